This is an optimization exercise on Yosys and OpenROAD, whose aim is small area, not a production implementation. Where RTL was checked, it was by simulation tests only, not by an equivalence proof against the original. Runs are listed by start time; runs that overlapped did not see each other's results, and the first one shown may already differ from the original design. Not every run is shown, and edits may drop behaviour that the tests do not exercise. Only the layout flow was run in run 1; the RTL was not checked for function there. Power and IR drop assume default switching activity.

File: run.sh
#!/bin/bash
# synth_recipe.tcl (not shown) runs the flow's synth.tcl, then flattens the netlist and writes it again
# the make line also repeats each setting of config.mk as NAME=value (left out here)
make -C /OpenROAD-flow-scripts/flow DESIGN_CONFIG=/design/flow/config.mk WORK_HOME=/design/flow/orfs CLKGATE_MAP_FILE= SYNTH_SCRIPT=/design/flow/synth_recipe.tcl finish
File: config.mk
export PLATFORM = sky130hd
export DESIGN_NAME = uart_alu_top
export DESIGN_NICKNAME = uart_alu_top
export VERILOG_FILES = /design/flow/design.v
export SDC_FILE = /design/flow/constraint.sdc
export NUM_CORES = 4
export LEC_CHECK = 0
export CAP_MARGIN = 20
export CORE_MARGIN = 2
export CORE_UTILIZATION = 40
export SLEW_MARGIN = 20
File: constraint.sdc
create_clock -name core_clock -period 10.0 [get_ports {clk}]
set_input_delay 2.0000 -clock core_clock [delete_from_list [all_inputs] [get_ports {clk}]]
set_output_delay 2.0000 -clock core_clock [all_outputs]
set_load 0.01 [all_outputs]
File: design.v
`timescale 1ns / 1ps
module alu #(parameter N = 8)(    
    input  [N-1:0] i_datoA,
    input  [N-1:0] i_datoB,
    input  [5:0]   i_operacion,
    output reg [N-1:0] o_resultado,
    output o_zero,       
    output o_overflow,   
    output o_carry      
    );
    wire signo_A, signo_B, signo_resultado;
    wire overflow_add, overflow_sub;
    wire [N:0] suma_extendida;
    wire carry_add;
    localparam OP_ADD = 6'b100000;
    localparam OP_SUB = 6'b100010;
    localparam OP_AND = 6'b100100;
    localparam OP_OR  = 6'b100101;
    localparam OP_XOR = 6'b100110;
    localparam OP_NOR = 6'b100111;
    localparam OP_SRL = 6'b000010;
    localparam OP_SRA = 6'b000011;
    always @(*) begin
       case(i_operacion)
           OP_ADD: o_resultado = i_datoA + i_datoB;    
           OP_SUB: o_resultado = i_datoA - i_datoB;    
           OP_AND: o_resultado = i_datoA & i_datoB;    
           OP_OR: o_resultado = i_datoA | i_datoB;     
           OP_XOR: o_resultado = i_datoA ^ i_datoB;    
           OP_NOR: o_resultado = ~(i_datoA | i_datoB); 
           OP_SRL: o_resultado = i_datoA >> i_datoB[$clog2(N)-1:0];              
           OP_SRA: o_resultado = $signed(i_datoA) >>> i_datoB[$clog2(N)-1:0];    
               default: o_resultado = {N{1'b0}};           
       endcase
    end
    assign signo_A = i_datoA[N-1];
    assign signo_B = i_datoB[N-1];
    assign signo_resultado = o_resultado[N-1];
    assign o_zero = (o_resultado == {N{1'b0}});
    assign overflow_add = (signo_A == signo_B) && (signo_A != signo_resultado);
    assign overflow_sub = (signo_A != signo_B) && (signo_A != signo_resultado);
    assign o_overflow = ((i_operacion == OP_ADD) && overflow_add) ||
                    ((i_operacion == OP_SUB) && overflow_sub);
    assign suma_extendida = {1'b0, i_datoA} + {1'b0, i_datoB}; 
    assign carry_add = suma_extendida[N];
    assign o_carry = (i_operacion == OP_ADD ) ? carry_add : 1'b0;
endmodule
`timescale 1ns / 1ps
module baud_rate_generator #(
    parameter DIVISOR = 651  
)(
    input  wire clk,
    input  wire reset,
    output wire tick
);
    localparam COUNTER_WIDTH = $clog2(DIVISOR);
    reg [COUNTER_WIDTH-1:0] counter;
    always @(posedge clk) begin
        if (reset) begin
            counter <= 0;
        end else begin
            if (counter == DIVISOR - 1) begin
                counter <= 0;
            end else begin
                counter <= counter + 1;
            end
        end
    end
    assign tick = (counter == DIVISOR - 1);
endmodule
`timescale 1ns / 1ps
module uart_rx #(
    parameter DBIT = 8,
    parameter SB_TICK = 16
)(
    input  wire clk,
    input  wire reset,
    input  wire rx,
    input  wire s_tick,
    output reg  rx_done_tick,
    output reg  [DBIT-1:0] dout
);
    localparam [1:0] IDLE  = 2'b00;
    localparam [1:0] START = 2'b01;
    localparam [1:0] DATA  = 2'b10;
    localparam [1:0] STOP  = 2'b11;
    reg [1:0] state_reg, state_next;
    reg [3:0] s_reg, s_next;
    reg [2:0] n_reg, n_next;
    reg [DBIT-1:0] b_reg, b_next;
    always @(posedge clk) begin
        if (reset) begin
            state_reg <= IDLE;
            s_reg <= 4'd0;
            n_reg <= 3'd0;
            b_reg <= {DBIT{1'b0}};
            dout <= {DBIT{1'b0}};
            rx_done_tick <= 1'b0;
        end else begin
            state_reg <= state_next;
            s_reg <= s_next;
            n_reg <= n_next;
            b_reg <= b_next;
            rx_done_tick <= (state_reg == STOP && s_reg == 4'd15 && s_tick);
            if (state_reg == STOP && s_reg == 4'd15 && s_tick) begin
                dout <= b_reg;
            end
        end
    end
    always @(*) begin
        state_next = state_reg;
        s_next = s_reg;
        n_next = n_reg;
        b_next = b_reg;
        case (state_reg)
            IDLE: begin
                if (~rx) begin
                    state_next = START;
                    s_next = 4'd0;
                end
            end
            START: begin
                if (s_tick) begin
                    if (s_reg == 4'd7) begin
                        if (~rx) begin
                            s_next = s_reg + 4'd1;
                        end else begin
                            state_next = IDLE;
                        end
                    end else if (s_reg == 4'd15) begin
                        state_next = DATA;
                        s_next = 4'd0;
                        n_next = 3'd0;
                    end else begin
                        s_next = s_reg + 4'd1;
                    end
                end
            end
            DATA: begin
                if (s_tick) begin
                    if (s_reg == 4'd7) begin
                        b_next = {rx, b_reg[DBIT-1:1]};
                    end
                    if (s_reg == 4'd15) begin
                        s_next = 4'd0;
                        if (n_reg == (DBIT - 1)) begin
                            state_next = STOP;
                        end else begin
                            n_next = n_reg + 3'd1;
                        end
                    end else begin
                        s_next = s_reg + 4'd1;
                    end
                end
            end
            STOP: begin
                if (s_tick) begin
                    if (s_reg == 4'd15) begin
                        state_next = IDLE;
                        s_next = 4'd0;
                    end else begin
                        s_next = s_reg + 4'd1;
                    end
                end
            end
            default: state_next = IDLE;
        endcase
    end
endmodule
`timescale 1ns / 1ps
module uart_tx #(
    parameter DBIT = 8,       
    parameter SB_TICK = 16    
)(
    input  wire clk,
    input  wire reset,
    input  wire tx_start,          
    input  wire s_tick,            
    input  wire [DBIT-1:0] din,    
    output wire  tx,                
    output wire tx_done_tick       
);
    localparam IDLE  = 2'b00;
    localparam START = 2'b01;
    localparam DATA  = 2'b10;
    localparam STOP  = 2'b11;
    reg [1:0] state_reg, state_next;   
    reg [3:0] s_reg, s_next;           
    reg [2:0] n_reg, n_next;           
    reg [DBIT-1:0] b_reg, b_next;      
    reg tx_reg, tx_next;               
    always @(posedge clk) begin
        if (reset) begin
            state_reg <= IDLE;
            s_reg <= 0;
            n_reg <= 0;
            b_reg <= 0;
            tx_reg <= 1'b1;   
        end else begin
            state_reg <= state_next;
            s_reg <= s_next;
            n_reg <= n_next;
            b_reg <= b_next;
            tx_reg <= tx_next;
        end
    end
    always @(*) begin
        state_next = state_reg;
        s_next = s_reg;
        n_next = n_reg;
        b_next = b_reg;
        tx_next = tx_reg;
        case (state_reg)
            IDLE: begin
                tx_next = 1'b1;   
                if (tx_start) begin
                    state_next = START;
                    s_next = 0;
                    b_next = din;   
                end
            end
            START: begin
                tx_next = 1'b0;   
                if (s_tick) begin
                    if (s_reg == SB_TICK - 1) begin   
                        state_next = DATA;
                        s_next = 0;
                        n_next = 0;
                    end else begin
                        s_next = s_reg + 1;
                    end
                end
            end
            DATA: begin
                tx_next = b_reg[0];   
                if (s_tick) begin
                    if (s_reg == SB_TICK - 1) begin  
                        s_next = 0;
                        b_next = {1'b0, b_reg[DBIT-1:1]};   
                        if (n_reg == DBIT - 1) begin
                            state_next = STOP;
                        end else begin
                            n_next = n_reg + 1;
                        end
                    end else begin
                        s_next = s_reg + 1;
                    end
                end
            end
            STOP: begin
                tx_next = 1'b1;   
                if (s_tick) begin
                    if (s_reg == SB_TICK - 1) begin
                        state_next = IDLE;
                    end else begin
                        s_next = s_reg + 1;
                    end
                end
            end
        endcase
    end
    assign tx = tx_reg;
    assign tx_done_tick = (state_reg == STOP) && (s_reg == SB_TICK - 1) && s_tick;
endmodule
`timescale 1ns / 1ps
module uart_alu_top #(
    parameter CLK_FREQ = 100_000_000,
    parameter BAUD_RATE = 9600,
    parameter DATA_BITS = 8
)(
    input  wire clk,
    input  wire reset,
    input  wire rx,
    output wire tx,
    output wire [15:0] led
);
    localparam DIVISOR = CLK_FREQ / (BAUD_RATE * 16);
    wire tick;
    baud_rate_generator #(
        .DIVISOR(DIVISOR)
    ) baud_gen (
        .clk(clk),
        .reset(reset),
        .tick(tick)
    );
    wire rx_done;
    wire [7:0] rx_data;
    uart_rx #(
        .DBIT(8),
        .SB_TICK(16)
    ) uart_rx_inst (
        .clk(clk),
        .reset(reset),
        .rx(rx),
        .s_tick(tick),
        .rx_done_tick(rx_done),
        .dout(rx_data)
    );
    reg tx_start_reg;
    reg [7:0] tx_data_reg;
    wire tx_done;
    wire tx_internal;
    uart_tx #(
        .DBIT(8),
        .SB_TICK(16)
    ) uart_tx_inst (
        .clk(clk),
        .reset(reset),
        .tx_start(tx_start_reg),
        .s_tick(tick),
        .din(tx_data_reg),
        .tx(tx_internal),
        .tx_done_tick(tx_done)
    );
    assign tx = tx_internal;
    reg [DATA_BITS-1:0] reg_A;
    reg [DATA_BITS-1:0] reg_B;
    reg [5:0] reg_op;
    wire [DATA_BITS-1:0] alu_result;
    wire alu_zero, alu_overflow, alu_carry;
    alu #(
        .N(DATA_BITS)
    ) alu_inst (
        .i_datoA(reg_A),
        .i_datoB(reg_B),
        .i_operacion(reg_op),
        .o_resultado(alu_result),
        .o_zero(alu_zero),
        .o_overflow(alu_overflow),
        .o_carry(alu_carry)
    );
    localparam S_IDLE         = 4'd0;    
    localparam S_RECV_A       = 4'd1;    
    localparam S_WAIT_B       = 4'd2;    
    localparam S_RECV_B       = 4'd3;    
    localparam S_WAIT_OP      = 4'd4;    
    localparam S_RECV_OP      = 4'd5;    
    localparam S_EXECUTE      = 4'd6;    
    localparam S_SEND_RES_ST  = 4'd7;    
    localparam S_SEND_RES_WT  = 4'd8;    
    localparam S_SEND_FLG_ST  = 4'd9;    
    localparam S_SEND_FLG_WT  = 4'd10;   
    localparam S_SEND_STA_ST  = 4'd11;   
    localparam S_SEND_STA_WT  = 4'd12;   
    reg [3:0] state_reg, state_next;
    always @(posedge clk) begin
        if (reset) begin
            state_reg <= S_IDLE;
        end else begin
            state_reg <= state_next;
        end
    end
    always @(posedge clk) begin
        if (reset) begin
            reg_A <= 0;
            reg_B <= 0;
            reg_op <= 0;
        end else begin
            case (state_reg)
                S_RECV_A:  reg_A <= rx_data;
                S_RECV_B:  reg_B <= rx_data;
                S_RECV_OP: reg_op <= rx_data[5:0];
            endcase
        end
    end
    always @(*) begin
        state_next = state_reg;
        case (state_reg)
            S_IDLE: begin
                if (rx_done) state_next = S_RECV_A;
            end
            S_RECV_A: begin
                state_next = S_WAIT_B;
            end
            S_WAIT_B: begin
                if (rx_done) state_next = S_RECV_B;
            end
            S_RECV_B: begin
                state_next = S_WAIT_OP;
            end
            S_WAIT_OP: begin
                if (rx_done) state_next = S_RECV_OP;
            end
            S_RECV_OP: begin
                state_next = S_EXECUTE;
            end
            S_EXECUTE: begin
                state_next = S_SEND_RES_ST;
            end
            S_SEND_RES_ST: begin
                state_next = S_SEND_RES_WT;
            end
            S_SEND_RES_WT: begin
                if (tx_done) state_next = S_SEND_FLG_ST;
            end
            S_SEND_FLG_ST: begin
                state_next = S_SEND_FLG_WT;
            end
            S_SEND_FLG_WT: begin
                if (tx_done) state_next = S_SEND_STA_ST;
            end
            S_SEND_STA_ST: begin
                state_next = S_SEND_STA_WT;
            end
            S_SEND_STA_WT: begin
                if (tx_done) state_next = S_IDLE;
            end
            default: state_next = S_IDLE;
        endcase
    end
    reg [3:0] state_prev;
    always @(posedge clk) begin
        if (reset) begin
            tx_start_reg <= 1'b0;
            tx_data_reg <= 8'h00;
            state_prev <= S_IDLE;
        end else begin
            state_prev <= state_reg;
            tx_start_reg <= 1'b0;   
            if ((state_prev != S_SEND_RES_ST) && (state_reg == S_SEND_RES_ST)) begin
                tx_start_reg <= 1'b1;
                tx_data_reg <= alu_result;
            end
            else if ((state_prev != S_SEND_FLG_ST) && (state_reg == S_SEND_FLG_ST)) begin
                tx_start_reg <= 1'b1;
                tx_data_reg <= {alu_zero, alu_overflow, alu_carry, 5'b00000};
            end
            else if ((state_prev != S_SEND_STA_ST) && (state_reg == S_SEND_STA_ST)) begin
                tx_start_reg <= 1'b1;
                tx_data_reg <= 8'h55;
            end
            else if (state_reg == S_SEND_RES_WT) begin
                tx_data_reg <= alu_result;
            end
            else if (state_reg == S_SEND_FLG_WT) begin
                tx_data_reg <= {alu_zero, alu_overflow, alu_carry, 5'b00000};
            end
            else if (state_reg == S_SEND_STA_WT) begin
                tx_data_reg <= 8'h55;
            end
        end
    end
    assign led[7:0] = alu_result;
    assign led[8] = alu_zero;
    assign led[9] = alu_overflow;
    assign led[10] = alu_carry;
    assign led[11] = (state_reg == S_RECV_A);
    assign led[12] = (state_reg == S_RECV_B);
    assign led[13] = (state_reg == S_RECV_OP);
    assign led[14] = rx_done;
    assign led[15] = tx_done;   
endmodule
==> results of run 1 <==
-- routing by layer --
layer  share of wire (%)  track usage [%]  up-vias  wire length (um)
li1                    -                -     2411                 -
met1                  49             24.9     2212              6350
met2                  45             27.6       89              5870
met3                 3.7             3.55       11               480
met4                 1.6             5.82        0               202
met5                   0                0        -                 0
-- Yosys cell counts, types with 4 or more instances --
cell and count:
a211oi_1 10, nor2b_1 12, a41oi_1 4, or3_1 6, nand2b_1 10, a21o_1 4, and3_1 7, buf_2 5
clkbuf_1 22, xor2_1 12, nand2_1 83, buf_4 8, inv_1 32, dfxtp_1 93, xnor2_1 19, ha_1 43
o211ai_1 4, o21ai_0 26, a21oi_1 56, nor2_1 66, nand3_1 24, nand4_1 6, nor3_1 11, mux2i_1 30
o21ai_1 4
-- report_power, final --
part	leakage (nW)	internal, mW	switching [mW]
sequential	0.750	0.393	0.0131
clock	0.152	0.226	0.140
combinational	1.44	0.0544	0.0842
-- cells by family (layout without fill, tap and decap cells) --
| kind of cell | after synthesis | count (layout) |
|---|---|---|
| buffers and inverters | 73 | 73 |
| xor gates and xnor gates | 31 | 31 |
| AOI/OAI and AO/OA | 157 | 157 |
| adders and majority gates | 44 | 44 |
| muxes | 40 | 40 |
| and+or+nand+nor | 250 | 250 |
| DFF | 93 | 93 |
-- cell type report --
cell class / instances / area, um2 / share of cell area, %
inverters: 35 / 131 / 2.09
repair buffers: 22 / 208 / 3.31
multi-input cells: 522 / 3530 / 56.2
clock buffers: 11 / 243 / 3.86
flip-flops and latches: 93 / 1860 / 29.6
well taps: 180 / 225 / 3.59
clock inverters: 5 / 83.8 / 1.33
-- path summary, 6_finish.rpt --
kind	from	end	cells past startpoint
worst max-delay path	reg_op[1]	led[8]	12
worst max register to register	reg_op[1]	tx_data_reg[7]	11
worst min register to register	tx_data_reg[2]	tx_data_reg[2]	2
worst min-delay path	tx_data_reg[2]	tx_data_reg[2]	2
-- worst reg2reg max path, stage by stage, from the launching register on --
cell and delay (ns):
dfxtp_1 1.00, nor2b_1 0.44, and2_1 0.32, mux2_2 0.39, fa_1 0.46, nand2b_1 0.18, a21oi_1 0.17, xor2_1 0.08
a211o_1 0.35, nor4_2 0.28, nand3_1 0.14, o31ai_2 0.30
-- per-stage QoR --
| stage | hold WS, ns | setup slack (ns) | area, um2 | std cells | total power, mW |
|---|---|---|---|---|---|
| final | 0.457 | 3.16 | 6280 | 868 | 0.910 |
| after CTS | 0.460 | 3.17 | 6280 | 868 | 0.922 |
| after global placement | 0.446 | 3.68 | 5950 | 852 | 0.546 |
| after detailed placement | 0.453 | 3.57 | 5950 | 852 | 0.552 |
| after global routing | 0.487 | 2.87 | 6280 | 868 | 0.959 |
| after floorplan | 0.431 | 4.71 | 5710 | 688 | 0.521 |
-- placed cells by master (no fill, tap or decap), drive strengths merged, types with 6 or more instances in the layout --
cell,synthesis,routed
dfxtp,93,93
nand2,83,83
nor2,67,67
a21oi,57,57
ha,43,43
inv,32,32
mux2i,30,30
o21ai,30,30
nand3,24,24
xnor2,19,19
clkdlybuf4s50,0,18
nor2b,12,12
xor2,12,12
nor3,11,11
a211oi,11,11
clkbuf,22,11
nand2b,10,10
and3,7,7
mux2,7,7
or3,6,6
nand4,6,6
==> qor.csv, run 1 <==
metric,value,unit
status,timing/DRC/antenna clean,
synth.area.top_cells,"dfxtp_1 33%, ha_1 9.4%, nand2_1 5.5%, mux2i_1 5.3%, a21oi_1 4.9%",
grt_pass1_wl,21.6,mm
cp.arrival,4.84,ns
synth_xor_area_share,4.76,%
die_x,123,um
vias,4723,
finalSetupTns,0,ns
start_util,41.0,%
clkSlewWorstSetupHoldPaths,0.06,ns
critPathRequiredTime,8.00,ns
die_h,123,um
hold_violations,0,
core,13900,um2
relSlewSlack,31.3,%
synth-compound-area-share,18.2,%
start_kind,flop,
ys_warn_count,5,
synth_area,5710,um2
crit_path_top_delay_cell,dfxtp_1,
crit_family,simple AND/OR/NAND/NOR gates,
post_cts_resized,0,
dr.pass1.iters,7,
synthSimpleGateAreaFrac,21.0,%
first_global_vias,4374,
critPathMaxStageDelay,1.00,ns
fmax,0.146,GHz
htree_num_levels,3,
hold_class,flop to flop,
overflow,0,
cts_setup_buffers,0,
maxCapViolCount,0,
cts_hold_buffers,0,
rsz0062_at_grt,no,
ir_drop,0.0925,mV
power_density,145,nW/um2
ys_ff_latch,93,
crit_type,flop to output port,
leakage,2.34,nW
crit_buf_inv,1,
cts.sinks,93,
tightestPinTransition,1.03,ns
grt_max_degree,76,
clock_latency,0.35,ns
die-area,15200,um2
syn_area_per_cell,8.30,um2
cts_tree,yes,
ys.flop_type,dfxtp_1,
path_cells,nor2b_1 > and2_1 > mux2_2 > fa_1 > nand2b_1 > a21oi_1 > xor2_1 > a211o_1 > nor4_2 > nand3_1 > nor2_1 > clkdlybuf4s50_1,
synth_nets,735,
async_flop_share,0,%
yosysTopAreaCell,dfxtp_1,
postRouteAntennaNets,0,
syn2layout_area_growth,10.0,%
maxSlewViolCount,0,
cts_buffers,9,
io_pins,20,
dp_hpwl,9.44,mm
synth_top_area_share,32.6,%
clk_root_buffer_cell,clkbuf_16,
yosysUniqueCellTypes,74,
r2r_slack,5.79,ns
critPathMaxFanout,20,
io_buffers,19,
routedWlPerCell,14.9,um
drc,0,
drtIter0Drc,339,
synth_edf_count,0,
yosys-mux-area-fraction,7.96,%
regMostFlops,baud_gen.counter,
nFillCells,1354,
setup_viol,0,
synth_fa_ha_area_share,9.77,%
gp_congestion,0.950,
groute.usage.overall,17.9,%
finalNetCount,730,
diodes,0,
fin_crit_sh,68.4,%
worst_setup_path_end_kind,output port,
skew,0.00819,ns
drive_gt1_share,5.96,%
syn_inst,688,
fin_util,45.1,%
synth_top_family_by_area,simple AND/OR/NAND/NOR gates,
largest_reg_flops,10,
clockBufferDepth,2,
min_period,6.84,ns
antenna_found_initial,0,
fp-row-count,43,
wl,12.9,mm
vias_per_cell,5.44,
yosysSeqAreaShare,32.6,%
==> inputs of run 2 (changes only) <==
==> design.v (replaced) <==
`timescale 1ns / 1ps
module alu (
    input  wire [7:0] a,
    input  wire [7:0] b,
    input  wire [3:0] e,
    output reg  [7:0] result,
    output wire       zero,
    output wire       overflow,
    output wire       carry
);
    wire arith = e[3] & ~e[2];
    wire sub   = ~e[2] & e[1];
    wire [7:0] bx = b ^ {8{sub}};
    wire [9:0] sum = {1'b0, a, sub} + {1'b0, bx, sub};
    wire [7:0] sh = $signed({e[0] & a[7], a}) >>> b[2:0];
    always @(*) begin
        if (e[3]) begin
            if (!e[2])
                result = sum[8:1];
            else case (e[1:0])
                2'b00: result = a & b;
                2'b01: result = a | b;
                2'b10: result = a ^ b;
                default: result = ~(a | b);
            endcase
        end else if (e[1])
            result = sh;
        else
            result = 8'd0;
    end
    assign zero     = (result == 8'd0);
    assign overflow = arith & (a[7] == bx[7]) & (a[7] != sum[8]);
    assign carry    = arith & ~e[1] & sum[9];
endmodule
`timescale 1ns / 1ps
module baud_rate_generator #(
    parameter DIVISOR = 651
)(
    input  wire clk,
    input  wire reset,
    output wire tick
);
    localparam COUNTER_WIDTH = $clog2(DIVISOR);
    reg [COUNTER_WIDTH-1:0] counter;
    assign tick = (counter == DIVISOR - 1);
    always @(posedge clk) begin
        if (reset || tick)
            counter <= 0;
        else
            counter <= counter + 1'b1;
    end
endmodule
`timescale 1ns / 1ps
module uart_rx (
    input  wire       clk,
    input  wire       reset,
    input  wire       rx,
    input  wire       s_tick,
    output wire       rx_done_tick,
    output reg  [7:0] dout
);
    localparam [3:0] Q_START = 4'd7;
    localparam [3:0] Q_STOP  = 4'd0;
    localparam [3:0] Q_IDLE  = 4'd1;
    reg [3:0] q;
    reg [3:0] s;
    wire idle  = (q == Q_IDLE);
    wire data  = q[3];
    wire s15   = (s == 4'd15);
    wire s7    = (s == 4'd7);
    assign rx_done_tick = idle && (s == 4'd0);
    always @(posedge clk) begin
        if (reset) begin
            q    <= Q_IDLE;
            s[0] <= 1'b1;
        end else if (idle) begin
            if (!rx) q <= Q_START;
            s <= {3'b000, rx};
        end else if (s_tick) begin
            s <= s + 1'b1;
            if (q == Q_START && s7 && rx)
                q <= Q_IDLE;
            else if (s15)
                q <= q + 1'b1;
        end
    end
    always @(posedge clk) begin
        if (data && s_tick && s7)
            dout <= {rx, dout[7:1]};
    end
endmodule
`timescale 1ns / 1ps
module uart_tx (
    input  wire [1:0] f,
    input  wire [2:0] k,
    input  wire [7:0] result,
    input  wire [2:0] flags,
    output wire       bit_out
);
    wire [7:0] flag_byte = {flags, 5'b00000};
    assign bit_out = (f == 2'd1) ? result[k] :
                     (f == 2'd2) ? flag_byte[k] : ~k[0];
endmodule
`timescale 1ns / 1ps
module uart_alu_top #(
    parameter CLK_FREQ = 100_000_000,
    parameter BAUD_RATE = 9600,
    parameter DATA_BITS = 8
)(
    input  wire clk,
    input  wire reset,
    input  wire rx,
    output wire tx,
    output wire [15:0] led
);
    localparam DIVISOR = CLK_FREQ / (BAUD_RATE * 16);
    wire tick;
    baud_rate_generator #(.DIVISOR(DIVISOR)) baud_gen (
        .clk(clk), .reset(reset), .tick(tick)
    );
    wire rx_done;
    wire [7:0] rx_data;
    uart_rx uart_rx_inst (
        .clk(clk), .reset(reset), .rx(rx), .s_tick(tick),
        .rx_done_tick(rx_done), .dout(rx_data)
    );
    reg [7:0] reg_A, reg_B;
    reg [3:0] reg_op;
    wire [7:0] alu_result;
    wire alu_zero, alu_overflow, alu_carry;
    alu alu_inst (
        .a(reg_A), .b(reg_B), .e(reg_op),
        .result(alu_result), .zero(alu_zero),
        .overflow(alu_overflow), .carry(alu_carry)
    );
    reg [1:0] f;
    reg [3:0] p;
    reg [3:0] ts;
    reg tx_reg;
    wire recv    = (f == 2'd0);
    wire sending = !recv && (p[3] || p == 4'd7 || p == 4'd0);
    wire ts15    = (ts == 4'd15);
    wire tx_done = !recv && (p == 4'd0) && ts15 && tick;
    wire op_valid = ~rx_data[4] & ~rx_data[3] &
                    (rx_data[5] ? ~(rx_data[0] & ~rx_data[2]) : (~rx_data[2] & rx_data[1]));
    always @(posedge clk) begin
        if (recv && p == 4'd1) reg_A <= rx_data;
        if (recv && p == 4'd3) reg_B <= rx_data;
    end
    always @(posedge clk) begin
        if (reset)
            reg_op <= 4'd0;
        else if (recv && p == 4'd5)
            reg_op <= {rx_data[5], rx_data[2:0]} & {4{op_valid}};
    end
    always @(posedge clk) begin
        if (reset) begin
            f <= 2'd0;
            p <= 4'd0;
        end else if (recv) begin
            if (p == 4'd5) begin
                f <= 2'd1;
                p <= 4'd4;
            end else if (p[0] || rx_done)
                p <= p + 1'b1;
        end else if (sending) begin
            if (tick && ts15) begin
                if (p == 4'd0) begin
                    f <= f + 1'b1;
                    p <= (f == 2'd3) ? 4'd0 : 4'd5;
                end else
                    p <= p + 1'b1;
            end
        end else
            p <= p + 1'b1;
    end
    always @(posedge clk) begin
        if (!sending)
            ts <= 4'd0;
        else if (tick)
            ts <= ts + 1'b1;
    end
    wire data_bit;
    uart_tx uart_tx_inst (
        .f(f), .k(p[2:0]), .result(alu_result),
        .flags({alu_zero, alu_overflow, alu_carry}), .bit_out(data_bit)
    );
    always @(posedge clk) begin
        if (reset)
            tx_reg <= 1'b1;
        else
            tx_reg <= !(sending && p == 4'd7) && !(sending && p[3] && !data_bit);
    end
    assign tx = tx_reg;
    assign led[7:0] = alu_result;
    assign led[8]   = alu_zero;
    assign led[9]   = alu_overflow;
    assign led[10]  = alu_carry;
    assign led[11]  = recv && (p == 4'd1);
    assign led[12]  = recv && (p == 4'd3);
    assign led[13]  = recv && (p == 4'd5);
    assign led[14]  = rx_done;
    assign led[15]  = tx_done;
endmodule
==> run 2 against run 1 <==
  * Combinational power about the same
  * Die area down 26%
  * Highest routed layer unchanged
  * Non-clock buffer count unchanged
  * Register-to-register slack better by 0.57 ns
  * Total power down 33%
  * Critical path depth down 1
  * Sequential power down 27%
  * Final cell count down 31%
  * Sequential share of layout area up 1.3 points
  * Critical endpoint unchanged
  * Routed wire length down 30%
  * Flip-flop and latch count down 36
  * Largest cell class unchanged
  * Still clean on timing, DRC and antenna
==> qor.csv, run 2 <==
metric,value,unit,change
pwr-share-comb,22.9,%,was 15.2%
nFillCells,983,,was 1354
min_period,6.27,ns,was 6.84 ns
maxSlewViolCount,0,,unchanged
power.share.clock,28.8,%,was 40.2%
ys_ff_latch,57,,was 93
die-area,11300,um2,was 15200 um2
cts_buffers,9,,unchanged
p_seq_share,48.3,%,was 44.6%
ys_top_cells_by_count,"47 x nor2_1, 40 x ha_1, 32 x inv_1",,"was 93 x dfxtp_1, 83 x nand2_1, 66 x nor2_1"
clk_root_buffer_cell,clkbuf_8,,was clkbuf_16
crit_type,flop to output port,,unchanged
crit_path_top_delay_cell,dfxtp_1,,unchanged
p_sw,195,uW,was 237 uW
overflow,0,,unchanged
fin_ws,3.73,ns,was 3.16 ns
first_global_vias,3184,,was 4374
yosysSeqAreaShare,33.7,%,was 32.6%
vias_per_cell,5.38,,was 5.44
final_common_cell,nor2_1,,was dfxtp_1
power_density,134,nW/um2,was 145 nW/um2
internal-power,415,uW,was 673 uW
synth_top_area_share,19.4,%,was 32.6%
leakage,1.73,nW,was 2.34 nW
htree_num_levels,3,,unchanged
die_h,106,um,was 123 um
drive_gt1_share,7.11,%,was 5.96%
cts_tree,yes,,unchanged
power.share.switching,31.9,%,was 26.0%
largest_reg_flops,10,,unchanged
layout_common_cells,"47 x nor2_1, 40 x ha_1, 32 x inv_1",,"was 93 x dfxtp_1, 83 x nand2_1, 66 x nor2_1"
clockBufferDepth,2,,unchanged
syn_area_per_cell,9.14,um2,was 8.30 um2
timing.hold.ws,0.472,ns,was 0.457 ns
critPathMaxFanout,15,,was 20
finalNetCount,502,,was 730
dr.pass1.iters,5,,was 7
die_x,106,um,was 123 um
drtIter0Drc,144,,was 339
gp_congestion,0.875,,was 0.950
hold_class,flop to flop,,unchanged
diodes,0,,unchanged
dp_cells,584,,was 852
io_buffers,19,,unchanged
regMostFlops,baud_gen.counter,,unchanged
finalSetupTns,0,ns,unchanged
fp-row-count,37,,was 43
cts.sinks,57,,was 93
synth_most_common_cell,nor2_1,,was dfxtp_1
path_cells,nand2b_1 > xnor2_1 > ha_1 > a21oi_1 > nand2_1 > xnor2_1 > o211ai_1 > or4_1 > or4_1 > nor2_2 > clkdlybuf4s50_1,,was nor2b_1 > and2_1 > mux2_2 > fa_1 > nand2b_1 > a21oi_1 > xor2_1 > a211o_1 > nor4_2 > nand3_1 > nor2_1 > clkdlybuf4s50_1
crit_family,simple AND/OR/NAND/NOR gates,,unchanged
setup_viol,0,,unchanged
cts_hold_buffers,0,,unchanged
tightestPinTransition,0.787,ns,was 1.03 ns
start_kind,flop,,unchanged
yosysUniqueCellTypes,64,,was 74
post_cts_resized,0,,unchanged
yosysTopAreaCell,edfxtp_1,,was dfxtp_1
postRouteAntennaNets,0,,unchanged
antenna_found_initial,0,,unchanged
critPathMaxStageDelay,0.65,ns,was 1.00 ns
routedWlPerCell,15.0,um,was 14.9 um
syn_inst,458,,was 688
critPathRequiredTime,8.00,ns,about the same
start_util,40.9,%,was 41.0%
relSlewSlack,47.5,%,was 31.3%
synth_edf_count,27,,was 0
crit_buf_inv,1,,unchanged
ir_drop,0.148,mV,was 0.0925 mV
groute.usage.overall,17.0,%,was 17.9%
clock_latency,0.33,ns,was 0.35 ns
synth.area.top_cells,"edfxtp_1 19%, dfxtp_1 14%, ha_1 12%, xnor2_1 4.6%, nor2_1 4.2%",,"was dfxtp_1 33%, ha_1 9.4%, nand2_1 5.5%, mux2i_1 5.3%, a21oi_1 4.9%"
grt_max_degree,26,,was 76
cp.arrival,4.27,ns,was 4.84 ns
io_pins,20,,unchanged
synth_nets,501,,was 735
ys_warn_count,4,,was 5
drc,0,,unchanged
core,10200,um2,was 13900 um2
syn2layout_area_growth,9.09,%,was 10.0%
worst_setup_path_end_kind,output port,,unchanged
fmax,0.159,GHz,was 0.146 GHz
layout.cells.non_filler,600,,was 868
grt_pass1_wl,15.5,mm,was 21.6 mm
rsz0062_at_grt,no,,unchanged
hold_violations,0,,unchanged
fin_crit_sh,62.7,%,was 68.4%
clkSlewWorstSetupHoldPaths,0.07,ns,was 0.06 ns
cts_setup_buffers,0,,unchanged
status,timing/DRC/antenna clean,,unchanged
wl,9.00,mm,was 12.9 mm
maxCapViolCount,0,,unchanged
vias,3225,,was 4723
async_flop_share,0,%,unchanged
ys.flop_type,dfxtp_1,,unchanged
dp_hpwl,6.68,mm,was 9.44 mm
synth_area,4190,um2,was 5710 um2
pre_cts_ws,4.10,ns,was 3.57 ns
skew,0.00928,ns,was 0.00819 ns
-- run 2: cell types whose count changed after synthesis, moves of 10 or more --
cell / previous run / this run
mux2i_1: 30 / 14
o21ai_0: 26 / 13
nand2_1: 83 / 31
dfxtp_1: 93 / 30
edfxtp_1: 0 / 27
a21oi_1: 56 / 19
nor2_1: 66 / 47
nand3_1: 24 / 14
-- run 2: final cells by class --
type | count | area (um2) | share of cell area, %
clock buffers | 11 | 131 | 2.88
inverters | 32 | 120 | 2.63
multi-input cells | 337 | 2500 | 54.7
flip-flops and latches | 57 | 1410 | 30.9
repair buffers | 22 | 213 | 4.66
well taps | 136 | 170 | 3.73
clock inverters | 5 | 22.5 | 0.493
-- run 2: kinds of logic (layout without fill, tap and decap cells) --
family                     count (synthesis)  in the layout  synth area share [%]
muxes                                     26             26                  8.10
DFF                                       57             57                  33.7
adders and majority gates                 40             40                  12.0
and+or+nand+nor                          152            152                  18.5
xor gates and xnor gates                  34             34                  7.11
buffers and inverters                     64             70                  6.60
AOI/OAI and AO/OA                         85             85                  14.0
-- run 2: layer usage --
metal | routed length [um] | part of all wire [%] | track usage (%)
met4 | 186 | 2.1 | 5.73
met3 | 439 | 4.9 | 3.49
met5 | 0 | 0 | 0
met1 | 4220 | 47 | 22.7
met2 | 4150 | 46 | 27.6
-- run 2: worst paths after layout --
kind              depth (start not counted)                 from             endpoint  slack [ns]
hold / removal                            1  baud_gen.counter[0]  baud_gen.counter[0]        0.47
setup / recovery                         11            reg_op[2]               led[8]        3.73
setup reg to reg                         11            reg_op[2]               tx_reg        6.36
hold reg to reg                           1  baud_gen.counter[0]  baud_gen.counter[0]        0.47
-- run 2: stage by stage --
step	power (mW)	util (%)	area (um2)
floorplan	0.406	-	4190
global placement	0.435	43.1	4410
detailed placement	0.439	43.1	4410
CTS	0.618	44.6	4570
global route	0.652	44.6	4570
finish	0.610	44.6	4570
-- run 2: power by group through the flow --
stage	Sequential, mW	Combinational (mW)	Clock, mW
final	0.295	0.140	0.176
after global routing	0.298	0.162	0.191
after CTS	0.295	0.141	0.182
after detailed placement	0.299	0.139	0
after global placement	0.299	0.136	0
after floorplan	0.289	0.117	0
==> inputs of run 3 (changes only) <==
--- a/design.v
+++ b/design.v
@@ -1,36 +1,39 @@
-`timescale 1ns / 1ps
 module alu (
     input  wire [7:0] a,
     input  wire [7:0] b,
     input  wire [3:0] e,
-    output reg  [7:0] result,
+    output wire [7:0] result,
     output wire       zero,
     output wire       overflow,
     output wire       carry
 );
     wire arith = e[3] & ~e[2];
-    wire sub   = ~e[2] & e[1];
+    wire logic_ = e[3] & e[2];
+    wire sub   = arith & e[1];
+    wire L     = logic_ & e[0];           
+    wire useS  = arith | (logic_ & e[1] & ~e[0]);    
+    wire inv   = logic_ & e[1] & e[0];    
+    wire shift = ~e[3] & e[1];
+    wire la_en = e[3];
     wire [7:0] bx = b ^ {8{sub}};
-    wire [9:0] sum = {1'b0, a, sub} + {1'b0, bx, sub};
+    wire [8:0] c;
+    wire [7:0] cin;
+    wire [7:0] s;
+    genvar i;
+    generate
+        for (i = 0; i < 8; i = i + 1) begin : rc
+            if (i == 0) assign cin[i] = sub | L;
+            else        assign cin[i] = (arith & c[i]) | L;
+            assign s[i]     = a[i] ^ bx[i] ^ cin[i];
+            assign c[i + 1] = (a[i] & bx[i]) | (cin[i] & (a[i] ^ bx[i]));
+        end
+    endgenerate
+    wire [7:0] la = useS ? s : (c[8:1] ^ {8{inv}});
     wire [7:0] sh = $signed({e[0] & a[7], a}) >>> b[2:0];
-    always @(*) begin
-        if (e[3]) begin
-            if (!e[2])
-                result = sum[8:1];
-            else case (e[1:0])
-                2'b00: result = a & b;
-                2'b01: result = a | b;
-                2'b10: result = a ^ b;
-                default: result = ~(a | b);
-            endcase
-        end else if (e[1])
-            result = sh;
-        else
-            result = 8'd0;
-    end
-    assign zero     = (result == 8'd0);
-    assign overflow = arith & (a[7] == bx[7]) & (a[7] != sum[8]);
-    assign carry    = arith & ~e[1] & sum[9];
+    assign result = ({8{shift}} & sh) | ({8{la_en}} & la);
+    assign zero     = ~|result;
+    assign overflow = arith & (c[8] ^ c[7]);
+    assign carry    = arith & ~e[1] & c[8];
 endmodule
 `timescale 1ns / 1ps
 module baud_rate_generator #(
@@ -40,14 +43,25 @@
     input  wire reset,
     output wire tick
 );
-    localparam COUNTER_WIDTH = $clog2(DIVISOR);
-    reg [COUNTER_WIDTH-1:0] counter;
-    assign tick = (counter == DIVISOR - 1);
+    function [9:0] lfsr_after;
+        input integer n;
+        integer i;
+        reg [9:0] x;
+        begin
+            x = 10'd0;
+            for (i = 0; i < n; i = i + 1)
+                x = {x[8:0], ~(x[9] ^ x[6])};
+            lfsr_after = x;
+        end
+    endfunction
+    localparam [9:0] LAST = lfsr_after(DIVISOR - 1);
+    reg [9:0] counter;
+    assign tick = (counter == LAST);
     always @(posedge clk) begin
         if (reset || tick)
-            counter <= 0;
+            counter <= 10'd0;
         else
-            counter <= counter + 1'b1;
+            counter <= {counter[8:0], ~(counter[9] ^ counter[6])};
     end
 endmodule
 `timescale 1ns / 1ps
==> run 3 against run 2 <==
  * Still clean
  * Die area down 15%
  * Design area down 13%
  * Worst setup slack worse by 3.2 ns
  * Area after synthesis down 16%
  * Non-clock buffer count up 5
  * Hold slack worse by 0.0081 ns
  * Clock power about the same
  * Global-route usage down 0.059 points
  * Final cell count down 16%
  * Critical path type unchanged
  * Highest routed layer unchanged
==> qor.csv, run 3 <==
metric,value,unit,change
status,timing/DRC/antenna clean,,unchanged
start_kind,flop,,unchanged
die_x,98.0,um,was 106 um
die-area,9600,um2,was 11300 um2
timing.hold.ws,0.464,ns,was 0.472 ns
post-route-cell-area,3950,um2,was 4570 um2
critPathRequiredTime,8.00,ns,about the same
dr.pass1.iters,5,,unchanged
drc,0,,unchanged
synth.area.top_cells,"edfxtp_1 23%, dfxtp_1 17%, ha_1 4.6%, fa_1 4.5%, a21oi_1 4.4%",,"was edfxtp_1 19%, dfxtp_1 14%, ha_1 12%, xnor2_1 4.6%, nor2_1 4.2%"
fin_ws,0.500,ns,was 3.73 ns
htree_num_levels,3,,unchanged
crit_path_top_delay_cell,fa_2,,was dfxtp_1
antenna_found_initial,0,,unchanged
min_period,9.50,ns,was 6.27 ns
seqCellArea,1420,um2,was 1410 um2
largest_reg_flops,10,,unchanged
power_density,144,nW/um2,was 134 nW/um2
synth_most_common_cell,nand2_1,,was nor2_1
synth_area,3530,um2,was 4190 um2
fp-row-count,34,,was 37
routedWlPerCell,15.2,um,was 15.0 um
clk_root_buffer_cell,clkbuf_8,,unchanged
setup_viol,0,,unchanged
vias,2749,,was 3225
maxSlewViolCount,0,,unchanged
synth_edf_count,27,,unchanged
ys_top_cells_by_count,"36 x nand2_1, 31 x a21oi_1, 30 x dfxtp_1",,"was 47 x nor2_1, 40 x ha_1, 32 x inv_1"
cts_hold_buffers,0,,unchanged
cts_buffers,9,,unchanged
regMostFlops,baud_gen.counter,,unchanged
hold_violations,0,,unchanged
overflow,0,,unchanged
fin_crit_sh,95.0,%,was 62.7%
grt_max_degree,27,,was 26
dpl-instance-area,3760,um2,was 4410 um2
power.total,570,uW,was 610 uW
finalNetCount,418,,was 502
cp.arrival,7.50,ns,was 4.27 ns
hold_class,flop to flop,,unchanged
leakage,1.44,nW,was 1.73 nW
ys_ff_latch,57,,unchanged
final_common_cell,nand2_1,,was nor2_1
grt_pass1_wl,13.1,mm,was 15.5 mm
crit_type,flop to output port,,unchanged
syn_area_per_cell,9.32,um2,was 9.14 um2
core,8640,um2,was 10200 um2
synth_top_area_share,23.0,%,was 19.4%
dp_cells,488,,was 584
drtIter0Drc,174,,was 144
drive_gt1_share,11.8,%,was 7.11%
pre_cts_ws,0.563,ns,was 4.10 ns
async_flop_share,0,%,unchanged
first_global_vias,2617,,was 3184
io_pins,20,,unchanged
yosysUniqueCellTypes,64,,unchanged
clockBufferDepth,2,,unchanged
relSlewSlack,36.3,%,was 47.5%
yosysTopAreaCell,edfxtp_1,,unchanged
multi_input_area,1870,um2,was 2500 um2
ir_drop,0.134,mV,was 0.148 mV
worst_setup_path_end_kind,output port,,unchanged
groute.usage.overall,17.0,%,about the same
critPathMaxFanout,4,,was 15
layout_common_cells,"36 x nand2_1, 31 x a21oi_1, 29 x inv_1",,"was 47 x nor2_1, 40 x ha_1, 32 x inv_1"
ys_warn_count,3,,was 4
diodes,0,,unchanged
crit_top_cell,o21ai_0,,
rsz0062_at_grt,no,,unchanged
nFillCells,823,,was 983
skew,0.00763,ns,was 0.00928 ns
clock_latency,0.33,ns,about the same
r2r_slack,3.07,ns,was 6.36 ns
synth_nets,403,,was 501
yosysSeqAreaShare,40.0,%,was 33.7%
maxCapViolCount,0,,unchanged
fmax,0.105,GHz,was 0.159 GHz
wl,7.71,mm,was 9.00 mm
gp_congestion,0.936,,was 0.875
syn_inst,379,,was 458
layout.cells.non_filler,507,,was 600
vias_per_cell,5.42,,was 5.38
clkSlewWorstSetupHoldPaths,0.07,ns,about the same
postRouteAntennaNets,0,,unchanged
io_buffers,19,,unchanged
ys.flop_type,dfxtp_1,,unchanged
cts.sinks,57,,unchanged
dp_hpwl,5.67,mm,was 6.68 mm
start_util,40.9,%,about the same
tightestPinTransition,0.952,ns,was 0.787 ns
fin_util,45.8,%,was 44.6%
die_h,98.0,um,was 106 um
finalSetupTns,0,ns,unchanged
syn2layout_area_growth,11.9,%,was 9.09%
critPathMaxStageDelay,0.56,ns,was 0.65 ns
cts_tree,yes,,unchanged
## run 3: worst paths after layout
check | start | endpoint | depth (start not counted)
max | reg_op[2] | led[8] | 30
min | baud_gen.counter[0] | baud_gen.counter[1] | 1
min reg2reg | baud_gen.counter[0] | baud_gen.counter[1] | 1
max reg2reg | reg_op[2] | tx_reg | 31
## run 3: repair_timing
item                                    in CTS  in global routing
gates resized for setup                      0                  4
hold endpoints to repair                     0                  0
setup buffers                                0                  3
endpoints found under the setup margin       0                  1
## run 3: layout make-up
cell class / instances / share of cell area [%]
tap: 108 / 3.42
multi-input combinational: 268 / 47.3
inverter: 31 / 2.94
clock buffer: 10 / 3.23
sequential: 57 / 35.8
clock inverter: 6 / 0.887
timing repair buffer: 27 / 6.33
## run 3: cell families after synthesis
family	count (synthesis)	synth area share, %
and+or+nand+nor	128	18.9
AOI/OAI and AO/OA	95	18.2
DFF	57	40.0
buffers and inverters	54	7.16
adders and majority gates	21	9.14
xor gates and xnor gates	16	3.97
muxes	8	2.73
## run 3: report_power, final
part | leakage (nW) | total (mW) | internal (mW) | switching, mW
logic | 0.871 | 0.104 | 0.0451 | 0.0593
clock network | 0.0835 | 0.178 | 0.0879 | 0.0906
registers | 0.490 | 0.287 | 0.265 | 0.0215
total | 1.44 | 0.570 | 0.398 | 0.171
## run 3: per-layer routing
| layer | routed length [um] | up-vias | global-route usage [%] |
|---|---|---|---|
| li1 | - | 1379 | - |
| met3 | 371 | 17 | 3.65 |
| met4 | 228 | 0 | 8.23 |
| met1 | 3620 | 1291 | 22.9 |
| met5 | 0 | - | 0 |
| met2 | 3490 | 62 | 25.9 |
## run 3: critical path: cells and delay by family, from the launching register on
family,cells,cell delay [ns]
buffers and inverters,8,1.04
AOI/OAI and AO/OA,9,0.87
xor gates and xnor gates,1,0.17
and+or+nand+nor,4,0.86
DFF,1,0.36
adders and majority gates,8,3.89
==> inputs of run 4 (changes only) <==
==> flow/run.sh (new file) <==
#!/bin/bash
set -euo pipefail
W=$(pwd)
FLOWDIR=$W/flow
# synthesis script: ORFS's synth.tcl with an ABC script override
sed 's|^  log_cmd abc {\*}\$abc_args|  if { [env_var_exists_and_non_empty MY_ABC_SCRIPT] } { set abc_args [lreplace $abc_args 1 1 $::env(MY_ABC_SCRIPT)] }\n  log_cmd abc {*}$abc_args|' \
  "$FLOW_HOME/scripts/synth.tcl" > "$W/synth_mod.tcl"
grep -q MY_ABC_SCRIPT "$W/synth_mod.tcl"
sed "s|\$::env(SCRIPTS_DIR)/synth.tcl|$W/synth_mod.tcl|" "$W/synth_recipe.tcl" > "$W/synth_recipe_mod.tcl"
grep -q synth_mod.tcl "$W/synth_recipe_mod.tcl"

bash "$W/standard.sh" \
  SYNTH_SCRIPT="$W/synth_recipe_mod.tcl" \
  ADDER_MAP_FILE= \
  MY_ABC_SCRIPT="$FLOWDIR/abc_area.script" \
  BUFFER_PORTS_ARGS="-buffer_cell sky130_fd_sc_hd__buf_1" \
  CTS_ARGS="-sink_clustering_enable -repair_clock_nets -dont_use_dummy_load" \
  finish > "$W/run_make.log" 2>&1
==> flow/abc_area.script (new file) <==
strash
&get -n
&fraig -x
&put
dc2
strash
&get -n
&dch -f
&nf -a
&put
==> standard.sh (new file) <==
#!/bin/bash
# synth_recipe.tcl (not shown) runs the flow's synth.tcl, then flattens the netlist and writes it again
# the make line also repeats each setting of config.mk as NAME=value (left out here)
make -C /OpenROAD-flow-scripts/flow DESIGN_CONFIG=/design/flow/config.mk WORK_HOME=/design/flow/orfs CLKGATE_MAP_FILE= SYNTH_SCRIPT=/design/flow/synth_recipe.tcl "${@:-finish}"
removed: run.sh
==> run 4 against run 3 <==
  * Routed wire length down 16%
  * Global-route usage down 1.0 points
  * Maximum frequency is 14% higher
  * Area after synthesis fell by 12%
  * Synthesized cell count shrank 8.2%
  * Non-clock buffer count decreased by 5
  * Final cell count shrank 6.1%
  * Via count shrank 9.7%
  * Design area fell by 13%
  * Highest routed layer unchanged
==> qor.csv, run 4 <==
metric,value,unit,change
start_util,40.8,%,was 40.9%
drtIter0Drc,145,,was 174
groute.usage.overall,15.9,%,was 17.0%
critPathMaxFanout,17,,was 4
critPathRequiredTime,8.00,ns,about the same
clock_latency,0.34,ns,was 0.33 ns
drive_gt1_share,3.74,%,was 11.8%
syn_inst,348,,was 379
cts.sinks,57,,unchanged
synth_most_common_cell,nor2_1,,was nand2_1
crit_type,flop to output port,,unchanged
worst_setup_path_end_kind,output port,,unchanged
route.met2.wl,2.91,mm,was 3.49 mm
vias_per_cell,5.21,,was 5.42
timing.hold.ws,0.443,ns,was 0.464 ns
syn2layout_area_growth,10.3,%,was 11.9%
first_global_vias,2222,,was 2617
leakage,1.13,nW,was 1.44 nW
yosysUniqueCellTypes,40,,was 64
largest_reg_flops,10,,unchanged
drc,0,,unchanged
syn_area_per_cell,8.96,um2,was 9.32 um2
wl_met1,3.22,mm,was 3.62 mm
start_kind,flop,,unchanged
fin_crit_sh,83.4,%,was 95.0%
die_h,92.3,um,was 98.0 um
diodes,0,,unchanged
synth_nets,351,,was 403
r2r_start,reg_op[3],,was reg_op[2]
cts_setup_buffers,0,,unchanged
regMostFlops,baud_gen.counter,,unchanged
die_x,92.3,um,was 98.0 um
synth-compound-area-share,16.2,%,was 18.2%
setup_viol,0,,unchanged
clockBufferDepth,2,,unchanged
cts_hold_buffers,0,,unchanged
dpl-instance-area,3310,um2,was 3760 um2
rsz0062_at_grt,no,,unchanged
antenna_found_initial,0,,unchanged
synth_top_family_by_area,simple AND/OR/NAND/NOR gates,,unchanged
postRouteAntennaNets,0,,unchanged
clk_root_buffer_cell,clkbuf_8,,unchanged
tightestPinTransition,0.986,ns,was 0.952 ns
hold_start,baud_gen.counter[4],,was baud_gen.counter[0]
finalNetCount,379,,was 418
layout_common_cells,"51 x nor2_1, 30 x dfxtp_1, 29 x a21oi_1",,"was 36 x nand2_1, 31 x a21oi_1, 29 x inv_1"
htree_num_levels,3,,unchanged
ir_drop,0.128,mV,was 0.134 mV
yosysTopAreaCell,edfxtp_1,,unchanged
wl,6.46,mm,was 7.71 mm
dr.pass1.iters,4,,was 5
async_flop_share,0,%,unchanged
synth_fa_ha_area_share,1.93,%,was 9.14%
min_period,8.34,ns,was 9.50 ns
cp.arrival,6.34,ns,was 7.50 ns
core,7650,um2,was 8640 um2
maxSlewViolCount,0,,unchanged
synth.area.top_cells,"edfxtp_1 26%, dfxtp_1 19%, nor2_1 6.1%, xnor2_1 5.9%, a21oi_1 4.7%",,"was edfxtp_1 23%, dfxtp_1 17%, ha_1 4.6%, fa_1 4.5%, a21oi_1 4.4%"
pre_cts_ws,2.05,ns,was 0.563 ns
cts_buffers,9,,unchanged
routedWlPerCell,13.6,um,was 15.2 um
synth_area,3120,um2,was 3530 um2
io_pins,20,,unchanged
ys_top_cells_by_count,"51 x nor2_1, 30 x dfxtp_1, 29 x a21oi_1",,"was 36 x nand2_1, 31 x a21oi_1, 30 x dfxtp_1"
skew,0.0303,ns,was 0.00763 ns
io_buffers,19,,unchanged
vias,2482,,was 2749
ys_warn_count,3,,unchanged
hold_violations,0,,unchanged
synth_top_area_share,26.0,%,was 23.0%
synth_xor_area_share,10.4,%,was 3.97%
status,timing/DRC/antenna clean,,unchanged
fmax,0.120,GHz,was 0.105 GHz
grt_pass1_wl,10.6,mm,was 13.1 mm
top_layer_used,met4,,unchanged
fin_ws,1.66,ns,was 0.500 ns
power_density,172,nW/um2,was 144 nW/um2
post-route-cell-area,3440,um2,was 3950 um2
maxCapViolCount,0,,unchanged
crit_start,reg_op[3],,was reg_op[2]
cts_tree,yes,,unchanged
finalSetupTns,0,ns,unchanged
yosysSeqAreaShare,45.3,%,was 40.0%
met3WireLength,230,um,was 371 um
post_cts_resized,0,,unchanged
synth_edf_count,27,,unchanged
grt_max_degree,23,,was 27
dp_hpwl,4.82,mm,was 5.67 mm
fp-row-count,32,,was 34
hold_class,flop to flop,,unchanged
gp_congestion,0.873,,was 0.936
yosys-mux-area-fraction,1.93,%,was 2.73%
synthSimpleGateAreaFrac,21.1,%,was 18.9%
clkSlewWorstSetupHoldPaths,0.08,ns,was 0.07 ns
overflow,0,,unchanged
die-area,8520,um2,was 9600 um2
relSlewSlack,34.3,%,was 36.3%
ys.flop_type,dfxtp_1,,unchanged
ys_ff_latch,57,,unchanged
final_common_cell,nor2_1,,was nand2_1
## run 4: cell count changes after synthesis, moves of 7 or more
cell      before  now
clkinv_1       0   16
nor2_1        25   51
o21ai_1        7    0
clkbuf_1       9    0
o21ai_0       15   23
fa_1           8    0
and2_1         7    0
xnor2_1        6   21
nand2_1       36   18
inv_1         29    0
and2_0         0    9
ha_1          13    0
## run 4: through the flow
step | cells | total power, mW | utilization (%)
finish | 476 | 0.592 | 45.0
global route | 476 | 0.631 | 45.0
CTS | 476 | 0.599 | 45.0
detailed placement | 467 | 0.442 | 43.3
global placement | 467 | 0.440 | 43.3
floorplan | 348 | 0.408 | -
## run 4: cells by family (layout without fill, tap and decap cells)
logic type / Yosys count / in the layout
compound gates: 86 / 86
xor+xnor: 37 / 37
fa+ha+maj: 6 / 6
buf+inv: 21 / 47
flops: 57 / 57
mux: 6 / 6
simple gates: 135 / 135
## run 4: critical path: stages (launching register included)
cell and delay, ns:
dfxtp_1 0.60, nand3b_1 0.42, xnor2_1 0.27, maj3_1 0.38, o21ai_0 0.30, maj3_1 0.28
a21oi_1 0.11, maj3_1 0.40, o21ai_0 0.29, a21oi_1 0.15, o21ai_0 0.30, maj3_1 0.28
a21oi_1 0.11, maj3_1 0.40, o21ai_0 0.29, maj3_1 0.31, a21oi_1 0.13, xor2_1 0.17
o21ai_0 0.15, o22ai_1 0.13, nor4b_1 0.35, buf_1 0.20
## run 4: where the power goes
group	total [mW]	internal (mW)	switching, mW
logic	0.137	0.0557	0.0810
registers	0.301	0.274	0.0278
clock network	0.154	0.0795	0.0747
## run 4: layer usage
metal	GRT usage, %	vias to the layer above
met5	0	-
met3	3.99	8
met1	21.9	1133
met2	24.1	54
li1	-	1287
met4	6.47	0
## run 4: area by class of cell
cell class                 count  area (um2)
clock buffer                   9         124
sequential                    57        1410
multi-input combinational    270        1620
tap                          102         128
fill                         762        4210
inverter                      16        60.1
timing repair buffer          22        93.8
## run 4: worst paths after layout
kind                         endpoint  slack, ns  cells past startpoint
setup / recovery               led[8]       1.66                     21
hold / removal    baud_gen.counter[5]       0.44                      1
hold reg to reg   baud_gen.counter[5]       0.44                      1
setup reg to reg               tx_reg       3.72                     23
==> inputs of run 5 (changes only) <==
--- a/flow/run.sh
+++ b/flow/run.sh
@@ -14,5 +14,5 @@
   ADDER_MAP_FILE= \
   MY_ABC_SCRIPT="$FLOWDIR/abc_area.script" \
   BUFFER_PORTS_ARGS="-buffer_cell sky130_fd_sc_hd__buf_1" \
-  CTS_ARGS="-sink_clustering_enable -repair_clock_nets -dont_use_dummy_load" \
+  CTS_ARGS="-sink_clustering_enable -repair_clock_nets -dont_use_dummy_load -buf_list sky130_fd_sc_hd__clkbuf_4 -root_buf sky130_fd_sc_hd__clkbuf_4 -sink_clustering_size 30 -sink_clustering_max_diameter 100" \
   finish > "$W/run_make.log" 2>&1
==> run 5 against run 4 <==
  * Sequential share of layout area increased by 0.68 points
  * Via count about the same
  * Highest routed layer unchanged
  * Critical endpoint unchanged
  * First-iteration DRC count decreased by 16%
  * Non-clock buffer count unchanged
  * Largest cell class unchanged
==> qor.csv, run 5 <==
metric,value,unit,change
cp.arrival,6.44,ns,was 6.34 ns
synth_fa_ha_area_share,1.93,%,unchanged
dp_hpwl,4.82,mm,unchanged
drc,0,,unchanged
ys_ff_latch,57,,unchanged
first_global_vias,2235,,was 2222
dpl-instance-area,3310,um2,unchanged
yosysUniqueCellTypes,40,,unchanged
ys_top_cells_by_count,"51 x nor2_1, 30 x dfxtp_1, 29 x a21oi_1",,unchanged
start_kind,flop,,unchanged
route.met2.wl,2.83,mm,was 2.91 mm
grt_max_degree,23,,unchanged
worst_setup_path_end_kind,output port,,unchanged
min_period,8.44,ns,was 8.34 ns
drive_gt1_share,3.74,%,unchanged
critPathRequiredTime,8.00,ns,about the same
synth_area,3120,um2,unchanged
synth_top_family_by_area,simple AND/OR/NAND/NOR gates,,unchanged
maxCapViolCount,0,,unchanged
synth-compound-area-share,16.2,%,unchanged
synthSimpleGateAreaFrac,21.1,%,unchanged
cts_hold_buffers,0,,unchanged
fmax,0.119,GHz,was 0.120 GHz
cts_setup_buffers,0,,unchanged
ys_warn_count,3,,unchanged
power_density,163,nW/um2,was 172 nW/um2
die-area,8520,um2,unchanged
relSlewSlack,34.7,%,was 34.3%
ir_drop,0.150,mV,was 0.128 mV
vias,2480,,was 2482
syn2layout_area_growth,8.47,%,was 10.3%
hold_violations,0,,unchanged
syn_area_per_cell,8.96,um2,unchanged
io_pins,20,,unchanged
syn_inst,348,,unchanged
largest_reg_flops,10,,unchanged
critPathMaxFanout,17,,unchanged
yosysSeqAreaShare,45.3,%,unchanged
cts_tree,yes,,unchanged
layout.cells.non_filler,476,,unchanged
gp_congestion,0.873,,unchanged
drtIter0Drc,122,,was 145
grt_pass1_wl,10.6,mm,about the same
cts_buffers,9,,unchanged
die_x,92.3,um,unchanged
pre_cts_ws,2.05,ns,unchanged
yosys-mux-area-fraction,1.93,%,unchanged
ys.flop_type,dfxtp_1,,unchanged
wl_met1,3.28,mm,was 3.22 mm
rsz0062_at_grt,no,,unchanged
r2r_start,reg_op[3],,unchanged
clk_root_buffer_cell,clkbuf_4,,was clkbuf_8
synth.area.top_cells,"edfxtp_1 26%, dfxtp_1 19%, nor2_1 6.1%, xnor2_1 5.9%, a21oi_1 4.7%",,unchanged
overflow,0,,unchanged
clkSlewWorstSetupHoldPaths,0.12,ns,was 0.08 ns
io_buffers,19,,unchanged
regMostFlops,baud_gen.counter,,unchanged
wl,6.45,mm,was 6.46 mm
power.total,550,uW,was 592 uW
leakage,1.10,nW,was 1.13 nW
async_flop_share,0,%,unchanged
fp-row-count,32,,unchanged
vias_per_cell,5.21,,about the same
postRouteAntennaNets,0,,unchanged
dr.pass1.iters,4,,unchanged
post_cts_resized,0,,unchanged
crit_type,flop to output port,,unchanged
hold_start,baud_gen.counter[4],,unchanged
die_h,92.3,um,unchanged
final_common_cell,nor2_1,,unchanged
hold_class,flop to flop,,unchanged
finalNetCount,379,,unchanged
fin_ws,1.56,ns,was 1.66 ns
yosysTopAreaCell,edfxtp_1,,unchanged
timing.hold.ws,0.428,ns,was 0.443 ns
setup_viol,0,,unchanged
antenna_found_initial,0,,unchanged
synth_edf_count,27,,unchanged
synth_top_area_share,26.0,%,unchanged
core,7650,um2,unchanged
synth_nets,351,,unchanged
clock_latency,0.41,ns,was 0.34 ns
maxSlewViolCount,0,,unchanged
met3WireLength,219,um,was 230 um
fin_util,44.2,%,was 45.0%
layout_common_cells,"51 x nor2_1, 30 x dfxtp_1, 29 x a21oi_1",,unchanged
fin_crit_sh,84.4,%,was 83.4%
clockBufferDepth,2,,unchanged
synth_xor_area_share,10.4,%,unchanged
tightestPinTransition,0.980,ns,was 0.986 ns
diodes,0,,unchanged
routedWlPerCell,13.6,um,about the same
cts.sinks,57,,unchanged
crit_start,reg_op[3],,unchanged
start_util,40.8,%,unchanged
top_layer_used,met4,,unchanged
synth_most_common_cell,nor2_1,,unchanged
groute.usage.overall,15.8,%,was 15.9%
dp_cells,467,,unchanged
finalSetupTns,0,ns,unchanged
htree_num_levels,3,,unchanged
skew,0.0512,ns,was 0.0303 ns
post-route-cell-area,3380,um2,was 3440 um2
status,timing/DRC/antenna clean,,unchanged
[run 5: worst paths after layout]
kind,to,slack (ns),cells past startpoint
worst min register to register,baud_gen.counter[5],0.43,1
worst min-delay path,baud_gen.counter[5],0.43,1
worst max-delay path,led[8],1.56,21
worst max register to register,tx_reg,3.70,23
[run 5: kinds of logic after synthesis]
kind of cell | count (synthesis)
simple gates | 135
compound gates | 86
flops | 57
xor+xnor | 37
buf+inv | 21
mux | 6
fa+ha+maj | 6
[run 5: final cells by class]
| type | instances | area (um2) |
|---|---|---|
| inverters | 16 | 60.1 |
| fillers | 766 | 4270 |
| repair buffers | 22 | 93.8 |
| well taps | 102 | 128 |
| flip-flops and latches | 57 | 1410 |
| multi-input cells | 270 | 1620 |
| clock buffers | 9 | 67.6 |
[run 5: critical path, stage by stage (launching register included)]
cell and delay [ns]:
dfxtp_1 0.61, nand3b_1 0.42, xnor2_1 0.27, maj3_1 0.38, o21ai_0 0.30, maj3_1 0.28, a21oi_1 0.11, maj3_1 0.40
o21ai_0 0.29, a21oi_1 0.15, o21ai_0 0.30, maj3_1 0.28, a21oi_1 0.11, maj3_1 0.40, o21ai_0 0.29, maj3_1 0.31
a21oi_1 0.13, xor2_1 0.17, o21ai_0 0.15, o22ai_1 0.13, nor4b_1 0.37, buf_1 0.20
[run 5: report_power, final]
group	internal (mW)	switching (mW)	leakage, nW	total (mW)
logic	0.0557	0.0813	0.572	0.137
clock network	0.0417	0.0700	0.0414	0.112
registers	0.273	0.0281	0.490	0.301
[run 5: routing by layer]
layer | GRT usage, % | vias to the layer above
li1 | - | 1292
met1 | 21.8 | 1133
met2 | 24.0 | 44
met3 | 3.25 | 11
met4 | 6.84 | 0
met5 | 0 | -
==> inputs of run 6 (changes only) <==
--- a/flow/run.sh
+++ b/flow/run.sh
@@ -14,5 +14,5 @@
   ADDER_MAP_FILE= \
   MY_ABC_SCRIPT="$FLOWDIR/abc_area.script" \
   BUFFER_PORTS_ARGS="-buffer_cell sky130_fd_sc_hd__buf_1" \
-  CTS_ARGS="-sink_clustering_enable -repair_clock_nets -dont_use_dummy_load -buf_list sky130_fd_sc_hd__clkbuf_4 -root_buf sky130_fd_sc_hd__clkbuf_4 -sink_clustering_size 30 -sink_clustering_max_diameter 100" \
+  CTS_ARGS="-sink_clustering_enable -repair_clock_nets -dont_use_dummy_load -buf_list sky130_fd_sc_hd__clkbuf_8 -root_buf sky130_fd_sc_hd__clkbuf_8 -sink_clustering_size 60 -sink_clustering_max_diameter 400" \
   finish > "$W/run_make.log" 2>&1
==> run 6 against run 5 <==
  * Routed wire length is 0.15% higher
  * Design area rose by 1.7%
  * First-iteration DRC count rose by 19%
  * Clock skew fell by 0.021 ns
  * Hold slack gained 0.015 ns
  * Non-clock buffer count did not move
==> qor.csv, run 6 <==
metric,value,unit,change
status,timing/DRC/antenna clean,,unchanged
fp-row-count,32,,unchanged
ys_ff_latch,57,,unchanged
power_density,172,nW/um2,was 163 nW/um2
ys_warn_count,3,,unchanged
pre_cts_ws,2.05,ns,unchanged
power.total,592,uW,was 550 uW
dpl-instance-area,3310,um2,unchanged
power.share.switching,31.0,%,was 32.6%
min_period,8.34,ns,was 8.44 ns
syn_area_per_cell,8.96,um2,unchanged
critPathMaxFanout,17,,unchanged
cts_setup_buffers,0,,unchanged
routedWlPerCell,13.6,um,about the same
cts_tree,yes,,unchanged
yosysUniqueCellTypes,40,,unchanged
die-area,8520,um2,unchanged
finalSetupTns,0,ns,unchanged
die_h,92.3,um,unchanged
ys.flop_type,dfxtp_1,,unchanged
grt_max_degree,23,,unchanged
hold_violations,0,,unchanged
final_common_cell,nor2_1,,unchanged
clk_root_buffer_cell,clkbuf_8,,was clkbuf_4
dp_hpwl,4.82,mm,unchanged
ir_drop,0.128,mV,was 0.150 mV
synth_edf_count,27,,unchanged
p_seq_share,50.9,%,was 54.8%
post-route-cell-area,3440,um2,was 3380 um2
first_global_vias,2222,,was 2235
crit_buf_inv,1,,unchanged
maxCapViolCount,0,,unchanged
grt_pass1_wl,10.6,mm,about the same
antenna_found_initial,0,,unchanged
groute.usage.overall,15.9,%,was 15.8%
reg2reg_depth,23,,unchanged
clkSlewWorstSetupHoldPaths,0.08,ns,was 0.12 ns
fin_ws,1.66,ns,was 1.56 ns
crit_path_top_delay_cell,dfxtp_1,,unchanged
ys_top_cells_by_count,"51 x nor2_1, 30 x dfxtp_1, 29 x a21oi_1",,unchanged
dr.pass1.iters,4,,unchanged
yosysTopAreaCell,edfxtp_1,,unchanged
hold_class,flop to flop,,unchanged
pwr-share-comb,23.1,%,was 24.9%
synth.area.top_cells,"edfxtp_1 26%, dfxtp_1 19%, nor2_1 6.1%, xnor2_1 5.9%, a21oi_1 4.7%",,unchanged
overflow,0,,unchanged
relSlewSlack,34.3,%,was 34.7%
cts.sinks,57,,unchanged
setup_viol,0,,unchanged
critPathMaxStageDelay,0.60,ns,was 0.61 ns
die_x,92.3,um,unchanged
drive_gt1_share,3.74,%,unchanged
layout.cells.non_filler,476,,unchanged
io_buffers,19,,unchanged
start_kind,flop,,unchanged
maxSlewViolCount,0,,unchanged
critPathRequiredTime,8.00,ns,about the same
path_cells,nand3b_1 > xnor2_1 > maj3_1 > o21ai_0 > maj3_1 > a21oi_1 > maj3_1 > o21ai_0 > a21oi_1 > o21ai_0 > maj3_1 > a21oi_1 > maj3_1 > o21ai_0 > maj3_1 > a21oi_1 > xor2_1 > o21ai_0 > o22ai_1 > nor4b_1 > buf_1,,unchanged
leakage,1.13,nW,was 1.10 nW
cts_hold_buffers,0,,unchanged
htree_num_levels,3,,unchanged
nFillCells,762,,was 766
postRouteAntennaNets,0,,unchanged
fin_util,45.0,%,was 44.2%
synth_top_area_share,26.0,%,unchanged
diodes,0,,unchanged
post_cts_resized,0,,unchanged
crit_top_cell,maj3_1,,unchanged
cp.arrival,6.34,ns,was 6.44 ns
vias_per_cell,5.21,,about the same
syn_inst,348,,unchanged
rsz0062_at_grt,no,,unchanged
drc,0,,unchanged
crit_type,flop to output port,,unchanged
dp_cells,467,,unchanged
async_flop_share,0,%,unchanged
skew,0.0303,ns,was 0.0512 ns
synth_area,3120,um2,unchanged
worstHoldPathCells,1,,unchanged
syn2layout_area_growth,10.3,%,was 8.47%
fmax,0.120,GHz,was 0.119 GHz
timing.hold.ws,0.443,ns,was 0.428 ns
gp_congestion,0.873,,unchanged
fin_crit_sh,83.4,%,was 84.4%
crit_family,adder cells,,unchanged
worst_setup_path_end_kind,output port,,unchanged
power.share.clock,26.0,%,was 20.3%
layout_common_cells,"51 x nor2_1, 30 x dfxtp_1, 29 x a21oi_1",,unchanged
tightestPinTransition,0.986,ns,was 0.980 ns
vias,2482,,was 2480
clock_latency,0.34,ns,was 0.41 ns
largest_reg_flops,10,,unchanged
regMostFlops,baud_gen.counter,,unchanged
p_sw,183,uW,was 179 uW
internal-power,409,uW,was 371 uW
core,7650,um2,unchanged
finalNetCount,379,,unchanged
clockBufferDepth,2,,unchanged
synth_most_common_cell,nor2_1,,unchanged
wl,6.46,mm,was 6.45 mm
cts_buffers,9,,unchanged
io_pins,20,,unchanged
start_util,40.8,%,unchanged
synth_nets,351,,unchanged
yosysSeqAreaShare,45.3,%,unchanged
path_depth,21,,unchanged
drtIter0Drc,145,,was 122
-- run 6: routing by layer --
layer  track usage (%)  routed length [um]
met5                 0                   0
met4              6.47                  97
met3              3.99                 230
met2              24.1                2910
met1              21.9                3220
-- run 6: path summary, 6_finish.rpt --
check	startpoint	to	slack (ns)
worst max-delay path	reg_op[3]	led[8]	1.66
worst min-delay path	baud_gen.counter[4]	baud_gen.counter[5]	0.44
worst max register to register	reg_op[3]	tx_reg	3.72
worst min register to register	baud_gen.counter[4]	baud_gen.counter[5]	0.44
-- run 6: power groups by stage --
stage	clock (mW)	sequential (mW)	combinational (mW)
final	0.154	0.301	0.137
after global routing	0.170	0.305	0.155
after global placement	0	0.305	0.135
after CTS	0.160	0.301	0.137
after floorplan	0	0.298	0.109
after detailed placement	0	0.306	0.136
-- run 6: cells by family (layout without fill, tap and decap cells) --
group | count (synthesis) | in the layout | share of synthesized area (%)
compound gates | 86 | 86 | 16.2
simple gates | 135 | 135 | 21.1
buf+inv | 21 | 47 | 3.13
mux | 6 | 6 | 1.93
flops | 57 | 57 | 45.3
fa+ha+maj | 6 | 6 | 1.93
xor+xnor | 37 | 37 | 10.4
-- run 6: final cells by class --
cell class	count	area, um2	area share (%)
inverters	16	60.1	1.75
multi-input cells	270	1620	47.2
repair buffers	22	93.8	2.73
clock buffers	9	124	3.60
flip-flops and latches	57	1410	41.0
well taps	102	128	3.71
==> inputs of run 7 (changes only) <==
--- a/design.v
+++ b/design.v
@@ -160,12 +160,19 @@
     always @(posedge clk) begin
         if (recv && p == 4'd1) reg_A <= rx_data;
         if (recv && p == 4'd3) reg_B <= rx_data;
-    end
-    always @(posedge clk) begin
-        if (reset)
-            reg_op <= 4'd0;
-        else if (recv && p == 4'd5)
-            reg_op <= {rx_data[5], rx_data[2:0]} & {4{op_valid}};
+        if (recv && p == 4'd5) begin
+            reg_op[2] <= rx_data[2];
+            reg_op[0] <= rx_data[0];
+        end
+    end
+    always @(posedge clk) begin
+        if (reset) begin
+            reg_op[3] <= 1'b0;
+            reg_op[1] <= 1'b0;
+        end else if (recv && p == 4'd5) begin
+            reg_op[3] <= rx_data[5] & op_valid;
+            reg_op[1] <= rx_data[1] & op_valid;
+        end
     end
     always @(posedge clk) begin
         if (reset) begin
==> flow/run.sh (replaced) <==
#!/bin/bash
# Layout flow: the standard ORFS flow (standard.sh) with these changes:
#  - synthesis: no full/half-adder extraction (ADDER_MAP_FILE empty), and ABC is run with each
#    area-oriented script flow/abc*.script in turn, keeping the smallest netlist (flow/abc_pick.tcl);
#    everything before ABC, the flip-flop mapping and everything after is ORFS's synth.tcl as is;
#  - ports are buffered with buf_1;
#  - CTS inserts no dummy loads.
# Floorplan, power grid, tap cells, placement, CTS, routing and finishing are the standard flow.
# Each tool's full output is in orfs/logs/ (one log per step); make's output is in run_make.log.
set -euo pipefail
W=$(pwd)
FLOWDIR=$W/flow
sed "s|^  log_cmd abc {\*}\$abc_args|  source $FLOWDIR/abc_pick.tcl|" \
  "$FLOW_HOME/scripts/synth.tcl" > "$W/synth_mod.tcl"
grep -q abc_pick.tcl "$W/synth_mod.tcl"
sed "s|\$::env(SCRIPTS_DIR)/synth.tcl|$W/synth_mod.tcl|" "$W/synth_recipe.tcl" > "$W/synth_recipe_mod.tcl"
grep -q synth_mod.tcl "$W/synth_recipe_mod.tcl"

bash "$W/standard.sh" \
  SYNTH_SCRIPT="$W/synth_recipe_mod.tcl" \
  ADDER_MAP_FILE= \
  MY_ABC_SCRIPTS="$(ls $FLOWDIR/abc*.script | tr '\n' ' ')" \
  BUFFER_PORTS_ARGS="-buffer_cell sky130_fd_sc_hd__buf_1" \
  CTS_ARGS="-sink_clustering_enable -repair_clock_nets -dont_use_dummy_load" \
  finish > "$W/run_make.log" 2>&1
==> flow/abc1.script (new file) <==
strash
&get -n
&fraig -x
&put
dc2
strash
dch -f
amap
==> flow/abc2.script (new file) <==
strash
&get -n
&fraig -x
&put
dc2
strash

dch -f
amap -F 4 -A 50 -C 1000
==> flow/abc3.script (new file) <==
strash
&get -n
&fraig -x
&put
dc2
strash
&get -n
&deepsyn -T 20
&put
dch -f
amap
==> flow/abc4.script (new file) <==
strash
&get -n
&fraig -x
&put
dc2
strash
&get -n
&dch -f
&nf -a
&put
==> flow/abc_pick.tcl (new file) <==
# Run ABC with each script in MY_ABC_SCRIPTS on the same netlist and keep the smallest result.
design -save my_pre_abc
set my_best_area ""
set my_best_script ""
set my_i 0
foreach my_script $::env(MY_ABC_SCRIPTS) {
  incr my_i
  design -load my_pre_abc
  log_cmd abc {*}[lreplace $abc_args 1 1 $my_script]
  opt_clean -purge
  set my_stat [tee -q -s result.string stat {*}$lib_args]
  if { [regexp {Chip area for module[^:]*:\s*([0-9.]+)} $my_stat -> my_area] } {
    puts "ABC script $my_script: area $my_area"
    if { $my_best_area eq "" || $my_area < $my_best_area } {
      set my_best_area $my_area
      set my_best_script $my_script
      design -save my_abc_best
    }
  }
}
puts "ABC script chosen: $my_best_script (area $my_best_area)"
design -load my_abc_best
removed: flow/abc_area.script
==> run 7 against run 6 <==
  * Die area shrank 4.5%
  * Sequential power shrank 6%
  * First-iteration DRC count grew 10%
  * Clock skew shrank 0.0062 ns
  * Area after synthesis shrank 4.7%
  * Combinational power shrank 25%
  * Global-route usage grew 1.8 points
  * Core utilization grew 0.84 points
  * Highest routed layer unchanged
==> qor.csv, run 7 <==
metric,value,unit,change
htree_num_levels,3,,unchanged
layout_common_cells,"59 x nor2_1, 49 x clkinv_1, 35 x o21ai_0",,"was 51 x nor2_1, 30 x dfxtp_1, 29 x a21oi_1"
start_kind,flop,,unchanged
cts_hold_buffers,0,,unchanged
synth_edf_count,29,,was 27
grt_pass1_wl,11.5,mm,was 10.6 mm
rsz0062_at_grt,no,,unchanged
reg2reg_depth,40,,was 23
tightestPinTransition,0.630,ns,was 0.986 ns
drive_gt1_share,4.13,%,was 3.74%
maxCapViolCount,0,,unchanged
worstHoldPathCells,2,,was 1
die-area,8130,um2,was 8520 um2
finalSetupTns,0,ns,unchanged
grt_max_degree,16,,was 23
yosysSeqAreaShare,48.2,%,was 45.3%
syn_area_per_cell,8.30,um2,was 8.96 um2
start_util,41.2,%,was 40.8%
first_global_vias,2415,,was 2222
dpl-instance-area,3170,um2,was 3310 um2
drtIter0Drc,160,,was 145
ir_drop,0.103,mV,was 0.128 mV
critPathMaxFanout,12,,was 17
final_common_cell,nor2_1,,unchanged
finalNetCount,392,,was 379
leakage,1.10,nW,was 1.13 nW
largest_reg_flops,10,,unchanged
vias_per_cell,5.42,,was 5.21
io_pins,20,,unchanged
relSlewSlack,58.0,%,was 34.3%
synth_area,2970,um2,was 3120 um2
r2r-end,tx_reg,,unchanged
syn2layout_area_growth,11.2,%,was 10.3%
crit_path_top_delay_cell,dfxtp_1,,unchanged
worst_setup_path_end_kind,output port,,unchanged
cts_tree,yes,,unchanged
die_x,90.2,um,was 92.3 um
overflow,0,,unchanged
hold_end,baud_gen.counter[9],,was baud_gen.counter[5]
ys_ff_latch,57,,unchanged
drc,0,,unchanged
synth_most_common_cell,nor2_1,,unchanged
ys_warn_count,3,,unchanged
min_period,8.98,ns,was 8.34 ns
clk_root_buffer_cell,clkbuf_8,,unchanged
antenna_found_initial,0,,unchanged
synth.area.top_cells,"edfxtp_1 29%, dfxtp_1 19%, nor2_1 7.6%, clkinv_1 6.2%, o21ai_0 5.9%",,"was edfxtp_1 26%, dfxtp_1 19%, nor2_1 6.1%, xnor2_1 5.9%, a21oi_1 4.7%"
hold_violations,0,,unchanged
async_flop_share,0,%,unchanged
routedWlPerCell,14.2,um,was 13.6 um
clkSlewWorstSetupHoldPaths,0.08,ns,about the same
ys_top_cells_by_count,"60 x nor2_1, 49 x clkinv_1, 35 x o21ai_0",,"was 51 x nor2_1, 30 x dfxtp_1, 29 x a21oi_1"
io_buffers,19,,unchanged
power_density,164,nW/um2,was 172 nW/um2
crit_top_cell,o21ai_0,,was maj3_1
clockBufferDepth,2,,unchanged
vias,2636,,was 2482
diodes,0,,unchanged
syn_inst,358,,was 348
synth_nets,361,,was 351
postRouteAntennaNets,0,,unchanged
die_h,90.2,um,was 92.3 um
wl,6.92,mm,was 6.46 mm
status,timing/DRC/antenna clean,,unchanged
crit_type,flop to output port,,unchanged
gp_congestion,0.943,,was 0.873
fin_crit_sh,89.8,%,was 83.4%
dr.pass1.iters,4,,unchanged
ys.flop_type,edfxtp_1,,was dfxtp_1
cts.sinks,57,,unchanged
synth_top_area_share,29.3,%,was 26.0%
core,7210,um2,was 7650 um2
cts_buffers,9,,unchanged
maxSlewViolCount,0,,unchanged
critPathMaxStageDelay,0.54,ns,was 0.60 ns
r2r_slack,2.61,ns,was 3.72 ns
dp_hpwl,5.17,mm,was 4.82 mm
groute.usage.overall,17.7,%,was 15.9%
r2r_start,reg_op[3],,unchanged
fmax,0.111,GHz,was 0.120 GHz
hold_start,baud_gen.counter[8],,was baud_gen.counter[4]
critPathRequiredTime,8.00,ns,about the same
regMostFlops,baud_gen.counter,,unchanged
setup_viol,0,,unchanged
cp.arrival,6.98,ns,was 6.34 ns
post-route-cell-area,3300,um2,was 3440 um2
clock_latency,0.34,ns,about the same
yosysTopAreaCell,edfxtp_1,,unchanged
fp-row-count,31,,was 32
skew,0.0241,ns,was 0.0303 ns
hold_class,flop to flop,,unchanged
yosysUniqueCellTypes,32,,was 40
run 7: cell count changes in the layout (fill, tap and decap cells not counted), moves of 9 or more:
cell      before  now
o22ai_1        7   22
o21a_1         1   14
xor2_1        16    0
and2_0         9    0
xnor2_1       21    0
o21ai_0       23   35
nand2b_1      10    0
a21oi_1       29   19
clkinv_1      16   49
run 7: area by class of cell:
type | instances | area, um2
inverter | 49 | 184
timing repair buffer | 25 | 116
multi-input combinational | 247 | 1330
tap | 99 | 124
fill | 734 | 3910
clock buffer | 9 | 124
sequential | 57 | 1430
run 7: kinds of logic after synthesis:
logic type	count (synthesis)	synth area share [%]
AND/OR/NAND/NOR	129	19.3
AO/OA/AOI/OAI	118	25.1
flip-flops	57	48.2
buffers and inverters	54	7.46
run 7: metrics by stage:
stage | utilization (%) | total power, mW | setup WS, ns | hold slack, ns | instances
after floorplan | - | 0.361 | 2.12 | 0.403 | 358
after global placement | 43.9 | 0.385 | 1.13 | 0.414 | 476
after detailed placement | 43.9 | 0.389 | 0.845 | 0.414 | 476
after CTS | 45.6 | 0.545 | 0.457 | 0.425 | 485
after global routing | 45.8 | 0.574 | 0.151 | 0.436 | 486
final | 45.8 | 0.541 | 1.02 | 0.421 | 486
run 7: critical path, delay by kind of cell, from the launching register on:
family	cells	cell delay [ns]
flip-flops	1	0.54
AO/OA/AOI/OAI	18	3.24
AND/OR/NAND/NOR	11	1.74
buffers and inverters	8	1.12
run 7: power by group:
| part | internal (mW) | leakage [nW] | switching (mW) |
|---|---|---|---|
| clock | 0.0795 | 0.0647 | 0.0770 |
| combinational | 0.0392 | 0.541 | 0.0633 |
| sequential | 0.267 | 0.490 | 0.0146 |
| total | 0.386 | 1.10 | 0.155 |
run 7: metal layers:
metal | routed length (um) | track usage, % | vias up
li1 | - | - | 1363
met3 | 198 | 3.77 | 7
met5 | 0 | 0 | -
met1 | 3500 | 24.3 | 1229
met2 | 3110 | 27.3 | 37
met4 | 108 | 7.31 | 0
run 7: repair_timing:
action | 4_1_cts | 5_1_grt
endpoints found under the setup margin | 0 | 4
resized for setup | 0 | 2
setup buffers | 0 | 1
run 7: worst max path at each step:
stage,startpoint,end,slack (ns),depth (start not counted)
floorplan,reg_op[3],led[8],2.12,37
global placement,reg_op[3],led[8],1.13,37
global route,reg_op[3],led[8],0.15,37
detailed placement,reg_op[3],led[8],0.85,37
CTS,reg_op[3],led[8],0.46,37
finish,reg_op[3],led[8],1.02,37
==> inputs of run 8 (changes only) <==
--- a/config.mk
+++ b/config.mk
@@ -7,5 +7,6 @@
 export LEC_CHECK = 0
 export CAP_MARGIN = 20
 export CORE_MARGIN = 2
-export CORE_UTILIZATION = 40
+export CORE_UTILIZATION = 70
+export PLACE_DENSITY = 0.85
 export SLEW_MARGIN = 20
==> run 8 against run 7 <==
  * Still clean on timing, DRC and antenna
  * Maximum frequency fell by 0.63%
  * Clock power is essentially flat
  * Critical path depth unchanged
  * Total power about the same
  * Core utilization rose by 34 points
  * Routed wire length up 6.0%
==> qor.csv, run 8 <==
metric,value,unit,change
min_period,9.04,ns,was 8.98 ns
crit_path_top_delay_cell,dfxtp_1,,unchanged
start_util,73.7,%,was 41.2%
synth_most_common_cell,nor2_1,,unchanged
routedWlPerCell,16.9,um,was 14.2 um
worst_setup_path_end_kind,output port,,unchanged
crit_buf_inv,7,,was 8
htree_num_levels,3,,unchanged
ys_top_cells_by_count,"60 x nor2_1, 49 x clkinv_1, 35 x o21ai_0",,unchanged
critPathMaxFanout,12,,unchanged
synth_top_area_share,29.3,%,unchanged
hold_violations,0,,unchanged
ys_warn_count,3,,unchanged
ir_drop,0.173,mV,was 0.103 mV
clockBufferDepth,2,,unchanged
finalSetupTns,0,ns,unchanged
status,timing/DRC/antenna clean,,unchanged
cts.sinks,57,,unchanged
dr.pass1.iters,5,,was 4
finalNetCount,389,,was 392
relSlewSlack,31.9,%,was 58.0%
core,4030,um2,was 7210 um2
leakage,1.08,nW,was 1.10 nW
maxCapViolCount,0,,unchanged
overflow,0,,unchanged
vias,2861,,was 2636
async_flop_share,0,%,unchanged
hold_class,flop to flop,,unchanged
synth_nets,361,,unchanged
crit_family,compound AO/OA/AOI/OAI gates,,unchanged
pre_cts_ws,0.996,ns,was 0.845 ns
critPathMaxStageDelay,0.52,ns,was 0.54 ns
layout_common_cells,"59 x nor2_1, 49 x clkinv_1, 35 x o21ai_0",,unchanged
dp_hpwl,5.16,mm,was 5.17 mm
first_global_vias,2605,,was 2415
vias_per_cell,6.59,,was 5.42
syn2layout_area_growth,8.42,%,was 11.2%
power.share.switching,29.4,%,was 28.6%
synth.area.top_cells,"edfxtp_1 29%, dfxtp_1 19%, nor2_1 7.6%, clkinv_1 6.2%, o21ai_0 5.9%",,unchanged
ys.flop_type,edfxtp_1,,unchanged
cts_buffers,9,,unchanged
synth_edf_count,29,,unchanged
fmax,0.111,GHz,about the same
yosysTopAreaCell,edfxtp_1,,unchanged
die_h,69.1,um,was 90.2 um
crit_type,flop to output port,,unchanged
syn_inst,358,,unchanged
fin_crit_sh,90.4,%,was 89.8%
crit_top_cell,o21ai_0,,unchanged
nFillCells,262,,was 734
cts_hold_buffers,0,,unchanged
synth_area,2970,um2,unchanged
pwr-share-comb,18.7,%,was 19.0%
clk_root_buffer_cell,clkbuf_8,,unchanged
diodes,0,,unchanged
fp-row-count,23,,was 31
power.share.clock,28.9,%,about the same
internal-power,382,uW,was 386 uW
drtIter0Drc,426,,was 160
rsz0062_at_grt,no,,unchanged
grt_pass1_wl,12.2,mm,was 11.5 mm
io_buffers,19,,unchanged
io_pins,20,,unchanged
die_x,69.1,um,was 90.2 um
critPathRequiredTime,8.00,ns,about the same
wl,7.33,mm,was 6.92 mm
ys_ff_latch,57,,unchanged
final_common_cell,nor2_1,,unchanged
timing.hold.ws,0.426,ns,was 0.421 ns
drive_gt1_share,3.39,%,was 4.13%
postRouteAntennaNets,0,,unchanged
cts_tree,yes,,unchanged
start_kind,flop,,unchanged
yosysSeqAreaShare,48.2,%,unchanged
grt_max_degree,16,,unchanged
p_sw,159,uW,was 155 uW
tightestPinTransition,1.02,ns,was 0.630 ns
skew,0.0142,ns,was 0.0241 ns
yosysUniqueCellTypes,32,,unchanged
groute.usage.overall,32.5,%,was 17.7%
largest_reg_flops,10,,unchanged
p_seq_share,52.4,%,was 52.1%
regMostFlops,baud_gen.counter,,unchanged
drc,0,,unchanged
clkSlewWorstSetupHoldPaths,0.06,ns,was 0.08 ns
fin_ws,0.959,ns,was 1.02 ns
clock_latency,0.33,ns,was 0.34 ns
die-area,4780,um2,was 8130 um2
antenna_found_initial,0,,unchanged
setup_viol,0,,unchanged
gp_congestion,1.01,,was 0.943
maxSlewViolCount,0,,unchanged
power_density,168,nW/um2,was 164 nW/um2
cp.arrival,7.04,ns,was 6.98 ns
syn_area_per_cell,8.30,um2,unchanged
-- run 8: kinds of logic (layout without fill, tap and decap cells) --
group | count (synthesis) | in the layout | synth area share (%)
AO/OA/AOI/OAI | 118 | 118 | 25.1
buffers and inverters | 54 | 80 | 7.46
flip-flops | 57 | 57 | 48.2
AND/OR/NAND/NOR | 129 | 129 | 19.3
-- run 8: final cells by class --
cell class | count | area, um2 | area share, %
clock buffer | 9 | 124 | 3.85
inverter | 49 | 184 | 5.71
sequential | 57 | 1430 | 44.4
tap | 50 | 62.6 | 1.94
multi-input combinational | 247 | 1330 | 41.1
timing repair buffer | 22 | 93.8 | 2.91
-- run 8: per-layer routing --
layer  global-route usage (%)  part of all wire (%)  vias up
met5                        0                     0        -
met4                     13.3                   2.9        0
met3                     9.65                    10       30
met2                     50.5                    47      189
met1                     42.7                    40     1279
li1                         -                     -     1363
-- run 8: worst min-delay path: stages (launching register included) --
cell and delay (ns):
dfxtp_1 0.30, clkinv_1 0.05, nor2_1 0.04
-- run 8: power by group through the flow --
stage,combinational (mW),clock (mW),sequential [mW]
6_report,0.101,0.156,0.284
4_1_cts,0.0994,0.157,0.283
2_1_floorplan,0.0778,0,0.283
3_3_place_gp,0.0920,0,0.286
5_1_grt,0.115,0.168,0.286
3_5_place_dp,0.0986,0,0.287
-- run 8: final timing paths --
kind	startpoint	to	slack, ns	cells after the start
max	reg_op[3]	led[8]	0.96	37
min	baud_gen.counter[8]	baud_gen.counter[9]	0.43	2
max reg2reg	reg_op[3]	tx_reg	2.58	40
min reg2reg	baud_gen.counter[8]	baud_gen.counter[9]	0.43	2
-- run 8: per-stage QoR --
| step | total power [mW] | std cells | utilization (%) | instance area (um2) |
|---|---|---|---|---|
| final | 0.541 | 434 | 79.9 | 3220 |
| after global routing | 0.569 | 434 | 79.9 | 3220 |
| after CTS | 0.539 | 433 | 79.6 | 3210 |
| after detailed placement | 0.386 | 424 | 76.5 | 3080 |
| after global placement | 0.378 | 424 | 76.5 | 3080 |
| after floorplan | 0.361 | 358 | - | 2970 |
-- run 8: repair_timing --
action | CTS | global route
resized for setup | 0 | 2
setup buffers | 0 | 1
setup endpoints to repair | 0 | 4
==> inputs of run 9 (changes only) <==
--- a/design.v
+++ b/design.v
@@ -11,8 +11,8 @@
     wire logic_ = e[3] & e[2];
     wire sub   = arith & e[1];
     wire L     = logic_ & e[0];           
-    wire useS  = arith | (logic_ & e[1] & ~e[0]);    
-    wire inv   = logic_ & e[1] & e[0];    
+    wire kx    = logic_ & e[1];           
+    wire useS  = arith | kx;
     wire shift = ~e[3] & e[1];
     wire la_en = e[3];
     wire [7:0] bx = b ^ {8{sub}};
@@ -28,7 +28,7 @@
             assign c[i + 1] = (a[i] & bx[i]) | (cin[i] & (a[i] ^ bx[i]));
         end
     endgenerate
-    wire [7:0] la = useS ? s : (c[8:1] ^ {8{inv}});
+    wire [7:0] la = useS ? (s & ~(c[8:1] & {8{kx}})) : c[8:1];
     wire [7:0] sh = $signed({e[0] & a[7], a}) >>> b[2:0];
     assign result = ({8{shift}} & sh) | ({8{la_en}} & la);
     assign zero     = ~|result;
--- a/flow/run.sh
+++ b/flow/run.sh
@@ -4,7 +4,7 @@
 #    area-oriented script flow/abc*.script in turn, keeping the smallest netlist (flow/abc_pick.tcl);
 #    everything before ABC, the flip-flop mapping and everything after is ORFS's synth.tcl as is;
 #  - ports are buffered with buf_1;
-#  - CTS inserts no dummy loads.
+#  - CTS builds its tree from clkbuf_4 cells and inserts no dummy loads.
 # Floorplan, power grid, tap cells, placement, CTS, routing and finishing are the standard flow.
 # Each tool's full output is in orfs/logs/ (one log per step); make's output is in run_make.log.
 set -euo pipefail
@@ -21,5 +21,5 @@
   ADDER_MAP_FILE= \
   MY_ABC_SCRIPTS="$(ls $FLOWDIR/abc*.script | tr '\n' ' ')" \
   BUFFER_PORTS_ARGS="-buffer_cell sky130_fd_sc_hd__buf_1" \
-  CTS_ARGS="-sink_clustering_enable -repair_clock_nets -dont_use_dummy_load" \
+  CTS_ARGS="-sink_clustering_enable -repair_clock_nets -dont_use_dummy_load -buf_list sky130_fd_sc_hd__clkbuf_4 -root_buf sky130_fd_sc_hd__clkbuf_4" \
   finish > "$W/run_make.log" 2>&1
==> run 9 against run 8 <==
  * First-iteration DRC count decreased by 17%
  * Critical path depth decreased by 6
  * Via count decreased by 2.9%
  * Final cell count decreased by 2.1%
  * Synthesized cell count decreased by 3.1%
  * Clock power decreased by about 30%
  * Total power decreased by 9.4%
  * Worst setup slack got worse by 0.029 ns
  * Sequential share of layout area increased by 1.5 points
  * Sequential power about the same
  * Global-route usage decreased by 1.8 points
==> qor.csv, run 9 <==
metric,value,unit,change
ys_ff_latch,57,,unchanged
ys_top_cells_by_count,"65 x nor2_1, 45 x clkinv_1, 30 x a21oi_1",,"was 60 x nor2_1, 49 x clkinv_1, 35 x o21ai_0"
async_flop_share,0,%,unchanged
gp_congestion,0.951,,was 1.01
crit_type,flop to output port,,unchanged
die_h,68.5,um,was 69.1 um
synth.area.top_cells,"edfxtp_1 30%, dfxtp_1 19%, nor2_1 8.4%, clkinv_1 5.8%, a21oi_1 5.2%",,"was edfxtp_1 29%, dfxtp_1 19%, nor2_1 7.6%, clkinv_1 6.2%, o21ai_0 5.9%"
first_global_vias,2290,,was 2605
cts.sinks,57,,unchanged
crit_top_cell,a21oi_1,,was o21ai_0
cts_buffers,9,,unchanged
drtIter0Drc,354,,was 426
hold_violations,0,,unchanged
ir_drop,0.181,mV,was 0.173 mV
yosysUniqueCellTypes,36,,was 32
worst_setup_path_end_kind,output port,,unchanged
hold_class,flop to flop,,unchanged
rsz0062_at_grt,no,,unchanged
tightestPinTransition,1.04,ns,was 1.02 ns
diodes,0,,unchanged
final_common_cell,nor2_1,,unchanged
leakage,1.03,nW,was 1.08 nW
die_x,68.5,um,was 69.1 um
clk_root_buffer_cell,clkbuf_4,,was clkbuf_8
maxSlewViolCount,0,,unchanged
crit_path_top_delay_cell,nor2_1,,was dfxtp_1
syn_area_per_cell,8.39,um2,was 8.30 um2
grt_pass1_wl,10.2,mm,was 12.2 mm
htree_num_levels,3,,unchanged
synthSimpleGateAreaFrac,18.9,%,was 19.3%
finalNetCount,380,,was 389
synth_most_common_cell,nor2_1,,unchanged
cts_setup_buffers,0,,unchanged
fin_crit_sh,90.7,%,was 90.4%
critPathMaxStageDelay,0.49,ns,was 0.52 ns
finalSetupTns,0,ns,unchanged
synth_fa_ha_area_share,0,%,unchanged
critPathRequiredTime,8.00,ns,about the same
vias_per_cell,6.54,,was 6.59
synth_top_area_share,29.9,%,was 29.3%
clkSlewWorstSetupHoldPaths,0.08,ns,was 0.06 ns
synth_xor_area_share,0,%,unchanged
groute.usage.overall,30.7,%,was 32.5%
status,timing/DRC/antenna clean,,unchanged
regMostFlops,baud_gen.counter,,unchanged
die-area,4690,um2,was 4780 um2
largest_reg_flops,10,,unchanged
relSlewSlack,30.2,%,was 31.9%
yosys-mux-area-fraction,0,%,unchanged
start_kind,flop,,unchanged
maxCapViolCount,0,,unchanged
nFillCells,291,,was 262
dp_hpwl,5.07,mm,was 5.16 mm
power_density,157,nW/um2,was 168 nW/um2
synth_edf_count,29,,unchanged
synth-compound-area-share,24.8,%,was 25.1%
cts_tree,yes,,unchanged
io_pins,20,,unchanged
dpl-instance-area,3050,um2,was 3080 um2
antenna_found_initial,0,,unchanged
fp-row-count,23,,unchanged
critPathMaxFanout,15,,was 12
drc,0,,unchanged
yosysSeqAreaShare,49.1,%,was 48.2%
seqCellArea,1430,um2,unchanged
ys_warn_count,3,,unchanged
skew,0.0345,ns,was 0.0142 ns
synth_nets,350,,was 361
min_period,9.07,ns,was 9.04 ns
cp.arrival,7.07,ns,was 7.04 ns
multi_input_area,1280,um2,was 1330 um2
fmax,0.110,GHz,was 0.111 GHz
post-route-cell-area,3120,um2,was 3220 um2
clockBufferDepth,2,,unchanged
clock_latency,0.39,ns,was 0.33 ns
grt_max_degree,16,,unchanged
synth_top_family_by_area,compound AO/OA/AOI/OAI gates,,unchanged
core,4000,um2,was 4030 um2
routedWlPerCell,16.0,um,was 16.9 um
start_util,72.8,%,was 73.7%
ys.flop_type,edfxtp_1,,unchanged
fin_util,77.9,%,was 79.9%
dr.pass1.iters,6,,was 5
drive_gt1_share,4.00,%,was 3.39%
overflow,0,,unchanged
io_buffers,19,,unchanged
wl,6.79,mm,was 7.33 mm
syn_inst,347,,was 358
synth_area,2910,um2,was 2970 um2
timing.hold.ws,0.425,ns,was 0.426 ns
setup_viol,0,,unchanged
yosysTopAreaCell,edfxtp_1,,unchanged
syn2layout_area_growth,7.00,%,was 8.42%
postRouteAntennaNets,0,,unchanged
layout_common_cells,"64 x nor2_1, 45 x clkinv_1, 30 x a21oi_1",,"was 59 x nor2_1, 49 x clkinv_1, 35 x o21ai_0"
vias,2778,,was 2861
run 9: changes by cell type in the layout (fill, tap and decap cells not counted), moves of 5 or more:
| cell | before | now |
|---|---|---|
| nor4_1 | 4 | 10 |
| a21oi_1 | 19 | 30 |
| clkbuf_4 | 0 | 9 |
| o21a_1 | 14 | 4 |
| clkbuf_8 | 9 | 0 |
| nand2_1 | 25 | 18 |
| o21ai_0 | 35 | 28 |
| nor3_1 | 14 | 9 |
| nor2_1 | 59 | 64 |
run 9: worst max-delay path: cells and delay by family (launching register included):
kind / cells / cell delay [ns]
DFF: 1 / 0.48
buffers and inverters: 6 / 1.14
and+or+nand+nor: 7 / 1.62
AOI/OAI and AO/OA: 18 / 3.48
run 9: final cells by class:
cell class,instances,share of cell area [%]
flip-flops and latches,57,45.9
inverters,45,5.42
repair buffers,24,3.49
multi-input cells,240,41.0
well taps,50,2.01
clock buffers,9,2.17
run 9: worst paths after layout:
check                                         start                   to  cells past startpoint  slack [ns]
worst max-delay path                      reg_op[3]               led[8]                     31        0.93
worst min-delay path            baud_gen.counter[0]  baud_gen.counter[1]                      2        0.43
worst max register to register            reg_op[3]               tx_reg                     34        2.87
worst min register to register  baud_gen.counter[0]  baud_gen.counter[1]                      2        0.43
run 9: power breakdown:
part	switching [mW]	leakage (nW)	total, mW	internal (mW)
logic	0.0661	0.499	0.101	0.0349
clock network	0.0672	0.0414	0.109	0.0416
registers	0.0154	0.491	0.281	0.265
total	0.149	1.03	0.491	0.342
run 9: cell families (layout without fill, tap and decap cells):
| family | after synthesis | in the layout |
|---|---|---|
| flops | 57 | 57 |
| buf+inv | 50 | 78 |
| compound gates | 116 | 116 |
| simple gates | 124 | 124 |
run 9: layer usage:
layer | GRT usage (%) | routed length (um) | part of all wire (%) | vias up
li1 | - | - | - | 1342
met5 | 0 | 0 | 0 | -
met4 | 12.0 | 184 | 2.7 | 0
met2 | 47.6 | 3050 | 45 | 146
met3 | 6.82 | 504 | 7.4 | 29
met1 | 42.2 | 3050 | 45 | 1261
run 9: per-stage QoR:
stage	setup slack, ns	power [mW]	cells
global route	0.175	0.513	425
finish	0.930	0.491	425
detailed placement	1.29	0.383	416
floorplan	2.27	0.352	347
CTS	0.900	0.489	425
global placement	1.72	0.373	416
run 9: timing repair:
item | in CTS | in global routing
resized for setup | 0 | 1
hold endpoints to repair | 0 | 0
hold buffers | 0 | 0
setup endpoints to repair | 0 | 1
==> inputs of run 10 (changes only) <==
==> flow/run.sh (replaced) <==
#!/bin/bash
# Layout flow: the standard ORFS flow (standard.sh) with these changes:
#  - synthesis: no full/half-adder extraction (ADDER_MAP_FILE empty), and ABC is run with each of
#    a set of area-oriented scripts (written below into abc_scripts/) in turn, keeping the
#    smallest netlist (flow/abc_pick.tcl). Everything before ABC, the flip-flop mapping and
#    everything after ABC is ORFS's synth.tcl as is;
#  - ports are buffered with buf_1;
#  - CTS builds its tree from clkbuf_4 cells and inserts no dummy loads.
# Floorplan, power grid, tap cells, placement, CTS, routing and finishing are the standard flow.
# Each tool's full output is in orfs/logs/ (one log per step); make's output is in run_make.log.
set -euo pipefail
W=$(pwd)
FLOWDIR=$W/flow

# ABC scripts: logic optimisation x choice computation x area-recovering standard-cell mapping
mkdir -p "$W/abc_scripts"
PRE_p0="strash"
PRE_p1=$'strash\ndc2'
PRE_p2=$'strash\n&get -n\n&fraig -x\n&put\ndc2\nstrash'
PRE_p3=$'strash\ndc2\ndc2\nstrash'
PRE_p4=$'strash\nrewrite\nrefactor\nbalance\nrewrite -z\nrefactor -z\nrewrite -z\nbalance\nstrash'
CH_c0="dch"
CH_c1="dch -f"
MAP_m1="amap -F 4 -A 50 -C 1000"
MAP_m4="amap -F 8 -A 100 -C 5000"
MAP_m5="amap -F 2 -A 20 -C 500"
MAP_m6="amap -F 4 -A 50 -C 1000 -m"
for p in p0 p1 p2 p3 p4; do
  for c in c0 c1; do
    for m in m1 m4 m5 m6; do
      pv=PRE_$p; cv=CH_$c; mv=MAP_$m
      printf '%s\n%s\n%s\n' "${!pv}" "${!cv}" "${!mv}" > "$W/abc_scripts/$p$c$m.script"
    done
  done
done

sed "s|^  log_cmd abc {\*}\$abc_args|  source $FLOWDIR/abc_pick.tcl|" \
  "$FLOW_HOME/scripts/synth.tcl" > "$W/synth_mod.tcl"
grep -q abc_pick.tcl "$W/synth_mod.tcl"
sed "s|\$::env(SCRIPTS_DIR)/synth.tcl|$W/synth_mod.tcl|" "$W/synth_recipe.tcl" > "$W/synth_recipe_mod.tcl"
grep -q synth_mod.tcl "$W/synth_recipe_mod.tcl"

bash "$W/standard.sh" \
  SYNTH_SCRIPT="$W/synth_recipe_mod.tcl" \
  ADDER_MAP_FILE= \
  MY_ABC_SCRIPTS="$(ls "$W"/abc_scripts/*.script | tr '\n' ' ')" \
  BUFFER_PORTS_ARGS="-buffer_cell sky130_fd_sc_hd__buf_1" \
  CTS_ARGS="-sink_clustering_enable -repair_clock_nets -dont_use_dummy_load -buf_list sky130_fd_sc_hd__clkbuf_4 -root_buf sky130_fd_sc_hd__clkbuf_4" \
  finish > "$W/run_make.log" 2>&1
--- a/flow/abc_pick.tcl
+++ b/flow/abc_pick.tcl
@@ -11,6 +11,9 @@
   set my_stat [tee -q -s result.string stat {*}$lib_args]
   if { [regexp {Chip area for module[^:]*:\s*([0-9.]+)} $my_stat -> my_area] } {
     puts "ABC script $my_script: area $my_area"
+    if { $my_i == 1 } { set my_first_area $my_area }
+    # a result far below the first script's is taken for a failed ABC run and not used
+    if { $my_area < 0.8 * $my_first_area } { continue }
     if { $my_best_area eq "" || $my_area < $my_best_area } {
       set my_best_area $my_area
       set my_best_script $my_script
removed: flow/abc1.script
removed: flow/abc2.script
removed: flow/abc3.script
removed: flow/abc4.script
==> run 10 against run 9 <==
  * Worst setup slack better by 0.13 ns
  * First-iteration DRC count down 12%
  * Maximum frequency up 1.4%
  * Flip-flop and latch count unchanged
  * Highest routed layer unchanged
  * Hold slack better by 0.025 ns
  * Die area down 0.60%
  * Synthesized cell count down 1.7%
  * Largest power group unchanged
  * Critical endpoint unchanged
  * Routed wire length down 2.6%
  * Register-to-register slack better by 0.02 ns
  * Largest cell class unchanged
  * Combinational power up 48%
  * Clock-buffer cell count unchanged
==> qor.csv, run 10 <==
metric,value,unit,change
status,timing/DRC/antenna clean,,unchanged
synth_area,2890,um2,was 2910 um2
crit_top_cell,a21oi_1,,unchanged
synth.area.top_cells,"edfxtp_1 30%, dfxtp_1 19%, nor2_1 7.7%, a21oi_1 6.2%, o21ai_0 5.7%",,"was edfxtp_1 30%, dfxtp_1 19%, nor2_1 8.4%, clkinv_1 5.8%, a21oi_1 5.2%"
worst_setup_path_end_kind,output port,,unchanged
postRouteAntennaNets,0,,unchanged
critPathMaxStageDelay,0.54,ns,was 0.49 ns
vias_per_cell,6.47,,was 6.54
regMostFlops,baud_gen.counter,,unchanged
io_buffers,19,,unchanged
dr.pass1.iters,5,,was 6
layout.cells.non_filler,418,,was 425
yosysUniqueCellTypes,32,,was 36
htree_num_levels,3,,unchanged
vias,2705,,was 2778
core,4000,um2,unchanged
antenna_found_initial,0,,unchanged
async_flop_share,0,%,unchanged
multi_input_area,1290,um2,was 1280 um2
die_h,68.3,um,was 68.5 um
layout_common_cells,"59 x nor2_1, 38 x clkinv_1, 36 x a21oi_1",,"was 64 x nor2_1, 45 x clkinv_1, 30 x a21oi_1"
grt_pass1_wl,10.2,mm,unchanged
die-area,4660,um2,was 4690 um2
grt_max_degree,16,,unchanged
post_cts_resized,0,,unchanged
dp_cells,409,,was 416
hold_class,flop to flop,,unchanged
synth_edf_count,29,,unchanged
r2r_slack,2.89,ns,was 2.87 ns
dp_hpwl,4.76,mm,was 5.07 mm
diodes,0,,unchanged
drc,0,,unchanged
fmax,0.112,GHz,was 0.110 GHz
clk_root_buffer_cell,clkbuf_4,,unchanged
groute.usage.overall,30.6,%,was 30.7%
tightestPinTransition,0.848,ns,was 1.04 ns
clkSlewWorstSetupHoldPaths,0.07,ns,was 0.08 ns
fp-row-count,23,,unchanged
maxCapViolCount,0,,unchanged
min_period,8.94,ns,was 9.07 ns
syn2layout_area_growth,6.87,%,was 7.00%
finalNetCount,373,,was 380
cts_tree,yes,,unchanged
wl,6.61,mm,was 6.79 mm
hold_violations,0,,unchanged
drive_gt1_share,3.80,%,was 4.00%
ys_top_cells_by_count,"59 x nor2_1, 38 x clkinv_1, 36 x a21oi_1",,"was 65 x nor2_1, 45 x clkinv_1, 30 x a21oi_1"
cts_setup_buffers,0,,unchanged
synth_top_area_share,30.1,%,was 29.9%
critPathRequiredTime,8.00,ns,about the same
io_pins,20,,unchanged
routedWlPerCell,15.8,um,was 16.0 um
drtIter0Drc,311,,was 354
maxSlewViolCount,0,,unchanged
yosysTopAreaCell,edfxtp_1,,unchanged
ys.flop_type,edfxtp_1,,unchanged
power_density,182,nW/um2,was 157 nW/um2
yosysSeqAreaShare,49.5,%,was 49.1%
relSlewSlack,43.1,%,was 30.2%
cp.arrival,6.94,ns,was 7.07 ns
cts.sinks,57,,unchanged
nFillCells,287,,was 291
setup_viol,0,,unchanged
leakage,1.01,nW,was 1.03 nW
crit_type,flop to output port,,unchanged
rsz0062_at_grt,no,,unchanged
clockBufferDepth,2,,unchanged
crit_path_top_delay_cell,dfxtp_1,,was nor2_1
critPathMaxFanout,15,,unchanged
ys_warn_count,3,,unchanged
first_global_vias,2252,,was 2290
syn_area_per_cell,8.49,um2,was 8.39 um2
fin_crit_sh,89.4,%,was 90.7%
cts_buffers,9,,unchanged
skew,0.0361,ns,was 0.0345 ns
ir_drop,0.134,mV,was 0.181 mV
gp_congestion,0.945,,was 0.951
die_x,68.3,um,was 68.5 um
overflow,0,,unchanged
final_common_cell,nor2_1,,unchanged
synth_nets,344,,was 350
start_util,72.3,%,was 72.8%
syn_inst,341,,was 347
largest_reg_flops,10,,unchanged
clock_latency,0.40,ns,was 0.39 ns
start_kind,flop,,unchanged
finalSetupTns,0,ns,unchanged
seqCellArea,1430,um2,unchanged
synth_most_common_cell,nor2_1,,unchanged
ys_ff_latch,57,,unchanged
cts_hold_buffers,0,,unchanged
run 10: changes by cell type in the layout (fill, tap and decap cells not counted), sizes merged, moves of 3 or more:
cell	change
clkinv	-7
a21oi	+6
nor2	-6
nand2	+5
o21ai	+5
nor3	+4
nor4	-4
o221ai	+4
o22ai	-4
nand3	-3
run 10: power breakdown:
group	switching (mW)	total (mW)	internal (mW)	leakage, nW
Combinational	0.0977	0.149	0.0509	0.480
Sequential	0.0270	0.305	0.278	0.491
Clock	0.0674	0.109	0.0415	0.0414
Total	0.192	0.563	0.371	1.01
run 10: logic make-up (layout without fill, tap and decap cells):
group                  count (synthesis)  count (layout)  synth area share, %
buffers and inverters                 43              70                 6.23
flip-flops                            57              57                 49.5
AO/OA/AOI/OAI                        123             123                 26.5
AND/OR/NAND/NOR                      118             118                 17.8
run 10: layer usage:
| metal | wire length (um) | track usage (%) | part of all wire [%] | vias to the layer above |
|---|---|---|---|---|
| met2 | 2930 | 46.0 | 44 | 128 |
| met4 | 138 | 13.5 | 2.1 | 0 |
| met5 | 0 | 0 | 0 | - |
| met3 | 488 | 9.05 | 7.4 | 19 |
| li1 | - | - | - | 1323 |
| met1 | 3060 | 41.2 | 46 | 1235 |
run 10: final timing paths:
| check | start | to | cells after the start |
|---|---|---|---|
| setup / recovery | reg_op[3] | led[8] | 32 |
| hold / removal | baud_gen.counter[1] | baud_gen.counter[2] | 2 |
| setup reg to reg | reg_op[3] | tx_reg | 36 |
| hold reg to reg | baud_gen.counter[1] | baud_gen.counter[2] | 2 |
run 10: final cells by class:
class	instances	area share [%]
Inverter	38	4.61
Multi-Input combinational cell	241	41.6
Tap cell	50	2.02
Timing Repair Buffer	23	3.28
Sequential cell	57	46.3
Clock buffer	9	2.18
run 10: stage by stage:
stage	power [mW]	setup WS [ns]	hold WS, ns	area, um2	utilization, %
4_1_cts	0.560	1.27	0.446	3090	77.2
5_1_grt	0.595	0.267	0.463	3090	77.3
2_1_floorplan	0.414	2.15	0.403	2890	-
6_report	0.563	1.06	0.450	3090	77.3
3_5_place_dp	0.454	1.71	0.420	3020	75.5
3_3_place_gp	0.451	2.08	0.411	3020	75.5
run 10: worst max-delay path, delay by kind of cell (launching register included):
kind / cells / cell delay (ns)
compound gates: 19 / 3.70
buf+inv: 6 / 1.11
flops: 1 / 0.54
simple gates: 7 / 1.21
==> inputs of run 11 (changes only) <==
--- a/design.v
+++ b/design.v
@@ -54,12 +54,12 @@
             lfsr_after = x;
         end
     endfunction
-    localparam [9:0] LAST = lfsr_after(DIVISOR - 1);
+    localparam [9:0] FIRST = lfsr_after(1023 - (DIVISOR - 1));
     reg [9:0] counter;
-    assign tick = (counter == LAST);
+    assign tick = (counter == 10'd0);
     always @(posedge clk) begin
         if (reset || tick)
-            counter <= 10'd0;
+            counter <= FIRST;
         else
             counter <= {counter[8:0], ~(counter[9] ^ counter[6])};
     end
==> run 11 against run 10 <==
  * Still clean on timing, DRC and antenna
  * First-iteration DRC count up 36%
  * Via count is 3.7% higher
  * Total power shrank 4.8%
  * Clock skew decreased by 0.021 ns
  * Routed wire length increased by 2.3%
  * Synthesized cell count grew 0.29%
  * Global-route usage is 1.0 points higher
  * Critical path depth fell by 1
  * Clock-buffer cell count stayed put
  * Worst setup slack lost 0.14 ns
==> qor.csv, run 11 <==
metric,value,unit,change
power.total,536,uW,was 563 uW
clockBufferDepth,2,,unchanged
crit_type,flop to output port,,unchanged
drive_gt1_share,4.07,%,was 3.80%
vias_per_cell,6.70,,was 6.47
regMostFlops,baud_gen.counter,,unchanged
fmax,0.110,GHz,was 0.112 GHz
yosysTopAreaCell,edfxtp_1,,unchanged
layout_common_cells,"52 x nor2_1, 36 x o21ai_0, 36 x a21oi_1",,"was 59 x nor2_1, 38 x clkinv_1, 36 x a21oi_1"
drtIter0Drc,424,,was 311
syn_area_per_cell,8.41,um2,was 8.49 um2
cts_tree,yes,,unchanged
power_density,174,nW/um2,was 182 nW/um2
synth.area.top_cells,"edfxtp_1 30%, dfxtp_1 19%, nor2_1 6.9%, a21oi_1 6.3%, o21ai_0 6.3%",,"was edfxtp_1 30%, dfxtp_1 19%, nor2_1 7.7%, a21oi_1 6.2%, o21ai_0 5.7%"
final_common_cell,nor2_1,,unchanged
first_global_vias,2431,,was 2252
grt_use_met2,48.1,%,was 46.0%
maxSlewViolCount,0,,unchanged
groute.usage.overall,31.7,%,was 30.6%
start_util,72.4,%,was 72.3%
ys_warn_count,3,,unchanged
cp.arrival,7.08,ns,was 6.94 ns
synth_top_area_share,30.3,%,was 30.1%
core,3970,um2,was 4000 um2
postRouteAntennaNets,0,,unchanged
tightestPinTransition,0.914,ns,was 0.848 ns
cts.sinks,57,,unchanged
grtUsageMet1,43.0,%,was 41.2%
use_met3,9.70,%,was 9.05%
finalNetCount,374,,was 373
relSlewSlack,38.6,%,was 43.1%
syn2layout_area_growth,7.05,%,was 6.87%
ys_ff_latch,57,,unchanged
drc,0,,unchanged
crit_top_cell,a21oi_1,,unchanged
yosysUniqueCellTypes,33,,was 32
crit_path_top_delay_cell,dfxtp_1,,unchanged
async_flop_share,0,%,unchanged
synth_area,2880,um2,was 2890 um2
fin_ws,0.916,ns,was 1.06 ns
dr.pass1.iters,5,,unchanged
start_kind,flop,,unchanged
reg2reg_depth,34,,was 36
finalSetupTns,0,ns,unchanged
cts_buffers,9,,unchanged
die_x,68.1,um,was 68.3 um
htree_num_levels,3,,unchanged
die-area,4640,um2,was 4660 um2
worst_setup_path_end_kind,output port,,unchanged
cts_setup_buffers,0,,unchanged
critPathRequiredTime,8.00,ns,about the same
nFillCells,289,,was 287
grt_pass1_wl,10.8,mm,was 10.2 mm
status,timing/DRC/antenna clean,,unchanged
critPathMaxFanout,13,,was 15
hold_class,flop to flop,,unchanged
routedWlPerCell,16.1,um,was 15.8 um
top_usage_layer,met2,,unchanged
grt_max_degree,15,,was 16
largest_reg_flops,10,,unchanged
fp-row-count,23,,unchanged
vias,2806,,was 2705
fin_crit_sh,90.8,%,was 89.4%
hold_violations,0,,unchanged
synth_most_common_cell,nor2_1,,unchanged
syn_inst,342,,was 341
io_pins,20,,unchanged
ys.flop_type,edfxtp_1,,unchanged
diodes,0,,unchanged
min_period,9.08,ns,was 8.94 ns
overflow,0,,unchanged
cts_hold_buffers,0,,unchanged
synth_edf_count,29,,unchanged
wl,6.76,mm,was 6.61 mm
ys_top_cells_by_count,"53 x nor2_1, 36 x a21oi_1, 36 x o21ai_0",,"was 59 x nor2_1, 38 x clkinv_1, 36 x a21oi_1"
fin_util,77.5,%,was 77.3%
worstHoldPathCells,1,,was 2
skew,0.0154,ns,was 0.0361 ns
clock_latency,0.38,ns,was 0.40 ns
synth_nets,345,,was 344
ir_drop,0.135,mV,was 0.134 mV
yosysSeqAreaShare,49.8,%,was 49.5%
maxCapViolCount,0,,unchanged
pre_cts_ws,1.48,ns,was 1.71 ns
antenna_found_initial,0,,unchanged
clk_root_buffer_cell,clkbuf_4,,unchanged
critPathMaxStageDelay,0.46,ns,was 0.54 ns
io_buffers,19,,unchanged
post_cts_resized,0,,unchanged
dp_hpwl,5.07,mm,was 4.76 mm
die_h,68.1,um,was 68.3 um
rsz0062_at_grt,no,,unchanged
clkSlewWorstSetupHoldPaths,0.08,ns,was 0.07 ns
setup_viol,0,,unchanged
leakage,1.03,nW,was 1.01 nW
gp_congestion,0.964,,was 0.945
## run 11: changes by cell type after synthesis, moves of 3 or more
| cell | change |
|---|---|
| clkinv_1 | -5 |
| o21ai_0 | +3 |
| or3_1 | +4 |
| nand2_1 | +6 |
| nor2_1 | -6 |
| nand3_1 | +5 |
| nor3_1 | +3 |
## run 11: layer usage
| layer | wire length [um] | up-vias |
|---|---|---|
| met1 | 2900 | 1273 |
| met2 | 2990 | 183 |
| met4 | 157 | 0 |
| met3 | 713 | 20 |
| li1 | - | 1330 |
| met5 | 0 | - |
## run 11: logic make-up (layout without fill, tap and decap cells)
family / Yosys count / in the layout / share of synthesized area [%]
AO/OA/AOI/OAI: 117 / 117 / 24.4
buffers and inverters: 38 / 65 / 5.61
flip-flops: 57 / 57 / 49.8
AND/OR/NAND/NOR: 130 / 130 / 20.3
## run 11: report_power, final
part	switching, mW	internal (mW)
sequential	0.0216	0.277
combinational	0.0893	0.0398
clock	0.0661	0.0417
## run 11: metrics by stage
stage               instance area, um2  cells  hold WS [ns]
finish                            3080    419         0.440
CTS                               3080    419         0.443
global placement                  3010    410         0.415
floorplan                         2880    342         0.410
detailed placement                3010    410         0.423
global route                      3080    419         0.470
## run 11: layout make-up
class	instances	area [um2]	share of cell area, %
Multi-Input combinational cell	247	1290	42.0
Timing Repair Buffer	23	101	3.29
Tap cell	50	62.6	2.03
Inverter	33	124	4.02
Sequential cell	57	1430	46.5
Clock buffer	9	67.6	2.19
## run 11: path summary, 6_finish.rpt
path         slack (ns)                 from             endpoint
min reg2reg        0.44  baud_gen.counter[5]  baud_gen.counter[6]
max                0.92            reg_op[3]               led[8]
max reg2reg        2.74            reg_op[3]               tx_reg
min                0.44  baud_gen.counter[5]  baud_gen.counter[6]
## run 11: worst max-delay path: cells and delay by family (launching register included)
family | cells | cell delay [ns]
buffers and inverters | 5 | 1.12
AOI/OAI and AO/OA | 18 | 3.68
and+or+nand+nor | 8 | 1.46
DFF | 1 | 0.46
==> inputs of run 12 (changes only) <==
--- a/config.mk
+++ b/config.mk
@@ -5,8 +5,9 @@
 export SDC_FILE = /design/flow/constraint.sdc
 export NUM_CORES = 4
 export LEC_CHECK = 0
-export CAP_MARGIN = 20
+export CAP_MARGIN = 0
 export CORE_MARGIN = 2
 export CORE_UTILIZATION = 70
+export GPL_TIMING_DRIVEN = 0
 export PLACE_DENSITY = 0.85
-export SLEW_MARGIN = 20
+export SLEW_MARGIN = 0
==> run 12 against run 11 <==
  * Still clean
  * Via count decreased by 2.3%
  * Area after synthesis unchanged
  * Global-route usage decreased by 0.61 points
  * Clock-buffer cell count unchanged
  * Hold slack improved by 0.013 ns
  * Total power decreased by 0.70%
  * Maximum frequency increased by 1.5%
  * Critical endpoint unchanged
==> qor.csv, run 12 <==
metric,value,unit,change
status,timing/DRC/antenna clean,,unchanged
critPathRequiredTime,8.00,ns,about the same
largest_reg_flops,10,,unchanged
die_h,68.1,um,unchanged
worst_setup_path_end_kind,output port,,unchanged
routedWlPerCell,15.4,um,was 16.1 um
antenna_found_initial,0,,unchanged
clockBufferDepth,2,,unchanged
cp.arrival,6.95,ns,was 7.08 ns
tightestPinTransition,1.06,ns,was 0.914 ns
synth_most_common_cell,nor2_1,,unchanged
die-area,4640,um2,unchanged
pwr-share-comb,23.5,%,was 24.1%
drtIter0Drc,282,,was 424
cts_tree,yes,,unchanged
dp_hpwl,4.76,mm,was 5.07 mm
grt_pass1_wl,10.4,mm,was 10.8 mm
yosysUniqueCellTypes,33,,unchanged
min_period,8.95,ns,was 9.08 ns
setup_viol,0,,unchanged
clk_root_buffer_cell,clkbuf_4,,unchanged
wl,6.51,mm,was 6.76 mm
dpl-instance-area,3020,um2,was 3010 um2
ys_ff_latch,57,,unchanged
power.share.switching,32.8,%,was 33.0%
leakage,1.05,nW,was 1.03 nW
internal-power,357,uW,was 359 uW
synth_edf_count,29,,unchanged
ir_drop,0.149,mV,was 0.135 mV
crit_path_top_delay_cell,dfxtp_1,,unchanged
skew,0.0236,ns,was 0.0154 ns
diodes,0,,unchanged
layout_common_cells,"51 x nor2_1, 36 x o21ai_0, 36 x a21oi_1",,"was 52 x nor2_1, 36 x o21ai_0, 36 x a21oi_1"
ys.flop_type,edfxtp_1,,unchanged
syn_area_per_cell,8.41,um2,unchanged
p_sw,175,uW,was 177 uW
ys_warn_count,3,,unchanged
vias_per_cell,6.48,,was 6.70
hold_violations,0,,unchanged
vias,2741,,was 2806
maxCapViolCount,0,,unchanged
post-route-cell-area,3130,um2,was 3080 um2
cts_hold_buffers,0,,unchanged
critPathMaxStageDelay,0.48,ns,was 0.46 ns
core,3970,um2,unchanged
drive_gt1_share,5.90,%,was 4.07%
synth_top_area_share,30.3,%,unchanged
crit_top_cell,a21oi_1,,unchanged
final_common_cell,nor2_1,,unchanged
synth.area.top_cells,"edfxtp_1 30%, dfxtp_1 19%, nor2_1 6.9%, a21oi_1 6.3%, o21ai_0 6.3%",,unchanged
cts_buffers,9,,unchanged
drc,0,,unchanged
regMostFlops,baud_gen.counter,,unchanged
groute.usage.overall,31.1,%,was 31.7%
critPathMaxFanout,9,,was 13
die_x,68.1,um,unchanged
crit_family,compound AO/OA/AOI/OAI gates,,unchanged
io_buffers,19,,unchanged
async_flop_share,0,%,unchanged
syn2layout_area_growth,8.70,%,was 7.05%
clkSlewWorstSetupHoldPaths,0.09,ns,was 0.08 ns
fmax,0.112,GHz,was 0.110 GHz
ys_top_cells_by_count,"53 x nor2_1, 36 x a21oi_1, 36 x o21ai_0",,unchanged
syn_inst,342,,unchanged
finalSetupTns,0,ns,unchanged
start_util,72.4,%,unchanged
cts.sinks,57,,unchanged
fp-row-count,23,,unchanged
hold_class,flop to flop,,unchanged
first_global_vias,2334,,was 2431
dr.pass1.iters,6,,was 5
gp_congestion,0.989,,was 0.964
synth_area,2880,um2,unchanged
io_pins,20,,unchanged
pre_cts_ws,0.983,ns,was 1.48 ns
grt_max_degree,15,,unchanged
power.share.clock,20.3,%,was 20.1%
postRouteAntennaNets,0,,unchanged
fin_ws,1.05,ns,was 0.916 ns
overflow,0,,unchanged
crit_buf_inv,6,,was 5
start_kind,flop,,unchanged
p_seq_share,56.2,%,was 55.8%
synth_nets,345,,unchanged
rsz0062_at_grt,no,,unchanged
fin_crit_sh,89.5,%,was 90.8%
clock_latency,0.38,ns,about the same
relSlewSlack,29.0,%,was 38.6%
maxSlewViolCount,0,,unchanged
yosysSeqAreaShare,49.8,%,unchanged
htree_num_levels,3,,unchanged
crit_type,flop to output port,,unchanged
yosysTopAreaCell,edfxtp_1,,unchanged
power_density,170,nW/um2,was 174 nW/um2
finalNetCount,378,,was 374
run 12: changes by cell type in the layout (fill, tap and decap cells not counted), sizes merged:
cell,change
buf,+4
clkinv,-1
clkinvlp,+1
run 12: metal layers:
layer / wire length [um] / global-route usage [%] / vias up
li1: - / - / 1337
met1: 2840 / 43.5 / 1271
met2: 3000 / 46.7 / 121
met3: 572 / 7.73 / 12
met4: 90 / 11.8 / 0
met5: 0 / 0 / -
run 12: metrics by stage:
step	utilization (%)	hold slack, ns	cells	power (mW)
after global placement	75.8	0.418	411	0.419
after CTS	77.9	0.449	421	0.531
after global routing	78.7	0.469	423	0.562
after floorplan	-	0.410	342	0.393
after detailed placement	76.1	0.422	412	0.424
final	78.7	0.453	423	0.532
run 12: repair_timing:
| item | CTS | global route |
|---|---|---|
| hold endpoints to repair | 0 | 0 |
| gates resized for setup | 0 | 4 |
| setup buffers | 0 | 2 |
| setup endpoints to repair | 0 | 4 |
run 12: layout make-up:
cell class                      count  area [um2]
Inverter                           33         128
Sequential cell                    57        1430
Clock buffer                        9        67.6
Multi-Input combinational cell    247        1310
Timing Repair Buffer               22        93.8
Fill cell                         299         845
Buffer                              5        37.5
Tap cell                           50        62.6
run 12: kinds of logic after synthesis:
logic type / share of synthesized area [%]
AO/OA/AOI/OAI: 24.4
AND/OR/NAND/NOR: 20.3
flip-flops: 49.8
buffers and inverters: 5.61
run 12: final timing paths:
path | startpoint | to | slack (ns) | cells past startpoint
setup / recovery | reg_op[3] | led[8] | 1.05 | 32
hold / removal | baud_gen.counter[5] | baud_gen.counter[6] | 0.45 | 1
setup reg to reg | reg_op[3] | tx_reg | 3.08 | 34
hold reg to reg | baud_gen.counter[5] | baud_gen.counter[6] | 0.45 | 1
run 12: power groups by stage:
stage	Clock [mW]	Combinational, mW	Sequential [mW]
floorplan	0	0.0965	0.297
finish	0.108	0.125	0.299
detailed placement	0	0.122	0.302
CTS	0.111	0.122	0.298
global route	0.119	0.141	0.302
global placement	0	0.118	0.302
==> inputs of run 13 (changes only) <==
--- a/flow/run.sh
+++ b/flow/run.sh
@@ -33,6 +33,22 @@
     done
   done
 done
+# the same, with the mapped netlist restructured and mapped again (2 or 3 rounds)
+for p in p1 p2 p3; do
+  pv=PRE_$p
+  for n in 2 3; do
+    {
+      printf '%s\n' "${!pv}"
+      for ((r = 1; r < n; r++)); do printf 'dch -f\n%s\nstrash\n' "$MAP_m4"; done
+      printf 'dch -f\n%s\n' "$MAP_m4"
+    } > "$W/abc_scripts/${p}i$n.script"
+    {
+      printf '%s\n' "${!pv}"
+      for ((r = 1; r < n; r++)); do printf 'dch\n%s\nstrash\ndc2\n' "$MAP_m1"; done
+      printf 'dch\n%s\n' "$MAP_m1"
+    } > "$W/abc_scripts/${p}j$n.script"
+  done
+done
 
 sed "s|^  log_cmd abc {\*}\$abc_args|  source $FLOWDIR/abc_pick.tcl|" \
   "$FLOW_HOME/scripts/synth.tcl" > "$W/synth_mod.tcl"
--- a/config.mk
+++ b/config.mk
@@ -5,9 +5,8 @@
 export SDC_FILE = /design/flow/constraint.sdc
 export NUM_CORES = 4
 export LEC_CHECK = 0
-export CAP_MARGIN = 0
+export CAP_MARGIN = 20
 export CORE_MARGIN = 2
 export CORE_UTILIZATION = 70
-export GPL_TIMING_DRIVEN = 0
 export PLACE_DENSITY = 0.85
-export SLEW_MARGIN = 0
+export SLEW_MARGIN = 20
==> run 13 against run 12 <==
  * Hold slack improved by 0.0040 ns
  * Register-to-register slack got worse by 0.03 ns
  * Largest power group unchanged
  * Flip-flop and latch count unchanged
  * Core utilization decreased by 1.8 points
  * Clock-buffer cell count unchanged
  * Clock power about the same
  * Highest routed layer unchanged
  * Critical path depth decreased by 1
  * Sequential power decreased by 3%
  * Area after synthesis decreased by 0.39%
  * Global-route usage increased by 0.079 points
==> qor.csv, run 13 <==
metric,value,unit,change
worst_setup_path_end_kind,output port,,unchanged
r2r_start,reg_op[3],,unchanged
synth_most_common_cell,nor2_1,,unchanged
start_kind,flop,,unchanged
r2r-end,tx_reg,,unchanged
drive_gt1_share,3.80,%,was 5.90%
cp.arrival,6.85,ns,was 6.95 ns
diodes,0,,unchanged
maxSlewViolCount,0,,unchanged
synth_nets,345,,unchanged
die-area,4620,um2,was 4640 um2
core,3970,um2,unchanged
dp_cells,409,,was 412
nFillCells,287,,was 299
ys_warn_count,3,,unchanged
overflow,0,,unchanged
groute.usage.overall,31.1,%,about the same
layout.cells.non_filler,418,,was 423
fin_crit_sh,88.5,%,was 89.5%
worstHoldPathCells,1,,unchanged
synth_fa_ha_area_share,0,%,unchanged
die_x,68.0,um,was 68.1 um
ys_ff_latch,57,,unchanged
gp_congestion,0.943,,was 0.989
syn2layout_area_growth,6.59,%,was 8.70%
start_util,72.1,%,was 72.4%
grt_max_degree,17,,was 15
yosysUniqueCellTypes,32,,was 33
synth_area,2870,um2,was 2880 um2
power_density,164,nW/um2,was 170 nW/um2
hold_end,baud_gen.counter[6],,unchanged
tightestPinTransition,0.988,ns,was 1.06 ns
ir_drop,0.141,mV,was 0.149 mV
synth_top_area_share,30.4,%,was 30.3%
finalNetCount,373,,was 378
ys.flop_type,edfxtp_1,,unchanged
postRouteAntennaNets,0,,unchanged
fin_util,76.9,%,was 78.7%
synth-compound-area-share,23.4,%,was 24.4%
synthSimpleGateAreaFrac,21.6,%,was 20.3%
clkSlewWorstSetupHoldPaths,0.08,ns,was 0.09 ns
reg2reg_depth,33,,was 34
dr.pass1.iters,7,,was 6
syn_inst,342,,unchanged
finalSetupTns,0,ns,unchanged
ys_top_cells_by_count,"61 x nor2_1, 38 x o21ai_0, 31 x a21oi_1",,"was 53 x nor2_1, 36 x a21oi_1, 36 x o21ai_0"
synth_xor_area_share,0,%,unchanged
htree_num_levels,3,,unchanged
yosys-mux-area-fraction,0,%,unchanged
io_pins,20,,unchanged
layout_common_cells,"60 x nor2_1, 38 x o21ai_0, 31 x a21oi_1",,"was 51 x nor2_1, 36 x o21ai_0, 36 x a21oi_1"
crit_type,flop to output port,,unchanged
die_h,68.0,um,was 68.1 um
skew,0.0232,ns,was 0.0236 ns
maxCapViolCount,0,,unchanged
final_common_cell,nor2_1,,unchanged
leakage,1.03,nW,was 1.05 nW
first_global_vias,2270,,was 2334
hold_violations,0,,unchanged
syn_area_per_cell,8.38,um2,was 8.41 um2
routedWlPerCell,15.7,um,was 15.4 um
synth_top_family_by_area,compound AO/OA/AOI/OAI gates,,unchanged
io_buffers,19,,unchanged
relSlewSlack,33.6,%,was 29.0%
cts_hold_buffers,0,,unchanged
critPathMaxStageDelay,0.45,ns,was 0.48 ns
rsz0062_at_grt,no,,unchanged
antenna_found_initial,0,,unchanged
drc,0,,unchanged
yosysTopAreaCell,edfxtp_1,,unchanged
clockBufferDepth,2,,unchanged
async_flop_share,0,%,unchanged
wl,6.55,mm,was 6.51 mm
crit_top_cell,o21ai_0,,was a21oi_1
dp_hpwl,4.87,mm,was 4.76 mm
synth.area.top_cells,"edfxtp_1 30%, dfxtp_1 20%, nor2_1 8.0%, o21ai_0 6.6%, a21oi_1 5.4%",,"was edfxtp_1 30%, dfxtp_1 19%, nor2_1 6.9%, a21oi_1 6.3%, o21ai_0 6.3%"
fp-row-count,23,,unchanged
crit_path_top_delay_cell,dfxtp_1,,unchanged
post-route-cell-area,3050,um2,was 3130 um2
vias,2693,,was 2741
min_period,8.85,ns,was 8.95 ns
regMostFlops,baud_gen.counter,,unchanged
hold_class,flop to flop,,unchanged
grt_pass1_wl,10.5,mm,was 10.4 mm
cts_buffers,9,,unchanged
critPathRequiredTime,8.00,ns,about the same
r2r_slack,3.05,ns,was 3.08 ns
dpl-instance-area,2980,um2,was 3020 um2
fmax,0.113,GHz,was 0.112 GHz
drtIter0Drc,288,,was 282
vias_per_cell,6.44,,was 6.48
cts.sinks,57,,unchanged
synth_edf_count,29,,unchanged
clk_root_buffer_cell,clkbuf_4,,unchanged
setup_viol,0,,unchanged
status,timing/DRC/antenna clean,,unchanged
clock_latency,0.39,ns,was 0.38 ns
hold_start,baud_gen.counter[5],,unchanged
cts_tree,yes,,unchanged
yosysSeqAreaShare,50.0,%,was 49.8%
largest_reg_flops,10,,unchanged
critPathMaxFanout,13,,was 9
-- run 13: how the worst max path moves through the flow --
| stage | startpoint | endpoint | slack [ns] | depth (start not counted) |
|---|---|---|---|---|
| 2_1_floorplan | reg_op[3] | led[8] | 2.35 | 31 |
| 3_3_place_gp | reg_op[3] | led[8] | 1.79 | 31 |
| 3_5_place_dp | reg_op[3] | led[8] | 1.45 | 31 |
| 4_1_cts | reg_op[3] | led[8] | 0.94 | 31 |
| 5_1_grt | reg_op[3] | led[8] | 0.23 | 31 |
| 6_report | reg_op[3] | led[8] | 1.15 | 31 |
-- run 13: stage by stage --
stage	hold WS [ns]	power [mW]	setup slack, ns
6_report	0.457	0.502	1.15
5_1_grt	0.472	0.528	0.232
3_5_place_dp	0.430	0.394	1.45
3_3_place_gp	0.416	0.389	1.79
4_1_cts	0.454	0.502	0.938
2_1_floorplan	0.410	0.365	2.35
-- run 13: what timing repair did --
item                       4_1_cts  5_1_grt
gates resized for setup          0        2
buffers inserted                 0        0
setup endpoints to repair        0        1
-- run 13: per-layer routing --
metal / part of all wire, % / track usage [%] / up-vias
li1: - / - / 1318
met5: 0 / 0 / -
met4: 1.2 / 10.8 / 0
met1: 46 / 45.4 / 1229
met3: 8.1 / 7.73 / 11
met2: 45 / 45.4 / 135
-- run 13: cell type report --
type,instances,area [um2],share of cell area (%)
inverters,29,109,3.56
well taps,50,62.6,2.05
repair buffers,22,93.8,3.07
flip-flops and latches,57,1430,46.9
multi-input cells,251,1290,42.2
clock buffers,9,67.6,2.21
-- run 13: kinds of logic (layout without fill, tap and decap cells) --
group	count (synthesis)	after routing
DFF	57	57
AOI/OAI and AO/OA	112	112
and+or+nand+nor	139	139
buffers and inverters	34	60
-- run 13: worst max-delay path, delay by kind of cell, from the launching register on --
kind,cells,cell delay (ns)
flip-flops,1,0.45
AO/OA/AOI/OAI,19,3.64
AND/OR/NAND/NOR,8,1.57
buffers and inverters,4,0.82
-- run 13: where the power goes --
part           switching, mW  leakage (nW)  internal, mW
logic                 0.0678         0.491        0.0325
clock network         0.0681        0.0414        0.0417
registers             0.0194         0.493         0.272
total                  0.155          1.03         0.346
==> inputs of run 14 (changes only) <==
==> run.sh (new file) <==
#!/bin/bash
# synth_recipe.tcl (not shown) runs the flow's synth.tcl, then flattens the netlist and writes it again
# the make line also repeats each setting of config.mk as NAME=value (left out here)
make -C /OpenROAD-flow-scripts/flow DESIGN_CONFIG=/design/flow/config.mk WORK_HOME=/design/flow/orfs CLKGATE_MAP_FILE= SYNTH_SCRIPT=/design/flow/synth_recipe.tcl finish
removed: flow/run.sh
removed: flow/abc_pick.tcl
removed: standard.sh
==> run 14 against run 13 <==
  * Critical endpoint unchanged
  * Worst setup slack got worse by 0.53 ns
  * Non-clock buffer count grew 9
  * Synthesized cell count is 5.6% higher
  * Combinational power decreased by 54%
  * Via count increased by 5.9%
  * Sequential share of layout area fell by 11 points
  * Still clean
  * Sequential power is 9.3% lower
  * Clock-buffer cell count is 1 higher
  * Final cell count grew 7.9%
==> qor.csv, run 14 <==
metric,value,unit,change
status,timing/DRC/antenna clean,,unchanged
dp_hpwl,5.75,mm,was 4.87 mm
dr.pass1.iters,5,,was 7
diodes,0,,unchanged
r2r-end,tx_reg,,unchanged
cts.sinks,57,,unchanged
critPathMaxFanout,3,,was 13
final_common_cell,inv_1,,was nor2_1
min_period,9.38,ns,was 8.85 ns
wl_met1,3.27,mm,was 3.00 mm
drive_gt1_share,13.0,%,was 3.80%
critPathMaxStageDelay,0.56,ns,was 0.45 ns
hold_end,baud_gen.counter[3],,was baud_gen.counter[6]
met3WireLength,486,um,was 530 um
reg2reg_depth,30,,was 33
synth.area.top_cells,"edfxtp_1 25%, dfxtp_1 16%, ha_1 4.7%, fa_1 4.6%, inv_1 3.3%",,"was edfxtp_1 30%, dfxtp_1 20%, nor2_1 8.0%, o21ai_0 6.6%, a21oi_1 5.4%"
crit_path_top_delay_cell,fa_2,,was dfxtp_1
synth_nets,385,,was 345
ys_warn_count,3,,unchanged
vias_per_cell,6.33,,was 6.44
wl,7.94,mm,was 6.55 mm
ir_drop,0.149,mV,was 0.141 mV
worst_setup_path_end_kind,output port,,unchanged
vias,2853,,was 2693
io_pins,20,,unchanged
skew,0.0121,ns,was 0.0232 ns
syn_inst,361,,was 342
pwr-share-comb,8.7,%,was 20.0%
core,4750,um2,was 3970 um2
fmax,0.107,GHz,was 0.113 GHz
postRouteAntennaNets,0,,unchanged
maxCapViolCount,0,,unchanged
cp.arrival,7.38,ns,was 6.85 ns
routedWlPerCell,17.6,um,was 15.7 um
fin_crit_sh,93.8,%,was 88.5%
htree_num_levels,3,,unchanged
r2r_start,reg_op[2],,was reg_op[3]
ys_top_cells_by_count,"31 x inv_1, 29 x edfxtp_1, 28 x dfxtp_1",,"was 61 x nor2_1, 38 x o21ai_0, 31 x a21oi_1"
regMostFlops,baud_gen.counter,,unchanged
crit_top_cell,fa_2,,was o21ai_0
grt_pass1_wl,12.7,mm,was 10.5 mm
start_kind,flop,,unchanged
yosysSeqAreaShare,41.0,%,was 50.0%
grt_max_degree,28,,was 17
yosysTopAreaCell,edfxtp_1,,unchanged
hold_class,flop to flop,,unchanged
async_flop_share,0,%,unchanged
synth_top_area_share,25.0,%,was 30.4%
synth_area,3490,um2,was 2870 um2
hold_start,baud_gen.counter[2],,was baud_gen.counter[5]
synth_edf_count,29,,unchanged
layout_common_cells,"31 x inv_1, 29 x edfxtp_1, 28 x dfxtp_1",,"was 60 x nor2_1, 38 x o21ai_0, 31 x a21oi_1"
die-area,5560,um2,was 4620 um2
crit_buf_inv,7,,was 4
clk_root_buffer_cell,clkbuf_8,,was clkbuf_4
setup_viol,0,,unchanged
ys.flop_type,edfxtp_1,,unchanged
largest_reg_flops,10,,unchanged
io_buffers,19,,unchanged
hold_violations,0,,unchanged
antenna_found_initial,0,,unchanged
cts_buffers,9,,unchanged
drc,0,,unchanged
power.share.clock,41.0,%,was 21.9%
relSlewSlack,31.2,%,was 33.6%
fp-row-count,25,,was 23
nFillCells,292,,was 287
r2r_slack,2.85,ns,was 3.05 ns
synth_most_common_cell,inv_1,,was nor2_1
power.total,525,uW,was 502 uW
internal-power,396,uW,was 346 uW
tightestPinTransition,1.02,ns,was 0.988 ns
clkSlewWorstSetupHoldPaths,0.07,ns,was 0.08 ns
cts_hold_buffers,0,,unchanged
leakage,1.50,nW,was 1.03 nW
critPathRequiredTime,8.00,ns,about the same
drtIter0Drc,261,,was 288
p_sw,129,uW,was 155 uW
gp_congestion,0.967,,was 0.943
maxSlewViolCount,0,,unchanged
syn_area_per_cell,9.66,um2,was 8.38 um2
first_global_vias,2635,,was 2270
clock_latency,0.34,ns,was 0.39 ns
fin_util,83.4,%,was 76.9%
groute.usage.overall,30.8,%,was 31.1%
start_util,73.4,%,was 72.1%
clockBufferDepth,2,,unchanged
syn2layout_area_growth,13.7,%,was 6.59%
die_x,74.6,um,was 68.0 um
cts_tree,yes,,unchanged
crit_family,adder cells,,was compound AO/OA/AOI/OAI gates
yosysUniqueCellTypes,59,,was 32
power.share.switching,24.5,%,was 31.0%
rsz0062_at_grt,no,,unchanged
crit_type,flop to output port,,unchanged
top_layer_used,met4,,unchanged
die_h,74.6,um,was 68.0 um
p_seq_share,50.4,%,was 58.1%
worstHoldPathCells,1,,unchanged
overflow,0,,unchanged
finalNetCount,403,,was 373
power_density,132,nW/um2,was 164 nW/um2
route.met2.wl,4.04,mm,was 2.94 mm
ys_ff_latch,57,,unchanged
[run 14: changes by cell type after synthesis, sizes merged, moves of 12 or more]
cell	change
clkbuf	+17
nor3	-12
clkinv	-28
nor2	-34
o21ai	-20
o22ai	-13
ha	+13
inv	+31
a21oi	-17
[run 14: kinds of logic after synthesis]
family	count (synthesis)	share of synthesized area, %
adders and majority gates	21	9.25
AOI/OAI and AO/OA	81	16.3
buffers and inverters	56	6.67
muxes	9	4.45
and+or+nand+nor	121	18.3
DFF	57	41.0
xor gates and xnor gates	16	4.02
[run 14: timing repair]
action,in CTS,in global routing
pin swaps,4,5
resized for setup,6,5
buffers inserted,2,1
gates cloned,0,0
endpoints found under the setup margin,1,1
[run 14: power by group through the flow]
stage	Sequential [mW]	Combinational, mW	Clock (mW)
finish	0.264	0.0456	0.215
global route	0.265	0.0514	0.229
CTS	0.264	0.0451	0.219
detailed placement	0.269	0.0444	0
global placement	0.268	0.0422	0
floorplan	0.265	0.0361	0
[run 14: worst reg2reg max path, delay by kind of cell, from the launching register on]
kind | cells | cell delay, ns
AO/OA/AOI/OAI | 10 | 1.36
buffers and inverters | 5 | 0.32
adder cells (fa/ha/maj) | 8 | 3.30
AND/OR/NAND/NOR | 6 | 1.54
flip-flops | 1 | 0.38
XOR/XNOR | 1 | 0.17
[run 14: cell type report]
cell class                      count  area, um2  area share [%]
Multi-Input combinational cell    248       1840            46.5
Sequential cell                    57       1430            36.1
Timing Repair Buffer               31        283            7.13
Clock buffer                       10        138            3.47
Inverter                           32        120            3.03
Tap cell                           67       83.8            2.11
Clock inverter                      6       65.1            1.64
[run 14: stage by stage]
stage	setup TNS [ns]	setup slack (ns)	instance area, um2	instances	hold WS [ns]
after floorplan	0	0.213	3490	361	0.416
after global placement	0	0.138	3720	432	0.436
after global routing	0	0.151	3970	451	0.464
final	0	0.620	3970	451	0.446
after detailed placement	-0.0600	-0.0600	3720	432	0.438
after CTS	0	0.0436	3950	450	0.455
[run 14: worst max path at each step]
stage / endpoint / slack, ns / cells after the start / start
after floorplan: led[8] / 0.21 / 34 / reg_op[2]
after global placement: led[8] / 0.14 / 32 / reg_op[2]
after detailed placement: led[8] / -0.06 / 32 / reg_op[2]
after CTS: led[8] / 0.04 / 32 / reg_op[2]
after global routing: led[8] / 0.15 / 32 / reg_op[2]
final: led[8] / 0.62 / 31 / reg_op[2]
[run 14: per-layer routing]
metal	track usage, %	up-vias
li1	-	1342
met1	39.2	1358
met2	51.4	138
met3	8.27	15
met4	10.3	0
met5	0	-
==> inputs of run 15 (changes only) <==
==> flow/run.sh: back to that of run 13 <==
==> flow/abc_pick.tcl (new file) <==
# Run ABC with each script in MY_ABC_SCRIPTS on the same netlist and keep the smallest result.
design -save my_pre_abc
set my_best_area ""
set my_best_script ""
set my_i 0
foreach my_script $::env(MY_ABC_SCRIPTS) {
  incr my_i
  design -load my_pre_abc
  log_cmd abc {*}[lreplace $abc_args 1 1 $my_script]
  opt_clean -purge
  set my_stat [tee -q -s result.string stat {*}$lib_args]
  if { [regexp {Chip area for module[^:]*:\s*([0-9.]+)} $my_stat -> my_area] } {
    puts "ABC script $my_script: area $my_area"
    if { $my_i == 1 } { set my_first_area $my_area }
    # a result far below the first script's is taken for a failed ABC run and not used
    if { $my_area < 0.8 * $my_first_area } { continue }
    if { $my_best_area eq "" || $my_area < $my_best_area } {
      set my_best_area $my_area
      set my_best_script $my_script
      design -save my_abc_best
    }
  }
}
puts "ABC script chosen: $my_best_script (area $my_best_area)"
design -load my_abc_best
==> standard.sh (new file) <==
#!/bin/bash
# synth_recipe.tcl (not shown) runs the flow's synth.tcl, then flattens the netlist and writes it again
# the make line also repeats each setting of config.mk as NAME=value (left out here)
make -C /OpenROAD-flow-scripts/flow DESIGN_CONFIG=/design/flow/config.mk WORK_HOME=/design/flow/orfs CLKGATE_MAP_FILE= SYNTH_SCRIPT=/design/flow/synth_recipe.tcl "${@:-finish}"
--- a/config.mk
+++ b/config.mk
@@ -7,6 +7,6 @@
 export LEC_CHECK = 0
 export CAP_MARGIN = 20
 export CORE_MARGIN = 2
-export CORE_UTILIZATION = 70
-export PLACE_DENSITY = 0.85
+export CORE_UTILIZATION = 85
+export PLACE_DENSITY = 0.92
 export SLEW_MARGIN = 20
removed: run.sh
==> run 15 against run 14 <==
  * The run now fails in global placement without I/O (3_1_place_gp_skip_io)
  * Area after synthesis shrank 18%
  * Synthesized cell count down 5.3%
==> qor.csv, run 15 <==
metric,value,unit,change
synth_area,2870,um2,was 3490 um2
yosysTopAreaCell,edfxtp_1,,unchanged
syn_area_per_cell,8.38,um2,was 9.66 um2
async_flop_share,0,%,unchanged
ys_warn_count,3,,unchanged
yosysUniqueCellTypes,32,,was 59
ys.flop_type,edfxtp_1,,unchanged
die_h,62.1,um,was 74.6 um
syn_inst,342,,was 361
die_x,62.1,um,was 74.6 um
yosysSeqAreaShare,50.0,%,was 41.0%
synth_nets,345,,was 385
synth.area.top_cells,"edfxtp_1 30%, dfxtp_1 20%, nor2_1 8.0%, o21ai_0 6.6%, a21oi_1 5.4%",,"was edfxtp_1 25%, dfxtp_1 16%, ha_1 4.7%, fa_1 4.6%, inv_1 3.3%"
start_util,87.2,%,was 73.4%
ys_top_cells_by_count,"61 x nor2_1, 38 x o21ai_0, 31 x a21oi_1",,"was 31 x inv_1, 29 x edfxtp_1, 28 x dfxtp_1"
synth_top_area_share,30.4,%,was 25.0%
ys_ff_latch,57,,unchanged
status,stopped before the end,,was timing/DRC/antenna clean
stop_stage,global placement without I/O (3_1_place_gp_skip_io),,
stop_error,[ERROR GPL-0301] Utilization 101.335 % exceeds 100%.,,
fp-row-count,21,,was 25
synth_most_common_cell,nor2_1,,was inv_1
synth_edf_count,29,,unchanged
run 15: cells by family after synthesis:
family | count (synthesis) | synth area share [%]
compound gates | 112 | 23.4
buf+inv | 34 | 5.11
flops | 57 | 50.0
simple gates | 139 | 21.6
==> inputs of run 16 (changes only) <==
--- a/config.mk
+++ b/config.mk
@@ -7,6 +7,6 @@
 export LEC_CHECK = 0
 export CAP_MARGIN = 20
 export CORE_MARGIN = 2
-export CORE_UTILIZATION = 85
-export PLACE_DENSITY = 0.92
+export CORE_UTILIZATION = 78
+export PLACE_DENSITY = 0.9
 export SLEW_MARGIN = 20
==> run 16 against run 15 <==
  * The run now finishes clean
  * Synthesized cell count unchanged
  * Area after synthesis unchanged
==> qor.csv, run 16 <==
metric,value,unit,change
r2r_slack,2.73,ns,
tightestPinTransition,1.03,ns,
start_kind,flop,,
wl,7.89,mm,
leakage,1.02,nW,
maxSlewViolCount,0,,
crit_path_top_delay_cell,dfxtp_1,,
htree_num_levels,3,,
core,3610,um2,
layout_common_cells,"60 x nor2_1, 38 x o21ai_0, 31 x a21oi_1",,
syn_inst,342,,unchanged
synth_most_common_cell,nor2_1,,unchanged
status,timing/DRC/antenna clean,,was stopped before the end
r2r-end,tx_reg,,
cts.sinks,57,,
worst_setup_path_end_kind,output port,,
overflow,0,,
dp_hpwl,5.50,mm,
critPathRequiredTime,8.00,ns,
ys_warn_count,3,,unchanged
ys_ff_latch,57,,unchanged
synth_edf_count,29,,unchanged
critPathMaxFanout,13,,
regMostFlops,baud_gen.counter,,
hold_class,flop to flop,,
gp_congestion,1.06,,
fin_ws,0.805,ns,
synth.area.top_cells,"edfxtp_1 30%, dfxtp_1 20%, nor2_1 8.0%, o21ai_0 6.6%, a21oi_1 5.4%",,unchanged
r2r_start,reg_op[3],,
critPathMaxStageDelay,0.46,ns,
die_x,64.6,um,was 62.1 um
post-route-cell-area,3040,um2,
timing.critical_path.to,led[8],,
maxCapViolCount,0,,
yosysTopAreaCell,edfxtp_1,,unchanged
clkSlewWorstSetupHoldPaths,0.10,ns,
first_global_vias,2633,,
ir_drop,0.151,mV,
skew,0.0266,ns,
dr.pass1.iters,6,,
syn2layout_area_growth,6.24,%,
antenna_found_initial,0,,
clock_latency,0.41,ns,
syn_area_per_cell,8.38,um2,unchanged
clk_root_buffer_cell,clkbuf_4,,
nFillCells,204,,
ys_top_cells_by_count,"61 x nor2_1, 38 x o21ai_0, 31 x a21oi_1",,unchanged
cp.arrival,7.20,ns,
start_util,79.5,%,was 87.2%
cts_tree,yes,,
finalSetupTns,0,ns,
synth_area,2870,um2,unchanged
die_h,64.6,um,was 62.1 um
cts_hold_buffers,0,,
relSlewSlack,30.6,%,
drive_gt1_share,3.27,%,
io_buffers,19,,
synth_top_area_share,30.4,%,unchanged
cts_setup_buffers,0,,
pre_cts_ws,1.41,ns,
crit_start,reg_op[3],,
min_period,9.20,ns,
largest_reg_flops,10,,
finalNetCount,372,,
crit_top_cell,o21ai_0,,
postRouteAntennaNets,0,,
die-area,4170,um2,
crit_type,flop to output port,,
drtIter0Drc,529,,
final_common_cell,nor2_1,,
power_density,171,nW/um2,
routedWlPerCell,19.0,um,
setup_viol,0,,
diodes,0,,
yosysUniqueCellTypes,32,,unchanged
fmax,0.109,GHz,
drc,0,,
grt_max_degree,17,,
clockBufferDepth,2,,
hold_violations,0,,
dpl-instance-area,2970,um2,
io_pins,20,,
synth_nets,345,,unchanged
fp-row-count,22,,was 21
yosysSeqAreaShare,50.0,%,unchanged
groute.usage.overall,41.4,%,
reg2reg_depth,33,,
grt_pass1_wl,12.7,mm,
vias,2893,,
rsz0062_at_grt,no,,
vias_per_cell,6.97,,
async_flop_share,0,%,unchanged
ys.flop_type,edfxtp_1,,unchanged
fin_crit_sh,92.0,%,
cts_buffers,9,,
==> run 16: cell counts after synthesis <==
Identical to the previous run, type by type.
==> run 16: what timing repair did <==
action | CTS | global route
resized for setup | 0 | 1
setup endpoints to repair | 0 | 1
hold endpoints to repair | 0 | 0
==> run 16: how the worst min path moves through the flow <==
stage / start / end / slack [ns] / depth (start not counted)
CTS: baud_gen.counter[2] / baud_gen.counter[3] / 0.44 / 1
finish: baud_gen.counter[2] / baud_gen.counter[3] / 0.45 / 1
floorplan: baud_gen.counter[7] / baud_gen.counter[8] / 0.41 / 1
detailed placement: baud_gen.counter[2] / baud_gen.counter[3] / 0.45 / 1
global placement: baud_gen.counter[7] / baud_gen.counter[8] / 0.42 / 1
global route: baud_gen.counter[2] / baud_gen.counter[3] / 0.47 / 1
==> run 16: layer usage <==
| layer | up-vias | global-route usage [%] | routed length, um |
|---|---|---|---|
| met5 | - | 0 | 0 |
| met4 | 0 | 24.7 | 487 |
| met3 | 59 | 10.4 | 974 |
| met2 | 267 | 64.8 | 3580 |
| met1 | 1254 | 52.3 | 2850 |
| li1 | 1313 | - | - |
==> run 16: cells by family after synthesis <==
family                 share of synthesized area, %
flip-flops                                     50.0
AND/OR/NAND/NOR                                21.6
buffers and inverters                          5.11
AO/OA/AOI/OAI                                  23.4
==> run 16: stage by stage <==
step / power (mW) / utilization (%) / hold WS, ns / instances
2_1_floorplan: 0.365 / - / 0.410 / 342
3_3_place_gp: 0.385 / 82.5 / 0.421 / 406
3_5_place_dp: 0.401 / 82.5 / 0.445 / 406
4_1_cts: 0.512 / 84.4 / 0.443 / 415
5_1_grt: 0.539 / 84.4 / 0.465 / 415
6_report: 0.521 / 84.4 / 0.448 / 415
==> run 16: layout make-up <==
type	instances	area (um2)	share of cell area, %
inverters	29	109	3.58
multi-input cells	251	1290	42.4
well taps	48	60.1	1.97
repair buffers	21	86.3	2.84
clock buffers	9	67.6	2.22
flip-flops and latches	57	1430	47.0
==> run 16: power by group <==
group	leakage [nW]	total [mW]	internal, mW	switching, mW
logic	0.486	0.111	0.0303	0.0807
clock network	0.0414	0.114	0.0416	0.0726
registers	0.493	0.296	0.272	0.0231
==> run 16: worst max-delay path: cells and delay by family, from the launching register on <==
family	cells	cell delay (ns)
buf+inv	4	1.00
flops	1	0.46
compound gates	19	3.71
simple gates	8	1.61

==> re-timing with driven ports <==
Ports are ideal in the flow. The routed layouts listed here were re-timed in OpenROAD.
Step 1 assumes that a clkbuf_16 drives the clock port and a buf_2 every other input.
Step 2, shift: input delay + t, output delay - t, t = (earliest + latest rising clock arrival at the registers) / 2. This alone moves slack from input paths to output paths.
Three values: ideal ports, drivers, drivers and shift; two values: the first two.
run | t (ns) | setup slack, ns | hold slack, ns | clock arrival spread, ns | slew at the worst register clock pin (ns)
run 1 | 0.382 | 3.164 / 3.124 / 3.506 | 0.457 / 0.457 / 0.457 | 0.009 / 0.009 | 0.07 / 0.07
run 2 | 0.355 | 3.728 / 3.699 / 4.054 | 0.472 / 0.472 / 0.472 | 0.009 / 0.010 | 0.07 / 0.07
run 3 | 0.359 | 0.500 / 0.471 / 0.831 | 0.464 / 0.464 / 0.464 | 0.008 / 0.007 | 0.07 / 0.07
run 4 | 0.350 | 1.659 / 1.630 / 1.980 | 0.443 / 0.443 / 0.443 | 0.030 / 0.030 | 0.08 / 0.08
run 5 | 0.408 | 1.561 / 1.534 / 1.942 | 0.428 / 0.428 / 0.428 | 0.051 / 0.052 | 0.12 / 0.12
run 6 | 0.350 | 1.659 / 1.630 / 1.980 | 0.443 / 0.443 / 0.443 | 0.030 / 0.030 | 0.08 / 0.08
run 7 | 0.354 | 1.015 / 0.986 / 1.340 | 0.421 / 0.421 / 0.421 | 0.034 / 0.034 | 0.08 / 0.08
run 8 | 0.352 | 0.959 / 0.932 / 1.284 | 0.426 / 0.426 / 0.426 | 0.014 / 0.014 | 0.06 / 0.06
run 9 | 0.398 | 0.930 / 0.900 / 1.298 | 0.425 / 0.425 / 0.425 | 0.035 / 0.034 | 0.09 / 0.09
run 10 | 0.407 | 1.059 / 1.032 / 1.439 | 0.450 / 0.450 / 0.450 | 0.037 / 0.036 | 0.09 / 0.09
run 11 | 0.396 | 0.916 / 0.889 / 1.285 | 0.440 / 0.440 / 0.440 | 0.016 / 0.015 | 0.09 / 0.09
run 12 | 0.395 | 1.050 / 1.026 / 1.421 | 0.453 / 0.453 / 0.453 | 0.023 / 0.023 | 0.09 / 0.09
run 13 | 0.404 | 1.152 / 1.124 / 1.528 | 0.457 / 0.457 / 0.457 | 0.023 / 0.024 | 0.09 / 0.09
run 14 | 0.360 | 0.620 / 0.593 / 0.953 | 0.446 / 0.446 / 0.446 | 0.013 / 0.013 | 0.07 / 0.07
run 16 | 0.420 | 0.805 / 0.779 / 1.199 | 0.448 / 0.448 / 0.448 | 0.027 / 0.027 | 0.10 / 0.10
After both steps setup and hold are still met in every run listed.
